Background: an optimization exercise with open tools, aiming at small area. Do not read the settings as production practice.
RTL that was checked went through simulation tests only; none was proved equivalent to the original.
Order is by start time. A run may have started before the one above it ended, and the first run may already hold edits.
Some runs may be left out. An edit can pass the tests and still lose a function that they never use.
Function not checked in runs 2 to 9: the RTL went through the layout flow alone.
The clock port is modelled as an ideal driver; clocking choices that lean on that would not hold on a real chip.
Power and IR drop assume default switching activity.

### run.sh
#!/bin/bash
# synth_recipe.tcl (not shown) runs the flow's synth.tcl, then flattens the netlist and writes it again
# the make line also repeats each setting of config.mk as NAME=value (left out here)
make -C /OpenROAD-flow-scripts/flow DESIGN_CONFIG=/design/flow/config.mk WORK_HOME=/design/flow/orfs CLKGATE_MAP_FILE= SYNTH_SCRIPT=/design/flow/synth_recipe.tcl finish
### config.mk
export PLATFORM = sky130hd
export DESIGN_NAME = stopwatch
export DESIGN_NICKNAME = stopwatch
export VERILOG_FILES = /design/flow/design.v
export SDC_FILE = /design/flow/constraint.sdc
export NUM_CORES = 4
export LEC_CHECK = 0
export ABC_AREA = 1
export CAP_MARGIN = 20
export CORE_MARGIN = 2
export CORE_UTILIZATION = 40
export SLEW_MARGIN = 20
### constraint.sdc
create_clock -name core_clock -period 10.0 [get_ports {clk}]
set_input_delay 2.0000 -clock core_clock [delete_from_list [all_inputs] [get_ports {clk}]]
set_output_delay 2.0000 -clock core_clock [all_outputs]
set_load 0.01 [all_outputs]
### design.v
`timescale 1ns / 1ps
module stopwatch(
	input clk,
	input btns,
	input btnr,
	input sw0,
	input sw1,
	output [7:0] rish,
	output [3:0] an
	);
reg [3:0] h;
reg clk_high;
wire h_term = ~h[0] & h[1] & ~h[2];
wire h_fb = ~(h[3] ^ h[2]);
reg [9:0] m;
reg clk_mid;
wire m_term = ~m[0] & ~m[1] & m[2] & ~m[3] & ~m[4] & m[5] & m[6] & ~m[7] & m[8] & ~m[9];
wire m_fb = ~(m[9] ^ m[6]);
reg [12:0] a;
reg clk_1hz;
wire a_term = ~a[0] & ~a[1] & ~a[2] & ~a[3] & a[4] & ~a[7] & ~a[9] & a[10] & a[11] & ~a[12];
wire a_fb = ~(a[12] ^ a[5]);
reg [11:0] b;
reg clk_2hz;
wire b_term = ~b[0] & ~b[1] & ~b[2] & b[3] & ~b[4] & ~b[5] & b[6] & ~b[7] & b[9] & b[11];
wire b_fb = ~(b[11] ^ b[10]);
always @(posedge clk) begin
	if (btns) begin
		h <= 0; m <= 0; a <= 0; b <= 0;
		clk_high <= 0; clk_mid <= 0; clk_1hz <= 0; clk_2hz <= 0;
	end else begin
		h <= h_term ? 4'd0  : {h[2:0], h_fb};
		m <= m_term ? 10'd0 : {m[8:0], m_fb};
		a <= a_term ? 13'd0 : {a[11:0], a_fb};
		b <= b_term ? 12'd0 : {b[10:0], b_fb};
		clk_high <= clk_high ^ h_term;
		clk_mid  <= clk_mid ^ m_term;
		clk_1hz  <= clk_1hz ^ a_term;
		clk_2hz  <= clk_2hz ^ b_term;
	end
end
wire high_rise = h_term & ~clk_high;
reg count_clk;
wire clk_next = sw1 ? clk_2hz : clk_1hz;
always @(posedge clk)
	count_clk <= clk_next;
wire count_rise = clk_next & ~count_clk;
reg [16:0] d;
reg btn_db;
reg pause;
wire d_term = ~d[0] & ~d[1] & d[2] & d[4] & ~d[5] & ~d[6] & ~d[7] & d[9] & d[10] & d[11] & d[12] & d[15] & d[16];
wire d_fb = ~(d[16] ^ d[5]);
always @(posedge clk) begin
	if (btns || !btnr) begin
		d <= 0;
		btn_db <= 0;
	end else begin
		d <= {d[15:0], d_fb};
		if (d_term)
			btn_db <= 1;
	end
end
always @(posedge clk) begin
	if (btns)
		pause <= 0;
	else if (btnr && d_term && !btn_db)
		pause <= ~pause;
end
reg [2:0] m1;
reg [3:0] m0;
reg [2:0] s1;
reg [3:0] s0;
wire s0_9 = s0[3] & s0[0];
wire s1_5 = s1[2] & s1[0];
wire m0_9 = m0[3] & m0[0];
wire m1_5 = m1[2] & m1[0];
wire tick = count_rise & ~pause;
wire inc_s = tick & (~sw1 | sw0);
wire inc_m = tick & (sw1 ? ~sw0 : (s0_9 & s1_5));
always @(posedge clk) begin
	if (btns) begin
		m1 <= 0; m0 <= 0; s1 <= 0; s0 <= 0;
	end else begin
		if (inc_s) begin
			s0 <= s0_9 ? 4'd0 : s0 + 4'd1;
			if (s0_9)
				s1 <= s1_5 ? 3'd0 : s1 + 3'd1;
		end
		if (inc_m) begin
			m0 <= m0_9 ? 4'd0 : m0 + 4'd1;
			if (m0_9)
				m1 <= m1_5 ? 3'd0 : m1 + 3'd1;
		end
	end
end
reg [1:0] anode_state;  
reg [3:0] digit;        
reg blank;              
always @(posedge clk) begin
	if (btns) begin
		anode_state <= 0;
		digit <= 0;
		blank <= 1;
	end else if (high_rise) begin
		anode_state <= anode_state + 2'd1;
		case (anode_state)
			2'd0: digit <= {1'b0, m1};
			2'd1: digit <= m0;
			2'd2: digit <= {1'b0, s1};
			default: digit <= s0;
		endcase
		blank <= clk_mid & sw1 & (anode_state[1] ? sw0 : ~sw0);
	end
end
assign an[3] = blank | (anode_state != 2'd1);
assign an[2] = blank | (anode_state != 2'd2);
assign an[1] = blank | (anode_state != 2'd3);
assign an[0] = blank | (anode_state != 2'd0);
wire A = digit[3], B = digit[2], C = digit[1], D = digit[0];
assign rish[0] = ~(A | C | (B & D) | (~B & ~D));
assign rish[1] = ~(~B | (~C & ~D) | (C & D));
assign rish[2] = ~(B | ~C | D);
assign rish[3] = ~(A | (~B & ~D) | (~B & C) | (C & ~D) | (B & ~C & D));
assign rish[4] = ~((~B & ~D) | (C & ~D));
assign rish[5] = ~(A | (~C & ~D) | (B & ~C) | (B & ~D));
assign rish[6] = ~(A | (~B & C) | (B & ~C) | (C & ~D));
assign rish[7] = 1'b1;
endmodule
==> metrics.md, run 1 <==
| Metric | Value |
|---|---|
| Antenna Cells | `0` |
| DRT Pass-1 Iters | `4` |
| Setup ws final | `6.14 ns` |
| Fin crit share | `38.6%` |
| Nets | `473` |
| Most common cell after layout, fill and taps aside | `nor2_1` |
| Residual DRC count | `0` |
| Status | `no timing/DRC/antenna violations` |
| Psw | `0.149 mW` |
| M1 WL | `between 2000 and 3000 um` |
| Synth top area share | `between 50% and 60%` |
| Power density cells | `167 mW/mm^2` |
| I/O Buffers | `15` |
| Top cells by area, synth | `dfxtp_1 50%, nor2_1 11%, inv_1 10%` |
| Syn nets | `455` |
| Setup Viol. Count Final | `0` |
| Clock skew | `between 0.009 and 0.01 ns` |
| Startpoint types | `flop` |
| Vias in the first global route | `2,437` |
| Routed wl met2 | `2450 um` |
| Gate power share | `between 6 and 7%` |
| Ys Warns | `1` |
| Gp weighted congestion | `~0.77` |
| CP required | `8.00 ns` |
| Slew Limit Fails | `0` |
| # IOs | `17` |
| Syn Inst Count | `440` |
| P&R area growth vs syn | `13.4%` |
| Minimum clock period | `3.86 ns` |
| Post-cts hold buffer count | `0` |
| Post-CTS Resized | `0` |
| Cts bufs inserted | `9` |
| Clk root buf | `clkbuf_8` |
| DRT antenna net count | `0` |
| Total grt overflow | `0` |
| Synth cell types | `37` |
| Leak | `1.56 nW` |
| Routed wire length | `5640 um` |
| Max Cap Violations | `0` |
| Primary FF master, synth | `dfxtp_1` |
| Sw Share | `23.3%` |
| RSZ-0062 raised after global routing | `no` |
| Setup TNS | `0 ns` |
| Height of the die | `95.6 um` |
| HP Class | `flop to flop` |
| Pre-CTS WS | `5.73 ns` |
| Sequential cell area fraction in the yosys report | `50.1%` |
| Site Rows | `33` |
| Post-DP HPWL | `4070 um` |
| Detailed router's first-iteration violation count | `73` |
| Most frequent cells in the layout | `94 x nor2_1, 90 x inv_1, 84 x dfxtp_1` |
| Data arrival time of the critical path | `1.86 ns` |
| Achievable frequency | `0.259 GHz` |
| Clock sinks | `84` |
| Avg Cell Area, Syn | `7.62 sq um` |
| H-tree depth | `3` |
| Seq pwr share | `54.4%` |
| Asr flop ratio synth | `0%` |
| Vias per Instance | `about 4.5` |
| CP max FO | `7` |
| Gr usage total | `14.6%` |
| Wire length on met3 | `between 200 and 250 um` |
| #FFs+latches synth | `84` |
| Clock-pin slew on the worst setup and hold paths | `0.08 ns` |
| Later-pin clock latency in the skew report | `approximately 0.35 ns` |
| Syn Std Cell Area | `0.00335 sq mm` |
| Die area | `0.00913 sq mm` |
| Worst-case clock buffer depth | `2` |
| Share of layout cells above drive strength 1 | `6.70%` |
| Vias | `2,561` |
| Critical path type | `flop to output port` |
| Largest net degree at the start of global routing | `22` |
| Least-Margin Pin Slew | `~0.74 ns` |
| Internal power | `about 0.49 mW` |
| Peak supply drop | `89.7 uV` |
| Rel. slew slack | `50.4%` |
| First-pass GRT wire length | `10,300 um` |
| Number of setup buffers added after CTS | `0` |
| Biggest area consumer among synthesized cells | `dfxtp_1` |
| FILL cells | `850` |
| Die span in x | `95.6 um` |
| Antenna violations before repair | `0` |
| Clock power share | `39.1%` |
| Worst setup EP type | `output port` |
| CORE AREA | `0.00818 sq mm` |
| Fin. Hold Viols | `0` |
| Average routed wire per standard cell | `9.92 um` |
| TritonCTS clock tree | `yes` |
| EDFF count, synth | `0` |
| Initial core utilization | `41.0%` |
| Top sig layer | `met4` |
-- layout make-up --
| cell class | count | area, sq um | share of cell area (%) |
|---|---|---|---|
| Timing Repair Buffer | 15 | 150 | 3.95 |
| Sequential cell | 84 | 1680 | 44.2 |
| Tap cell | 105 | 131 | 3.46 |
| Inverter | 93 | 350 | 9.22 |
| Clock inverter | 5 | 60.1 | 1.58 |
| Clock buffer | 11 | 151 | 3.98 |
| Multi-Input combinational cell | 255 | 1280 | 33.6 |
-- state kept, by name, indices dropped and copies added (netlist names) --
signal       count
a               13
anode_state      2
b               12
blank            1
btn_db           1
clk_1hz          1
clk_2hz          1
clk_high         1
clk_mid          1
count_clk        1
d               17
digit            4
h                4
m               10
m0               4
m1               3
pause            1
s0               4
s1               3
-- cells in the mapped netlist, drive strengths merged (2+ instances only) --
| master | count |
|---|---|
| a21oi | 25 |
| buf | 5 |
| clkbuf | 3 |
| clkinv | 2 |
| dfxtp | 84 |
| ha | 10 |
| inv | 91 |
| nand2 | 63 |
| nand3 | 15 |
| nand4 | 9 |
| nor2 | 95 |
| nor3 | 6 |
| o21ai | 14 |
| o22ai | 2 |
| or2 | 4 |
| xor2 | 4 |
-- final timing paths --
| path | from | end | slack (ns) | cells after the start |
|---|---|---|---|---|
| worst max register to register | h[0]$_SDFF_PP0_ | digit[3]$_SDFFE_PP0P_ | 8.39 | 4 |
| worst min-delay path | a[6]$_SDFF_PP0_ | a[7]$_SDFF_PP0_ | 0.41 | 2 |
| worst max-delay path | digit[0]$_SDFFE_PP0P_ | rish[5] | 6.14 | 5 |
| worst min register to register | a[6]$_SDFF_PP0_ | a[7]$_SDFF_PP0_ | 0.41 | 2 |
-- metal layers --
| layer | track usage [%] | vias up |
|---|---|---|
| met1 | 17.5 | 1140 |
| met5 | 0 | - |
| met3 | 3.79 | 11 |
| met2 | 23.4 | 43 |
| li1 | - | 1367 |
| met4 | 8.57 | 0 |
-- per-stage QoR --
| stage | area (sq um) | power, mW | hold slack, ns | util (%) | instances |
|---|---|---|---|---|---|
| after floorplan | 3350 | 0.381 | 0.394 | - | 440 |
| after global placement | 3590 | 0.395 | 0.395 | 43.9 | 552 |
| after detailed placement | 3590 | 0.396 | 0.400 | 43.9 | 552 |
| after CTS | 3800 | 0.644 | 0.414 | 46.5 | 568 |
| after global routing | 3800 | 0.665 | 0.426 | 46.5 | 568 |
| final | 3800 | 0.636 | 0.411 | 46.5 | 568 |
-- kinds of logic after synthesis --
kind of cell	share of synthesized area (%)
buf+inv	11.8
xor+xnor	1.04
fa+ha+maj	3.73
simple gates	25.5
flops	50.1
other cells	0.112
compound gates	7.65
-- worst max-delay path, cell delays in order (launching register included) --
cell and delay [ns]:
dfxtp_1 0.45, inv_1 0.09, a21oi_1 0.20, inv_1 0.08, nor3_1 0.14, clkdlybuf4s50_1 0.56
-- power by group through the flow --
stage	logic [mW]	clock network, mW	registers [mW]
5_1_grt	0.0477	0.270	0.348
6_report	0.0415	0.249	0.346
3_3_place_gp	0.0412	0	0.354
3_5_place_dp	0.0420	0	0.354
4_1_cts	0.0420	0.256	0.346
2_1_floorplan	0.0284	0	0.353
==> inputs of run 2 (changes only) <==
--- a/design.v
+++ b/design.v
@@ -8,31 +8,35 @@
 	output [7:0] rish,
 	output [3:0] an
 	);
-reg [3:0] h;
+reg [3:0] h_r;  
+wire [3:0] h = h_r ^ 4'b1010;
 reg clk_high;
 wire h_term = ~h[0] & h[1] & ~h[2];
 wire h_fb = ~(h[3] ^ h[2]);
-reg [9:0] m;
+reg [9:0] m_r;  
+wire [9:0] m = m_r ^ 10'b1010101010;
 reg clk_mid;
 wire m_term = ~m[0] & ~m[1] & m[2] & ~m[3] & ~m[4] & m[5] & m[6] & ~m[7] & m[8] & ~m[9];
 wire m_fb = ~(m[9] ^ m[6]);
-reg [12:0] a;
+reg [12:0] a_r;  
+wire [12:0] a = a_r ^ 13'b0101010101010;
 reg clk_1hz;
 wire a_term = ~a[0] & ~a[1] & ~a[2] & ~a[3] & a[4] & ~a[7] & ~a[9] & a[10] & a[11] & ~a[12];
 wire a_fb = ~(a[12] ^ a[5]);
-reg [11:0] b;
+reg [11:0] b_r;  
+wire [11:0] b = b_r ^ 12'b101010101010;
 reg clk_2hz;
 wire b_term = ~b[0] & ~b[1] & ~b[2] & b[3] & ~b[4] & ~b[5] & b[6] & ~b[7] & b[9] & b[11];
 wire b_fb = ~(b[11] ^ b[10]);
 always @(posedge clk) begin
 	if (btns) begin
-		h <= 0; m <= 0; a <= 0; b <= 0;
+		h_r <= 4'b1010; m_r <= 10'b1010101010; a_r <= 13'b0101010101010; b_r <= 12'b101010101010;
 		clk_high <= 0; clk_mid <= 0; clk_1hz <= 0; clk_2hz <= 0;
 	end else begin
-		h <= h_term ? 4'd0  : {h[2:0], h_fb};
-		m <= m_term ? 10'd0 : {m[8:0], m_fb};
-		a <= a_term ? 13'd0 : {a[11:0], a_fb};
-		b <= b_term ? 12'd0 : {b[10:0], b_fb};
+		h_r <= (h_term ? 4'd0  : {h[2:0], h_fb}) ^ 4'b1010;
+		m_r <= (m_term ? 10'd0 : {m[8:0], m_fb}) ^ 10'b1010101010;
+		a_r <= (a_term ? 13'd0 : {a[11:0], a_fb}) ^ 13'b0101010101010;
+		b_r <= (b_term ? 12'd0 : {b[10:0], b_fb}) ^ 12'b101010101010;
 		clk_high <= clk_high ^ h_term;
 		clk_mid  <= clk_mid ^ m_term;
 		clk_1hz  <= clk_1hz ^ a_term;
@@ -45,17 +49,18 @@
 always @(posedge clk)
 	count_clk <= clk_next;
 wire count_rise = clk_next & ~count_clk;
-reg [16:0] d;
+reg [16:0] d_r;  
+wire [16:0] d = d_r ^ 17'b01010101010101010;
 reg btn_db;
 reg pause;
 wire d_term = ~d[0] & ~d[1] & d[2] & d[4] & ~d[5] & ~d[6] & ~d[7] & d[9] & d[10] & d[11] & d[12] & d[15] & d[16];
 wire d_fb = ~(d[16] ^ d[5]);
 always @(posedge clk) begin
 	if (btns || !btnr) begin
-		d <= 0;
+		d_r <= 17'b01010101010101010;
 		btn_db <= 0;
 	end else begin
-		d <= {d[15:0], d_fb};
+		d_r <= {d[15:0], d_fb} ^ 17'b01010101010101010;
 		if (d_term)
 			btn_db <= 1;
 	end
==> run 2 against run 1 <==
Compared with the run above:
- global-route usage fell by 0.73 points
- worst setup slack got worse by 0.055 ns
- area after synthesis fell by 4.3%
- combinational power fell by 7.0%
- hold slack got worse by 0.039 ns
- via count fell by 4.7%
- register-to-register slack got worse by 0.04 ns
- sequential share of layout area rose by 1.6 points
- sequential power barely moved
- critical path type unchanged
==> metrics.md, run 2 <==
| Metric | Value |
|---|---|
| Status | `no timing/DRC/antenna violations` |
| Most frequent cell after synthesis | `nand2_1` |
| Asr flop ratio synth | `0% (unchanged)` |
| Placed cell areas | `0.00344 sq mm (-4.0%)` |
| Setup TNS | `0 ns (unchanged)` |
| Nets | `429 (-9.3%)` |
| Post-CTS Resized | `0 (unchanged)` |
| Cts bufs inserted | `9 (unchanged)` |
| Number of setup buffers added after CTS | `0 (unchanged)` |
| P&R area growth vs syn | `14.2%` |
| TritonCTS clock tree | `yes` |
| Clock skew | `0.00937 ns (+0.0000255 ns)` |
| CP Cell Sequence | `inv_1 -> o21ai_0 -> inv_1 -> a211oi_1 -> clkdlybuf4s50_1` |
| Design Area, Final | `0.00367 sq mm (-3.6%)` |
| Fin. Hold Viols | `0 (unchanged)` |
| Worst-case clock buffer depth | `2 (unchanged)` |
| Clk root buf | `clkbuf_8` |
| CP required | `8.00 ns (about the same)` |
| CP max FO | `6 (-1)` |
| Avg Cell Area, Syn | `8.15 sq um (+6.9%)` |
| Launch point of the critical path | `digit[0]$_SDFFE_PP0P_` |
| Initial core utilization | `41.3% (+0.32 points)` |
| Height of the die | `93.6 um (-2.1%)` |
| EDFF count, synth | `0 (unchanged)` |
| Sequential cell area fraction in the yosys report | `52.4% (+2.2 points)` |
| Leak | `1.52 nW (-2.7%)` |
| Primary FF master, synth | `dfxtp_1` |
| Rel. slew slack | `42.9% (-7.5 points)` |
| Worst setup EP type | `output port` |
| Gr usage total | `13.8% (-0.73 points)` |
| Biggest area consumer among synthesized cells | `dfxtp_1` |
| Average routed wire per standard cell | `10.8 um (+8.6%)` |
| Most common cell after layout, fill and taps aside | `nand2_1` |
| Startpoint types | `flop` |
| Site Rows | `32 (-3.0%)` |
| RSZ-0062 raised after global routing | `no` |
| Data arrival time of the critical path | `1.92 ns (+0.06 ns)` |
| Ys Warns | `1 (unchanged)` |
| Most flop-heavy register | `d_r` |
| Reg2reg end | `digit[3]$_SDFFE_PP0P_` |
| Minimum clock period | `3.92 ns (+0.0545 ns)` |
| Footprint of the multi-input gates | `0.00131 sq mm (+2.5%)` |
| Family with the most delay on the worst path | `buffers and inverters` |
| Power density cells | `176 mW/mm^2 (+4.9%)` |
| Largest net degree at the start of global routing | `31 (+41%)` |
| Critical path type | `flop to output port` |
| DRT antenna net count | `0 (unchanged)` |
| Fin crit share | `39.2% (+0.55 points)` |
| DRT Pass-1 Iters | `4 (unchanged)` |
| Post-DP HPWL | `4000 um (-1.6%)` |
| Residual DRC count | `0 (unchanged)` |
| Largest registers | `d_r (17), a_r (13), b_r (12)` |
| H-tree depth | `3 (unchanged)` |
| Vias in the first global route | `2,176 (-11%)` |
| Detailed router's first-iteration violation count | `74 (+1.4%)` |
| Antenna Cells | `0 (unchanged)` |
| Crit-path most repeated cell | `inv_1` |
| Share of layout cells above drive strength 1 | `7.64% (+0.94 points)` |
| First-pass GRT wire length | `9520 um (-7.9%)` |
| Vias | `2,440 (-4.7%)` |
| Synth cell types | `38 (+2.7%)` |
| Gp weighted congestion | `0.785 (+2.2%)` |
| Top cells by area, synth | `dfxtp_1 52%, nand2_1 10%, nor2_1 8.1%` |
| Setup Viol. Count Final | `0 (unchanged)` |
| Critical-path top delay cell | `clkdlybuf4s50_1` |
| FF-to-FF path depth | `4 (unchanged)` |
| Syn nets | `409 (-10%)` |
| Later-pin clock latency in the skew report | `0.35 ns (about the same)` |
| Final Util | `47.2% (+0.70 points)` |
| # IOs | `17 (unchanged)` |
| Maximum single-stage delay on the critical path | `0.57 ns (about the same)` |
| Worst Path Buf+Inv | `3 (unchanged)` |
| Syn Inst Count | `394 (-10%)` |
| Max Cap Violations | `0 (unchanged)` |
| Peak supply drop | `77.6 uV (-14%)` |
| Least-Margin Pin Slew | `0.855 ns (+0.116 ns)` |
| CORE AREA | `0.00777 sq mm (-5.0%)` |
| Slew Limit Fails | `0 (unchanged)` |
| I/O Buffers | `15 (unchanged)` |
| Max reg flops | `17 (unchanged)` |
| Levels on crit path | `5 (unchanged)` |
| Die area | `0.00876 sq mm (-4.1%)` |
| Die span in x | `93.6 um (-2.1%)` |
| Synth top area share | `52.4% (+2.2 points)` |
| Antenna violations before repair | `0 (unchanged)` |
| Reg2reg start | `h_r[2]$_SDFF_PP0_` |
| FILL cells | `803 (-5.5%)` |
| Clock sinks | `84 (unchanged)` |
| FF+latch area | `0.00168 sq mm (unchanged)` |
| Post-cts hold buffer count | `0 (unchanged)` |
| HP Class | `flop to flop` |
| Vias per Instance | `4.68 (+3.9%)` |
| Clock-pin slew on the worst setup and hold paths | `0.08 ns (about the same)` |
| Most frequent cells in the layout | `88 x nand2_1, 84 x dfxtp_1, 69 x nor2_1` |
| Routed wire length | `5620 um (-0.39%)` |
| CP endpoint | `rish[5]` |
| Most instantiated cells after synthesis | `88 x nand2_1, 84 x dfxtp_1, 69 x nor2_1` |
| Total grt overflow | `0 (unchanged)` |
| Syn Std Cell Area | `0.00321 sq mm (-4.3%)` |
| Flop2flop setup slack | `8.35 ns (-0.04 ns)` |
| Achievable frequency | `0.255 GHz (-1.4%)` |
| #FFs+latches synth | `84 (unchanged)` |
run 2: cell count changes in the layout (fill, tap and decap cells not counted), sizes merged, moves of 4 or more:
cell   delta
inv      -46
nand2    +29
xnor2     +5
nor2     -24
a21oi     -4
run 2: cell type report:
class | count | share of cell area, %
clock buffer | 12 | 4.51
clock inverter | 4 | 1.54
tap | 102 | 3.48
sequential | 84 | 45.9
timing repair buffer | 15 | 4.10
multi-input combinational | 257 | 35.7
inverter | 47 | 4.81
run 2: cells by family (layout without fill, tap and decap cells):
kind of cell               Yosys count  count (layout)  share of synthesized area [%]
and+or+nand+nor                    197             197                           27.5
DFF                                 84              84                           52.4
buffers and inverters               53              78                           6.86
AOI/OAI and AO/OA                   42              42                           7.37
adders and majority gates           10              10                           3.90
xor gates and xnor gates             7               7                           1.91
other                                1               1                          0.117
run 2: where the power goes:
group / leakage (nW) / switching, mW / internal (mW) / total (mW)
clock: 0.113 / 0.121 / 0.137 / 0.258
combinational: 0.720 / 0.0226 / 0.0160 / 0.0386
sequential: 0.683 / 0.00531 / 0.341 / 0.347
total: 1.52 / 0.149 / 0.494 / 0.644
run 2: worst min-delay path by stage:
| stage | start | end | slack, ns | cells after the start |
|---|---|---|---|---|
| floorplan | b_r[8]$_SDFF_PP0_ | b_r[9]$_SDFF_PP1_ | 0.35 | 1 |
| global placement | d_r[14]$_SDFF_PP0_ | d_r[15]$_SDFF_PP1_ | 0.35 | 1 |
| detailed placement | d_r[14]$_SDFF_PP0_ | d_r[15]$_SDFF_PP1_ | 0.36 | 1 |
| CTS | d_r[14]$_SDFF_PP0_ | d_r[15]$_SDFF_PP1_ | 0.38 | 1 |
| global route | d_r[14]$_SDFF_PP0_ | d_r[15]$_SDFF_PP1_ | 0.39 | 1 |
| finish | d_r[14]$_SDFF_PP0_ | d_r[15]$_SDFF_PP1_ | 0.37 | 1 |
run 2: routing by layer:
layer / routed length, um / global-route usage, %
met5: 0 / 0
met4: 111 / 6.52
met3: 253 / 4.11
met2: 2510 / 22.5
met1: 2740 / 16.8
run 2: stage by stage:
stage / setup slack [ns] / hold WS, ns / instances / total power, mW
3_5_place_dp: 5.96 / 0.357 / 505 / 0.394
3_3_place_gp: 6.03 / 0.354 / 505 / 0.393
6_report: 6.08 / 0.372 / 521 / 0.644
5_1_grt: 5.88 / 0.386 / 521 / 0.672
4_1_cts: 6.04 / 0.376 / 521 / 0.651
2_1_floorplan: 6.96 / 0.351 / 394 / 0.379
run 2: worst reg2reg max path, delay by kind of cell (launching register included):
family,cells,cell delay (ns)
flip-flops,1,0.34
adder cells (fa/ha/maj),1,0.35
AND/OR/NAND/NOR,1,0.24
AO/OA/AOI/OAI,1,0.35
buffers and inverters,1,0.26
==> inputs of run 3 (changes only) <==
--- a/config.mk
+++ b/config.mk
@@ -6,6 +6,7 @@
 export NUM_CORES = 4
 export LEC_CHECK = 0
 export ABC_AREA = 1
+export ABC_CLOCK_PERIOD_IN_PS = 1000000
 export CAP_MARGIN = 20
 export CORE_MARGIN = 2
 export CORE_UTILIZATION = 40
==> run 3 against run 2 <==
Compared with the run above:
- still clean
- critical path depth did not move
- register-to-register slack barely moved
- global-route usage did not move
- area after synthesis unchanged
- synthesized cell count unchanged
- cell area unchanged
- die area unchanged
- hold slack stayed put
- sequential cell count stayed put
- power is the same
- fmax unchanged
- worst setup slack did not move
- largest cell class unchanged
- highest routed layer unchanged
==> metrics.md, run 3 <==
| Metric | Value |
|---|---|
| Status | `no timing/DRC/antenna violations` |
| Most common cell after layout, fill and taps aside | `nand2_1` |
| Maximum single-stage delay on the critical path | `0.57 ns (about the same)` |
| Met3 GRT Util | `4.11% (unchanged)` |
| H-tree depth | `3 (unchanged)` |
| CP max FO | `6 (unchanged)` |
| Top cells by area, synth | `dfxtp_1 52%, nand2_1 10%, nor2_1 8.1%` |
| Hold Crit Depth | `1 (unchanged)` |
| Clk root buf | `clkbuf_8` |
| FF+latch area | `0.00168 sq mm (unchanged)` |
| Minimum clock period | `3.92 ns (unchanged)` |
| Syn Inst Count | `394 (unchanged)` |
| #FFs+latches synth | `84 (unchanged)` |
| Worst setup EP type | `output port` |
| DRT antenna net count | `0 (unchanged)` |
| Gp weighted congestion | `0.785 (unchanged)` |
| Vias | `2,440 (unchanged)` |
| Syn nets | `409 (unchanged)` |
| Cts bufs inserted | `9 (unchanged)` |
| Fin cells | `521 (unchanged)` |
| Die area | `0.00876 sq mm (unchanged)` |
| Startpoint types | `flop` |
| Residual DRC count | `0 (unchanged)` |
| Rel. slew slack | `42.9% (unchanged)` |
| Top Usage Layer GRT | `met2` |
| Critical path type | `flop to output port` |
| I/O Buffers | `15 (unchanged)` |
| Max Cap Violations | `0 (unchanged)` |
| Antenna violations before repair | `0 (unchanged)` |
| P&R area growth vs syn | `14.2% (unchanged)` |
| Fin crit share | `39.2% (unchanged)` |
| Worst-case clock buffer depth | `2 (unchanged)` |
| RSZ-0062 raised after global routing | `no` |
| Clock-pin slew on the worst setup and hold paths | `0.08 ns (about the same)` |
| Total power | `0.644 mW (unchanged)` |
| Setup ws final | `6.08 ns (unchanged)` |
| Vias in the first global route | `2,176 (unchanged)` |
| Number of setup buffers added after CTS | `0 (unchanged)` |
| GR Util met2 | `22.5% (unchanged)` |
| TritonCTS clock tree | `yes` |
| Avg Cell Area, Syn | `8.15 sq um (unchanged)` |
| Sequential cell area fraction in the yosys report | `52.4% (unchanged)` |
| Initial core utilization | `41.3% (unchanged)` |
| Share of layout cells above drive strength 1 | `7.64% (unchanged)` |
| Average routed wire per standard cell | `10.8 um (unchanged)` |
| Most flop-heavy register | `d_r` |
| Post-DP HPWL | `4000 um (unchanged)` |
| FILL cells | `803 (unchanged)` |
| Fin. Hold Viols | `0 (unchanged)` |
| CP Cell Sequence | `inv_1 -> o21ai_0 -> inv_1 -> a211oi_1 -> clkdlybuf4s50_1` |
| Least-Margin Pin Slew | `0.855 ns (unchanged)` |
| Vias per Instance | `4.68 (unchanged)` |
| Largest net degree at the start of global routing | `31 (unchanged)` |
| Crit-path most repeated cell | `inv_1` |
| Height of the die | `93.6 um (unchanged)` |
| Placed insts | `505 (unchanged)` |
| Detailed router's first-iteration violation count | `74 (unchanged)` |
| Achievable frequency | `0.255 GHz (unchanged)` |
| Most frequent cells in the layout | `88 x nand2_1, 84 x dfxtp_1, 69 x nor2_1` |
| Post-CTS Resized | `0 (unchanged)` |
| Data arrival time of the critical path | `1.92 ns (about the same)` |
| EDFF count, synth | `0 (unchanged)` |
| Slew Limit Fails | `0 (unchanged)` |
| Gr usage total | `13.8% (unchanged)` |
| Final Util | `47.2% (unchanged)` |
| Asr flop ratio synth | `0% (unchanged)` |
| CP required | `8.00 ns (about the same)` |
| Pre-CTS WS | `5.96 ns (unchanged)` |
| Post-cts hold buffer count | `0 (unchanged)` |
| Primary FF master, synth | `dfxtp_1` |
| Antenna Cells | `0 (unchanged)` |
| HP Class | `flop to flop` |
| Power density cells | `176 mW/mm^2 (unchanged)` |
| Site Rows | `32 (unchanged)` |
| Setup Viol. Count Final | `0 (unchanged)` |
| Biggest area consumer among synthesized cells | `dfxtp_1` |
| Clock skew | `0.00937 ns (unchanged)` |
| # IOs | `17 (unchanged)` |
| Most instantiated cells after synthesis | `88 x nand2_1, 84 x dfxtp_1, 69 x nor2_1` |
| Max reg flops | `17 (unchanged)` |
| Peak supply drop | `77.6 uV (unchanged)` |
| Later-pin clock latency in the skew report | `0.35 ns (about the same)` |
| GR met1 Demand/Resource | `16.8% (unchanged)` |
| Die span in x | `93.6 um (unchanged)` |
| CORE AREA | `0.00777 sq mm (unchanged)` |
| Setup TNS | `0 ns (unchanged)` |
| Leak | `1.52 nW (unchanged)` |
| Synth cell types | `38 (unchanged)` |
| FF-to-FF path depth | `4 (unchanged)` |
| Nets | `429 (unchanged)` |
| Largest registers | `d_r (17), a_r (13), b_r (12)` |
| Most frequent cell after synthesis | `nand2_1` |
| Total grt overflow | `0 (unchanged)` |
| Syn Std Cell Area | `0.00321 sq mm (unchanged)` |
| Critical-path top delay cell | `clkdlybuf4s50_1` |
| Ys Warns | `1 (unchanged)` |
| First-pass GRT wire length | `9520 um (unchanged)` |
| Footprint of the multi-input gates | `0.00131 sq mm (unchanged)` |
| Routed wire length | `5620 um (unchanged)` |
| Clock sinks | `84 (unchanged)` |
| Synth top area share | `52.4% (unchanged)` |
| DRT Pass-1 Iters | `4 (unchanged)` |
-- run 3: metrics by stage --
step	area (sq um)	hold WS [ns]
2_1_floorplan	3210	0.351
3_3_place_gp	3440	0.354
3_5_place_dp	3440	0.357
4_1_cts	3670	0.376
5_1_grt	3670	0.386
6_report	3670	0.372
-- run 3: layer usage --
metal  up-vias  wire [um]
met5         -          0
li1       1281          -
met1      1104       2740
met2        43       2510
met3        12        253
met4         0        111
-- run 3: path summary, 6_finish.rpt --
check	slack (ns)	start	endpoint
setup / recovery	6.08	digit[0]$_SDFFE_PP0P_	rish[5]
hold / removal	0.37	d_r[14]$_SDFF_PP0_	d_r[15]$_SDFF_PP1_
hold reg to reg	0.37	d_r[14]$_SDFF_PP0_	d_r[15]$_SDFF_PP1_
setup reg to reg	8.35	h_r[2]$_SDFF_PP0_	digit[3]$_SDFFE_PP0P_
-- run 3: power breakdown --
| part | internal (mW) | total, mW | switching [mW] |
|---|---|---|---|
| sequential | 0.341 | 0.347 | 0.00531 |
| combinational | 0.0160 | 0.0386 | 0.0226 |
| clock | 0.137 | 0.258 | 0.121 |
-- run 3: final cells by class --
| class | instances | share of cell area [%] |
|---|---|---|
| flip-flops and latches | 84 | 45.9 |
| multi-input cells | 257 | 35.7 |
| inverters | 47 | 4.81 |
| clock buffers | 12 | 4.51 |
| repair buffers | 15 | 4.10 |
| well taps | 102 | 3.48 |
| clock inverters | 4 | 1.54 |
-- run 3: kinds of logic after synthesis --
| logic type | synth area share (%) |
|---|---|
| flip-flops | 52.4 |
| AND/OR/NAND/NOR | 27.5 |
| buffers and inverters | 6.86 |
| XOR/XNOR | 1.91 |
| adder cells (fa/ha/maj) | 3.90 |
| other | 0.117 |
| AO/OA/AOI/OAI | 7.37 |
-- run 3: worst max-delay path: cells and delay by family (launching register included) --
family	cells	cell delay (ns)
buffers and inverters	3	0.76
AO/OA/AOI/OAI	2	0.39
flip-flops	1	0.42
==> inputs of run 4 (changes only) <==
--- a/config.mk
+++ b/config.mk
@@ -6,8 +6,7 @@
 export NUM_CORES = 4
 export LEC_CHECK = 0
 export ABC_AREA = 1
-export ABC_CLOCK_PERIOD_IN_PS = 1000000
 export CAP_MARGIN = 20
 export CORE_MARGIN = 2
-export CORE_UTILIZATION = 40
+export CORE_UTILIZATION = 70
 export SLEW_MARGIN = 20
==> run 4 against run 3 <==
Compared with the run above:
- still clean
- global-route usage increased by 10 points
- non-clock buffer count unchanged
- sequential cell count unchanged
- die area decreased by 41%
- count of clock-buffer cells in the layout unchanged
- area after synthesis unchanged
- via count increased by 1.1%
- clock power decreased by 14%
- highest routed layer unchanged
==> metrics.md, run 4 <==
| Metric | Value |
|---|---|
| Status | `no timing/DRC/antenna violations` |
| Most instantiated cells after synthesis | `88 x nand2_1, 84 x dfxtp_1, 69 x nor2_1` |
| Pre-CTS WS | `6.03 ns (+0.0700 ns)` |
| Biggest area consumer among synthesized cells | `dfxtp_1` |
| Most frequent cell after synthesis | `nand2_1` |
| # IOs | `17 (unchanged)` |
| Setup Viol. Count Final | `0 (unchanged)` |
| Asr flop ratio synth | `0% (unchanged)` |
| Minimum clock period | `3.94 ns (+0.0230 ns)` |
| Fin. Hold Viols | `0 (unchanged)` |
| Antenna Cells | `0 (unchanged)` |
| Syn Std Cell Area | `0.00321 sq mm (unchanged)` |
| H-tree depth | `3 (unchanged)` |
| Largest registers | `d_r (17), a_r (13), b_r (12)` |
| Total grt overflow | `0 (unchanged)` |
| CP max FO | `6 (unchanged)` |
| FF+latch area | `0.00168 sq mm (unchanged)` |
| Share of layout cells above drive strength 1 | `7.64% (unchanged)` |
| Synth top area share | `52.4% (unchanged)` |
| Max reg flops | `17 (unchanged)` |
| Least-Margin Pin Slew | `0.820 ns (-0.0351 ns)` |
| Syn Inst Count | `394 (unchanged)` |
| Most flop-heavy register | `d_r` |
| FILL cells | `305 (-62%)` |
| Fin cells | `471 (-9.6%)` |
| Synth cell types | `38 (unchanged)` |
| Most common cell after layout, fill and taps aside | `nand2_1` |
| Vias in the first global route | `2,313 (+6.3%)` |
| Routed wire length | `5610 um (-0.14%)` |
| Clock skew | `0.00608 ns (-0.00329 ns)` |
| Critical-path top delay cell | `clkdlybuf4s50_1` |
| Worst Path Buf+Inv | `3 (unchanged)` |
| #FFs+latches synth | `84 (unchanged)` |
| Power density cells | `170 mW/mm^2 (-3.1%)` |
| HP Class | `flop to flop` |
| Leak | `1.50 nW (-0.96%)` |
| Syn nets | `409 (unchanged)` |
| EDFF count, synth | `0 (unchanged)` |
| Family with the most delay on the worst path | `buffers and inverters` |
| Critical path type | `flop to output port` |
| First-pass GRT wire length | `9780 um (+2.7%)` |
| Cts bufs inserted | `9 (unchanged)` |
| Top cells by area, synth | `dfxtp_1 52%, nand2_1 10%, nor2_1 8.1%` |
| Residual DRC count | `0 (unchanged)` |
| Initial core utilization | `73.2% (+32 points)` |
| Footprint of the multi-input gates | `0.00131 sq mm (unchanged)` |
| Peak supply drop | `135 uV (+74%)` |
| TritonCTS clock tree | `yes` |
| Total power | `0.607 mW (-5.6%)` |
| Sequential cell area fraction in the yosys report | `52.4% (unchanged)` |
| Launch point of the critical path | `digit[0]$_SDFFE_PP0P_` |
| Vias | `2,468 (+1.1%)` |
| Worst-case clock buffer depth | `2 (unchanged)` |
| Placed cell areas | `0.00338 sq mm (-1.8%)` |
| Avg Cell Area, Syn | `8.15 sq um (unchanged)` |
| Antenna violations before repair | `0 (unchanged)` |
| Post-DP HPWL | `4070 um (+1.8%)` |
| DRT antenna net count | `0 (unchanged)` |
| Min-Delay Startpoint | `d_r[8]$_SDFF_PP0_` |
| Gr usage total | `24.1% (+10 points)` |
| Slew Limit Fails | `0 (unchanged)` |
| Achievable frequency | `0.254 GHz (-0.58%)` |
| Height of the die | `71.7 um (-23%)` |
| Clk root buf | `clkbuf_8` |
| Die area | `0.00514 sq mm (-41%)` |
| Site Rows | `24 (-25%)` |
| CP Cell Sequence | `inv_1 -> o21ai_0 -> inv_1 -> a211oi_1 -> clkdlybuf4s50_1` |
| Placed insts | `455 (-9.9%)` |
| Fin crit share | `39.4% (+0.23 points)` |
| Primary FF master, synth | `dfxtp_1` |
| Die span in x | `71.7 um (-23%)` |
| Rel. slew slack | `45.3% (+2.3 points)` |
| Gp weighted congestion | `0.849 (+8.2%)` |
| Average routed wire per standard cell | `11.9 um (+10%)` |
| Nets | `429 (unchanged)` |
| Min Hold Slack | `0.384 ns (+0.0119 ns)` |
| Crit-path most repeated cell | `inv_1` |
| DRT Pass-1 Iters | `4 (unchanged)` |
| Data arrival time of the critical path | `1.94 ns (+0.02 ns)` |
| Later-pin clock latency in the skew report | `0.35 ns (about the same)` |
| CORE AREA | `0.00438 sq mm (-44%)` |
| Post-cts hold buffer count | `0 (unchanged)` |
| Maximum single-stage delay on the critical path | `0.57 ns (about the same)` |
| CP required | `8.00 ns (about the same)` |
| Worst setup EP type | `output port` |
| Reg2reg start | `h_r[2]$_SDFF_PP0_` |
| P&R area growth vs syn | `11.2%` |
| Clock sinks | `84 (unchanged)` |
| Max Cap Violations | `0 (unchanged)` |
| Ys Warns | `1 (unchanged)` |
| Flop2flop setup slack | `8.29 ns (-0.06 ns)` |
| Design Area, Final | `0.00357 sq mm (-2.6%)` |
| Clock-pin slew on the worst setup and hold paths | `0.08 ns (about the same)` |
| Final Util | `81.4% (+34 points)` |
| I/O Buffers | `15 (unchanged)` |
| Largest net degree at the start of global routing | `31 (unchanged)` |
| Number of setup buffers added after CTS | `0 (unchanged)` |
| Vias per Instance | `5.24 (+12%)` |
| Most frequent cells in the layout | `88 x nand2_1, 84 x dfxtp_1, 69 x nor2_1` |
| Setup ws final | `6.06 ns (-0.0230 ns)` |
| RSZ-0062 raised after global routing | `no` |
| Setup TNS | `0 ns (unchanged)` |
| Post-CTS Resized | `0 (unchanged)` |
| Startpoint types | `flop` |
| Detailed router's first-iteration violation count | `142 (+92%)` |
==> run 4: cell count changes in the layout (fill, tap and decap cells not counted), sizes merged <==
| cell | before | now |
|---|---|---|
| bufinv | 1 | 0 |
| clkinvlp | 0 | 1 |
==> run 4: path summary, 6_finish.rpt <==
kind                                              end  cells past startpoint
worst max register to register  digit[3]$_SDFFE_PP0P_                      4
worst min-delay path                d_r[9]$_SDFF_PP1_                      1
worst max-delay path                          rish[5]                      5
worst min register to register      d_r[9]$_SDFF_PP1_                      1
==> run 4: area by class of cell <==
| class | instances | area share, % |
|---|---|---|
| Clock buffer | 12 | 4.63 |
| Clock inverter | 4 | 0.631 |
| Inverter | 47 | 4.94 |
| Multi-Input combinational cell | 257 | 36.7 |
| Sequential cell | 84 | 47.1 |
| Tap cell | 52 | 1.82 |
| Timing Repair Buffer | 15 | 4.21 |
==> run 4: logic make-up (layout without fill, tap and decap cells) <==
group           count (synthesis)  after routing  synth area share [%]
compound gates                 42             42                  7.37
buf+inv                        53             78                  6.86
xor+xnor                        7              7                  1.91
other cells                     1              1                 0.117
simple gates                  197            197                  27.5
fa+ha+maj                      10             10                  3.90
flops                          84             84                  52.4
==> run 4: where the power goes <==
| part | total (mW) | switching [mW] | internal, mW |
|---|---|---|---|
| Clock | 0.222 | 0.113 | 0.109 |
| Sequential | 0.347 | 0.00527 | 0.341 |
| Combinational | 0.0388 | 0.0228 | 0.0160 |
==> run 4: routing by layer <==
layer  global-route usage [%]  up-vias  part of all wire, %
met1                     29.8     1121                   45
met2                     41.7       57                   50
met5                        0        -                    0
met4                     7.76        0                  1.1
met3                     5.49        8                  3.9
li1                         -     1282                    -
==> run 4: worst reg2reg max path, cell delays in order (launching register included) <==
cell and delay (ns):
dfxtp_1 0.33, nor3_1 0.33, ha_1 0.34, clkinv_1 0.26, a221oi_1 0.34
==> inputs of run 5 (changes only) <==
--- a/config.mk
+++ b/config.mk
@@ -8,5 +8,8 @@
 export ABC_AREA = 1
 export CAP_MARGIN = 20
 export CORE_MARGIN = 2
-export CORE_UTILIZATION = 70
+export CORE_UTILIZATION = 40
+export CTS_BUF_LIST = sky130_fd_sc_hd__clkbuf_16
+export CTS_CLUSTER_DIAMETER = 500
+export CTS_CLUSTER_SIZE = 100
 export SLEW_MARGIN = 20
==> run 5 against run 4 <==
Compared with the run above:
- sequential cell count unchanged
- critical path depth unchanged
- power up 16%
- register-to-register slack better by 0.06 ns
- still clean on timing, DRC and antenna
- non-clock buffer count unchanged
- cell area up 4.7%
- fmax up 1.3%
- area after synthesis unchanged
- synthesized cell count unchanged
- sequential power about the same
- core utilization down 33 points
- combinational power about the same
==> metrics.md, run 5 <==
| Metric | Value |
|---|---|
| Status | `no timing/DRC/antenna violations` |
| Least-Margin Pin Slew | `0.855 ns (+0.0346 ns)` |
| Vias in the first global route | `2,209 (-4.5%)` |
| DRT Pass-1 Iters | `4 (unchanged)` |
| Setup ws final | `6.11 ns (+0.0525 ns)` |
| # IOs | `17 (unchanged)` |
| EDFF count, synth | `0 (unchanged)` |
| I/O Buffers | `15 (unchanged)` |
| Worst setup EP type | `output port` |
| Die span in x | `93.6 um (+30%)` |
| FILL cells | `787 (+160%)` |
| Setup TNS | `0 ns (unchanged)` |
| Number of setup buffers added after CTS | `0 (unchanged)` |
| Min Hold Slack | `0.368 ns (-0.0157 ns)` |
| Site Rows | `32 (+33%)` |
| First-pass GRT wire length | `9580 um (-2.0%)` |
| Synth cell types | `38 (unchanged)` |
| Pre-CTS WS | `5.96 ns (-0.0700 ns)` |
| Antenna Cells | `0 (unchanged)` |
| Most frequent cell after synthesis | `nand2_1` |
| Slew Limit Fails | `0 (unchanged)` |
| Critical path type | `flop to output port` |
| Post-cts hold buffer count | `0 (unchanged)` |
| Clock sinks | `84 (unchanged)` |
| Clock skew | `0.00523 ns (-0.000850 ns)` |
| Synth top area share | `52.4% (unchanged)` |
| Most common cell after layout, fill and taps aside | `nand2_1` |
| Fin crit share | `38.9% (-0.52 points)` |
| Peak supply drop | `93.4 uV (-31%)` |
| Detailed router's first-iteration violation count | `57 (-60%)` |
| TritonCTS clock tree | `yes` |
| Routed wire length | `5640 um (+0.54%)` |
| Max Cap Violations | `0 (unchanged)` |
| CP max FO | `6 (unchanged)` |
| Power density cells | `189 mW/mm^2 (+11%)` |
| Leak | `1.54 nW (+2.9%)` |
| Syn Std Cell Area | `0.00321 sq mm (unchanged)` |
| Startpoint types | `flop` |
| Placed insts | `505 (+11%)` |
| Vias per Instance | `4.67 (-11%)` |
| Final Util | `48.1% (-33 points)` |
| Internal power | `0.550 mW (+18%)` |
| Die area | `0.00876 sq mm (+70%)` |
| HP Class | `flop to flop` |
| FF+latch area | `0.00168 sq mm (unchanged)` |
| P&R area growth vs syn | `16.4%` |
| Post-DP HPWL | `4000 um (-1.7%)` |
| Vias | `2,435 (-1.3%)` |
| Nets | `429 (unchanged)` |
| Later-pin clock latency in the skew report | `0.33 ns (-0.02 ns)` |
| Sequential cell area fraction in the yosys report | `52.4% (unchanged)` |
| Height of the die | `93.6 um (+30%)` |
| Total power | `0.706 mW (+16%)` |
| Flop2flop setup slack | `8.35 ns (+0.06 ns)` |
| H-tree depth | `3 (unchanged)` |
| Largest net degree at the start of global routing | `31 (unchanged)` |
| Placed cell areas | `0.00344 sq mm (+1.8%)` |
| Rel. slew slack | `43.0% (-2.3 points)` |
| Cts bufs inserted | `9 (unchanged)` |
| Data arrival time of the critical path | `1.89 ns (-0.05 ns)` |
| Sw Share | `22.1% (-1.1 points)` |
| Psw | `0.156 mW (+11%)` |
| CP required | `8.00 ns (about the same)` |
| Seq pwr share | `49.2% (-7.9 points)` |
| Fin cells | `521 (+11%)` |
| Initial core utilization | `41.3% (-32 points)` |
| Clock power share | `45.3% (+8.8 points)` |
| Setup Viol. Count Final | `0 (unchanged)` |
| Primary FF master, synth | `dfxtp_1` |
| Clock-pin slew on the worst setup and hold paths | `0.06 ns (-0.02 ns)` |
| DRT antenna net count | `0 (unchanged)` |
| Post-CTS Resized | `0 (unchanged)` |
| Top cells by area, synth | `dfxtp_1 52%, nand2_1 10%, nor2_1 8.1%` |
| Average routed wire per standard cell | `10.8 um (-9.1%)` |
| Design Area, Final | `0.00374 sq mm (+4.7%)` |
| Gate power share | `5.5% (-0.9 points)` |
| #FFs+latches synth | `84 (unchanged)` |
| Most instantiated cells after synthesis | `88 x nand2_1, 84 x dfxtp_1, 69 x nor2_1` |
| Clk root buf | `clkbuf_16` |
| Share of layout cells above drive strength 1 | `6.92% (-0.72 points)` |
| Ys Warns | `1 (unchanged)` |
| Asr flop ratio synth | `0% (unchanged)` |
| Most flop-heavy register | `d_r` |
| Achievable frequency | `0.257 GHz (+1.3%)` |
| Footprint of the multi-input gates | `0.00131 sq mm (unchanged)` |
| Biggest area consumer among synthesized cells | `dfxtp_1` |
| Total grt overflow | `0 (unchanged)` |
| Antenna violations before repair | `0 (unchanged)` |
| RSZ-0062 raised after global routing | `no` |
| Residual DRC count | `0 (unchanged)` |
| Minimum clock period | `3.89 ns (-0.0525 ns)` |
| Gr usage total | `13.9% (-10 points)` |
| Max reg flops | `17 (unchanged)` |
| Gp weighted congestion | `0.785 (-7.6%)` |
| CORE AREA | `0.00777 sq mm (+77%)` |
| FF-to-FF path depth | `4 (unchanged)` |
| Syn nets | `409 (unchanged)` |
| Fin. Hold Viols | `0 (unchanged)` |
| Largest registers | `d_r (17), a_r (13), b_r (12)` |
| Syn Inst Count | `394 (unchanged)` |
| Avg Cell Area, Syn | `8.15 sq um (unchanged)` |
| Most frequent cells in the layout | `88 x nand2_1, 84 x dfxtp_1, 69 x nor2_1` |
| Worst-case clock buffer depth | `2 (unchanged)` |
| Hold Crit Depth | `1 (unchanged)` |
run 5: cell types whose count changed in the layout (fill, tap and decap cells not counted):
cell	before	now
clkinv_4	0	3
clkbuf_16	0	9
clkinvlp_4	1	0
clkinv_2	3	0
clkinv_1	2	5
clkbuf_8	12	0
bufinv_16	0	1
run 5: cell type report:
cell class,instances,share of cell area [%]
repair buffers,15,4.02
inverters,47,4.72
well taps,102,3.41
flip-flops and latches,84,45.0
multi-input cells,257,35.0
clock buffers,9,6.03
clock inverters,7,1.81
run 5: cell families (layout without fill, tap and decap cells):
| logic type | after synthesis | count (layout) | synth area share [%] |
|---|---|---|---|
| DFF | 84 | 84 | 52.4 |
| and+or+nand+nor | 197 | 197 | 27.5 |
| buffers and inverters | 53 | 78 | 6.86 |
| AOI/OAI and AO/OA | 42 | 42 | 7.37 |
| adders and majority gates | 10 | 10 | 3.90 |
| other | 1 | 1 | 0.117 |
| xor gates and xnor gates | 7 | 7 | 1.91 |
run 5: metal layers:
layer	GRT usage, %	up-vias	part of all wire, %
met1	16.9	1107	49
met5	0	-	0
met2	22.6	34	45
met3	3.63	12	3.5
li1	-	1282	-
met4	7.25	0	2.3
run 5: final timing paths:
path	startpoint	to
worst max-delay path	digit[0]$_SDFFE_PP0P_	rish[5]
worst min-delay path	d_r[14]$_SDFF_PP0_	d_r[15]$_SDFF_PP1_
worst max register to register	h_r[2]$_SDFF_PP0_	digit[3]$_SDFFE_PP0P_
worst min register to register	d_r[14]$_SDFF_PP0_	d_r[15]$_SDFF_PP1_
run 5: power by group through the flow:
stage	Combinational [mW]	Sequential (mW)	Clock, mW
CTS	0.0392	0.347	0.329
floorplan	0.0264	0.353	0
global placement	0.0384	0.354	0
detailed placement	0.0391	0.354	0
global route	0.0433	0.348	0.344
finish	0.0386	0.347	0.320
run 5: critical path, stage by stage, from the launching register on:
cell,delay [ns]
dfxtp_1,0.41
inv_1,0.11
o21ai_0,0.22
inv_1,0.08
a211oi_1,0.17
clkdlybuf4s50_1,0.57
==> inputs of run 6 (changes only) <==
==> flow/run.sh (new file) <==
#!/bin/bash
# Standard ORFS layout with smaller port buffers and a clock tree without dummy loads.
set -uo pipefail
export BUFFER_PORTS_ARGS="-buffer_cell sky130_fd_sc_hd__buf_1"
export CTS_ARGS="-sink_clustering_enable -repair_clock_nets -dont_use_dummy_load"
bash standard.sh > flow.log 2>&1
rc=$?
cp -r orfs/logs orfs_logs 2>/dev/null
exit $rc
==> standard.sh (new file) <==
#!/bin/bash
# synth_recipe.tcl (not shown) runs the flow's synth.tcl, then flattens the netlist and writes it again
# the make line also repeats each setting of config.mk as NAME=value (left out here)
make -C /OpenROAD-flow-scripts/flow DESIGN_CONFIG=/design/flow/config.mk WORK_HOME=/design/flow/orfs CLKGATE_MAP_FILE= SYNTH_SCRIPT=/design/flow/synth_recipe.tcl "${@:-finish}"
--- a/config.mk
+++ b/config.mk
@@ -8,8 +8,5 @@
 export ABC_AREA = 1
 export CAP_MARGIN = 20
 export CORE_MARGIN = 2
-export CORE_UTILIZATION = 40
-export CTS_BUF_LIST = sky130_fd_sc_hd__clkbuf_16
-export CTS_CLUSTER_DIAMETER = 500
-export CTS_CLUSTER_SIZE = 100
+export CORE_UTILIZATION = 70
 export SLEW_MARGIN = 20
removed: run.sh
==> run 6 against run 5 <==
Compared with the run above:
- area after synthesis unchanged
- worst setup slack improved by 0.41 ns
- global-route usage up 10 points
- power down 21%
==> metrics.md, run 6 <==
| Metric | Value |
|---|---|
| Worst setup EP type | `output port` |
| Post-cts hold buffer count | `0 (unchanged)` |
| Min Hold Slack | `0.371 ns (+0.00260 ns)` |
| Launch point of the critical path | `digit[0]$_SDFFE_PP0P_` |
| Top cells by area, synth | `dfxtp_1 52%, nand2_1 10%, nor2_1 8.1%` |
| Avg Cell Area, Syn | `8.15 sq um (unchanged)` |
| Min-Delay Startpoint | `d_r[8]$_SDFF_PP0_` |
| CP required | `8.00 ns (about the same)` |
| Critical path type | `flop to output port` |
| Gr usage total | `23.9% (+10 points)` |
| Setup ws final | `6.52 ns (+0.406 ns)` |
| Rel. slew slack | `42.7% (-0.22 points)` |
| Total power | `0.558 mW (-21%)` |
| Psw | `0.125 mW (-20%)` |
| Most instantiated cells after synthesis | `88 x nand2_1, 84 x dfxtp_1, 69 x nor2_1` |
| Seq pwr share | `62.2% (+13 points)` |
| Status | `no timing/DRC/antenna violations` |
| Startpoint types | `flop` |
| Asr flop ratio synth | `0% (unchanged)` |
| Post-CTS Resized | `0 (unchanged)` |
| Fin crit share | `34.8% (-4.1 points)` |
| Nets | `429 (unchanged)` |
| Detailed router's first-iteration violation count | `103 (+81%)` |
| Residual DRC count | `0 (unchanged)` |
| Flop2flop setup slack | `8.40 ns (+0.05 ns)` |
| Minimum clock period | `3.48 ns (-0.406 ns)` |
| CP Cell Sequence | `inv_1 -> o21ai_0 -> inv_1 -> a211oi_1 -> buf_1` |
| Max reg flops | `17 (unchanged)` |
| Reg2reg end | `digit[3]$_SDFFE_PP0P_` |
| EDFF count, synth | `0 (unchanged)` |
| Total grt overflow | `0 (unchanged)` |
| # IOs | `17 (unchanged)` |
| Share of layout cells above drive strength 1 | `6.07% (-0.85 points)` |
| Gate power share | `6.0% (+0.5 points)` |
| TritonCTS clock tree | `yes` |
| Die area | `0.00514 sq mm (-41%)` |
| #FFs+latches synth | `84 (unchanged)` |
| DRT antenna net count | `0 (unchanged)` |
| H-tree depth | `3 (unchanged)` |
| Clock-pin slew on the worst setup and hold paths | `0.07 ns (about the same)` |
| Number of setup buffers added after CTS | `0 (unchanged)` |
| Family with the most delay on the worst path | `flip-flops` |
| Post-DP HPWL | `4020 um (+0.40%)` |
| Vias | `2,410 (-1.0%)` |
| HP Class | `flop to flop` |
| Placed cell areas | `0.00329 sq mm (-4.5%)` |
| Height of the die | `71.7 um (-23%)` |
| Peak supply drop | `161 uV (+72%)` |
| Syn Inst Count | `394 (unchanged)` |
| CP max FO | `6 (unchanged)` |
| WHS Endpoint | `d_r[9]$_SDFF_PP1_` |
| Data arrival time of the critical path | `1.48 ns (-0.41 ns)` |
| Most frequent cells in the layout | `88 x nand2_1, 84 x dfxtp_1, 69 x nor2_1` |
| Site Rows | `24 (-25%)` |
| Design Area, Final | `0.00341 sq mm (-8.7%)` |
| Synth top area share | `52.4% (unchanged)` |
| Worst Path Buf+Inv | `3 (unchanged)` |
| Clock skew | `0.0148 ns (+0.00957 ns)` |
| Clock sinks | `84 (unchanged)` |
| Initial core utilization | `73.2% (+32 points)` |
| Primary FF master, synth | `dfxtp_1` |
| Most flop-heavy register | `d_r` |
| Gp weighted congestion | `0.866 (+10%)` |
| Most frequent cell after synthesis | `nand2_1` |
| Leak | `1.43 nW (-7.6%)` |
| P&R area growth vs syn | `6.27%` |
| Average routed wire per standard cell | `11.9 um (+10%)` |
| Achievable frequency | `0.287 GHz (+12%)` |
| Critical-path top delay cell | `dfxtp_1` |
| Crit-path most repeated cell | `inv_1` |
| FF-to-FF path depth | `5 (+1)` |
| Synth cell types | `38 (unchanged)` |
| Largest registers | `d_r (17), a_r (13), b_r (12)` |
| Syn Std Cell Area | `0.00321 sq mm (unchanged)` |
| I/O Buffers | `15 (unchanged)` |
| FILL cells | `322 (-59%)` |
| Slew Limit Fails | `0 (unchanged)` |
| Sw Share | `22.4% (+0.32 points)` |
| Setup TNS | `0 ns (unchanged)` |
| Hold Crit Depth | `1 (unchanged)` |
| Maximum single-stage delay on the critical path | `0.40 ns (-0.17 ns)` |
| Pre-CTS WS | `6.35 ns (+0.394 ns)` |
| Vias per Instance | `5.19 (+11%)` |
| Power density cells | `163 mW/mm^2 (-13%)` |
| Antenna Cells | `0 (unchanged)` |
| Biggest area consumer among synthesized cells | `dfxtp_1` |
| Routed wire length | `5530 um (-1.9%)` |
| Least-Margin Pin Slew | `0.858 ns (+0.00326 ns)` |
| Clock power share | `31.8% (-13 points)` |
| Ys Warns | `1 (unchanged)` |
| Syn nets | `409 (unchanged)` |
| First-pass GRT wire length | `9580 um (about the same)` |
| Later-pin clock latency in the skew report | `0.34 ns (about the same)` |
| Vias in the first global route | `2,200 (-0.41%)` |
| Fin. Hold Viols | `0 (unchanged)` |
| DRT Pass-1 Iters | `4 (unchanged)` |
| Cts bufs inserted | `9 (unchanged)` |
| Antenna violations before repair | `0 (unchanged)` |
| Largest net degree at the start of global routing | `31 (unchanged)` |
| Internal power | `0.433 mW (-21%)` |
| Worst-case clock buffer depth | `2 (unchanged)` |
| Max Cap Violations | `0 (unchanged)` |
| Most common cell after layout, fill and taps aside | `nand2_1` |
| Die span in x | `71.7 um (-23%)` |
| Clk root buf | `clkbuf_8` |
| Sequential cell area fraction in the yosys report | `52.4% (unchanged)` |
| RSZ-0062 raised after global routing | `no` |
| Setup Viol. Count Final | `0 (unchanged)` |
| CORE AREA | `0.00438 sq mm (-44%)` |
| Reg2reg start | `h_r[2]$_SDFF_PP0_` |
==> run 6: cell counts after synthesis <==
No cell type changed its count.
==> run 6: through the flow <==
step	utilization, %	instances
4_1_cts	77.8	464
6_report	77.8	464
2_1_floorplan	-	394
3_3_place_gp	75.0	455
3_5_place_dp	75.0	455
5_1_grt	77.8	464
==> run 6: kinds of logic (layout without fill, tap and decap cells) <==
family | Yosys count | count (layout) | synth area share, %
buffers and inverters | 53 | 71 | 6.86
other | 1 | 1 | 0.117
adder cells (fa/ha/maj) | 10 | 10 | 3.90
AND/OR/NAND/NOR | 197 | 197 | 27.5
flip-flops | 84 | 84 | 52.4
XOR/XNOR | 7 | 7 | 1.91
AO/OA/AOI/OAI | 42 | 42 | 7.37
==> run 6: worst max path at each step <==
stage,depth (start not counted),endpoint,slack (ns)
after global placement,4,m_r[4]$_SDFF_PP0_,6.36
final,5,rish[5],6.52
after detailed placement,4,m_r[8]$_SDFF_PP0_,6.35
after global routing,5,rish[5],6.33
after CTS,5,rish[5],6.48
after floorplan,4,rish[5],6.96
==> run 6: final cells by class <==
type	count	area (sq um)	share of cell area, %
multi-input combinational	257	1310	38.4
clock buffer	9	124	3.63
timing repair buffer	15	56.3	1.65
sequential	84	1680	49.3
inverter	47	176	5.17
tap	52	65.1	1.91
==> run 6: per-layer routing <==
metal / wire (um) / vias up / global-route usage (%)
met1: 2580 / 1097 / 30.1
li1: - / 1274 / -
met5: 0 / - / 0
met2: 2710 / 29 / 39.1
met4: 81 / 0 / 12.6
met3: 153 / 10 / 4.64
==> run 6: power groups by stage <==
stage	Sequential (mW)	Combinational, mW	Clock (mW)
2_1_floorplan	0.353	0.0264	0
3_3_place_gp	0.354	0.0329	0
3_5_place_dp	0.354	0.0337	0
4_1_cts	0.347	0.0339	0.182
5_1_grt	0.348	0.0382	0.196
6_report	0.347	0.0336	0.177
==> run 6: worst reg2reg max path: cells and delay by family, from the launching register on <==
kind | cells | cell delay (ns)
adder cells (fa/ha/maj) | 1 | 0.32
flip-flops | 1 | 0.35
AO/OA/AOI/OAI | 2 | 0.27
buffers and inverters | 1 | 0.26
AND/OR/NAND/NOR | 1 | 0.23
==> inputs of run 7 (changes only) <==
--- a/design.v
+++ b/design.v
@@ -13,11 +13,12 @@
 reg clk_high;
 wire h_term = ~h[0] & h[1] & ~h[2];
 wire h_fb = ~(h[3] ^ h[2]);
-reg [9:0] m_r;  
-wire [9:0] m = m_r ^ 10'b1010101010;
+reg [6:0] m_r;  
+wire [6:0] m = m_r ^ 7'b0101010;
 reg clk_mid;
-wire m_term = ~m[0] & ~m[1] & m[2] & ~m[3] & ~m[4] & m[5] & m[6] & ~m[7] & m[8] & ~m[9];
-wire m_fb = ~(m[9] ^ m[6]);
+wire m_wrap = ~m[0] & ~m[1] & ~m[2] & ~m[3] & m[6];
+wire m_fb = ~(m[6] ^ m[1]);
+wire m_term = h_term & m_wrap;
 reg [12:0] a_r;  
 wire [12:0] a = a_r ^ 13'b0101010101010;
 reg clk_1hz;
@@ -30,11 +31,11 @@
 wire b_fb = ~(b[11] ^ b[10]);
 always @(posedge clk) begin
 	if (btns) begin
-		h_r <= 4'b1010; m_r <= 10'b1010101010; a_r <= 13'b0101010101010; b_r <= 12'b101010101010;
+		h_r <= 4'b1010; m_r <= 7'b0101010; a_r <= 13'b0101010101010; b_r <= 12'b101010101010;
 		clk_high <= 0; clk_mid <= 0; clk_1hz <= 0; clk_2hz <= 0;
 	end else begin
 		h_r <= (h_term ? 4'd0  : {h[2:0], h_fb}) ^ 4'b1010;
-		m_r <= (m_term ? 10'd0 : {m[8:0], m_fb}) ^ 10'b1010101010;
+		m_r <= (m_wrap ? 7'd0 : {m[5:0], m_fb}) ^ 7'b0101010;
 		a_r <= (a_term ? 13'd0 : {a[11:0], a_fb}) ^ 13'b0101010101010;
 		b_r <= (b_term ? 12'd0 : {b[10:0], b_fb}) ^ 12'b101010101010;
 		clk_high <= clk_high ^ h_term;
==> flow/run.sh (replaced) <==
#!/bin/bash
# ORFS layout through standard.sh, with three changes:
#  - synthesis maps logic with an area-only ABC script (flow/abc_area.script), so the
#    ORFS scripts are used from a private copy that holds that script;
#  - ports are buffered with sky130_fd_sc_hd__buf_1;
#  - the clock tree uses small clock buffers and no dummy loads.
# Each tool's output stays in orfs/logs/; everything make prints goes to flow.log.
set -euo pipefail
here=$(pwd)
rm -rf "$here/scripts"
cp -r "$FLOW_HOME/scripts" "$here/scripts"
cp "$here/flow/abc_area.script" "$here/scripts/abc_area.script"
export SCRIPTS_DIR="$here/scripts"
export BUFFER_PORTS_ARGS="-buffer_cell sky130_fd_sc_hd__buf_1"
export CTS_ARGS="-sink_clustering_enable -repair_clock_nets -dont_use_dummy_load -buf_list ${CTS_CELL:-sky130_fd_sc_hd__clkbuf_4}"
bash standard.sh > flow.log 2>&1
==> flow/abc_area.script (new file) <==
strash
dc2
dch -f
amap
topo
--- a/config.mk
+++ b/config.mk
@@ -8,5 +8,5 @@
 export ABC_AREA = 1
 export CAP_MARGIN = 20
 export CORE_MARGIN = 2
-export CORE_UTILIZATION = 70
+export CORE_UTILIZATION = 85
 export SLEW_MARGIN = 20
==> run 7 against run 6 <==
Compared with the run above:
- the flow now stops in global placement (3_3_place_gp)
- area after synthesis is 13% lower
- synthesized cell count is 22% lower
==> metrics.md, run 7 <==
| Metric | Value |
|---|---|
| Synth top area share | `58.1% (+5.7 points)` |
| #FFs+latches synth | `81 (-3.6%)` |
| Syn Inst Count | `308 (-22%)` |
| Status | `aborted with a tool error` |
| Top cells by area, synth | `dfxtp_1 58%, nor2_1 8.2%, nand2_1 5.0%` |
| Sequential cell area fraction in the yosys report | `58.1% (+5.7 points)` |
| Initial core utilization | `90.7% (+17 points)` |
| Site Rows | `20 (-17%)` |
| EDFF count, synth | `0 (unchanged)` |
| Most instantiated cells after synthesis | `81 x dfxtp_1, 61 x nor2_1, 37 x nand2_1` |
| Syn Std Cell Area | `0.00279 sq mm (-13%)` |
| I/O Buffers | `15 (unchanged)` |
| Avg Cell Area, Syn | `9.06 sq um (+11%)` |
| Stopped at | `global placement (3_3_place_gp)` |
| Synth cell types | `34 (-11%)` |
| Die span in x | `61.3 um (-15%)` |
| Height of the die | `61.3 um (-15%)` |
| Asr flop ratio synth | `0% (unchanged)` |
| Halt Reason | `[ERROR GPL-0301] Utilization 101.288 % exceeds 100%.` |
| Ys Warns | `1 (unchanged)` |
| Biggest area consumer among synthesized cells | `dfxtp_1` |
| Most frequent cell after synthesis | `dfxtp_1` |
| # IOs | `17 (unchanged)` |
| Syn nets | `323 (-21%)` |
| Primary FF master, synth | `dfxtp_1` |
## run 7: cell count changes after synthesis, sizes merged, moves of 8 or more
cell,delta
a211oi,+8
nor2,-10
nand2,-55
inv,-45
o22ai,+8
clkinv,+32
## run 7: cell families after synthesis
kind of cell,after synthesis,synth area share [%]
adder cells (fa/ha/maj),10,4.48
buffers and inverters,35,4.84
AND/OR/NAND/NOR,126,19.5
AO/OA/AOI/OAI,55,12.9
flip-flops,81,58.1
other,1,0.134
==> inputs of run 8 (changes only) <==
--- a/flow/run.sh
+++ b/flow/run.sh
@@ -3,7 +3,8 @@
 #  - synthesis maps logic with an area-only ABC script (flow/abc_area.script), so the
 #    ORFS scripts are used from a private copy that holds that script;
 #  - ports are buffered with sky130_fd_sc_hd__buf_1;
-#  - the clock tree uses small clock buffers and no dummy loads.
+#  - the clock tree uses small clock buffers and no dummy loads; flow/post_cts.tcl
+#    upsizes the clock buffers whose output slew is high.
 # Each tool's output stays in orfs/logs/; everything make prints goes to flow.log.
 set -euo pipefail
 here=$(pwd)
@@ -13,4 +14,5 @@
 export SCRIPTS_DIR="$here/scripts"
 export BUFFER_PORTS_ARGS="-buffer_cell sky130_fd_sc_hd__buf_1"
 export CTS_ARGS="-sink_clustering_enable -repair_clock_nets -dont_use_dummy_load -buf_list ${CTS_CELL:-sky130_fd_sc_hd__clkbuf_4}"
+export POST_CTS_TCL="$here/flow/post_cts.tcl"
 bash standard.sh > flow.log 2>&1
==> flow/post_cts.tcl (new file) <==
estimate_parasitics -placement
set upsized 0
foreach inst [get_cells -quiet clkbuf_*] {
  set pin [get_pins -quiet [get_name $inst]/X]
  if {$pin eq ""} { continue }
  if {[get_property $pin slew_max] > 0.105} {
    replace_cell $inst sky130_fd_sc_hd__clkbuf_8
    incr upsized
  }
}
puts "post_cts: upsized $upsized clock buffers"
detailed_placement
estimate_parasitics -placement
--- a/config.mk
+++ b/config.mk
@@ -8,5 +8,5 @@
 export ABC_AREA = 1
 export CAP_MARGIN = 20
 export CORE_MARGIN = 2
-export CORE_UTILIZATION = 85
+export CORE_UTILIZATION = 75
 export SLEW_MARGIN = 20
==> run 8 against run 7 <==
Compared with the run above:
- now clean on timing, DRC and antenna
- synthesized cell count is the same
- area after synthesis stayed put
==> metrics.md, run 8 <==
| Metric | Value |
|---|---|
| Status | `no timing/DRC/antenna violations` |
| Primary FF master, synth | `dfxtp_1` |
| Gr usage total | `27.0%` |
| DRT Pass-1 Iters | `4` |
| Startpoint types | `flop` |
| Multiplexer share of the synthesized area | `0% (unchanged)` |
| Biggest area consumer among synthesized cells | `dfxtp_1` |
| Ys Warns | `1 (unchanged)` |
| Setup Viol. Count Final | `0` |
| Clock skew | `0.0377 ns` |
| Height of the die | `65.0 um (+6.0%)` |
| Vias in the first global route | `1,948` |
| TritonCTS clock tree | `yes` |
| Crit-path most repeated cell | `nor2_1` |
| Max reg flops | `17` |
| Maximum single-stage delay on the critical path | `about 0.38 ns` |
| Simple-gate area share of the yosys netlist | `19.5% (unchanged)` |
| Minimum clock period | `3.64 ns` |
| Least-Margin Pin Slew | `around 0.64 ns` |
| Routed wire length | `between 4000 and 5000 um` |
| Sequential cell area fraction in the yosys report | `58.1% (unchanged)` |
| RSZ-0062 raised after global routing | `no` |
| Final Util | `83.4%` |
| First-pass GRT wire length | `8480 um` |
| Data arrival time of the critical path | `1.64 ns` |
| Vias | `2,096` |
| Average routed wire per standard cell | `around 13 um` |
| Flop2flop setup slack | `8.08 ns` |
| Power density cells | `172 mW/mm^2` |
| Most frequent cells in the layout | `81 x dfxtp_1, 61 x nor2_1, 37 x nand2_1` |
| Largest family of logic cells by synthesized area | `simple AND/OR/NAND/NOR gates` |
| Top cells by area, synth | `dfxtp_1 58%, nor2_1 8.2%, nand2_1 5.0%` |
| FF-to-FF path depth | `5` |
| Most frequent cell after synthesis | `dfxtp_1` |
| Avg Cell Area, Syn | `9.06 sq um (unchanged)` |
| # IOs | `17 (unchanged)` |
| Detailed router's first-iteration violation count | `approximately 150` |
| Nets | `349` |
| EDFF count, synth | `0 (unchanged)` |
| Antenna Cells | `0` |
| Die span in x | `65.0 um (+6.0%)` |
| Die area | `0.00423 sq mm` |
| Share of layout cells above drive strength 1 | `3.01%` |
| Asr flop ratio synth | `0% (unchanged)` |
| Total power | `0.517 mW` |
| Largest net degree at the start of global routing | `20` |
| Launch point of the critical path | `digit[2]$_SDFFE_PP0P_` |
| Largest registers | `d_r (17), a_r (13), b_r (12)` |
| Most flop-heavy register | `d_r` |
| HP Class | `flop to flop` |
| DRT antenna net count | `0` |
| Most common cell after layout, fill and taps aside | `dfxtp_1` |
| Total grt overflow | `0` |
| Min Hold Slack | `0.365 ns` |
| Leak | `approximately 1.1 nW` |
| CP required | `8.00 ns` |
| Compound-gate portion of the synthesized area | `12.9% (unchanged)` |
| Rel. slew slack | `57.4%` |
| Initial core utilization | `77.4% (-13 points)` |
| Synth cell types | `34 (unchanged)` |
| Fin crit share | `about 36%` |
| Syn nets | `323 (unchanged)` |
| Antenna violations before repair | `0` |
| Peak supply drop | `164 uV` |
| CP endpoint | `rish[3]` |
| Pre-CTS WS | `between 6 and 7 ns` |
| Clock sinks | `roughly 80` |
| Worst setup EP type | `output port` |
| CORE AREA | `0.00361 sq mm` |
| Critical path type | `flop to output port` |
| Post-DP HPWL | `between 3000 and 4000 um` |
| Synthesized-area fraction occupied by xor and xnor cells | `0% (unchanged)` |
| Residual DRC count | `0` |
| Setup ws final | `about 6.4 ns` |
| Site Rows | `22 (+10%)` |
| Achievable frequency | `0.275 GHz` |
| Synth top area share | `58.1% (unchanged)` |
| Syn Std Cell Area | `0.00279 sq mm (unchanged)` |
| Reg2reg start | `b_r[2]$_SDFF_PP0_` |
| Clock-pin slew on the worst setup and hold paths | `0.09 ns` |
| Critical-path top delay cell | `a2111oi_0` |
| P&R area growth vs syn | `7.71%` |
| Most instantiated cells after synthesis | `81 x dfxtp_1, 61 x nor2_1, 37 x nand2_1` |
| Max Cap Violations | `0` |
| #FFs+latches synth | `81 (unchanged)` |
| Later-pin clock latency in the skew report | `between 0.3 and 0.4 ns` |
| Setup TNS | `0 ns` |
| I/O Buffers | `15 (unchanged)` |
| Gp weighted congestion | `0.826` |
| Syn Inst Count | `308 (unchanged)` |
| Vias per Instance | `5.52` |
| Reg2reg end | `b_r[2]$_SDFF_PP0_` |
| CP max FO | `7` |
| Post-synthesis adder-cell area fraction | `4.48% (unchanged)` |
| Slew Limit Fails | `0` |
| CP Cell Sequence | `clkinv_1 -> nor2_1 -> nor2_1 -> a2111oi_0 -> buf_1` |
| Fin. Hold Viols | `0` |
==> run 8: cell counts after synthesis <==
No cell type changed its count.
==> run 8: cells by family (layout without fill, tap and decap cells) <==
logic type,count (synthesis),in the layout
buf+inv,35,59
simple gates,126,126
compound gates,55,55
other cells,1,1
fa+ha+maj,10,10
flops,81,81
==> run 8: through the flow <==
step / cells / cell area [sq um]
after global placement: 371 / 2910
final: 380 / 3010
after global routing: 380 / 3010
after floorplan: 308 / 2790
after detailed placement: 371 / 2910
==> run 8: routing by layer <==
metal	global-route usage, %	vias up	routed length (um)	share of wire (%)
li1	-	1091	-	-
met1	32.7	952	2240	46
met2	43.9	47	2380	48
met3	8.85	6	223	4.5
met4	11.4	0	68	1.4
met5	0	-	0	0
==> run 8: worst min path at each step <==
stage	start	endpoint	slack, ns	cells after the start
after global placement	a_r[6]$_SDFF_PP0_	a_r[7]$_SDFF_PP1_	0.35	1
after detailed placement	a_r[6]$_SDFF_PP0_	a_r[7]$_SDFF_PP1_	0.35	1
final	m_r[2]$_SDFF_PP0_	m_r[3]$_SDFF_PP1_	0.36	1
after floorplan	a_r[6]$_SDFF_PP0_	a_r[7]$_SDFF_PP1_	0.34	1
after global routing	a_r[6]$_SDFF_PP0_	a_r[7]$_SDFF_PP1_	0.38	1
==> run 8: worst max-delay path: cells and delay by family, from the launching register on <==
kind	cells	cell delay, ns
buffers and inverters	2	0.36
DFF	1	0.32
AOI/OAI and AO/OA	1	0.38
and+or+nand+nor	2	0.25
==> run 8: power by group <==
group,internal (mW),total [mW],switching (mW)
Combinational,0.00947,0.0286,0.0192
Sequential,0.329,0.333,0.00447
Clock,0.0636,0.156,0.0920
==> run 8: cell type report <==
type / instances / area (sq um)
flip-flops and latches: 81 / 1620
multi-input cells: 192 / 1030
fillers: 232 / 599
inverters: 34 / 128
clock buffers: 9 / 98.8
repair buffers: 16 / 63.8
well taps: 48 / 60.1
==> inputs of run 9 (changes only) <==
--- a/config.mk
+++ b/config.mk
@@ -8,5 +8,5 @@
 export ABC_AREA = 1
 export CAP_MARGIN = 20
 export CORE_MARGIN = 2
-export CORE_UTILIZATION = 75
+export CORE_UTILIZATION = 80
 export SLEW_MARGIN = 20
==> run 9 against run 8 <==
Compared with the run above:
- wire length rose by 18%
- die area is 5.9% lower
- sequential share of layout area hardly changed
- critical endpoint unchanged
- fmax up 0.52%
- clock skew down 0.010 ns
- register-to-register slack worse by 0.21 ns
- sequential power is essentially flat
- core utilization rose by 6.6 points
- cell area hardly changed
- clock power up 3%
- critical path type unchanged
- worst setup slack improved by 0.019 ns
- area after synthesis is the same
==> metrics.md, run 9 <==
| Metric | Value |
|---|---|
| Synth top area share | `58.1% (unchanged)` |
| CORE AREA | `0.00334 sq mm (-7.5%)` |
| Ys Warns | `1 (unchanged)` |
| Worst setup EP type | `output port` |
| Clock-pin slew on the worst setup and hold paths | `0.09 ns (about the same)` |
| Setup TNS | `0 ns (unchanged)` |
| Final Util | `90.0% (+6.6 points)` |
| Gp weighted congestion | `0.903 (+9.2%)` |
| Levels on crit path | `5 (unchanged)` |
| Placed insts | `369 (-0.54%)` |
| P&R area growth vs syn | `7.62% (about the same)` |
| Most instantiated cells after synthesis | `81 x dfxtp_1, 61 x nor2_1, 37 x nand2_1` |
| Synth cell types | `34 (unchanged)` |
| Power density cells | `174 mW/mm^2 (+1.3%)` |
| Vias per Instance | `6.01 (+8.9%)` |
| Syn Inst Count | `308 (unchanged)` |
| Later-pin clock latency in the skew report | `0.35 ns (about the same)` |
| Site Rows | `21 (-4.5%)` |
| Most flop-heavy register | `d_r` |
| Share of layout cells above drive strength 1 | `3.01% (unchanged)` |
| Max reg flops | `17 (unchanged)` |
| Least-Margin Pin Slew | `0.637 ns (+0.000534 ns)` |
| Fin crit share | `36.2% (-0.19 points)` |
| Antenna violations before repair | `0 (unchanged)` |
| Peak supply drop | `162 uV (-0.91%)` |
| Initial core utilization | `83.7% (+6.2 points)` |
| Syn Std Cell Area | `0.00279 sq mm (unchanged)` |
| Setup ws final | `6.38 ns (+0.0190 ns)` |
| Critical-path top delay cell | `a2111oi_0` |
| HP Class | `flop to flop` |
| Data arrival time of the critical path | `1.62 ns (-0.02 ns)` |
| Total grt overflow | `0 (unchanged)` |
| Fin. Hold Viols | `0 (unchanged)` |
| Primary FF master, synth | `dfxtp_1` |
| Clock skew | `0.0277 ns (-0.00996 ns)` |
| Pre-CTS WS | `6.16 ns (+0.00269 ns)` |
| Launch point of the critical path | `digit[2]$_SDFFE_PP0P_` |
| Sequential cell area fraction in the yosys report | `58.1% (unchanged)` |
| Top cells by area, synth | `dfxtp_1 58%, nor2_1 8.2%, nand2_1 5.0%` |
| Most frequent cells in the layout | `81 x dfxtp_1, 61 x nor2_1, 37 x nand2_1` |
| FILL cells | `156 (-33%)` |
| Status | `no timing/DRC/antenna violations` |
| Reg2reg end | `b_r[8]$_SDFF_PP0_` |
| Avg Cell Area, Syn | `9.06 sq um (unchanged)` |
| Maximum single-stage delay on the critical path | `0.38 ns (about the same)` |
| Reg2reg start | `b_r[2]$_SDFF_PP0_` |
| Achievable frequency | `0.276 GHz (+0.52%)` |
| Crit-path most repeated cell | `nor2_1` |
| I/O Buffers | `15 (unchanged)` |
| FF-to-FF path depth | `5 (unchanged)` |
| Slew Limit Fails | `0 (unchanged)` |
| Average routed wire per standard cell | `15.4 um (+19%)` |
| # IOs | `17 (unchanged)` |
| Post-DP HPWL | `3880 um (+8.5%)` |
| Setup Viol. Count Final | `0 (unchanged)` |
| Nets | `349 (unchanged)` |
| DRT Pass-1 Iters | `7 (+3)` |
| Critical path type | `flop to output port` |
| RSZ-0062 raised after global routing | `no` |
| Gr usage total | `33.2% (+6.2 points)` |
| Vias in the first global route | `2,188 (+12%)` |
| First-pass GRT wire length | `10,000 um (+18%)` |
| Max Cap Violations | `0 (unchanged)` |
| Most common cell after layout, fill and taps aside | `dfxtp_1` |
| Biggest area consumer among synthesized cells | `dfxtp_1` |
| Asr flop ratio synth | `0% (unchanged)` |
| Vias | `2,271 (+8.3%)` |
| Most frequent cell after synthesis | `dfxtp_1` |
| Worst Path Buf+Inv | `2 (unchanged)` |
| CP endpoint | `rish[3]` |
| Residual DRC count | `0 (unchanged)` |
| Family with the most delay on the worst path | `compound AO/OA/AOI/OAI gates` |
| Flop2flop setup slack | `7.87 ns (-0.21 ns)` |
| Height of the die | `63.1 um (-3.0%)` |
| Startpoint types | `flop` |
| EDFF count, synth | `0 (unchanged)` |
| Antenna Cells | `0 (unchanged)` |
| Leak | `1.10 nW (unchanged)` |
| DRT antenna net count | `0 (unchanged)` |
| CP required | `8.00 ns (about the same)` |
| Rel. slew slack | `56.9% (-0.48 points)` |
| Largest net degree at the start of global routing | `20 (unchanged)` |
| Minimum clock period | `3.62 ns (-0.0190 ns)` |
| CP Cell Sequence | `clkinv_1 -> nor2_1 -> nor2_1 -> a2111oi_0 -> buf_1` |
| Clock sinks | `81 (unchanged)` |
| Detailed router's first-iteration violation count | `235 (+61%)` |
| Fin cells | `378 (-0.53%)` |
| Routed wire length | `5810 um (+18%)` |
| TritonCTS clock tree | `yes` |
| Die span in x | `63.1 um (-3.0%)` |
| Hold Crit Depth | `1 (unchanged)` |
| Syn nets | `323 (unchanged)` |
| #FFs+latches synth | `81 (unchanged)` |
| Die area | `0.00398 sq mm (-5.9%)` |
| Largest registers | `d_r (17), a_r (13), b_r (12)` |
| CP max FO | `7 (unchanged)` |
==> run 9: cell counts in the layout (fill, tap and decap cells not counted) <==
No cell type changed its count.
==> run 9: power by group <==
part           total (mW)  internal [mW]  switching, mW
logic              0.0291        0.00939         0.0198
registers           0.334          0.329        0.00508
clock network       0.161         0.0637         0.0973
total               0.524          0.402          0.122
==> run 9: how the worst min path moves through the flow <==
stage / slack (ns) / start / to
final: 0.36 / a_r[8]$_SDFF_PP0_ / a_r[9]$_SDFF_PP1_
after detailed placement: 0.35 / d_r[14]$_SDFF_PP0_ / d_r[15]$_SDFF_PP1_
after floorplan: 0.34 / a_r[6]$_SDFF_PP0_ / a_r[7]$_SDFF_PP1_
after global routing: 0.37 / a_r[8]$_SDFF_PP0_ / a_r[9]$_SDFF_PP1_
after global placement: 0.35 / b_r[8]$_SDFF_PP0_ / b_r[9]$_SDFF_PP1_
==> run 9: cells by family (layout without fill, tap and decap cells) <==
group                      count (synthesis)  count (layout)  synth area share, %
AOI/OAI and AO/OA                         55              55                 12.9
adders and majority gates                 10              10                 4.48
buffers and inverters                     35              59                 4.84
DFF                                       81              81                 58.1
other                                      1               1                0.134
and+or+nand+nor                          126             126                 19.5
==> run 9: metrics by stage <==
stage                     area [sq um]  hold WS [ns]  power, mW
after floorplan                   2790         0.343      0.359
after global placement            2910         0.346      0.367
after detailed placement          2910         0.351      0.369
after global routing              3000         0.367      0.542
final                             3000         0.358      0.524
==> run 9: layer usage <==
layer	track usage (%)	routed length, um	vias up
li1	-	-	1088
met2	55.1	2830	107
met1	38.5	2380	1041
met3	9.46	336	35
met5	0	0	-
met4	18.6	263	0
==> run 9: final cells by class <==
type                    count  area, sq um  share of cell area (%)
flip-flops and latches     81         1620                    54.0
multi-input cells         192         1030                    34.4
inverters                  34          128                    4.25
clock buffers               9         98.8                    3.29
repair buffers             16         63.8                    2.12
well taps                  46         57.6                    1.92
==> inputs of run 10 (changes only) <==
--- a/design.v
+++ b/design.v
@@ -83,20 +83,26 @@
 wire tick = count_rise & ~pause;
 wire inc_s = tick & (~sw1 | sw0);
 wire inc_m = tick & (sw1 ? ~sw0 : (s0_9 & s1_5));
+wire inc_s1 = inc_s & s0_9;
+wire inc_m1 = inc_m & m0_9;
 always @(posedge clk) begin
 	if (btns) begin
 		m1 <= 0; m0 <= 0; s1 <= 0; s0 <= 0;
 	end else begin
-		if (inc_s) begin
-			s0 <= s0_9 ? 4'd0 : s0 + 4'd1;
-			if (s0_9)
-				s1 <= s1_5 ? 3'd0 : s1 + 3'd1;
-		end
-		if (inc_m) begin
-			m0 <= m0_9 ? 4'd0 : m0 + 4'd1;
-			if (m0_9)
-				m1 <= m1_5 ? 3'd0 : m1 + 3'd1;
-		end
+		s0[0] <= s0[0] ^ inc_s;
+		s0[1] <= s0[1] ^ (inc_s & s0[0] & ~s0[3]);
+		s0[2] <= s0[2] ^ (inc_s & s0[0] & s0[1]);
+		s0[3] <= s0[3] ^ (inc_s & s0[0] & (s0[3] | (s0[2] & s0[1])));
+		s1[0] <= s1[0] ^ inc_s1;
+		s1[1] <= s1[1] ^ (inc_s1 & s1[0] & ~s1[2]);
+		s1[2] <= s1[2] ^ (inc_s1 & s1[0] & (s1[2] | s1[1]));
+		m0[0] <= m0[0] ^ inc_m;
+		m0[1] <= m0[1] ^ (inc_m & m0[0] & ~m0[3]);
+		m0[2] <= m0[2] ^ (inc_m & m0[0] & m0[1]);
+		m0[3] <= m0[3] ^ (inc_m & m0[0] & (m0[3] | (m0[2] & m0[1])));
+		m1[0] <= m1[0] ^ inc_m1;
+		m1[1] <= m1[1] ^ (inc_m1 & m1[0] & ~m1[2]);
+		m1[2] <= m1[2] ^ (inc_m1 & m1[0] & (m1[2] | m1[1]));
 	end
 end
 reg [1:0] anode_state;  
@@ -108,7 +114,7 @@
 		digit <= 0;
 		blank <= 1;
 	end else if (high_rise) begin
-		anode_state <= anode_state + 2'd1;
+		anode_state <= {anode_state[1] ^ anode_state[0], ~anode_state[0]};
 		case (anode_state)
 			2'd0: digit <= {1'b0, m1};
 			2'd1: digit <= m0;
==> run 10 against run 9 <==
Compared with the run above:
- clock power barely moved
- core utilization fell by 0.94 points
- combinational power fell by 2%
- cell area fell by 1.0%
- count of clock-buffer cells in the layout did not move
- power fell by 0.34%
- first-iteration DRC count fell by 40%
- register-to-register slack got worse by 0.18 ns
- non-clock buffer count did not move
- sequential cell count did not move
- die area fell by 1.0%
- wire length rose by 8.8%
- largest cell class unchanged
==> metrics.md, run 10 <==
| Metric | Value |
|---|---|
| Asr flop ratio synth | `0% (unchanged)` |
| Clock skew | `0.0227 ns (-0.00498 ns)` |
| DRT Pass-1 Iters | `5 (-2)` |
| Fin. Hold Viols | `0 (unchanged)` |
| #FFs+latches synth | `81 (unchanged)` |
| Post-DP HPWL | `3580 um (-7.7%)` |
| Largest registers | `d_r (17), a_r (13), b_r (12)` |
| Leak | `1.08 nW (-1.6%)` |
| Average routed wire per standard cell | `17.0 um (+10%)` |
| DRT antenna net count | `0 (unchanged)` |
| Height of the die | `62.7 um (-0.52%)` |
| Syn Inst Count | `303 (-1.6%)` |
| Routed wire length | `6320 um (+8.8%)` |
| Final Util | `89.1% (-0.94 points)` |
| CORE AREA | `0.00334 sq mm (unchanged)` |
| Syn nets | `318 (-1.5%)` |
| TritonCTS clock tree | `yes` |
| Ys Warns | `1 (unchanged)` |
| Setup Viol. Count Final | `0 (unchanged)` |
| Antenna Cells | `0 (unchanged)` |
| Syn Std Cell Area | `0.00276 sq mm (-1.1%)` |
| Status | `no timing/DRC/antenna violations` |
| Launch point of the critical path | `digit[2]$_SDFFE_PP0P_` |
| Worst setup EP type | `output port` |
| # IOs | `17 (unchanged)` |
| HP Class | `flop to flop` |
| Nets | `344 (-1.4%)` |
| Fin cells | `373 (-1.3%)` |
| Most frequent cells in the layout | `81 x dfxtp_1, 60 x nor2_1, 38 x nand2_1` |
| Rel. slew slack | `46.0% (-11 points)` |
| Largest net degree at the start of global routing | `29 (+45%)` |
| Die area | `0.00394 sq mm (-1.0%)` |
| Most frequent cell after synthesis | `dfxtp_1` |
| Setup TNS | `0 ns (unchanged)` |
| Residual DRC count | `0 (unchanged)` |
| Die span in x | `62.7 um (-0.52%)` |
| Vias per Instance | `5.86 (-2.4%)` |
| Peak supply drop | `182 uV (+12%)` |
| Synth top area share | `58.7% (+0.66 points)` |
| Primary FF master, synth | `dfxtp_1` |
| Gr usage total | `35.7% (+2.5 points)` |
| Detailed router's first-iteration violation count | `140 (-40%)` |
| Vias | `2,187 (-3.7%)` |
| I/O Buffers | `15 (unchanged)` |
| Clock-pin slew on the worst setup and hold paths | `0.10 ns (about the same)` |
| RSZ-0062 raised after global routing | `no` |
| Gp weighted congestion | `0.835 (-7.5%)` |
| Minimum clock period | `3.59 ns (-0.0287 ns)` |
| Share of layout cells above drive strength 1 | `3.06% (+0.046 points)` |
| Min-Delay Startpoint | `a_r[8]$_SDFF_PP0_` |
| Total grt overflow | `0 (unchanged)` |
| Avg Cell Area, Syn | `9.11 sq um (+0.51%)` |
| Antenna violations before repair | `0 (unchanged)` |
| Least-Margin Pin Slew | `0.799 ns (+0.162 ns)` |
| Initial core utilization | `82.7% (-0.94 points)` |
| Synth cell types | `31 (-8.8%)` |
| Placed insts | `364 (-1.4%)` |
| CP max FO | `7 (unchanged)` |
| Clock sinks | `81 (unchanged)` |
| Startpoint types | `flop` |
| Fin crit share | `35.9% (-0.29 points)` |
| Max reg flops | `17 (unchanged)` |
| Most instantiated cells after synthesis | `81 x dfxtp_1, 60 x nor2_1, 38 x nand2_1` |
| Later-pin clock latency in the skew report | `0.35 ns (about the same)` |
| CP required | `8.00 ns (about the same)` |
| Power density cells | `176 mW/mm^2 (+0.71%)` |
| Critical path type | `flop to output port` |
| Achievable frequency | `0.278 GHz (+0.80%)` |
| FILL cells | `154 (-1.3%)` |
| First-pass GRT wire length | `10,700 um (+6.3%)` |
| Vias in the first global route | `2,247 (+2.7%)` |
| Sequential cell area fraction in the yosys report | `58.7% (+0.66 points)` |
| Data arrival time of the critical path | `1.59 ns (-0.03 ns)` |
| Slew Limit Fails | `0 (unchanged)` |
| Top cells by area, synth | `dfxtp_1 59%, nor2_1 8.2%, nand2_1 5.2%` |
| P&R area growth vs syn | `7.71% (about the same)` |
| Biggest area consumer among synthesized cells | `dfxtp_1` |
| Most flop-heavy register | `d_r` |
| EDFF count, synth | `0 (unchanged)` |
| Most common cell after layout, fill and taps aside | `dfxtp_1` |
| Site Rows | `21 (unchanged)` |
| Max Cap Violations | `0 (unchanged)` |
| Reg2reg start | `b_r[2]$_SDFF_PP0_` |
[run 10: cell types whose count changed in the layout (fill, tap and decap cells not counted), sizes merged, moves of 2 or more]
cell	before	now
o22ai	8	1
nand3	7	4
a2111oi	1	3
a21oi	14	12
a211oi	10	5
nor3	7	15
nor2b	2	6
a22oi	0	2
[run 10: layout make-up]
type / instances / area, sq um / area share, %
flip-flops and latches: 81 / 1620 / 54.5
repair buffers: 16 / 63.8 / 2.15
clock buffers: 9 / 98.8 / 3.32
multi-input cells: 188 / 1010 / 33.9
inverters: 33 / 124 / 4.17
well taps: 46 / 57.6 / 1.94
[run 10: path summary, 6_finish.rpt]
check        slack [ns]           endpoint  depth (start not counted)
min                0.36  a_r[9]$_SDFF_PP1_                          1
min reg2reg        0.36  a_r[9]$_SDFF_PP1_                          1
max                6.41            rish[3]                          5
max reg2reg        7.69  b_r[0]$_SDFF_PP0_                          5
[run 10: kinds of logic (layout without fill, tap and decap cells)]
group | Yosys count | count (layout) | synth area share, %
AOI/OAI and AO/OA | 42 | 42 | 10.1
other | 1 | 1 | 0.136
DFF | 81 | 81 | 58.7
and+or+nand+nor | 135 | 135 | 21.8
buffers and inverters | 34 | 58 | 4.76
adders and majority gates | 10 | 10 | 4.53
[run 10: routing by layer]
metal	part of all wire, %	GRT usage, %	vias up
li1	-	-	1055
met1	39	39.0	980
met2	49	59.0	118
met3	7.0	11.0	34
met4	5.2	25.3	0
met5	0	0	-
[run 10: power breakdown]
group | total, mW | switching (mW) | internal [mW]
Sequential | 0.333 | 0.00488 | 0.329
Clock | 0.160 | 0.0963 | 0.0637
Combinational | 0.0285 | 0.0194 | 0.00904
[run 10: through the flow]
stage	instance area (sq um)	total power, mW	hold slack (ns)	worst slack, ns
after detailed placement	2870	0.368	0.354	6.33
after floorplan	2760	0.358	0.343	6.70
after global routing	2970	0.538	0.356	6.26
after global placement	2870	0.367	0.344	6.43
final	2970	0.522	0.361	6.41
[run 10: critical path: stages, from the launching register on]
cell and delay (ns):
dfxtp_1 0.32, clkinv_1 0.15, nor2_1 0.16, nor2_1 0.07, a2111oi_0 0.36, buf_1 0.19
==> inputs of run 11 (changes only) <==
==> flow/run.sh (replaced) <==
#!/bin/bash
# ORFS layout through standard.sh, with these changes:
#  - synthesis maps logic with an area-only ABC script (flow/abc_area.script), so the
#    ORFS scripts are used from a private copy that holds that script, and it leaves
#    half adders to ABC (no ADDER_MAP_FILE) instead of mapping them to ha cells first;
#  - ports are buffered with sky130_fd_sc_hd__buf_1;
#  - the clock tree uses clkbuf_4 buffers and no dummy loads; flow/post_cts.tcl
#    upsizes the clock buffers whose flip-flop clock pins see a high slew.
# Each tool's output stays in its own log in orfs/logs/; all make prints goes to flow.log.
set -euo pipefail
here=$(pwd)
rm -rf "$here/scripts"
cp -r "$FLOW_HOME/scripts" "$here/scripts"
cp "$here/flow/abc_area.script" "$here/scripts/abc_area.script"
export SCRIPTS_DIR="$here/scripts"
export ADDER_MAP_FILE=
export BUFFER_PORTS_ARGS="-buffer_cell sky130_fd_sc_hd__buf_1"
export CTS_ARGS="-sink_clustering_enable -repair_clock_nets -dont_use_dummy_load -buf_list sky130_fd_sc_hd__clkbuf_4"
export POST_CTS_TCL="$here/flow/post_cts.tcl"
bash standard.sh > flow.log 2>&1
==> flow/abc_area.script (replaced) <==
strash
dc2
dc2
dch -f
amap
topo
==> flow/post_cts.tcl (replaced) <==
set limit [expr {[info exists ::env(CLK_SLEW_TARGET)] ? $::env(CLK_SLEW_TARGET) : 0.115}]
estimate_parasitics -placement
set upsized 0
foreach inst [get_cells -quiet clkbuf_*] {
  set out [get_pins -quiet [get_name $inst]/X]
  if {$out eq ""} { continue }
  set worst 0
  foreach p [get_pins -quiet -of_objects [get_nets -of_objects $out]] {
    if {[get_property $p direction] ne "input"} { continue }
    if {[string match "*/CLK" [get_full_name $p]]} {
      set s [get_property $p slew_max]
      if {$s > $worst} { set worst $s }
    }
  }
  if {$worst > $limit} {
    replace_cell $inst sky130_fd_sc_hd__clkbuf_8
    incr upsized
  }
}
puts "post_cts: upsized $upsized clock buffers"
detailed_placement
estimate_parasitics -placement
==> run 11 against run 10 <==
Compared with the run above:
- combinational power is 6% lower
- via count is 0.59% higher
- cell area is 4.4% lower
- highest routed layer unchanged
==> metrics.md, run 11 <==
| Metric | Value |
|---|---|
| TritonCTS clock tree | `yes` |
| Psw | `0.119 mW (-1.2%)` |
| Residual DRC count | `0 (unchanged)` |
| Reg2reg end | `anode_state[1]$_SDFFE_PP0P_` |
| Antenna violations before repair | `0 (unchanged)` |
| Maximum single-stage delay on the critical path | `0.52 ns (+0.16 ns)` |
| Vias | `2,200 (+0.59%)` |
| Most flop-heavy register | `d_r` |
| Gr usage total | `35.3% (-0.40 points)` |
| P&R area growth vs syn | `7.22%` |
| Setup Viol. Count Final | `0 (unchanged)` |
| Fin. Hold Viols | `0 (unchanged)` |
| Worst Path Buf+Inv | `2 (unchanged)` |
| Die span in x | `61.6 um (-1.9%)` |
| Detailed router's first-iteration violation count | `248 (+77%)` |
| Avg Cell Area, Syn | `9.08 sq um (-0.37%)` |
| CP endpoint | `an[1]` |
| RSZ-0062 raised after global routing | `no` |
| CORE AREA | `0.00310 sq mm (-7.0%)` |
| Ys Warns | `1 (unchanged)` |
| Internal power | `0.387 mW (-3.5%)` |
| Clock sinks | `81 (unchanged)` |
| Largest net degree at the start of global routing | `27 (-6.9%)` |
| Average routed wire per standard cell | `16.6 um (-1.8%)` |
| Post-DP HPWL | `3950 um (+10%)` |
| # IOs | `17 (unchanged)` |
| HP Class | `flop to flop` |
| FILL cells | `129 (-16%)` |
| Pre-CTS WS | `6.28 ns (-0.0481 ns)` |
| Site Rows | `20 (-4.8%)` |
| First-pass GRT wire length | `9360 um (-12%)` |
| Biggest area consumer among synthesized cells | `dfxtp_1` |
| Syn Inst Count | `292 (-3.6%)` |
| Total power | `0.507 mW (-3.0%)` |
| Later-pin clock latency in the skew report | `0.41 ns (+0.06 ns)` |
| Minimum clock period | `3.67 ns (+0.0733 ns)` |
| Power density cells | `178 mW/mm^2 (+1.5%)` |
| Achievable frequency | `0.273 GHz (-2.0%)` |
| FF-to-FF path depth | `7 (+2)` |
| Setup ws final | `6.33 ns (-0.0733 ns)` |
| Levels on crit path | `4 (-1)` |
| Top cells by area, synth | `dfxtp_1 61%, nor2_1 9.2%, nand2_1 5.4%` |
| Startpoint types | `flop` |
| Antenna Cells | `0 (unchanged)` |
| Vias per Instance | `6.11 (+4.2%)` |
| Rel. slew slack | `58.6% (+13 points)` |
| Slew Limit Fails | `0 (unchanged)` |
| CP max FO | `9 (+2)` |
| Share of layout cells above drive strength 1 | `3.16% (+0.11 points)` |
| Leak | `0.990 nW (-8.6%)` |
| Die area | `0.00379 sq mm (-3.7%)` |
| Reg2reg start | `h_r[1]$_SDFF_PP1_` |
| Height of the die | `61.6 um (-1.9%)` |
| Most frequent cell after synthesis | `dfxtp_1` |
| Gp weighted congestion | `0.908 (+8.8%)` |
| Flop2flop setup slack | `7.80 ns (+0.11 ns)` |
| Critical-path top delay cell | `dfxtp_1` |
| Most common cell after layout, fill and taps aside | `dfxtp_1` |
| Synth cell types | `36 (+16%)` |
| Nets | `323 (-6.1%)` |
| Max reg flops | `17 (unchanged)` |
| Asr flop ratio synth | `0% (unchanged)` |
| Vias in the first global route | `2,157 (-4.0%)` |
| DRT Pass-1 Iters | `5 (unchanged)` |
| Synth top area share | `61.2% (+2.4 points)` |
| Launch point of the critical path | `anode_state[1]$_SDFFE_PP0P_` |
| Critical path type | `flop to output port` |
| Least-Margin Pin Slew | `0.612 ns (-0.187 ns)` |
| Status | `no timing/DRC/antenna violations` |
| Clock-pin slew on the worst setup and hold paths | `0.11 ns (about the same)` |
| Min Hold Slack | `0.380 ns (+0.0190 ns)` |
| Gate power share | `5.3% (-0.2 points)` |
| Initial core utilization | `85.4% (+2.7 points)` |
| CP required | `8.00 ns (about the same)` |
| Peak supply drop | `135 uV (-26%)` |
| Sequential cell area fraction in the yosys report | `61.2% (+2.4 points)` |
| Seq pwr share | `65.9% (+2.0 points)` |
| Syn Std Cell Area | `0.00265 sq mm (-4.0%)` |
| Most frequent cells in the layout | `81 x dfxtp_1, 65 x nor2_1, 38 x nand2_1` |
| Routed wire length | `5990 um (-5.2%)` |
| Data arrival time of the critical path | `1.67 ns (+0.08 ns)` |
| Final Util | `91.6% (+2.5 points)` |
| Most instantiated cells after synthesis | `81 x dfxtp_1, 65 x nor2_1, 38 x nand2_1` |
| Sw Share | `23.5% (+0.43 points)` |
| Primary FF master, synth | `dfxtp_1` |
| Syn nets | `297 (-6.6%)` |
| DRT antenna net count | `0 (unchanged)` |
| Fin crit share | `36.7% (+0.73 points)` |
| Setup TNS | `0 ns (unchanged)` |
| EDFF count, synth | `0 (unchanged)` |
| Worst setup EP type | `output port` |
| Total grt overflow | `0 (unchanged)` |
| Clock skew | `0.0285 ns (+0.00577 ns)` |
| CP Cell Sequence | `clkinv_1 -> nor2_1 -> nand2_1 -> buf_1` |
| Clock power share | `28.8% (-1.9 points)` |
| Family with the most delay on the worst path | `flip-flops` |
| Max Cap Violations | `0 (unchanged)` |
| I/O Buffers | `15 (unchanged)` |
| Largest registers | `d_r (17), a_r (13), b_r (12)` |
| #FFs+latches synth | `81 (unchanged)` |
run 11: changes by cell type after synthesis, moves of 2 or more:
cell | previous run | this run
a211oi_1 | 5 | 10
o21ai_0 | 9 | 7
o22ai_1 | 1 | 4
ha_1 | 10 | 0
a21oi_1 | 12 | 8
clkinv_1 | 33 | 25
a32oi_1 | 0 | 3
nand3_1 | 4 | 7
nor2b_1 | 6 | 2
a221oi_1 | 3 | 1
nor2_1 | 60 | 65
a2111oi_0 | 3 | 1
run 11: metrics by stage:
step	instance area (sq um)	cells
detailed placement	2760	351
global placement	2760	351
floorplan	2650	292
global route	2840	360
finish	2840	360
run 11: cells by family after synthesis:
family,share of synthesized area [%]
AO/OA/AOI/OAI,11.2
XOR/XNOR,0.331
buffers and inverters,3.82
flip-flops,61.2
other,0.142
AND/OR/NAND/NOR,23.3
run 11: cell type report:
cell class / count / area, sq um / area share (%)
Clock buffer: 9 / 80.1 / 2.82
Tap cell: 44 / 55.1 / 1.94
Inverter: 25 / 93.8 / 3.30
Sequential cell: 81 / 1620 / 57.1
Timing Repair Buffer: 16 / 63.8 / 2.25
Multi-Input combinational cell: 185 / 927 / 32.6
run 11: worst register-to-register path, cell delays in order (launching register included):
cell	delay, ns
dfxtp_1	0.32
nor3_1	0.35
clkinv_1	0.20
nor2_1	0.40
clkinv_1	0.34
nor2_1	0.25
nor2_1	0.07
a211oi_1	0.20
run 11: worst min-delay path by stage:
stage | from | slack, ns | cells past startpoint | to
2_1_floorplan | a_r[6]$_SDFF_PP0_ | 0.34 | 1 | a_r[7]$_SDFF_PP1_
3_3_place_gp | a_r[8]$_SDFF_PP0_ | 0.34 | 1 | a_r[9]$_SDFF_PP1_
3_5_place_dp | a_r[6]$_SDFF_PP0_ | 0.35 | 1 | a_r[7]$_SDFF_PP1_
5_1_grt | a_r[8]$_SDFF_PP0_ | 0.39 | 1 | a_r[9]$_SDFF_PP1_
6_report | a_r[8]$_SDFF_PP0_ | 0.38 | 1 | a_r[9]$_SDFF_PP1_
run 11: metal layers:
metal | GRT usage, % | routed length (um) | up-vias | share of wire, %
met5 | 0 | 0 | - | 0
met4 | 21.6 | 210 | 0 | 3.5
met3 | 8.82 | 408 | 24 | 6.8
met2 | 62.1 | 3130 | 114 | 52
met1 | 37.7 | 2240 | 1023 | 37
li1 | - | - | 1039 | -
run 11: power groups by stage:
stage                     Combinational [mW]  Clock, mW  Sequential (mW)
after global placement                0.0247          0            0.341
after floorplan                       0.0176          0            0.340
final                                 0.0267      0.146            0.334
after detailed placement              0.0261          0            0.341
after global routing                  0.0305      0.157            0.335
==> inputs of run 12 (changes only) <==
==> design.v (replaced) <==
`timescale 1ns / 1ps
module stopwatch(
	input clk,
	input btns,
	input btnr,
	input sw0,
	input sw1,
	output [7:0] rish,
	output [3:0] an
	);
reg [3:0] h_r;  
wire [3:0] h = h_r ^ 4'b1010;
wire h_term = ~h[0] & h[1] & ~h[2];
wire h_fb = ~(h[3] ^ h[2]);
reg [6:0] m_r;  
wire [6:0] m = m_r ^ 7'b0101010;
wire m_wrap = ~m[0] & ~m[1] & ~m[2] & ~m[3] & m[6];
wire m_fb = ~(m[6] ^ m[1]);
wire m_term = h_term & m_wrap;
reg [12:0] a_r;  
wire [12:0] a = a_r ^ 13'b0101010101010;
wire a_term = ~a[0] & ~a[1] & ~a[2] & ~a[3] & a[4] & ~a[7] & ~a[9] & a[10] & a[11] & ~a[12];
wire a_fb = ~(a[12] ^ a[5]);
reg [11:0] b_r;  
wire [11:0] b = b_r ^ 12'b101010101010;
wire b_term = ~b[0] & ~b[1] & ~b[2] & b[3] & ~b[4] & ~b[5] & b[6] & ~b[7] & b[9] & b[11];
wire b_fb = ~(b[11] ^ b[10]);
localparam [3:0] P_T = 4'b0010;       
localparam [2:0] P_Q = 3'b000;       
localparam [2:0] P_M1 = 3'b000;
localparam [3:0] P_M0 = 4'b0000;
localparam [2:0] P_S1 = 3'b000;
localparam [3:0] P_S0 = 4'b0000;
localparam [1:0] P_A = 2'b00;       
localparam [3:0] P_D = 4'b0001;       
localparam P_B = 1'b0;             
reg [3:0] t_r;
wire clk_high = t_r[3] ^ P_T[3];
wire clk_mid  = t_r[2] ^ P_T[2];
wire clk_1hz  = t_r[1] ^ P_T[1];
wire clk_2hz  = t_r[0] ^ P_T[0];
always @(posedge clk) begin
	if (btns) begin
		h_r <= 4'b1010; m_r <= 7'b0101010; a_r <= 13'b0101010101010; b_r <= 12'b101010101010;
		t_r <= P_T;
	end else begin
		h_r <= (h_term ? 4'd0  : {h[2:0], h_fb}) ^ 4'b1010;
		m_r <= (m_wrap ? 7'd0 : {m[5:0], m_fb}) ^ 7'b0101010;
		a_r <= (a_term ? 13'd0 : {a[11:0], a_fb}) ^ 13'b0101010101010;
		b_r <= (b_term ? 12'd0 : {b[10:0], b_fb}) ^ 12'b101010101010;
		t_r <= {clk_high ^ h_term, clk_mid ^ m_term, clk_1hz ^ a_term, clk_2hz ^ b_term} ^ P_T;
	end
end
wire high_rise = h_term & ~clk_high;
reg count_clk_r;
wire count_clk = count_clk_r ^ P_Q[2];
wire clk_next = sw1 ? clk_2hz : clk_1hz;
always @(posedge clk)
	count_clk_r <= clk_next ^ P_Q[2];
wire count_rise = clk_next & ~count_clk;
reg [16:0] d_r;  
wire [16:0] d = d_r ^ 17'b01010101010101010;
reg btn_db_r, pause_r;
wire btn_db = btn_db_r ^ P_Q[1];
wire pause = pause_r ^ P_Q[0];
wire d_term = ~d[0] & ~d[1] & d[2] & d[4] & ~d[5] & ~d[6] & ~d[7] & d[9] & d[10] & d[11] & d[12] & d[15] & d[16];
wire d_fb = ~(d[16] ^ d[5]);
always @(posedge clk) begin
	if (btns || !btnr) begin
		d_r <= 17'b01010101010101010;
		btn_db_r <= P_Q[1];
	end else begin
		d_r <= {d[15:0], d_fb} ^ 17'b01010101010101010;
		btn_db_r <= (btn_db | d_term) ^ P_Q[1];
	end
end
always @(posedge clk) begin
	if (btns)
		pause_r <= P_Q[0];
	else
		pause_r <= (pause ^ (btnr & d_term & ~btn_db)) ^ P_Q[0];
end
reg [2:0] m1_r;
reg [3:0] m0_r;
reg [2:0] s1_r;
reg [3:0] s0_r;
wire [2:0] m1 = m1_r ^ P_M1;
wire [3:0] m0 = m0_r ^ P_M0;
wire [2:0] s1 = s1_r ^ P_S1;
wire [3:0] s0 = s0_r ^ P_S0;
wire s0_9 = s0[3] & s0[0];
wire s1_5 = s1[2] & s1[0];
wire m0_9 = m0[3] & m0[0];
wire m1_5 = m1[2] & m1[0];
wire tick = count_rise & ~pause;
wire inc_s = tick & (~sw1 | sw0);
wire inc_m = tick & (sw1 ? ~sw0 : (s0_9 & s1_5));
wire inc_s1 = inc_s & s0_9;
wire inc_m1 = inc_m & m0_9;
always @(posedge clk) begin
	if (btns) begin
		m1_r <= P_M1; m0_r <= P_M0; s1_r <= P_S1; s0_r <= P_S0;
	end else begin
		s0_r <= {s0[3] ^ (inc_s & s0[0] & (s0[3] | (s0[2] & s0[1]))),
		         s0[2] ^ (inc_s & s0[0] & s0[1]),
		         s0[1] ^ (inc_s & s0[0] & ~s0[3]),
		         s0[0] ^ inc_s} ^ P_S0;
		s1_r <= {s1[2] ^ (inc_s1 & s1[0] & (s1[2] | s1[1])),
		         s1[1] ^ (inc_s1 & s1[0] & ~s1[2]),
		         s1[0] ^ inc_s1} ^ P_S1;
		m0_r <= {m0[3] ^ (inc_m & m0[0] & (m0[3] | (m0[2] & m0[1]))),
		         m0[2] ^ (inc_m & m0[0] & m0[1]),
		         m0[1] ^ (inc_m & m0[0] & ~m0[3]),
		         m0[0] ^ inc_m} ^ P_M0;
		m1_r <= {m1[2] ^ (inc_m1 & m1[0] & (m1[2] | m1[1])),
		         m1[1] ^ (inc_m1 & m1[0] & ~m1[2]),
		         m1[0] ^ inc_m1} ^ P_M1;
	end
end
reg [1:0] anode_state_r;  
reg [3:0] digit_r;        
reg blank_r;              
wire [1:0] anode_state = anode_state_r ^ P_A;
wire [3:0] digit = digit_r ^ P_D;
wire blank = blank_r ^ P_B;
reg [3:0] next_digit;
always @(*)
	case (anode_state)
		2'd0: next_digit = {1'b0, m1};
		2'd1: next_digit = m0;
		2'd2: next_digit = {1'b0, s1};
		default: next_digit = s0;
	endcase
always @(posedge clk) begin
	if (btns) begin
		anode_state_r <= P_A;
		digit_r <= P_D;
		blank_r <= ~P_B;
	end else if (high_rise) begin
		anode_state_r <= {anode_state[1] ^ anode_state[0], ~anode_state[0]} ^ P_A;
		digit_r <= next_digit ^ P_D;
		blank_r <= (clk_mid & sw1 & (anode_state[1] ? sw0 : ~sw0)) ^ P_B;
	end
end
assign an[3] = blank | (anode_state != 2'd1);
assign an[2] = blank | (anode_state != 2'd2);
assign an[1] = blank | (anode_state != 2'd3);
assign an[0] = blank | (anode_state != 2'd0);
wire A = digit[3], B = digit[2], C = digit[1], D = digit[0];
assign rish[0] = ~(A | C | (B & D) | (~B & ~D));
assign rish[1] = ~(~B | (~C & ~D) | (C & D));
assign rish[2] = ~(B | ~C | D);
assign rish[3] = ~(A | (~B & ~D) | (~B & C) | (C & ~D) | (B & ~C & D));
assign rish[4] = ~((~B & ~D) | (C & ~D));
assign rish[5] = ~(A | (~C & ~D) | (B & ~C) | (B & ~D));
assign rish[6] = ~(A | (~B & C) | (B & ~C) | (C & ~D));
assign rish[7] = 1'b1;
endmodule
--- a/flow/run.sh
+++ b/flow/run.sh
@@ -2,7 +2,8 @@
 # ORFS layout through standard.sh, with these changes:
 #  - synthesis maps logic with an area-only ABC script (flow/abc_area.script), so the
 #    ORFS scripts are used from a private copy that holds that script, and it leaves
-#    half adders to ABC (no ADDER_MAP_FILE) instead of mapping them to ha cells first;
+#    half adders to ABC (no ADDER_MAP_FILE) instead of mapping them to ha cells first,
+#    and it puts no buffer between the constant cell and the output it drives;
 #  - ports are buffered with sky130_fd_sc_hd__buf_1;
 #  - the clock tree uses clkbuf_4 buffers and no dummy loads; flow/post_cts.tcl
 #    upsizes the clock buffers whose flip-flop clock pins see a high slew.
@@ -14,6 +15,7 @@
 cp "$here/flow/abc_area.script" "$here/scripts/abc_area.script"
 export SCRIPTS_DIR="$here/scripts"
 export ADDER_MAP_FILE=
+export SYNTH_INSBUF=0
 export BUFFER_PORTS_ARGS="-buffer_cell sky130_fd_sc_hd__buf_1"
 export CTS_ARGS="-sink_clustering_enable -repair_clock_nets -dont_use_dummy_load -buf_list sky130_fd_sc_hd__clkbuf_4"
 export POST_CTS_TCL="$here/flow/post_cts.tcl"
==> run 12 against run 11 <==
Compared with the run above:
- still clean on timing, DRC and antenna
- clock skew is 0.0060 ns higher
- hold slack worse by 0.00055 ns
- sequential power hardly changed
- critical path depth is 6 higher
- final cell count is 0.56% higher
- count of clock-buffer cells in the layout stayed put
- first-iteration DRC count is 19% higher
- wire length is 18% higher
- clock power hardly changed
- die area is 0.71% lower
- non-clock buffer count stayed put
- sequential share of layout area is 0.25 points higher
- critical path type is now primary input to flop
- largest power group unchanged
==> metrics.md, run 12 <==
| Metric | Value |
|---|---|
| Routed wire length | `7100 um (+18%)` |
| Post-DP HPWL | `4100 um (+3.6%)` |
| Max Cap Violations | `0 (unchanged)` |
| Detailed router's first-iteration violation count | `295 (+19%)` |
| Clock skew | `0.0345 ns (+0.00595 ns)` |
| Synth top area share | `61.7% (+0.47 points)` |
| Nets | `325 (+0.62%)` |
| Vias per Instance | `6.58 (+7.7%)` |
| Clock power share | `29.2% (+0.4 points)` |
| Hold Crit Depth | `1 (unchanged)` |
| Most common cell after layout, fill and taps aside | `dfxtp_1` |
| Site Rows | `20 (unchanged)` |
| Primary FF master, synth | `dfxtp_1` |
| Critical-path top delay cell | `nor3_1` |
| Gp weighted congestion | `0.858 (-5.5%)` |
| Top sig layer | `met4` |
| Largest registers | `d_r (17), a_r (13), b_r (12)` |
| M1 WL | `2450 um (+9.4%)` |
| Maximum single-stage delay on the critical path | `0.43 ns (-0.09 ns)` |
| Height of the die | `61.3 um (-0.36%)` |
| Syn Std Cell Area | `0.00263 sq mm (-0.76%)` |
| CP required | `10.33 ns (+2.33 ns)` |
| Setup TNS | `0 ns (unchanged)` |
| Family with the most delay on the worst path | `simple AND/OR/NAND/NOR gates` |
| FILL cells | `127 (-1.6%)` |
| Wire length on met3 | `725 um (+78%)` |
| Gr usage total | `42.2% (+6.9 points)` |
| Most frequent cells in the layout | `81 x dfxtp_1, 61 x nor2_1, 42 x nand2_1` |
| Seq pwr share | `66.0% (about the same)` |
| Initial core utilization | `85.4% (about the same)` |
| Worst Path Buf+Inv | `2 (unchanged)` |
| CP Cell Sequence | `buf_1 -> clkinv_1 -> o22ai_1 -> nor3b_1 -> o21ai_0 -> nor3_1 -> nand2_1 -> nor2_1 -> o21ai_0 -> a21oi_1` |
| FF-to-FF path depth | `5 (-2)` |
| Most frequent cell after synthesis | `dfxtp_1` |
| Die area | `0.00376 sq mm (-0.71%)` |
| Power density cells | `178 mW/mm^2 (about the same)` |
| Internal power | `0.385 mW (-0.57%)` |
| Average routed wire per standard cell | `19.6 um (+18%)` |
| Flop2flop setup slack | `7.57 ns (-0.23 ns)` |
| Worst setup EP type | `flop` |
| CORE AREA | `0.00308 sq mm (-0.81%)` |
| Sw Share | `23.6% (+0.051 points)` |
| Syn Inst Count | `293 (+0.34%)` |
| DRT Pass-1 Iters | `5 (unchanged)` |
| Minimum clock period | `3.87 ns (+0.201 ns)` |
| Routed wl met2 | `3470 um (+11%)` |
| Peak supply drop | `140 uV (+3.4%)` |
| Final Util | `91.9% (+0.34 points)` |
| Antenna Cells | `0 (unchanged)` |
| Gate power share | `4.8% (-0.5 points)` |
| I/O Buffers | `15 (unchanged)` |
| # IOs | `17 (unchanged)` |
| Largest net degree at the start of global routing | `29 (+7.4%)` |
| Status | `no timing/DRC/antenna violations` |
| Antenna violations before repair | `0 (unchanged)` |
| Vias | `2,382 (+8.3%)` |
| P&R area growth vs syn | `7.56%` |
| Fin crit share | `38.7% (+2.0 points)` |
| HP Class | `flop to flop` |
| Most instantiated cells after synthesis | `81 x dfxtp_1, 61 x nor2_1, 42 x nand2_1` |
| Max reg flops | `17 (unchanged)` |
| First-pass GRT wire length | `11,000 um (+17%)` |
| DRT antenna net count | `0 (unchanged)` |
| Rel. slew slack | `38.9% (-20 points)` |
| Total grt overflow | `0 (unchanged)` |
| Data arrival time of the critical path | `4.20 ns (+2.53 ns)` |
| Critical path type | `primary input to flop` |
| Share of layout cells above drive strength 1 | `3.14% (-0.020 points)` |
| Top cells by area, synth | `dfxtp_1 62%, nor2_1 8.7%, nand2_1 6.0%` |
| Later-pin clock latency in the skew report | `0.42 ns (about the same)` |
| Leak | `0.974 nW (-1.6%)` |
| Biggest area consumer among synthesized cells | `dfxtp_1` |
| TritonCTS clock tree | `yes` |
| Slew Limit Fails | `0 (unchanged)` |
| Clock sinks | `81 (unchanged)` |
| Startpoint types | `primary input` |
| Setup Viol. Count Final | `0 (unchanged)` |
| Levels on crit path | `10 (+6)` |
| Clock-pin slew on the worst setup and hold paths | `0.10 ns (about the same)` |
| Synth cell types | `30 (-17%)` |
| Die span in x | `61.3 um (-0.36%)` |
| Asr flop ratio synth | `0% (unchanged)` |
| Residual DRC count | `0 (unchanged)` |
| Sequential cell area fraction in the yosys report | `61.7% (+0.47 points)` |
| Crit-path most repeated cell | `o21ai_0` |
| Ys Warns | `1 (unchanged)` |
| #FFs+latches synth | `81 (unchanged)` |
| Least-Margin Pin Slew | `0.904 ns (+0.292 ns)` |
| Avg Cell Area, Syn | `8.98 sq um (-1.1%)` |
| Fin. Hold Viols | `0 (unchanged)` |
| Most flop-heavy register | `d_r` |
| EDFF count, synth | `0 (unchanged)` |
| Syn nets | `298 (+0.34%)` |
| Vias in the first global route | `2,230 (+3.4%)` |
| Achievable frequency | `0.259 GHz (-5.2%)` |
| Psw | `0.119 mW (-0.29%)` |
| RSZ-0062 raised after global routing | `no` |
| CP max FO | `4 (-5)` |
## run 12: cell types whose count changed after synthesis, moves of 2 or more
| cell | before | now |
|---|---|---|
| o21ai_0 | 7 | 13 |
| a21oi_1 | 8 | 13 |
| nand2_1 | 38 | 42 |
| nor2_1 | 65 | 61 |
| a32oi_1 | 3 | 0 |
| a221oi_1 | 1 | 3 |
| nand4_1 | 0 | 2 |
| nor2b_1 | 2 | 0 |
| nor3_1 | 15 | 13 |
| o22ai_1 | 4 | 2 |
## run 12: stage by stage
step | total power [mW] | setup slack [ns] | instance area, sq um | hold slack [ns] | std cells
after floorplan | 0.353 | 6.60 | 2630 | 0.343 | 293
after global placement | 0.360 | 6.27 | 2750 | 0.344 | 353
after detailed placement | 0.362 | 6.00 | 2750 | 0.353 | 353
after global routing | 0.516 | 5.96 | 2830 | 0.395 | 362
final | 0.504 | 6.13 | 2830 | 0.380 | 362
## run 12: per-layer routing
metal	track usage [%]	up-vias
li1	-	1039
met1	47.7	1075
met2	70.7	213
met3	11.1	55
met4	27.4	0
met5	0	-
## run 12: layout make-up
type | count | area [sq um] | area share [%]
clock buffers | 9 | 80.1 | 2.83
flip-flops and latches | 81 | 1620 | 57.3
inverters | 24 | 90.1 | 3.18
repair buffers | 16 | 63.8 | 2.26
multi-input cells | 188 | 918 | 32.5
well taps | 44 | 55.1 | 1.95
## run 12: path summary, 6_finish.rpt
| path | start | end |
|---|---|---|
| worst max-delay path | sw1 | s1_r[1]$_SDFF_PP0_ |
| worst min-delay path | d_r[14]$_SDFF_PP0_ | d_r[15]$_SDFF_PP1_ |
| worst max register to register | b_r[2]$_SDFF_PP0_ | b_r[0]$_SDFF_PP0_ |
| worst min register to register | d_r[14]$_SDFF_PP0_ | d_r[15]$_SDFF_PP1_ |
## run 12: power by group through the flow
stage / clock network [mW] / logic [mW] / registers (mW)
after floorplan: 0 / 0.0144 / 0.338
after global placement: 0 / 0.0214 / 0.339
after detailed placement: 0 / 0.0229 / 0.339
after global routing: 0.157 / 0.0261 / 0.333
final: 0.147 / 0.0243 / 0.333
## run 12: cells by family (layout without fill, tap and decap cells)
kind of cell           after synthesis  after routing  synth area share [%]
other                                1              1                 0.143
AOI/OAI and AO/OA                   49             49                  11.8
and+or+nand+nor                    138            138                  22.9
DFF                                 81             81                  61.7
buffers and inverters               24             49                  3.43
==> inputs of run 13 (changes only) <==
--- a/flow/run.sh
+++ b/flow/run.sh
@@ -5,9 +5,6 @@
 #    half adders to ABC (no ADDER_MAP_FILE) instead of mapping them to ha cells first,
 #    and it puts no buffer between the constant cell and the output it drives;
 #  - ports are buffered with sky130_fd_sc_hd__buf_1;
-#  - the clock tree uses clkbuf_4 buffers and no dummy loads; flow/post_cts.tcl
-#    upsizes the clock buffers whose flip-flop clock pins see a high slew.
-# Each tool's output stays in its own log in orfs/logs/; all make prints goes to flow.log.
 set -euo pipefail
 here=$(pwd)
 rm -rf "$here/scripts"
==> flow/post_cts.tcl (replaced) <==
set limit [expr {[info exists ::env(CLK_SLEW_TARGET)] ? $::env(CLK_SLEW_TARGET) : 0.115}]
set sizes {sky130_fd_sc_hd__clkbuf_1 sky130_fd_sc_hd__clkbuf_2 sky130_fd_sc_hd__clkbuf_4 sky130_fd_sc_hd__clkbuf_8 sky130_fd_sc_hd__clkbuf_16}
proc worst_clk_pin {} {
  set w 0; set wp ""
  foreach p [get_pins -hierarchical */CLK] {
    set s [get_property $p slew_max]
    if {$s > $w} { set w $s; set wp $p }
  }
  return [list $w $wp]
}
proc worst_clk_slew {} { return [lindex [worst_clk_pin] 0] }
estimate_parasitics -placement
# leaves first, then the root
set bufs [concat [get_cells -quiet clkbuf_*__f_*] [get_cells -quiet clkbuf_0_*]]
foreach inst $bufs { replace_cell $inst sky130_fd_sc_hd__clkbuf_8 }
estimate_parasitics -placement
foreach inst $bufs {
  foreach cell $sizes {
    replace_cell $inst $cell
    estimate_parasitics -placement
    if {[worst_clk_slew] <= $limit} { break }
  }
}
# legalize, then upsize the buffer that drives the worst pin until the target holds again
for {set i 0} {$i < 12} {incr i} {
  detailed_placement
  estimate_parasitics -placement
  lassign [worst_clk_pin] w wp
  if {$w <= $limit} { break }
  set drv ""
  foreach p [get_pins -quiet -of_objects [get_nets -of_objects $wp]] {
    if {[get_property $p direction] eq "output"} { set drv [get_cells -of_objects $p] }
  }
  if {$drv eq ""} { break }
  set cur [get_property $drv ref_name]
  set k [lsearch $sizes $cur]
  if {$k < 0 || $k + 1 >= [llength $sizes]} { break }
  replace_cell $drv [lindex $sizes [expr {$k + 1}]]
}
foreach inst $bufs { puts "post_cts: [get_name $inst] [get_property $inst ref_name]" }
puts "post_cts: worst clock pin slew [worst_clk_slew]"
==> run 13 against run 12 <==
Compared with the run above:
- global-route usage down 1.8 points
- hold slack worse by 0.0029 ns
- critical endpoint is now rish[5]
- power shrank 0.39%
- critical path type is now flop to output port
- still clean
==> metrics.md, run 13 <==
| Metric | Value |
|---|---|
| Die span in x | `61.3 um (unchanged)` |
| Most flop-heavy register | `d_r` |
| # IOs | `17 (unchanged)` |
| Total power | `0.502 mW (-0.39%)` |
| Antenna Cells | `0 (unchanged)` |
| Achievable frequency | `0.258 GHz (about the same)` |
| Min Hold Slack | `0.377 ns (-0.00292 ns)` |
| DRT antenna net count | `0 (unchanged)` |
| TritonCTS clock tree | `yes` |
| Critical path type | `flop to output port` |
| Critical-path top delay cell | `dfxtp_1` |
| Setup Viol. Count Final | `0 (unchanged)` |
| Post-DP HPWL | `4100 um (unchanged)` |
| Vias per Instance | `6.43 (-2.4%)` |
| Avg Cell Area, Syn | `8.98 sq um (unchanged)` |
| Flop2flop setup slack | `7.54 ns (-0.03 ns)` |
| Asr flop ratio synth | `0% (unchanged)` |
| Initial core utilization | `85.4% (unchanged)` |
| Design Area, Final | `0.00283 sq mm (about the same)` |
| Vias in the first global route | `2,129 (-4.5%)` |
| Synth cell types | `30 (unchanged)` |
| Total grt overflow | `0 (unchanged)` |
| Final Util | `91.8% (about the same)` |
| Ys Warns | `1 (unchanged)` |
| Sequential cell area fraction in the yosys report | `61.7% (unchanged)` |
| Leak | `0.974 nW (about the same)` |
| P&R area growth vs syn | `7.47% (about the same)` |
| Most common cell after layout, fill and taps aside | `dfxtp_1` |
| EDFF count, synth | `0 (unchanged)` |
| #FFs+latches synth | `81 (unchanged)` |
| Syn Inst Count | `293 (unchanged)` |
| Startpoint types | `flop` |
| Data arrival time of the critical path | `1.87 ns (-2.33 ns)` |
| I/O Buffers | `15 (unchanged)` |
| CP endpoint | `rish[5]` |
| Reg2reg start | `b_r[2]$_SDFF_PP0_` |
| Peak supply drop | `139 uV (-0.65%)` |
| Maximum single-stage delay on the critical path | `0.38 ns (-0.05 ns)` |
| Routed wire length | `6820 um (-3.9%)` |
| Syn nets | `298 (unchanged)` |
| HP Class | `flop to flop` |
| CP max FO | `5 (+1)` |
| Later-pin clock latency in the skew report | `0.52 ns (+0.10 ns)` |
| CORE AREA | `0.00308 sq mm (unchanged)` |
| Residual DRC count | `0 (unchanged)` |
| Clock skew | `0.0334 ns (-0.00108 ns)` |
| Max reg flops | `17 (unchanged)` |
| CP Cell Sequence | `clkinv_1 -> o21ai_0 -> clkinv_1 -> nor3_1 -> buf_1` |
| Syn Std Cell Area | `0.00263 sq mm (unchanged)` |
| First-pass GRT wire length | `10,500 um (-4.9%)` |
| Slew Limit Fails | `0 (unchanged)` |
| Status | `no timing/DRC/antenna violations` |
| Largest net degree at the start of global routing | `29 (unchanged)` |
| Top cells by area, synth | `dfxtp_1 62%, nor2_1 8.7%, nand2_1 6.0%` |
| RSZ-0062 raised after global routing | `no` |
| Max Cap Violations | `0 (unchanged)` |
| Most instantiated cells after synthesis | `81 x dfxtp_1, 61 x nor2_1, 42 x nand2_1` |
| Least-Margin Pin Slew | `0.894 ns (-0.0108 ns)` |
| Launch point of the critical path | `digit_r[1]$_SDFFE_PP0P_` |
| Share of layout cells above drive strength 1 | `3.14% (unchanged)` |
| Gp weighted congestion | `0.858 (unchanged)` |
| Synth top area share | `61.7% (unchanged)` |
| Largest registers | `d_r (17), a_r (13), b_r (12)` |
| Primary FF master, synth | `dfxtp_1` |
| Reg2reg end | `b_r[0]$_SDFF_PP0_` |
| Placed cell areas | `0.00275 sq mm (unchanged)` |
| Power density cells | `178 mW/mm^2 (-0.30%)` |
| Nets | `325 (unchanged)` |
| Rel. slew slack | `39.6% (+0.73 points)` |
| Worst setup EP type | `output port` |
| Gr usage total | `40.4% (-1.8 points)` |
| Minimum clock period | `3.87 ns (+0.00212 ns)` |
| Die area | `0.00376 sq mm (unchanged)` |
| Clock-pin slew on the worst setup and hold paths | `0.10 ns (about the same)` |
| Most frequent cells in the layout | `81 x dfxtp_1, 61 x nor2_1, 42 x nand2_1` |
| Fin. Hold Viols | `0 (unchanged)` |
| Antenna violations before repair | `0 (unchanged)` |
| Most frequent cell after synthesis | `dfxtp_1` |
| Setup TNS | `0 ns (unchanged)` |
| FF-to-FF path depth | `5 (unchanged)` |
| Site Rows | `20 (unchanged)` |
| CP required | `8.00 ns (-2.33 ns)` |
| Fin crit share | `38.7% (about the same)` |
| Vias | `2,326 (-2.4%)` |
| DRT Pass-1 Iters | `6 (+1)` |
| Clock sinks | `81 (unchanged)` |
| Height of the die | `61.3 um (unchanged)` |
| Crit-path most repeated cell | `clkinv_1` |
| Detailed router's first-iteration violation count | `324 (+9.8%)` |
| Biggest area consumer among synthesized cells | `dfxtp_1` |
| Average routed wire per standard cell | `18.8 um (-3.9%)` |
run 13: cell counts after synthesis:
No cell type changed its count.
run 13: report_power, final:
part / internal [mW] / switching (mW)
registers: 0.328 / 0.00433
logic: 0.00655 / 0.0177
clock network: 0.0476 / 0.0977
run 13: cells by family (layout without fill, tap and decap cells):
| family | count (synthesis) | after routing | share of synthesized area, % |
|---|---|---|---|
| buf+inv | 24 | 49 | 3.43 |
| flops | 81 | 81 | 61.7 |
| simple gates | 138 | 138 | 22.9 |
| other cells | 1 | 1 | 0.143 |
| compound gates | 49 | 49 | 11.8 |
run 13: final cells by class:
| type | instances | area, sq um |
|---|---|---|
| Fill cell | 129 | 251 |
| Timing Repair Buffer | 16 | 63.8 |
| Sequential cell | 81 | 1620 |
| Clock buffer | 9 | 77.6 |
| Inverter | 24 | 90.1 |
| Tap cell | 44 | 55.1 |
| Multi-Input combinational cell | 188 | 918 |
run 13: worst min path at each step:
stage	slack, ns	depth (start not counted)	end	startpoint
2_1_floorplan	0.34	1	a_r[7]$_SDFF_PP1_	a_r[6]$_SDFF_PP0_
3_3_place_gp	0.34	1	d_r[9]$_SDFF_PP1_	d_r[8]$_SDFF_PP0_
3_5_place_dp	0.35	1	d_r[9]$_SDFF_PP1_	d_r[8]$_SDFF_PP0_
6_report	0.38	1	d_r[15]$_SDFF_PP1_	d_r[14]$_SDFF_PP0_
5_1_grt	0.40	1	d_r[15]$_SDFF_PP1_	d_r[14]$_SDFF_PP0_
run 13: per-stage QoR:
stage | worst slack, ns | std cells
floorplan | 6.60 | 293
global placement | 6.27 | 353
detailed placement | 6.00 | 353
global route | 6.06 | 362
finish | 6.13 | 362
run 13: metal layers:
layer  track usage, %  wire, um
met5                0         0
met4             22.5       413
met3             11.8       669
met2             69.9      3370
met1             44.4      2370
run 13: worst max-delay path: cells and delay by family, from the launching register on:
| kind | cells | cell delay, ns |
|---|---|---|
| flops | 1 | 0.38 |
| buf+inv | 3 | 0.48 |
| simple gates | 1 | 0.24 |
| compound gates | 1 | 0.26 |
==> inputs of run 14 (changes only) <==
--- a/design.v
+++ b/design.v
@@ -8,29 +8,33 @@
 	output [7:0] rish,
 	output [3:0] an
 	);
-reg [3:0] h_r;  
-wire [3:0] h = h_r ^ 4'b1010;
-wire h_term = ~h[0] & h[1] & ~h[2];
-wire h_fb = ~(h[3] ^ h[2]);
-reg [6:0] m_r;  
-wire [6:0] m = m_r ^ 7'b0101010;
-wire m_wrap = ~m[0] & ~m[1] & ~m[2] & ~m[3] & m[6];
-wire m_fb = ~(m[6] ^ m[1]);
+localparam [3:0] L_H = 4'h5;
+reg [3:0] h_r;
+wire [3:0] h = h_r ^ L_H;
+wire h_term = h[0] & h[1] & h[2];
+wire h_fb = h[3] ^ h[0];
+localparam [6:0] L_M = 7'h55;
+reg [6:0] m_r;
+wire [6:0] m = m_r ^ L_M;
+wire m_wrap = m[0] & ~m[1] & ~m[2] & m[3] & ~m[6];
+wire m_fb = ~(m[6] ^ m[5]);
 wire m_term = h_term & m_wrap;
-reg [12:0] a_r;  
-wire [12:0] a = a_r ^ 13'b0101010101010;
-wire a_term = ~a[0] & ~a[1] & ~a[2] & ~a[3] & a[4] & ~a[7] & ~a[9] & a[10] & a[11] & ~a[12];
+localparam [12:0] L_A = 13'haaa;
+reg [12:0] a_r;
+wire [12:0] a = a_r ^ L_A;
+wire a_term = a[0] & a[2] & ~a[3] & a[4] & ~a[6] & a[7] & ~a[8] & ~a[9] & a[11] & a[12];
 wire a_fb = ~(a[12] ^ a[5]);
-reg [11:0] b_r;  
-wire [11:0] b = b_r ^ 12'b101010101010;
-wire b_term = ~b[0] & ~b[1] & ~b[2] & b[3] & ~b[4] & ~b[5] & b[6] & ~b[7] & b[9] & b[11];
-wire b_fb = ~(b[11] ^ b[10]);
-localparam [3:0] P_T = 4'b0010;       
-localparam [2:0] P_Q = 3'b000;       
+localparam [11:0] L_B = 12'h555;
+reg [11:0] b_r;
+wire [11:0] b = b_r ^ L_B;
+wire b_term = ~b[0] & b[1] & ~b[2] & b[3] & b[4] & ~b[5] & b[7] & ~b[8] & b[10] & ~b[11];
+wire b_fb = b[11] ^ b[10];
+localparam [3:0] P_T = 4'b0000;       
+localparam [2:0] P_Q = 3'b100;       
 localparam [2:0] P_M1 = 3'b000;
-localparam [3:0] P_M0 = 4'b0000;
+localparam [3:0] P_M0 = 4'b0011;
 localparam [2:0] P_S1 = 3'b000;
-localparam [3:0] P_S0 = 4'b0000;
+localparam [3:0] P_S0 = 4'b0001;
 localparam [1:0] P_A = 2'b00;       
 localparam [3:0] P_D = 4'b0001;       
 localparam P_B = 1'b0;             
@@ -41,13 +45,13 @@
 wire clk_2hz  = t_r[0] ^ P_T[0];
 always @(posedge clk) begin
 	if (btns) begin
-		h_r <= 4'b1010; m_r <= 7'b0101010; a_r <= 13'b0101010101010; b_r <= 12'b101010101010;
+		h_r <= 0; m_r <= 0; a_r <= 0; b_r <= 0;
 		t_r <= P_T;
 	end else begin
-		h_r <= (h_term ? 4'd0  : {h[2:0], h_fb}) ^ 4'b1010;
-		m_r <= (m_wrap ? 7'd0 : {m[5:0], m_fb}) ^ 7'b0101010;
-		a_r <= (a_term ? 13'd0 : {a[11:0], a_fb}) ^ 13'b0101010101010;
-		b_r <= (b_term ? 12'd0 : {b[10:0], b_fb}) ^ 12'b101010101010;
+		h_r <= h_term ? 4'd0  : {h[2:0], h_fb} ^ L_H;
+		m_r <= m_wrap ? 7'd0  : {m[5:0], m_fb} ^ L_M;
+		a_r <= a_term ? 13'd0 : {a[11:0], a_fb} ^ L_A;
+		b_r <= b_term ? 12'd0 : {b[10:0], b_fb} ^ L_B;
 		t_r <= {clk_high ^ h_term, clk_mid ^ m_term, clk_1hz ^ a_term, clk_2hz ^ b_term} ^ P_T;
 	end
 end
@@ -58,19 +62,20 @@
 always @(posedge clk)
 	count_clk_r <= clk_next ^ P_Q[2];
 wire count_rise = clk_next & ~count_clk;
-reg [16:0] d_r;  
-wire [16:0] d = d_r ^ 17'b01010101010101010;
+localparam [16:0] L_D = 17'h15555;
+reg [16:0] d_r;
+wire [16:0] d = d_r ^ L_D;
 reg btn_db_r, pause_r;
 wire btn_db = btn_db_r ^ P_Q[1];
 wire pause = pause_r ^ P_Q[0];
-wire d_term = ~d[0] & ~d[1] & d[2] & d[4] & ~d[5] & ~d[6] & ~d[7] & d[9] & d[10] & d[11] & d[12] & d[15] & d[16];
-wire d_fb = ~(d[16] ^ d[5]);
+wire d_term = d[0] & d[1] & d[2] & d[3] & d[5] & d[7] & ~d[8] & d[9] & ~d[10] & ~d[11] & ~d[12] & d[14] & d[16];
+wire d_fb = d[16] ^ d[10];
 always @(posedge clk) begin
 	if (btns || !btnr) begin
-		d_r <= 17'b01010101010101010;
+		d_r <= 0;
 		btn_db_r <= P_Q[1];
 	end else begin
-		d_r <= {d[15:0], d_fb} ^ 17'b01010101010101010;
+		d_r <= {d[15:0], d_fb} ^ L_D;
 		btn_db_r <= (btn_db | d_term) ^ P_Q[1];
 	end
 end
==> run 14 against run 13 <==
Compared with the run above:
- clock skew decreased by 0.012 ns
- die area decreased by 0.62%
- wire length fell by 20%
- final cell count fell by 2.8%
- core utilization down 0.98 points
- power rose by 8.7%
- critical path depth did not move
- largest power group unchanged
==> metrics.md, run 14 <==
| Metric | Value |
|---|---|
| Syn nets | `288 (-3.4%)` |
| Syn Inst Count | `283 (-3.4%)` |
| Placed insts | `343 (-2.8%)` |
| Gp weighted congestion | `0.866 (+0.93%)` |
| Clock sinks | `81 (unchanged)` |
| Largest net degree at the start of global routing | `24 (-17%)` |
| Largest family of logic cells by synthesized area | `simple AND/OR/NAND/NOR gates` |
| Die area | `0.00374 sq mm (-0.62%)` |
| Startpoint types | `flop` |
| Most instantiated cells after synthesis | `82 x nor2_1, 81 x dfxtp_1, 20 x clkinv_1` |
| Max reg flops | `17 (unchanged)` |
| Antenna Cells | `0 (unchanged)` |
| Share of layout cells above drive strength 1 | `3.25% (+0.10 points)` |
| Setup Viol. Count Final | `0 (unchanged)` |
| DRT Pass-1 Iters | `5 (-1)` |
| TritonCTS clock tree | `yes` |
| Syn Std Cell Area | `0.00261 sq mm (-0.67%)` |
| Height of the die | `61.1 um (-0.31%)` |
| Synthesized-area fraction occupied by xor and xnor cells | `0% (unchanged)` |
| Biggest area consumer among synthesized cells | `dfxtp_1` |
| Routed wire length | `5470 um (-20%)` |
| HP Class | `flop to flop` |
| Ys Warns | `1 (unchanged)` |
| Fin crit share | `37.4% (-1.3 points)` |
| Multiplexer share of the synthesized area | `0% (unchanged)` |
| CP required | `8.00 ns (about the same)` |
| Antenna violations before repair | `0 (unchanged)` |
| Nets | `315 (-3.1%)` |
| Clock-pin slew on the worst setup and hold paths | `0.11 ns (about the same)` |
| First-pass GRT wire length | `8770 um (-16%)` |
| #FFs+latches synth | `81 (unchanged)` |
| EDFF count, synth | `0 (unchanged)` |
| Worst setup EP type | `output port` |
| Clock skew | `0.0209 ns (-0.0125 ns)` |
| Setup ws final | `6.26 ns (+0.132 ns)` |
| Average routed wire per standard cell | `15.5 um (-18%)` |
| Most common cell after layout, fill and taps aside | `nor2_1` |
| Total grt overflow | `0 (unchanged)` |
| Leak | `1.05 nW (+7.4%)` |
| Vias per Instance | `6.11 (-4.9%)` |
| I/O Buffers | `15 (unchanged)` |
| Most frequent cell after synthesis | `nor2_1` |
| Data arrival time of the critical path | `1.74 ns (-0.13 ns)` |
| P&R area growth vs syn | `7.04%` |
| Critical path type | `flop to output port` |
| Vias in the first global route | `2,024 (-4.9%)` |
| Max Cap Violations | `0 (unchanged)` |
| Setup TNS | `0 ns (unchanged)` |
| Slew Limit Fails | `0 (unchanged)` |
| # IOs | `17 (unchanged)` |
| DRT antenna net count | `0 (unchanged)` |
| Synth top area share | `62.1% (+0.41 points)` |
| Primary FF master, synth | `dfxtp_1` |
| Later-pin clock latency in the skew report | `0.48 ns (-0.04 ns)` |
| Gr usage total | `33.2% (-7.2 points)` |
| Top cells by area, synth | `dfxtp_1 62%, nor2_1 12%, a211oi_1 3.7%` |
| Most frequent cells in the layout | `82 x nor2_1, 81 x dfxtp_1, 20 x clkinv_1` |
| Simple-gate area share of the yosys netlist | `21.6% (-1.3 points)` |
| Fin. Hold Viols | `0 (unchanged)` |
| Initial core utilization | `84.9% (-0.57 points)` |
| Final Util | `90.9% (-0.98 points)` |
| Rel. slew slack | `57.0% (+17 points)` |
| Vias | `2,151 (-7.5%)` |
| Compound-gate portion of the synthesized area | `13.3% (+1.5 points)` |
| Synth cell types | `30 (unchanged)` |
| Site Rows | `20 (unchanged)` |
| Residual DRC count | `0 (unchanged)` |
| Most flop-heavy register | `d_r` |
| Power density cells | `195 mW/mm^2 (+9.8%)` |
| Avg Cell Area, Syn | `9.23 sq um (+2.8%)` |
| Sequential cell area fraction in the yosys report | `62.1% (+0.41 points)` |
| Largest registers | `d_r (17), a_r (13), b_r (12)` |
| Detailed router's first-iteration violation count | `178 (-45%)` |
| Pre-CTS WS | `6.22 ns (+0.214 ns)` |
| Least-Margin Pin Slew | `0.645 ns (-0.249 ns)` |
| Achievable frequency | `0.268 GHz (+3.5%)` |
| Die span in x | `61.1 um (-0.31%)` |
| Minimum clock period | `3.74 ns (-0.132 ns)` |
| CORE AREA | `0.00308 sq mm (unchanged)` |
| RSZ-0062 raised after global routing | `no` |
| Peak supply drop | `160 uV (+15%)` |
| CP max FO | `5 (unchanged)` |
| Post-DP HPWL | `3890 um (-4.9%)` |
| Fin cells | `352 (-2.8%)` |
| Post-synthesis adder-cell area fraction | `0% (unchanged)` |
| Asr flop ratio synth | `0% (unchanged)` |
| Status | `no timing/DRC/antenna violations` |
==> run 14: cell count changes in the layout (fill, tap and decap cells not counted), moves of 2 or more <==
cell      delta
clkinv_1     -4
or2_0        +4
nor3_1       -7
nand2_1     -25
nor2_1      +21
clkbuf_8     -2
clkbuf_4     +2
nand3_1      +5
a21oi_1      -6
a211oi_1     +3
and2_0       -2
o21ai_0      -3
==> run 14: critical path: stages (launching register included) <==
cell      delay, ns
dfxtp_1        0.38
clkinv_1       0.15
o21ai_0        0.25
clkinv_1       0.10
a211oi_1       0.20
buf_1          0.17
==> run 14: path summary, 6_finish.rpt <==
path         slack, ns  depth (start not counted)                  to                     from
max               6.26                          5             rish[3]  digit_r[2]$_SDFFE_PP0P_
min               0.36                          1   a_r[2]$_SDFF_PP0_        a_r[1]$_SDFF_PP0_
max reg2reg       7.85                          9  m1_r[1]$_SDFF_PP0_       s1_r[2]$_SDFF_PP0_
min reg2reg       0.36                          1   a_r[2]$_SDFF_PP0_        a_r[1]$_SDFF_PP0_
==> run 14: where the power goes <==
group | switching, mW | leakage, nW | total, mW | internal, mW
sequential | 0.0145 | 0.670 | 0.359 | 0.344
combinational | 0.0367 | 0.335 | 0.0547 | 0.0180
clock | 0.0926 | 0.0410 | 0.132 | 0.0393
total | 0.144 | 1.05 | 0.546 | 0.402
==> run 14: final cells by class <==
cell class              instances  area, sq um
multi-input cells             182          916
well taps                      44         55.1
fillers                       138          282
flip-flops and latches         81         1620
clock buffers                   9         65.1
repair buffers                 16         63.8
inverters                      20         75.1
==> run 14: routing by layer <==
layer	vias to the layer above	part of all wire [%]	track usage, %
met5	-	0	0
met4	0	3.6	19.6
met3	23	6.1	11.6
met2	106	51	57.0
met1	1001	39	35.0
li1	1021	-	-
==> run 14: through the flow <==
| stage | hold slack, ns | instance area (sq um) | total power [mW] |
|---|---|---|---|
| 6_report | 0.363 | 2800 | 0.546 |
| 5_1_grt | 0.396 | 2800 | 0.569 |
| 3_5_place_dp | 0.372 | 2730 | 0.420 |
| 3_3_place_gp | 0.369 | 2730 | 0.414 |
| 2_1_floorplan | 0.368 | 2610 | 0.400 |
==> run 14: cells by family after synthesis <==
| logic type | Yosys count |
|---|---|
| other | 1 |
| buffers and inverters | 20 |
| and+or+nand+nor | 131 |
| DFF | 81 |
| AOI/OAI and AO/OA | 50 |
==> inputs of run 15 (changes only) <==
--- a/config.mk
+++ b/config.mk
@@ -8,5 +8,5 @@
 export ABC_AREA = 1
 export CAP_MARGIN = 20
 export CORE_MARGIN = 2
-export CORE_UTILIZATION = 80
+export CORE_UTILIZATION = 84
 export SLEW_MARGIN = 20
==> run 15 against run 14 <==
Compared with the run above:
- count of clock-buffer cells in the layout unchanged
- critical endpoint is now rish[0]
- critical path type unchanged
- first-iteration DRC count up 8.4%
- core utilization up 1.8 points
- critical path depth down 2
- still clean
- combinational power up 3%
- sequential share of layout area up 0.31 points
- synthesized cell count unchanged
- highest routed layer unchanged
- via count up 1.8%
- clock power about the same
- register-to-register slack better by 0.03 ns
- sequential power about the same
==> metrics.md, run 15 <==
| Metric | Value |
|---|---|
| Status | `no timing/DRC/antenna violations` |
| Internal power | `0.401 mW (-0.29%)` |
| Later-pin clock latency in the skew report | `0.68 ns (+0.20 ns)` |
| Ys Warns | `1 (unchanged)` |
| Asr flop ratio synth | `0% (unchanged)` |
| Most flop-heavy register | `d_r` |
| Gate power share | `10.2% (+0.2 points)` |
| Largest net degree at the start of global routing | `24 (unchanged)` |
| Post-DP HPWL | `4020 um (+3.3%)` |
| TritonCTS clock tree | `yes` |
| First-pass GRT wire length | `9370 um (+6.9%)` |
| Vias | `2,189 (+1.8%)` |
| Clock power share | `24.0% (-0.2 points)` |
| Average routed wire per standard cell | `18.0 um (+16%)` |
| Syn Inst Count | `283 (unchanged)` |
| Multiplexer share of the synthesized area | `0% (unchanged)` |
| Leak | `1.04 nW (-0.28%)` |
| Maximum single-stage delay on the critical path | `0.54 ns (+0.16 ns)` |
| Die span in x | `59.8 um (-2.2%)` |
| Data arrival time of the critical path | `1.93 ns (+0.19 ns)` |
| Total power | `0.548 mW (+0.44%)` |
| Worst setup EP type | `output port` |
| Largest registers | `d_r (17), a_r (13), b_r (12)` |
| I/O Buffers | `15 (unchanged)` |
| Clock skew | `0.0223 ns (+0.00145 ns)` |
| Routed wire length | `6120 um (+12%)` |
| Design Area, Final | `0.00278 sq mm (-0.54%)` |
| HP Class | `flop to flop` |
| P&R area growth vs syn | `6.47%` |
| Synth top area share | `62.1% (unchanged)` |
| Setup Viol. Count Final | `0 (unchanged)` |
| Most frequent cells in the layout | `82 x nor2_1, 81 x dfxtp_1, 20 x clkinv_1` |
| Gp weighted congestion | `0.892 (+2.9%)` |
| Antenna Cells | `0 (unchanged)` |
| Simple-gate area share of the yosys netlist | `21.6% (unchanged)` |
| Residual DRC count | `0 (unchanged)` |
| Vias in the first global route | `2,039 (+0.74%)` |
| Avg Cell Area, Syn | `9.23 sq um (unchanged)` |
| Achievable frequency | `0.255 GHz (-4.8%)` |
| CP Cell Sequence | `clkinv_1 -> a2111oi_0 -> buf_1` |
| Most common cell after layout, fill and taps aside | `nor2_1` |
| RSZ-0062 raised after global routing | `no` |
| Antenna violations before repair | `0 (unchanged)` |
| Fin. Hold Viols | `0 (unchanged)` |
| Placed cell areas | `0.00272 sq mm (-0.50%)` |
| Gr usage total | `36.6% (+3.4 points)` |
| DRT Pass-1 Iters | `5 (unchanged)` |
| Height of the die | `59.8 um (-2.2%)` |
| Initial core utilization | `87.0% (+2.1 points)` |
| Biggest area consumer among synthesized cells | `dfxtp_1` |
| Critical-path top delay cell | `a2111oi_0` |
| Detailed router's first-iteration violation count | `193 (+8.4%)` |
| Nets | `315 (unchanged)` |
| Clock sinks | `81 (unchanged)` |
| Peak supply drop | `154 uV (-4.3%)` |
| #FFs+latches synth | `81 (unchanged)` |
| CP max FO | `5 (unchanged)` |
| Sw Share | `26.9% (+0.54 points)` |
| Sequential cell area fraction in the yosys report | `62.1% (unchanged)` |
| Syn Std Cell Area | `0.00261 sq mm (unchanged)` |
| EDFF count, synth | `0 (unchanged)` |
| Critical path type | `flop to output port` |
| # IOs | `17 (unchanged)` |
| Post-synthesis adder-cell area fraction | `0% (unchanged)` |
| Rel. slew slack | `53.8% (-3.2 points)` |
| Setup TNS | `0 ns (unchanged)` |
| Startpoint types | `flop` |
| Psw | `0.147 mW (+2.5%)` |
| Primary FF master, synth | `dfxtp_1` |
| Synth cell types | `30 (unchanged)` |
| Synthesized-area fraction occupied by xor and xnor cells | `0% (unchanged)` |
| Die area | `0.00357 sq mm (-4.4%)` |
| Site Rows | `20 (unchanged)` |
| Least-Margin Pin Slew | `0.694 ns (+0.0484 ns)` |
| Syn nets | `288 (unchanged)` |
| Compound-gate portion of the synthesized area | `13.3% (unchanged)` |
| Top cells by area, synth | `dfxtp_1 62%, nor2_1 12%, a211oi_1 3.7%` |
| Most instantiated cells after synthesis | `82 x nor2_1, 81 x dfxtp_1, 20 x clkinv_1` |
| Total grt overflow | `0 (unchanged)` |
| Fin crit share | `39.3% (+1.9 points)` |
| DRT antenna net count | `0 (unchanged)` |
| Max reg flops | `17 (unchanged)` |
| Clock-pin slew on the worst setup and hold paths | `0.12 ns (about the same)` |
| Minimum clock period | `3.93 ns (+0.190 ns)` |
| Largest family of logic cells by synthesized area | `simple AND/OR/NAND/NOR gates` |
| Most frequent cell after synthesis | `nor2_1` |
| Share of layout cells above drive strength 1 | `2.92% (-0.32 points)` |
| Max Cap Violations | `0 (unchanged)` |
| Seq pwr share | `65.8% (about the same)` |
| CP required | `8.00 ns (about the same)` |
| CORE AREA | `0.00300 sq mm (-2.4%)` |
| Power density cells | `197 mW/mm^2 (+0.99%)` |
| Slew Limit Fails | `0 (unchanged)` |
| Vias per Instance | `6.42 (+5.0%)` |
==> run 15: cell counts after synthesis <==
Identical to the previous run, type by type.
==> run 15: layer usage <==
| layer | GRT usage, % | routed length [um] | vias up |
|---|---|---|---|
| li1 | - | - | 1024 |
| met5 | 0 | 0 | - |
| met2 | 64.1 | 3040 | 127 |
| met4 | 20.6 | 339 | 0 |
| met1 | 41.0 | 2370 | 997 |
| met3 | 7.36 | 375 | 41 |
==> run 15: critical path, delay by kind of cell (launching register included) <==
kind	cells	cell delay [ns]
buffers and inverters	2	0.35
AO/OA/AOI/OAI	1	0.54
flip-flops	1	0.37
==> run 15: layout make-up <==
cell class              count  area, sq um
fillers                   112          221
multi-input cells         182          916
inverters                  20         75.1
repair buffers             16         63.8
flip-flops and latches     81         1620
well taps                  33         41.3
clock buffers               9         63.8
==> run 15: metrics by stage <==
stage                     util (%)  hold WS [ns]  setup slack, ns  std cells
after global routing          92.6         0.390             5.93        341
final                         92.6         0.373             6.07        341
after detailed placement      90.5         0.373             6.30        332
after global placement        90.5         0.370             6.43        332
after floorplan                  -         0.368             6.69        283
==> run 15: worst paths after layout <==
| check | start | to | slack, ns | cells past startpoint |
|---|---|---|---|---|
| worst max-delay path | digit_r[2]$_SDFFE_PP0P_ | rish[0] | 6.07 | 3 |
| worst min-delay path | m_r[4]$_SDFF_PP0_ | m_r[5]$_SDFF_PP0_ | 0.37 | 1 |
| worst max register to register | t_r[1]$_SDFF_PP0_ | s0_r[3]$_SDFF_PP0_ | 7.88 | 8 |
| worst min register to register | m_r[4]$_SDFF_PP0_ | m_r[5]$_SDFF_PP0_ | 0.37 | 1 |
==> run 15: cell families after synthesis <==
family | after synthesis
other cells | 1
simple gates | 131
compound gates | 50
flops | 81
buf+inv | 20
==> run 15: power by group through the flow <==
stage / Clock, mW / Combinational, mW / Sequential, mW
2_1_floorplan: 0 / 0.0381 / 0.361
3_3_place_gp: 0 / 0.0508 / 0.364
3_5_place_dp: 0 / 0.0542 / 0.366
5_1_grt: 0.143 / 0.0621 / 0.362
6_report: 0.131 / 0.0562 / 0.360
==> inputs of run 16 (changes only) <==
--- a/config.mk
+++ b/config.mk
@@ -8,5 +8,6 @@
 export ABC_AREA = 1
 export CAP_MARGIN = 20
 export CORE_MARGIN = 2
-export CORE_UTILIZATION = 84
+export CORE_UTILIZATION = 80
+export GPL_TIMING_DRIVEN = 0
 export SLEW_MARGIN = 20
==> run 16 against run 15 <==
Compared with the run above:
- final cell count increased by 2.9%
- critical path type unchanged
- still clean on timing, DRC and antenna
- cell area up 0.27%
- highest routed layer unchanged
- critical path depth up 2
- via count shrank 5.3%
- first-iteration DRC count decreased by 3.1%
- sequential share of layout area decreased by 0.16 points
- hold slack improved by 0.022 ns
- worst setup slack gained 0.22 ns
- non-clock buffer count fell by 1
- clock skew fell by 0.0062 ns
- core utilization fell by 2.0 points
- synthesized cell count did not move
==> metrics.md, run 16 <==
| Metric | Value |
|---|---|
| Die span in x | `61.1 um (+2.3%)` |
| Sequential cell area fraction in the yosys report | `62.1% (unchanged)` |
| Detailed router's first-iteration violation count | `187 (-3.1%)` |
| TritonCTS clock tree | `yes` |
| Max Cap Violations | `0 (unchanged)` |
| Most flop-heavy register | `d_r` |
| Fin. Hold Viols | `0 (unchanged)` |
| HP Class | `flop to flop` |
| Largest registers | `d_r (17), a_r (13), b_r (12)` |
| Power density cells | `195 mW/mm^2 (-1.1%)` |
| DRT antenna net count | `0 (unchanged)` |
| Vias per Instance | `5.90 (-8.0%)` |
| Biggest area consumer among synthesized cells | `dfxtp_1` |
| Later-pin clock latency in the skew report | `0.48 ns (-0.20 ns)` |
| Setup Viol. Count Final | `0 (unchanged)` |
| Antenna violations before repair | `0 (unchanged)` |
| I/O Buffers | `15 (unchanged)` |
| Synth top area share | `62.1% (unchanged)` |
| Peak supply drop | `147 uV (-4.4%)` |
| P&R area growth vs syn | `6.75%` |
| RSZ-0062 raised after global routing | `no` |
| Primary FF master, synth | `dfxtp_1` |
| Footprint of the multi-input gates | `916 sq um (unchanged)` |
| Most instantiated cells after synthesis | `82 x nor2_1, 81 x dfxtp_1, 20 x clkinv_1` |
| DRT Pass-1 Iters | `5 (unchanged)` |
| Ys Warns | `1 (unchanged)` |
| Clock sinks | `81 (unchanged)` |
| Syn Std Cell Area | `0.00261 sq mm (unchanged)` |
| Achievable frequency | `0.269 GHz (+5.8%)` |
| # IOs | `17 (unchanged)` |
| Share of layout cells above drive strength 1 | `2.93% (+0.0095 points)` |
| Least-Margin Pin Slew | `1.08 ns (+0.386 ns)` |
| Vias in the first global route | `1,885 (-7.6%)` |
| Residual DRC count | `0 (unchanged)` |
| #FFs+latches synth | `81 (unchanged)` |
| Post-DP HPWL | `3490 um (-13%)` |
| CP max FO | `5 (unchanged)` |
| Leak | `1.04 nW (-0.18%)` |
| Family with the most delay on the worst path | `compound AO/OA/AOI/OAI gates` |
| Initial core utilization | `84.9% (-2.1 points)` |
| CP Cell Sequence | `clkinv_1 -> o21ai_0 -> clkinv_1 -> a211oi_1 -> buf_1` |
| Total grt overflow | `0 (unchanged)` |
| Startpoint types | `flop` |
| Most frequent cell after synthesis | `nor2_1` |
| Die area | `0.00374 sq mm (+4.7%)` |
| CORE AREA | `0.00308 sq mm (+2.5%)` |
| Critical-path top delay cell | `dfxtp_1` |
| Asr flop ratio synth | `0% (unchanged)` |
| Largest net degree at the start of global routing | `24 (unchanged)` |
| Max reg flops | `17 (unchanged)` |
| Routed wire length | `5300 um (-13%)` |
| Most common cell after layout, fill and taps aside | `nor2_1` |
| Placed cell areas | `0.00272 sq mm (+0.23%)` |
| Slew Limit Fails | `0 (unchanged)` |
| EDFF count, synth | `0 (unchanged)` |
| Data arrival time of the critical path | `1.71 ns (-0.22 ns)` |
| Status | `no timing/DRC/antenna violations` |
| Average routed wire per standard cell | `15.1 um (-16%)` |
| Syn Inst Count | `283 (unchanged)` |
| Crit-path most repeated cell | `clkinv_1` |
| Worst Path Buf+Inv | `3 (+1)` |
| Setup TNS | `0 ns (unchanged)` |
| Avg Cell Area, Syn | `9.23 sq um (unchanged)` |
| Most frequent cells in the layout | `82 x nor2_1, 81 x dfxtp_1, 20 x clkinv_1` |
| FILL cells | `132 (+18%)` |
| CP required | `8.00 ns (about the same)` |
| Antenna Cells | `0 (unchanged)` |
| Worst setup EP type | `output port` |
| Rel. slew slack | `28.1% (-26 points)` |
| Critical path type | `flop to output port` |
| Gp weighted congestion | `0.875 (-1.8%)` |
| Syn nets | `288 (unchanged)` |
| Fin crit share | `37.1% (-2.2 points)` |
| First-pass GRT wire length | `8540 um (-8.9%)` |
| Design Area, Final | `0.00279 sq mm (+0.27%)` |
| Minimum clock period | `3.71 ns (-0.215 ns)` |
| Clock-pin slew on the worst setup and hold paths | `0.10 ns (-0.02 ns)` |
| Gr usage total | `32.6% (-4.0 points)` |
| FF+latch area | `0.00162 sq mm (unchanged)` |
| Maximum single-stage delay on the critical path | `0.36 ns (-0.18 ns)` |
| Height of the die | `61.1 um (+2.3%)` |
| Nets | `314 (-0.32%)` |
| Site Rows | `20 (unchanged)` |
| Top cells by area, synth | `dfxtp_1 62%, nor2_1 12%, a211oi_1 3.7%` |
| Clock skew | `0.0161 ns (-0.00618 ns)` |
| Vias | `2,072 (-5.3%)` |
| Synth cell types | `30 (unchanged)` |
-- run 16: cell counts after synthesis --
Identical to the previous run, type by type.
-- run 16: kinds of logic after synthesis --
family                 synth area share [%]
other                                 0.144
buffers and inverters                  2.87
flip-flops                             62.1
AO/OA/AOI/OAI                          13.3
AND/OR/NAND/NOR                        21.6
-- run 16: worst paths after layout --
path / start / to / slack (ns) / cells after the start
max: digit_r[2]$_SDFFE_PP0P_ / rish[3] / 6.29 / 5
min: d_r[15]$_SDFF_PP0_ / d_r[16]$_SDFF_PP0_ / 0.40 / 1
max reg2reg: t_r[1]$_SDFF_PP0_ / m1_r[1]$_SDFF_PP0_ / 7.98 / 9
min reg2reg: d_r[15]$_SDFF_PP0_ / d_r[16]$_SDFF_PP0_ / 0.40 / 1
-- run 16: where the power goes --
group / total (mW) / leakage [nW] / switching [mW] / internal [mW]
combinational: 0.0540 / 0.330 / 0.0362 / 0.0177
sequential: 0.359 / 0.670 / 0.0148 / 0.344
clock: 0.131 / 0.0410 / 0.0912 / 0.0393
-- run 16: worst reg2reg max path, delay by kind of cell (launching register included) --
kind	cells	cell delay [ns]
compound gates	4	0.54
flops	1	0.38
simple gates	5	1.04
-- run 16: layout make-up --
cell class | instances | area share, %
multi-input combinational | 182 | 32.8
clock buffer | 9 | 2.33
inverter | 20 | 2.69
timing repair buffer | 15 | 2.02
sequential | 81 | 58.1
tap | 44 | 1.97
-- run 16: per-layer routing --
layer	vias to the layer above	global-route usage (%)	part of all wire, %	routed length, um
met5	-	0	0	0
li1	1018	-	-	-
met4	0	13.7	3.0	159
met2	101	54.6	50	2650
met3	19	12.4	6.8	363
met1	934	37.4	40	2130
-- run 16: stage by stage --
stage	worst slack [ns]	hold WS (ns)	std cells	util (%)	power [mW]
global route	6.05	0.384	351	90.6	0.568
finish	6.29	0.395	351	90.6	0.544
detailed placement	5.82	0.379	342	88.5	0.418
floorplan	6.69	0.368	283	-	0.400
global placement	5.93	0.369	342	88.5	0.414
==> inputs of run 17 (changes only) <==
--- a/design.v
+++ b/design.v
@@ -32,7 +32,7 @@
 localparam [3:0] P_T = 4'b0000;       
 localparam [2:0] P_Q = 3'b100;       
 localparam [2:0] P_M1 = 3'b000;
-localparam [3:0] P_M0 = 4'b0011;
+localparam [3:0] P_M0 = 4'b0010;
 localparam [2:0] P_S1 = 3'b000;
 localparam [3:0] P_S0 = 4'b0001;
 localparam [1:0] P_A = 2'b00;       
==> run 17 against run 16 <==
Compared with the run above:
- sequential cell count stayed put
- sequential share of layout area stayed put
- worst setup slack worse by 0.12 ns
- cell area stayed put
- largest power group unchanged
- critical path type unchanged
- combinational power is 4.3% higher
==> metrics.md, run 17 <==
| Metric | Value |
|---|---|
| Antenna violations before repair | `0 (unchanged)` |
| Total power | `0.548 mW (+0.83%)` |
| Most instantiated cells after synthesis | `81 x dfxtp_1, 81 x nor2_1, 18 x clkinv_1` |
| Max reg flops | `17 (unchanged)` |
| Worst setup EP type | `output port` |
| Launch point of the critical path | `anode_state_r[1]$_SDFFE_PP0P_` |
| Reg2reg start | `t_r[0]$_SDFF_PP0_` |
| Flop2flop setup slack | `7.86 ns (-0.12 ns)` |
| FF-to-FF path depth | `10 (+1)` |
| Placed insts | `340 (-0.58%)` |
| Die span in x | `61.1 um (about the same)` |
| Minimum clock period | `3.83 ns (+0.115 ns)` |
| Critical path type | `flop to output port` |
| Residual DRC count | `0 (unchanged)` |
| Least-Margin Pin Slew | `0.986 ns (-0.0931 ns)` |
| Final Util | `90.6% (unchanged)` |
| Clock skew | `0.0441 ns (+0.0280 ns)` |
| Setup ws final | `6.17 ns (-0.115 ns)` |
| Total grt overflow | `0 (unchanged)` |
| # IOs | `17 (unchanged)` |
| CP Cell Sequence | `clkinv_1 -> nor2_1 -> nand2_1 -> buf_1` |
| TritonCTS clock tree | `yes` |
| Gp weighted congestion | `0.862 (-1.5%)` |
| Vias per Instance | `6.09 (+3.2%)` |
| Post-DP HPWL | `3910 um (+12%)` |
| FILL cells | `134 (+1.5%)` |
| Routed wire length | `5690 um (+7.3%)` |
| Later-pin clock latency in the skew report | `0.50 ns (+0.02 ns)` |
| First-pass GRT wire length | `9090 um (+6.5%)` |
| Setup Viol. Count Final | `0 (unchanged)` |
| Biggest area consumer among synthesized cells | `dfxtp_1` |
| Footprint of the multi-input gates | `920 sq um (+0.41%)` |
| Min Hold Slack | `0.397 ns (+0.00150 ns)` |
| Rel. slew slack | `34.3% (+6.2 points)` |
| Clock-pin slew on the worst setup and hold paths | `0.10 ns (about the same)` |
| Min-Delay Startpoint | `b_r[6]$_SDFF_PP0_` |
| CP required | `8.00 ns (about the same)` |
| Most frequent cells in the layout | `81 x nor2_1, 81 x dfxtp_1, 18 x clkinv_1` |
| Largest registers | `d_r (17), a_r (13), b_r (12)` |
| DRT antenna net count | `0 (unchanged)` |
| Achievable frequency | `0.261 GHz (-3.0%)` |
| Syn Inst Count | `281 (-0.71%)` |
| Fin cells | `349 (-0.57%)` |
| Fin crit share | `38.3% (+1.2 points)` |
| Vias | `2,127 (+2.7%)` |
| P&R area growth vs syn | `6.91%` |
| Nets | `312 (-0.64%)` |
| Die area | `0.00373 sq mm (-0.13%)` |
| Data arrival time of the critical path | `1.83 ns (+0.12 ns)` |
| Max Cap Violations | `0 (unchanged)` |
| Detailed router's first-iteration violation count | `143 (-24%)` |
| Fin. Hold Viols | `0 (unchanged)` |
| Maximum single-stage delay on the critical path | `0.46 ns (+0.10 ns)` |
| Setup TNS | `0 ns (unchanged)` |
| Pre-CTS WS | `5.90 ns (+0.0816 ns)` |
| Site Rows | `20 (unchanged)` |
| Clock sinks | `81 (unchanged)` |
| HP Class | `flop to flop` |
| Primary FF master, synth | `dfxtp_1` |
| Initial core utilization | `84.8% (-0.12 points)` |
| Top cells by area, synth | `dfxtp_1 62%, nor2_1 12%, a211oi_1 3.7%` |
| Antenna Cells | `0 (unchanged)` |
| EDFF count, synth | `0 (unchanged)` |
| Synth top area share | `62.2% (+0.089 points)` |
| Status | `no timing/DRC/antenna violations` |
| Peak supply drop | `194 uV (+32%)` |
| Share of layout cells above drive strength 1 | `2.95% (+0.019 points)` |
| Asr flop ratio synth | `0% (unchanged)` |
| Slew Limit Fails | `0 (unchanged)` |
| Placed cell areas | `0.00272 sq mm (-0.14%)` |
| I/O Buffers | `15 (unchanged)` |
| Sequential cell area fraction in the yosys report | `62.2% (+0.089 points)` |
| Reg2reg end | `m1_r[2]$_SDFF_PP0_` |
| Gr usage total | `34.7% (+2.1 points)` |
| Critical-path top delay cell | `dfxtp_1` |
| Avg Cell Area, Syn | `9.28 sq um (+0.57%)` |
| Power density cells | `197 mW/mm^2 (+0.83%)` |
| Largest net degree at the start of global routing | `23 (-4.2%)` |
| CP endpoint | `an[1]` |
| #FFs+latches synth | `81 (unchanged)` |
| Height of the die | `61.1 um (about the same)` |
| Syn nets | `286 (-0.69%)` |
| Design Area, Final | `0.00279 sq mm (unchanged)` |
| Syn Std Cell Area | `0.00261 sq mm (-0.14%)` |
| DRT Pass-1 Iters | `6 (+1)` |
| Synth cell types | `32 (+6.7%)` |
| CORE AREA | `0.00308 sq mm (unchanged)` |
| RSZ-0062 raised after global routing | `no` |
| Vias in the first global route | `2,071 (+9.9%)` |
| Average routed wire per standard cell | `16.3 um (+7.9%)` |
| CP max FO | `9 (+4)` |
| Most flop-heavy register | `d_r` |
| Startpoint types | `flop` |
| Ys Warns | `1 (unchanged)` |
| Leak | `1.04 nW (-0.30%)` |
| FF+latch area | `0.00162 sq mm (unchanged)` |
## run 17: changes by cell type after synthesis, moves of 2 or more
cell       before  now
a21oi_1         7   11
a221oi_1        2    0
a31oi_1         0    4
clkinv_1       20   18
nand3_1        11    8
o2111ai_1       3    1
o22ai_1         3    1
## run 17: kinds of logic (layout without fill, tap and decap cells)
| kind of cell | after synthesis | after routing | synth area share [%] |
|---|---|---|---|
| simple gates | 126 | 126 | 20.9 |
| flops | 81 | 81 | 62.2 |
| compound gates | 54 | 54 | 13.9 |
| buf+inv | 18 | 42 | 2.59 |
| other cells | 1 | 1 | 0.144 |
| xor+xnor | 1 | 1 | 0.336 |
## run 17: critical path, delay by kind of cell (launching register included)
kind	cells	cell delay, ns
and+or+nand+nor	2	0.47
DFF	1	0.46
buffers and inverters	2	0.42
## run 17: cell type report
class	instances	share of cell area, %
Multi-Input combinational cell	182	33.0
Timing Repair Buffer	15	2.02
Clock buffer	9	2.47
Inverter	18	2.42
Tap cell	44	1.97
Sequential cell	81	58.1
## run 17: worst min-delay path by stage
stage | end | slack (ns) | cells after the start
floorplan | a_r[11]$_SDFF_PP0_ | 0.37 | 1
detailed placement | d_r[7]$_SDFF_PP0_ | 0.38 | 1
global route | d_r[14]$_SDFF_PP0_ | 0.40 | 1
global placement | b_r[10]$_SDFF_PP0_ | 0.37 | 1
finish | b_r[7]$_SDFF_PP0_ | 0.40 | 1
## run 17: power breakdown
group | leakage, nW | switching (mW) | total [mW] | internal [mW]
logic | 0.325 | 0.0381 | 0.0563 | 0.0181
clock network | 0.0431 | 0.0910 | 0.132 | 0.0415
registers | 0.670 | 0.0151 | 0.359 | 0.344
## run 17: layer usage
layer	track usage (%)	routed length (um)	vias up
li1	-	-	1014
met1	34.8	2130	1016
met2	62.9	3040	76
met3	12.6	318	21
met4	16.8	199	0
met5	0	0	-
==> inputs of run 18 (changes only) <==
--- a/config.mk
+++ b/config.mk
@@ -10,4 +10,5 @@
 export CORE_MARGIN = 2
 export CORE_UTILIZATION = 80
 export GPL_TIMING_DRIVEN = 0
+export PLACE_DENSITY = 0.9
 export SLEW_MARGIN = 20
==> run 18 against run 17 <==
Compared with the run above:
- critical path depth did not move
- hold slack unchanged
- wire length unchanged
- synthesized cell count stayed put
- clock power about the same
- largest cell class unchanged
==> metrics.md, run 18 <==
| Metric | Value |
|---|---|
| Startpoint types | `flop` |
| Fin. Hold Viols | `0 (unchanged)` |
| Pre-CTS WS | `5.90 ns (unchanged)` |
| Maximum single-stage delay on the critical path | `0.46 ns (about the same)` |
| Critical path type | `flop to output port` |
| Later-pin clock latency in the skew report | `0.50 ns (about the same)` |
| Biggest area consumer among synthesized cells | `dfxtp_1` |
| Most flop-heavy register | `d_r` |
| Total power | `0.548 mW (unchanged)` |
| # IOs | `17 (unchanged)` |
| CP Cell Sequence | `clkinv_1 -> nor2_1 -> nand2_1 -> buf_1` |
| Vias per Instance | `6.09 (unchanged)` |
| Least-Margin Pin Slew | `0.986 ns (unchanged)` |
| Gate power share | `10.3% (about the same)` |
| Most frequent cells in the layout | `81 x nor2_1, 81 x dfxtp_1, 18 x clkinv_1` |
| Ys Warns | `1 (unchanged)` |
| Synth top area share | `62.2% (unchanged)` |
| Data arrival time of the critical path | `1.83 ns (about the same)` |
| Largest registers | `d_r (17), a_r (13), b_r (12)` |
| DRT antenna net count | `0 (unchanged)` |
| #FFs+latches synth | `81 (unchanged)` |
| Largest net degree at the start of global routing | `23 (unchanged)` |
| Vias in the first global route | `2,071 (unchanged)` |
| Vias | `2,127 (unchanged)` |
| Min-Delay Startpoint | `b_r[6]$_SDFF_PP0_` |
| Site Rows | `20 (unchanged)` |
| Setup TNS | `0 ns (unchanged)` |
| Final Util | `90.6% (unchanged)` |
| Primary FF master, synth | `dfxtp_1` |
| Nets | `312 (unchanged)` |
| Slew Limit Fails | `0 (unchanged)` |
| P&R area growth vs syn | `6.91% (unchanged)` |
| First-pass GRT wire length | `9090 um (unchanged)` |
| Average routed wire per standard cell | `16.3 um (unchanged)` |
| Hold Crit Depth | `1 (unchanged)` |
| Design Area, Final | `0.00279 sq mm (unchanged)` |
| Psw | `0.144 mW (unchanged)` |
| Routed wire length | `5690 um (unchanged)` |
| Detailed router's first-iteration violation count | `143 (unchanged)` |
| Clock skew | `0.0441 ns (unchanged)` |
| Antenna violations before repair | `0 (unchanged)` |
| Achievable frequency | `0.261 GHz (unchanged)` |
| Status | `no timing/DRC/antenna violations` |
| Simple-gate area share of the yosys netlist | `20.9% (unchanged)` |
| Initial core utilization | `84.8% (unchanged)` |
| Worst setup EP type | `output port` |
| Residual DRC count | `0 (unchanged)` |
| Placed cell areas | `0.00272 sq mm (unchanged)` |
| Height of the die | `61.1 um (unchanged)` |
| Peak supply drop | `194 uV (unchanged)` |
| Sw Share | `26.3% (unchanged)` |
| Antenna Cells | `0 (unchanged)` |
| Compound-gate portion of the synthesized area | `13.9% (unchanged)` |
| Multiplexer share of the synthesized area | `0% (unchanged)` |
| Syn Inst Count | `281 (unchanged)` |
| Die area | `0.00373 sq mm (unchanged)` |
| Max Cap Violations | `0 (unchanged)` |
| Sequential cell area fraction in the yosys report | `62.2% (unchanged)` |
| Largest family of logic cells by synthesized area | `simple AND/OR/NAND/NOR gates` |
| I/O Buffers | `15 (unchanged)` |
| Avg Cell Area, Syn | `9.28 sq um (unchanged)` |
| Syn nets | `286 (unchanged)` |
| Top cells by area, synth | `dfxtp_1 62%, nor2_1 12%, a211oi_1 3.7%` |
| Minimum clock period | `3.83 ns (unchanged)` |
| Power density cells | `197 mW/mm^2 (unchanged)` |
| Reg2reg end | `m1_r[2]$_SDFF_PP0_` |
| Min Hold Slack | `0.397 ns (unchanged)` |
| CP required | `8.00 ns (about the same)` |
| Synthesized-area fraction occupied by xor and xnor cells | `0.336% (unchanged)` |
| Seq pwr share | `65.6% (about the same)` |
| Die span in x | `61.1 um (unchanged)` |
| EDFF count, synth | `0 (unchanged)` |
| Fin crit share | `38.3% (unchanged)` |
| Share of layout cells above drive strength 1 | `2.95% (unchanged)` |
| DRT Pass-1 Iters | `6 (unchanged)` |
| FILL cells | `134 (unchanged)` |
| Leak | `1.04 nW (unchanged)` |
| Total grt overflow | `0 (unchanged)` |
| RSZ-0062 raised after global routing | `no` |
| Clock-pin slew on the worst setup and hold paths | `0.10 ns (about the same)` |
| Placed insts | `340 (unchanged)` |
| Post-DP HPWL | `3910 um (unchanged)` |
| CORE AREA | `0.00308 sq mm (unchanged)` |
| Critical-path top delay cell | `dfxtp_1` |
| Synth cell types | `32 (unchanged)` |
| Rel. slew slack | `34.3% (unchanged)` |
| Asr flop ratio synth | `0% (unchanged)` |
| Internal power | `0.404 mW (unchanged)` |
| Clock sinks | `81 (unchanged)` |
| Most instantiated cells after synthesis | `81 x dfxtp_1, 81 x nor2_1, 18 x clkinv_1` |
| CP max FO | `9 (unchanged)` |
| Setup ws final | `6.17 ns (unchanged)` |
| TritonCTS clock tree | `yes` |
| WHS Endpoint | `b_r[7]$_SDFF_PP0_` |
| Syn Std Cell Area | `0.00261 sq mm (unchanged)` |
| Gr usage total | `34.7% (unchanged)` |
| HP Class | `flop to flop` |
| Fin cells | `349 (unchanged)` |
| Flop2flop setup slack | `7.86 ns (about the same)` |
| Gp weighted congestion | `0.862 (unchanged)` |
| Setup Viol. Count Final | `0 (unchanged)` |
| FF-to-FF path depth | `10 (unchanged)` |
| Post-synthesis adder-cell area fraction | `0% (unchanged)` |
| Clock power share | `24.2% (about the same)` |
| Max reg flops | `17 (unchanged)` |
| Reg2reg start | `t_r[0]$_SDFF_PP0_` |
==> run 18: cell counts after synthesis <==
No cell type changed its count.
==> run 18: cells by family after synthesis <==
logic type	Yosys count
other	1
DFF	81
xor gates and xnor gates	1
buffers and inverters	18
and+or+nand+nor	126
AOI/OAI and AO/OA	54
==> run 18: cell type report <==
class	count	area, sq um	area share, %
clock buffer	9	68.8	2.47
sequential	81	1620	58.1
multi-input combinational	182	920	33.0
inverter	18	67.6	2.42
tap	44	55.1	1.97
timing repair buffer	15	56.3	2.02
==> run 18: layer usage <==
layer	global-route usage (%)	routed length, um	vias up	part of all wire, %
met2	62.9	3040	76	53
met3	12.6	318	21	5.6
met1	34.8	2130	1016	37
met5	0	0	-	0
li1	-	-	1014	-
met4	16.8	199	0	3.5
==> run 18: worst max-delay path by stage <==
stage | startpoint | endpoint | slack [ns] | cells past startpoint
2_1_floorplan | sw1 | m1_r[1]$_SDFF_PP0_ | 6.69 | 11
3_3_place_gp | btns | d_r[3]$_SDFF_PP0_ | 5.92 | 4
3_5_place_dp | btns | d_r[4]$_SDFF_PP0_ | 5.90 | 4
5_1_grt | anode_state_r[1]$_SDFFE_PP0P_ | an[1] | 6.06 | 4
6_report | anode_state_r[1]$_SDFFE_PP0P_ | an[1] | 6.17 | 4
==> run 18: critical path, delay by kind of cell (launching register included) <==
family	cells	cell delay, ns
and+or+nand+nor	2	0.47
DFF	1	0.46
buffers and inverters	2	0.42
==> run 18: power by group through the flow <==
stage	logic, mW	registers (mW)	clock network [mW]
2_1_floorplan	0.0388	0.361	0
3_3_place_gp	0.0514	0.364	0
3_5_place_dp	0.0551	0.366	0
5_1_grt	0.0634	0.362	0.144
6_report	0.0563	0.359	0.132

[what the ideal ports hide]
No port has a modelled driver above. Below, the same layouts with a new extraction and two added sets of constraints. Step 1: set_driving_cell puts a clkbuf_16 on clk and a buf_2 on each other input, an assumption about the parent block. Step 2 times the ports against the registers' clock, not the clock port: input delays grow and output delays shrink by t, the midpoint of the rising clock arrivals with the driver on. Three values: ideal, step 1, step 2; two values: the first two.
run | shift t [ns] | setup WS [ns] | hold WS [ns] | latest minus earliest clock arrival (ns) | worst data-port slew with drivers (ns)
run 1 | 0.381 | 6.138 / 6.106 / 5.801 | 0.411 / 0.411 / 0.411 | 0.010 / 0.010 | 0.04
run 2 | 0.379 | 6.083 / 6.055 / 6.034 | 0.372 / 0.372 / 0.372 | 0.010 / 0.009 | 0.03
run 3 | 0.379 | 6.083 / 6.055 / 6.034 | 0.372 / 0.372 / 0.372 | 0.010 / 0.009 | 0.03
run 4 | 0.368 | 6.060 / 6.037 / 6.054 | 0.384 / 0.384 / 0.384 | 0.007 / 0.007 | 0.03
run 5 | 0.364 | 6.113 / 6.079 / 6.032 | 0.368 / 0.368 / 0.368 | 0.006 / 0.006 | 0.03
run 6 | 0.358 | 6.519 / 6.496 / 6.310 | 0.371 / 0.371 / 0.371 | 0.014 / 0.015 | 0.03
run 8 | 0.364 | 6.359 / 6.330 / 6.133 | 0.365 / 0.365 / 0.365 | 0.038 / 0.038 | 0.03
run 9 | 0.364 | 6.378 / 6.351 / 6.057 | 0.358 / 0.358 / 0.358 | 0.032 / 0.032 | 0.03
run 10 | 0.365 | 6.407 / 6.381 / 6.177 | 0.361 / 0.361 / 0.361 | 0.024 / 0.024 | 0.03
run 11 | 0.417 | 6.334 / 6.309 / 6.190 | 0.380 / 0.380 / 0.380 | 0.028 / 0.029 | 0.04
run 12 | 0.433 | 6.133 / 6.128 / 5.695 | 0.380 / 0.380 / 0.380 | 0.034 / 0.034 | 0.03
run 13 | 0.525 | 6.131 / 6.105 / 5.804 | 0.377 / 0.377 / 0.377 | 0.034 / 0.034 | 0.03
run 14 | 0.495 | 6.263 / 6.237 / 6.063 | 0.363 / 0.363 / 0.363 | 0.021 / 0.021 | 0.04
run 15 | 0.691 | 6.073 / 6.052 / 6.111 | 0.373 / 0.373 / 0.373 | 0.023 / 0.022 | 0.03
run 16 | 0.493 | 6.288 / 6.266 / 5.804 | 0.395 / 0.395 / 0.395 | 0.020 / 0.020 | 0.03
run 17 | 0.502 | 6.173 / 6.150 / 5.773 | 0.397 / 0.397 / 0.397 | 0.045 / 0.044 | 0.03
run 18 | 0.502 | 6.173 / 6.150 / 5.773 | 0.397 / 0.397 / 0.397 | 0.045 / 0.044 | 0.03
After both steps every run listed still meets setup and hold. The setup slack of run 16, which loses most, moves by -0.022 ns with the drivers and by -0.484 ns with both steps.
